Source: an optimization exercise on an open RTL-to-GDS flow (aim: small area and a short achievable clock period). Production flows keep margins and buffers that such runs may drop.
RTL that was checked went through simulation tests only; none was proved equivalent to the original.
The runs stand in the order in which they began. Some may have run side by side, so a run need not build on the results above it, and the first need not be the original design.
Some runs may be left out. An edit can pass the tests and still lose a function that they never use.
No functional check of the RTL was part of runs 2 to 6, 9 to 15, 17 and 18.

[flow/constraint.sdc]
create_clock -name core_clock -period 8.0 [get_ports {clk}]
set_input_delay 1.6000 -clock core_clock [delete_from_list [all_inputs] [get_ports {clk}]]
set_output_delay 1.6000 -clock core_clock [all_outputs]
set_load 0.01 [all_outputs]
[flow/config.mk]
export PLATFORM = sky130hd
export DESIGN_NAME = ddfs
export DESIGN_NICKNAME = ddfs
export VERILOG_FILES = /design/flow/design.v
export SDC_FILE = /design/flow/constraint.sdc
export NUM_CORES = 4
export LEC_CHECK = 0
export CAP_MARGIN = 20
export CORE_MARGIN = 2
export CORE_UTILIZATION = 45
export PLACE_DENSITY = 0.6
export SLEW_MARGIN = 20
[flow/design.v]
module cordic_unit
    #(
        parameter WIDTH = 24
    )
    (
        input  logic                clk,
        input  logic                rst_n,
        input  signed [WIDTH - 1:0] x_i,
        input  signed [WIDTH - 1:0] y_i,
        input  signed [WIDTH - 1:0] z_i,
        input  logic  [4:0]         shift_i,
        input  signed [WIDTH - 1:0] tan_table_i,
        output signed [WIDTH - 1:0] x_o,
        output signed [WIDTH - 1:0] y_o,
        output signed [WIDTH - 1:0] z_o
    );
    logic signed [WIDTH - 1 : 0] x_ff;
    logic signed [WIDTH - 1 : 0] y_ff;
    logic signed [WIDTH - 1 : 0] z_ff;
    always_ff @(posedge clk, negedge rst_n) begin
        if (!rst_n) begin
            x_ff <= 0;
            y_ff <= 0;
            z_ff <= 0;
        end else begin
            x_ff <= x_i;
            y_ff <= y_i;
            z_ff <= z_i;
        end
    end
    assign x_o = z_ff[WIDTH - 1] ? x_ff + (y_ff >>> shift_i) : x_ff - (y_ff >>> shift_i);
    assign y_o = z_ff[WIDTH - 1] ? y_ff - (x_ff >>> shift_i) : y_ff + (x_ff >>> shift_i);
    assign z_o = z_ff[WIDTH - 1] ? z_ff + tan_table_i        : z_ff - tan_table_i;
endmodule
module cordic
    #(
        parameter ITERATIONS = 16,
        parameter WIDTH      = 16
    )
    (
        input  logic              clk,
        input  logic              rst_n,
        input  signed [WIDTH-1:0] angle_i,
        output signed [WIDTH-1:0] sine_o,
        output signed [WIDTH-1:0] cosine_o
    );
    function automatic logic [31:0] ANGLE_TAN_TABLE(input integer n);
      case (n)
         0: ANGLE_TAN_TABLE = 32'h2000_0000;  
         1: ANGLE_TAN_TABLE = 32'h12E4_051D;  
         2: ANGLE_TAN_TABLE = 32'h09FB_385B;  
         3: ANGLE_TAN_TABLE = 32'h0511_11D4;  
         4: ANGLE_TAN_TABLE = 32'h028B_0D43;  
         5: ANGLE_TAN_TABLE = 32'h0145_d7e1;  
         6: ANGLE_TAN_TABLE = 32'h00a2_f61e;  
         7: ANGLE_TAN_TABLE = 32'h0051_7c55;  
         8: ANGLE_TAN_TABLE = 32'h0028_be53;  
         9: ANGLE_TAN_TABLE = 32'h0014_5f2e;  
        10: ANGLE_TAN_TABLE = 32'h000a_2f98;  
        11: ANGLE_TAN_TABLE = 32'h0005_17cc;  
        12: ANGLE_TAN_TABLE = 32'h0002_8be6;  
        13: ANGLE_TAN_TABLE = 32'h0001_45f3;  
        14: ANGLE_TAN_TABLE = 32'h0000_a2f9;  
        15: ANGLE_TAN_TABLE = 32'h0000_517c;  
        16: ANGLE_TAN_TABLE = 32'h0000_28be;  
        17: ANGLE_TAN_TABLE = 32'h0000_145f;  
        18: ANGLE_TAN_TABLE = 32'h0000_0a2f;  
        19: ANGLE_TAN_TABLE = 32'h0000_0517;  
        20: ANGLE_TAN_TABLE = 32'h0000_028b;  
        21: ANGLE_TAN_TABLE = 32'h0000_0145;  
        22: ANGLE_TAN_TABLE = 32'h0000_00a2;  
        23: ANGLE_TAN_TABLE = 32'h0000_0051;  
        24: ANGLE_TAN_TABLE = 32'h0000_0028;  
        25: ANGLE_TAN_TABLE = 32'h0000_0014;  
        26: ANGLE_TAN_TABLE = 32'h0000_000a;  
        27: ANGLE_TAN_TABLE = 32'h0000_0005;  
        28: ANGLE_TAN_TABLE = 32'h0000_0002;  
        29: ANGLE_TAN_TABLE = 32'h0000_0001;  
        30: ANGLE_TAN_TABLE = 32'h0000_0000;  
        31: ANGLE_TAN_TABLE = 32'h0000_0000;  
        default: ANGLE_TAN_TABLE = 32'h0000_0000;
      endcase
    endfunction
    logic signed            [31:0] START_POINT_X;
    localparam logic signed [31:0] START_POINT_Y = 32'h0000_0000;
    generate
      case(WIDTH) 
        16: assign START_POINT_X = 32'h4db7_0000;
        17: assign START_POINT_X = 32'h4db7_8000;
        18: assign START_POINT_X = 32'h4db8_8000;
        19: assign START_POINT_X = 32'h4db9_8000;
        20: assign START_POINT_X = 32'h4dba_2000;
        21: assign START_POINT_X = 32'h4dba_4000;
        22: assign START_POINT_X = 32'h4dba_4800;
        23: assign START_POINT_X = 32'h4dba_5e00;
        24: assign START_POINT_X = 32'h4dba_6800;
        25: assign START_POINT_X = 32'h4dba_7300;
        26: assign START_POINT_X = 32'h4dba_7480;
        27: assign START_POINT_X = 32'h4dba_75c0;
        28: assign START_POINT_X = 32'h4dba_7650;
        29: assign START_POINT_X = 32'h4dba_7690;
        30: assign START_POINT_X = 32'h4dba_76b0;
        31: assign START_POINT_X = 32'h4dba_76c1;
        32: assign START_POINT_X = 32'h4dba_76c9;
      endcase
    endgenerate
    logic signed [WIDTH - 1 : 0] x_s, y_s;
    logic signed [WIDTH-1:0]      x_w [ITERATIONS-1:0];
    logic signed [WIDTH-1:0]      y_w [ITERATIONS-1:0];
    logic signed [WIDTH-1:0]      z_w [ITERATIONS-1:0];
    logic        [1:0]            quadrant;
    logic        [WIDTH - 1 : 0]  x_ff;
    logic        [WIDTH - 1 : 0]  y_ff;
    logic        [WIDTH - 1 : 0]  z_ff;
    assign x_s = START_POINT_X[31:31-WIDTH+1];
    assign y_s = START_POINT_Y[31:31-WIDTH+1];
    assign quadrant = angle_i[WIDTH - 1:WIDTH - 2];
    always_ff @(posedge clk, negedge rst_n) begin 
      if(!rst_n) begin
        x_ff <= 0;
        y_ff <= 0;
        z_ff <= 0;
      end
      else begin
        case(quadrant)
          2'b00, 2'b11:
          begin
            x_ff <= x_s;
            y_ff <= y_s;
            z_ff <= angle_i;
          end
          2'b01:
          begin
            x_ff <= -y_s;
            y_ff <= x_s;
            z_ff <= {2'b00,angle_i[WIDTH-3:0]};  
          end
          2'b10:
          begin
            x_ff <= y_s;
            y_ff <= -x_s;
            z_ff <= {2'b11,angle_i[WIDTH-3:0]};  
          end
          default: 
          begin
            x_ff <= 0;
            y_ff <= 0;
            z_ff <= 0;
          end
        endcase
      end
    end
    genvar i;
    generate
      for (i = 0; i < ITERATIONS; i++) begin
        if(i==0) begin
          cordic_unit #(.WIDTH(WIDTH))
          inst0(
              .clk(clk),
              .rst_n(rst_n),
              .x_i(x_ff),
              .y_i(y_ff),
              .z_i(z_ff),
              .shift_i(5'b00000),
              .tan_table_i(WIDTH'(ANGLE_TAN_TABLE(0) >> (32-WIDTH))),
              .x_o(x_w[0]),
              .y_o(y_w[0]),
              .z_o(z_w[0])
          );
        end
        else begin
          cordic_unit #(.WIDTH(WIDTH))
          inst_i(
              .clk(clk),
              .rst_n(rst_n),
              .x_i(x_w[i-1]),
              .y_i(y_w[i-1]),
              .z_i(z_w[i-1]),
              .shift_i(i[4:0]),
              .tan_table_i(WIDTH'(ANGLE_TAN_TABLE(i) >> (32-WIDTH))),
              .x_o(x_w[i]),
              .y_o(y_w[i]),
              .z_o(z_w[i])
          );
        end
      end
    endgenerate
    assign sine_o   = y_w[ITERATIONS-1] ;
    assign cosine_o = x_w[ITERATIONS-1] ;
endmodule
module cordic_angle_acc
    #(
        parameter FREQ_START  = 1000000,
        parameter CLK_FREQ    = 100000000,
        parameter ANGLE_WIDTH = 24,
        parameter PARAM_WIDTH = 32
    )
    (
        input  logic                     clk,
        input  logic                     rst_n,
        input  logic [7:0]               freq_i,
        output logic [ANGLE_WIDTH-1:0]   angle_o
    );
    localparam logic [2*PARAM_WIDTH-1:0] basic_inc  = ((2**PARAM_WIDTH - 1) << (PARAM_WIDTH));
    localparam logic [2*PARAM_WIDTH-1:0] basic_step = basic_inc / CLK_FREQ * FREQ_START;
    logic [7:0]               freq,  next_freq;
    logic [PARAM_WIDTH-1:0]   angle, next_angle;
    logic [2*PARAM_WIDTH-1:0] step;
    assign step = basic_step * freq_i;  
    assign angle_o = angle[PARAM_WIDTH-1:PARAM_WIDTH-ANGLE_WIDTH];
    always_ff @(posedge clk, negedge rst_n) begin
        if(!rst_n) begin
            angle <= 0;
        end else begin
            angle <= angle + step[2*PARAM_WIDTH-1:PARAM_WIDTH];
        end
    end
endmodule
module ddfs (
    input  logic        clk,
    input  logic        rst_n,
    input  logic [7:0]  freq_i,
    output logic [15:0] sine_o,
    output logic [15:0] cosine_o
);
    logic [15:0] angle;
    cordic_angle_acc #(.ANGLE_WIDTH(16), .PARAM_WIDTH(32), .CLK_FREQ(330000000), .FREQ_START(1000000))
    ANG_ACC (
        .clk     (clk),
        .rst_n   (rst_n),
        .freq_i  (freq_i),
        .angle_o (angle)
    );
    cordic #(.ITERATIONS(16), .WIDTH(16))
    CORDIC_CORE (
        .clk      (clk),
        .rst_n    (rst_n),
        .angle_i  (angle),
        .sine_o   (sine_o),
        .cosine_o (cosine_o)
    );
endmodule
[flow/run.sh]
#!/bin/bash
# synth_recipe.tcl (not shown) runs the flow's synth.tcl, then flattens the netlist and writes it again
# the make line also repeats each setting of config.mk as NAME=value (left out here)
make -C /OpenROAD-flow-scripts/flow DESIGN_CONFIG=/design/flow/config.mk WORK_HOME=/design/flow/orfs CLKGATE_MAP_FILE= SYNTH_SCRIPT=/design/flow/synth_recipe.tcl finish
==> reports/results.ini, run 1 <==
[route]
via_count_normalized_by_instance_count=5.45
wl_per_cell_um=16.4
antenna_violating_nets_post_route=0
drt_pre_antenna_iters=5
routed_wirelength_mm=133
route.detailed.drc=0
detailed_router_s_first_iteration_violation_count=2489
via_count=44200

[critical_path]
worstSetupPathType=input pin to flip-flop
cpLargestDelayFamily=adder cells
critical_path.n_buffers_inverters=5
critPathCaptureType=flip-flop
cp_max_fo=5
worst_path_largest_cell_delay_ns=0.54
critical_path.most_common_cell=sky130_fd_sc_hd__fa_1
crit_path_top_delay_cell=sky130_fd_sc_hd__fa_1
worst-endpoint-arrival_ns=8.20
setup.worst_path.start_class=input pin
worst_ep_required_time_ns=8.58

[logic_synthesis]
syn-mean-instance-area_um2=9.49
synthesis.nets=7036
ys.flop_type=sky130_fd_sc_hd__dfrtp_1
netlist-cell-type-count=85
total_of_flip_flops_plus_latches_after_synthesis=761
synth_async_sr_flop_share=1.00
netlist_instances=6092
mappedNetlistArea_mm2=0.0578
warnings_from_yosys=6
post_synth_edffs=0
synth_sequential_area_ratio=0.329

[cts]
cts_buffer_depth=3
clkSlewWorstSetupHoldPaths_ns=0.06
tritoncts_num_sinks=761
cts.root.buffer_cell=sky130_fd_sc_hd__clkbuf_16
clock_tree.htree_level_count=3
insertion_delay_ns=0.71
cts_tree=yes
cts_made_buffers=90

[cells_and_area]
finalInstanceArea_mm2=0.0648
diodes=0
final_cell_mix=839 x sky130_fd_sc_hd__ha_1, 761 x sky130_fd_sc_hd__dfrtp_1, 570 x sky130_fd_sc_hd__xnor2_1
number_of_nets_in_the_final_layout=7336
post_route_cells_drive_above_1_share=0.0778
layout_commonest_cell=sky130_fd_sc_hd__ha_1
syn_to_final_growth_pct=12.1

[timing]
fin_crit_sh=0.952
finalMaxSlewViolations=0
transition_at_the_pin_with_the_smallest_max_transition_slack_ns=1.07
clock.fmax_ghz=0.131
setup_viol=0
final_period_minus_worst_setup_slack_ns=7.61
slew_headroom=0.284
hold_viol=0
fin_worst_skew_ns=0.0306

[flow_run]
max_cap_viols=0

[global_routing]
first_global_vias=44100
grt-ovfl-total=0
gr-usage-all-layers=0.204
grt_antenna_before_repair=5
grt_pass1_wl_mm=221
grt_start_max_net_pins=175

[floorplanning]
die-area_mm2=0.131
floorplan.rows=131
die_w_um=362
floorplan.initialDensity=0.454
floorplan.core_area_mm2=0.128
fp.dieH_um=362
ios=42

[run_status]
status=finished clean

[placed_design]
dpl-instance-area_mm2=0.0618
hpwlAfterDp_mm=106
place.port_buffers=41
gpl.final_weighted_congestion=0.915

[min_path]
min_path_type=flip-flop to flip-flop

-- cells by family after synthesis --
logic type | after synthesis | synth area share
and+or+nand+nor | 1689 | 0.141
AOI/OAI and AO/OA | 1421 | 0.160
adders and majority gates | 934 | 0.214
DFF | 761 | 0.329
xor gates and xnor gates | 759 | 0.115
buffers and inverters | 476 | 0.0311
muxes | 52 | 0.00943
-- synth_stat cells, types with 11 or more instances --
cell type | number | area [um2]
sky130_fd_sc_hd__a2111oi_0 | 17 | 149
sky130_fd_sc_hd__a211o_1 | 43 | 377
sky130_fd_sc_hd__a211oi_1 | 59 | 443
sky130_fd_sc_hd__a21boi_0 | 13 | 97.6
sky130_fd_sc_hd__a21o_1 | 121 | 908
sky130_fd_sc_hd__a21oi_1 | 481 | 2410
sky130_fd_sc_hd__a31o_2 | 29 | 254
sky130_fd_sc_hd__a31oi_1 | 63 | 394
sky130_fd_sc_hd__and2_1 | 24 | 150
sky130_fd_sc_hd__and3_1 | 90 | 563
sky130_fd_sc_hd__and4b_1 | 11 | 110
sky130_fd_sc_hd__clkbuf_1 | 46 | 173
sky130_fd_sc_hd__dfrtp_1 | 761 | 19000
sky130_fd_sc_hd__fa_1 | 94 | 1880
sky130_fd_sc_hd__ha_1 | 840 | 10500
sky130_fd_sc_hd__inv_1 | 415 | 1560
sky130_fd_sc_hd__mux2_2 | 20 | 225
sky130_fd_sc_hd__mux2i_1 | 32 | 320
sky130_fd_sc_hd__nand2_1 | 264 | 991
sky130_fd_sc_hd__nand2b_1 | 58 | 363
sky130_fd_sc_hd__nand3_1 | 133 | 666
sky130_fd_sc_hd__nand4_1 | 29 | 181
sky130_fd_sc_hd__nor2_1 | 554 | 2080
sky130_fd_sc_hd__nor2b_1 | 86 | 538
sky130_fd_sc_hd__nor3_1 | 265 | 1330
sky130_fd_sc_hd__nor4_1 | 26 | 163
sky130_fd_sc_hd__nor4b_1 | 18 | 158
sky130_fd_sc_hd__o2111a_1 | 14 | 158
sky130_fd_sc_hd__o2111ai_1 | 20 | 175
sky130_fd_sc_hd__o211ai_1 | 12 | 90.1
sky130_fd_sc_hd__o21a_1 | 86 | 646
sky130_fd_sc_hd__o21ai_0 | 196 | 981
sky130_fd_sc_hd__o21ai_1 | 48 | 240
sky130_fd_sc_hd__o21bai_1 | 61 | 458
sky130_fd_sc_hd__o31ai_1 | 31 | 233
sky130_fd_sc_hd__o41ai_1 | 30 | 263
sky130_fd_sc_hd__or2_2 | 45 | 282
sky130_fd_sc_hd__or3_1 | 55 | 344
sky130_fd_sc_hd__or4_1 | 11 | 82.6
sky130_fd_sc_hd__xnor2_1 | 571 | 5000
sky130_fd_sc_hd__xor2_1 | 186 | 1630
-- repair_timing --
item,CTS,global route
endpoints found under the setup margin,2,11
resized for setup,2,21
setup buffers,0,4
pin swaps,0,8
hold endpoints to repair,0,0
hold buffers,0,0
-- metrics by stage --
stage               worst slack, ns  TNS, ns  std cells   util  hold slack, ns
floorplan                     0.551        0       6092      -           0.331
global placement             -0.653    -4.87       7958  0.485           0.333
global route                -0.0258  -0.0573       8118  0.508           0.346
finish                        0.387        0       8118  0.508           0.342
detailed placement           -0.817    -6.56       7958  0.485           0.336
CTS                          0.0164        0       8114  0.507           0.346
-- layout make-up --
cell class | instances | area, um2
clock buffer | 126 | 2560
fill | 11800 | 62700
multi-input combinational | 4855 | 37100
sequential | 761 | 19000
inverter | 417 | 1570
timing repair buffer | 267 | 2170
clock inverter | 30 | 317
tap | 1662 | 2080
-- worst paths after layout --
| check | slack, ns | cells past startpoint | startpoint | endpoint |
|---|---|---|---|---|
| max in group asynchronous | 5.55 | 2 | rst_n | CORDIC_CORE.genblk2[5].genblk1.inst_i.y_ff[13] |
| hold / removal | 0.34 | 0 | CORDIC_CORE.genblk2[12].genblk1.inst_i.z_ff[0] | CORDIC_CORE.genblk2[13].genblk1.inst_i.z_ff[0] |
| min in group asynchronous | 0.96 | 1 | rst_n | CORDIC_CORE.z_ff[9] |
| setup / recovery | 0.39 | 30 | freq_i[5] | ANG_ACC.angle[29] |
| hold reg to reg | 0.34 | 0 | CORDIC_CORE.genblk2[12].genblk1.inst_i.z_ff[0] | CORDIC_CORE.genblk2[13].genblk1.inst_i.z_ff[0] |
| setup reg to reg | 3.91 | 12 | CORDIC_CORE.genblk2[11].genblk1.inst_i.z_ff[15] | CORDIC_CORE.genblk2[12].genblk1.inst_i.x_ff[15] |
-- state kept, by name, indices dropped and copies added (netlist names), 3 cells and up --
signal / cells
CORDIC_CORE.y_ff: 3
CORDIC_CORE.genblk2.genblk1.inst_i.y_ff: 240
CORDIC_CORE.genblk2.genblk1.inst_i.z_ff: 210
CORDIC_CORE.z_ff: 16
CORDIC_CORE.genblk2.genblk1.inst_i.x_ff: 239
CORDIC_CORE.genblk2.genblk1.inst0.z_ff: 16
ANG_ACC.angle: 32
CORDIC_CORE.genblk2.genblk1.inst0.y_ff: 3
-- metal layers --
metal | vias to the layer above | global-route usage | wire length, um
li1 | 22300 | - | -
met1 | 21200 | 0.267 | 61600
met2 | 589 | 0.358 | 64800
met3 | 166 | 0.0237 | 4000
met4 | 0 | 0.0529 | 2850
met5 | - | 0 | 0
Power of run 1 is not shown: default switching activity piles up to over one toggle a cycle in this logic, so the estimate is an artifact.
==> run 2, diff against run 1 <==
==> flow/design.v (replaced) <==
module cordic_unit #(
    parameter int          SHIFT = 0,
    parameter logic [15:0] TAN   = 16'h0,
    parameter int          ZWI   = 16,
    parameter int          ZWO   = 16
) (
    input  logic                   clk,
    input  logic signed [15:0]     x_i,
    input  logic signed [15:0]     y_i,
    input  logic        [15:0]     z_i,
    output logic signed [15:0]     x_o,
    output logic signed [15:0]     y_o,
    output logic        [15:0]     z_o
);
    logic [ZWO-1:0] z_r;
    assign z_o = 16'(z_r);
    logic        neg;
    logic [15:0] ys, xs;
    assign neg = z_i[ZWI-1];
    assign ys  = 16'(y_i >>> SHIFT) ^ {16{~neg}};
    assign xs  = 16'(x_i >>> SHIFT) ^ {16{neg}};
    always_ff @(posedge clk) begin
        x_o <= x_i + ys + {15'd0, ~neg};
        y_o <= y_i + xs + {15'd0, neg};
        z_r <= neg ? ZWO'(z_i) + ZWO'(TAN) : ZWO'(z_i) - ZWO'(TAN);
    end
endmodule
module cordic (
    input  logic        clk,
    input  logic        rst_n,
    input  logic [15:0] angle_i,
    output logic [15:0] sine_o,
    output logic [15:0] cosine_o
);
    localparam int K = 5;
    function automatic int ZW(input int i);
        case (i)
            0: ZW = 16;  1: ZW = 14;  2: ZW = 14;  3: ZW = 13;  4: ZW = 12;
            5: ZW = 11;  6: ZW = 10;  7: ZW = 9;   8: ZW = 8;   9: ZW = 7;
            10: ZW = 6;  11: ZW = 5;  default: ZW = 4;
        endcase
    endfunction
    function automatic logic [15:0] TAN(input int i);
        case (i)
            0: TAN = 16'h2000;  1: TAN = 16'h12E4;  2: TAN = 16'h09FB;  3: TAN = 16'h0511;
            4: TAN = 16'h028B;  5: TAN = 16'h0145;  6: TAN = 16'h00a2;  7: TAN = 16'h0051;
            8: TAN = 16'h0028;  9: TAN = 16'h0014; 10: TAN = 16'h000a; 11: TAN = 16'h0005;
            12: TAN = 16'h0002; 13: TAN = 16'h0001; default: TAN = 16'h0000;
        endcase
    endfunction
    function automatic logic [31:0] START(input logic [K:0] idx);
        logic [31:0] xy;
        case (idx)
            6'd0: xy = 32'hf1f7_7f1e;
            6'd1: xy = 32'h01e7_7fe2;
            6'd2: xy = 32'h11b0_7eaa;
            6'd3: xy = 32'h2152_7b7a;
            6'd4: xy = 32'h2f70_76c5;
            6'd5: xy = 32'h3dda_6ff1;
            6'd6: xy = 32'h4b36_6770;
            6'd7: xy = 32'h5780_5d46;
            6'd8: xy = 32'h5d46_5780;
            6'd9: xy = 32'h6770_4b36;
            6'd10: xy = 32'h6ff1_3dda;
            6'd11: xy = 32'h76c5_2f70;
            6'd12: xy = 32'h7b7a_2152;
            6'd13: xy = 32'h7eaa_11b0;
            6'd14: xy = 32'h7fe2_01e7;
            6'd15: xy = 32'h7f1e_f1f7;
            6'd16: xy = 32'h80e4_f1f5;
            6'd17: xy = 32'h8020_01e5;
            6'd18: xy = 32'h8157_11ad;
            6'd19: xy = 32'h8485_2151;
            6'd20: xy = 32'h893a_2f6e;
            6'd21: xy = 32'h900e_3dda;
            6'd22: xy = 32'h988f_4b36;
            6'd23: xy = 32'ha2b9_5782;
            6'd24: xy = 32'ha880_5d46;
            6'd25: xy = 32'hb4ca_6772;
            6'd26: xy = 32'hc226_6ff1;
            6'd27: xy = 32'hd090_76c7;
            6'd28: xy = 32'hdeae_7b7a;
            6'd29: xy = 32'hee50_7eac;
            6'd30: xy = 32'hfe19_7fe2;
            6'd31: xy = 32'h0e09_7f20;
            6'd32: xy = 32'h0e0d_80e0;
            6'd33: xy = 32'hfe1b_801e;
            6'd34: xy = 32'hee52_8155;
            6'd35: xy = 32'hdeae_8485;
            6'd36: xy = 32'hd092_8939;
            6'd37: xy = 32'hc226_900f;
            6'd38: xy = 32'hb4ca_988e;
            6'd39: xy = 32'ha87e_a2ba;
            6'd40: xy = 32'ha2ba_a87e;
            6'd41: xy = 32'h988e_b4ca;
            6'd42: xy = 32'h900f_c226;
            6'd43: xy = 32'h8939_d092;
            6'd44: xy = 32'h8485_deae;
            6'd45: xy = 32'h8155_ee52;
            6'd46: xy = 32'h801e_fe1b;
            6'd47: xy = 32'h80e0_0e0d;
            6'd48: xy = 32'h7f20_0e09;
            6'd49: xy = 32'h7fe2_fe19;
            6'd50: xy = 32'h7eac_ee50;
            6'd51: xy = 32'h7b7a_deae;
            6'd52: xy = 32'h76c7_d090;
            6'd53: xy = 32'h6ff1_c226;
            6'd54: xy = 32'h6772_b4ca;
            6'd55: xy = 32'h5d46_a880;
            6'd56: xy = 32'h5782_a2b9;
            6'd57: xy = 32'h4b36_988f;
            6'd58: xy = 32'h3dda_900e;
            6'd59: xy = 32'h2f6e_893a;
            6'd60: xy = 32'h2151_8485;
            6'd61: xy = 32'h11ad_8157;
            6'd62: xy = 32'h01e5_8020;
            6'd63: xy = 32'hf1f5_80e4;
            default: xy = 32'h0;
        endcase
        START = xy;
    endfunction
    logic signed [15:0] z0;
    logic signed [13:0] z1, z2;
    logic signed [12:0] z3;
    assign z0 = {angle_i[15], angle_i[15], angle_i[13:0]};
    assign z1 = z0[15] ? z0[13:0] + 14'sh2000 : z0[13:0] - 14'sh2000;
    assign z2 = z1[13] ? z1 + 14'(TAN(1)) : z1 - 14'(TAN(1));
    assign z3 = z2[13] ? z2[12:0] + 13'(TAN(2)) : z2[12:0] - 13'(TAN(2));
    logic [1:0]  q_r;
    logic        d1_r, d2_r;
    logic [12:0] z3_r;
    always_ff @(posedge clk) begin
        q_r  <= angle_i[15:14];
        d1_r <= z1[13];
        d2_r <= z2[13];
        z3_r <= z3;
    end
    logic signed [11:0] z4;
    logic signed [10:0] z5;
    logic        [31:0] xy5;
    assign z4  = z3_r[12] ? z3_r[11:0] + 12'(TAN(3)) : z3_r[11:0] - 12'(TAN(3));
    assign z5  = z4[11]   ? z4[10:0] + 11'(TAN(4))   : z4[10:0] - 11'(TAN(4));
    assign xy5 = START({q_r, d1_r, d2_r, z3_r[12], z4[11]});
    logic [15:0] x5_r, y5_r;
    logic [10:0] z5_r;
    always_ff @(posedge clk) begin
        x5_r <= xy5[31:16];
        y5_r <= xy5[15:0];
        z5_r <= z5;
    end
    wire [15:0] x_w [K:16];
    wire [15:0] y_w [K:16];
    wire [15:0] z_w [K:16];
    assign x_w[K] = x5_r;
    assign y_w[K] = y5_r;
    assign z_w[K] = {5'd0, z5_r};
    genvar i;
    generate
        for (i = K; i < 16; i++) begin : g_it
            cordic_unit #(.SHIFT(i), .TAN(TAN(i)), .ZWI(ZW(i)), .ZWO(ZW(i+1)))
            u (
                .clk (clk),
                .x_i (x_w[i]),
                .y_i (y_w[i]),
                .z_i (z_w[i]),
                .x_o (x_w[i+1]),
                .y_o (y_w[i+1]),
                .z_o (z_w[i+1])
            );
        end
    endgenerate
    assign sine_o   = y_w[16];
    assign cosine_o = x_w[16];
endmodule
module cordic_angle_acc (
    input  logic        clk,
    input  logic        rst_n,
    input  logic [7:0]  freq_i,
    output logic [15:0] angle_o
);
    logic [7:0]  f1, f2, f3;
    logic [31:0] inc;
    logic [31:0] acc;
    logic [43:0] prod;
    assign prod    = {36'd0, f3} * 44'hC6980C68B;
    assign angle_o = acc[31:16];
    always_ff @(posedge clk, negedge rst_n) begin
        if (!rst_n) begin
            f1  <= 0;
            f2  <= 0;
            f3  <= 0;
            inc <= 0;
            acc <= 0;
        end else begin
            f1  <= freq_i;
            f2  <= f1;
            f3  <= f2;
            inc <= prod[43:12];
            acc <= acc + inc;
        end
    end
endmodule
module ddfs (
    input  logic        clk,
    input  logic        rst_n,
    input  logic [7:0]  freq_i,
    output logic [15:0] sine_o,
    output logic [15:0] cosine_o
);
    logic [15:0] angle;
    cordic_angle_acc ANG_ACC (
        .clk     (clk),
        .rst_n   (rst_n),
        .freq_i  (freq_i),
        .angle_o (angle)
    );
    cordic CORDIC_CORE (
        .clk      (clk),
        .rst_n    (rst_n),
        .angle_i  (angle),
        .sine_o   (sine_o),
        .cosine_o (cosine_o)
    );
endmodule
==> reports/results.ini, run 2 <==
[run_status]
status=finished clean

[critical_path]
r2r.worst_path.cells=19  ; +7
cpLargestDelayFamily=compound AO/OA/AOI/OAI gates
critical_path.endpoint=CORDIC_CORE.z5_r[9]
worst-endpoint-arrival_ns=5.67  ; -2.53 ns
crit_path_top_delay_cell=sky130_fd_sc_hd__ha_1
worst-r2r-setup-slack_ns=2.88  ; -1.03 ns
critical_path_start=CORDIC_CORE.z3_r[12]
cp_max_fo=24  ; +19
r2r_start=CORDIC_CORE.z3_r[12]
critical_path.most_common_cell=sky130_fd_sc_hd__o21ai_0
critPathCaptureType=flip-flop
worstSetupPathType=flip-flop to flip-flop
r2r-end=CORDIC_CORE.z5_r[9]
worst_ep_required_time_ns=8.55  ; -0.03 ns
crit_path_cell_trace=buf_4 -> inv_1 -> ha_1 -> a211oi_2 -> o21ai_1 -> a41oi_1 -> a21oi_2 -> xnor2_2 -> buf_4 -> inv_1 -> ha_1 -> o21ai_0 -> a21boi_1 -> o21ai_0 -> a21boi_1 -> o21ai_0 -> a21boi_0 -> or4_1 -> nand3_1
setup.worst_path.start_class=flip-flop
depth_of_the_critical_timing_path_with_buffers_and_inverters_included=19  ; -37%
critical_path.n_buffers_inverters=4  ; -1
worst_path_largest_cell_delay_ns=0.50  ; -0.04 ns

[floorplanning]
fp.dieH_um=289  ; -20%
floorplan.rows=104  ; -21%
floorplan.initialDensity=0.454  ; about the same
die-area_mm2=0.0832  ; -37%
die_w_um=289  ; -20%
ios=42  ; unchanged
floorplan.core_area_mm2=0.0803  ; -37%

[route]
via_count_normalized_by_instance_count=5.27  ; -3.3%
detailed_router_s_first_iteration_violation_count=1448  ; -42%
wl_per_cell_um=15.0  ; -8.9%
routed_wirelength_mm=75.9  ; -43%
via_count=26800  ; -40%
route.detailed.drc=0  ; unchanged
antenna_violating_nets_post_route=0  ; unchanged
drt_pre_antenna_iters=6  ; +1

[cells_and_area]
post_route_cells_drive_above_1_share=0.0600  ; -0.0178
number_of_nets_in_the_final_layout=4548  ; -38%
layout_commonest_cell=sky130_fd_sc_hd__ha_1
reg.largest.list=CORDIC_CORE.g_it.u.x_o (176), CORDIC_CORE.g_it.u.y_o (176), CORDIC_CORE.g_it.u.z_r (55)
final_cell_mix=514 x sky130_fd_sc_hd__ha_1, 464 x sky130_fd_sc_hd__dfxtp_1, 394 x sky130_fd_sc_hd__xnor2_1
diodes=0  ; unchanged
syn_to_final_growth_pct=10.8
fillerInstances=7474  ; -37%

[cts]
cts_made_buffers=69  ; -23%
cts.root.buffer_cell=sky130_fd_sc_hd__clkbuf_16
postCtsResizedCells=0  ; -2
cts_setup_buffers=0  ; unchanged
holdBufCountCts=0  ; unchanged
tritoncts_num_sinks=555  ; -27%
cts_buffer_depth=3  ; unchanged
cts_tree=yes
insertion_delay_ns=0.61  ; -0.10 ns
clock_tree.htree_level_count=3  ; unchanged
clkSlewWorstSetupHoldPaths_ns=0.06  ; about the same

[logic_synthesis]
post_synth_edffs=0  ; unchanged
synth_sequential_area_ratio=0.317  ; -0.0122
synth_async_sr_flop_share=0.159  ; -0.841
yosysMostFrequentCell=sky130_fd_sc_hd__ha_1
top_cell_type_s_share_of_synthesized_area=0.257  ; -0.0726
yosys-top-cells-count=514 x sky130_fd_sc_hd__ha_1, 467 x sky130_fd_sc_hd__dfxtp_1, 395 x sky130_fd_sc_hd__xnor2_1
warnings_from_yosys=13  ; +7
mappedNetlistArea_mm2=0.0364  ; -37%
synth_top_area_cell=sky130_fd_sc_hd__dfxtp_1
netlist-cell-type-count=86  ; +1.2%
netlist_instances=3909  ; -36%
total_of_flip_flops_plus_latches_after_synthesis=555  ; -27%
ys_top_cells_by_area=sky130_fd_sc_hd__dfxtp_1 26%, sky130_fd_sc_hd__ha_1 18%, sky130_fd_sc_hd__xnor2_1 9.5%
synthesis.nets=4493  ; -36%
syn-mean-instance-area_um2=9.32  ; -1.8%
ys.flop_type=sky130_fd_sc_hd__dfxtp_1

[timing]
fin_setup_tns_ns=0  ; unchanged
final_period_minus_worst_setup_slack_ns=5.12  ; -2.49 ns
transition_at_the_pin_with_the_smallest_max_transition_slack_ns=1.01  ; -0.0595 ns
finalMaxSlewViolations=0  ; unchanged
slew_headroom=0.322  ; +0.0374
hold_viol=0  ; unchanged
fin_worst_skew_ns=0.0271  ; -0.00359 ns
setup_viol=0  ; unchanged
setup_repair_after_global_routing_missed_its_margin=no
clock.fmax_ghz=0.195  ; +49%
fin_crit_sh=0.640  ; -0.311

[placed_design]
gpl.final_weighted_congestion=0.867  ; -5.3%
place.port_buffers=41  ; unchanged
hpwlAfterDp_mm=58.8  ; -45%

[global_routing]
grt_pass1_wl_mm=124  ; -44%
gr-usage-all-layers=0.181  ; -0.0230
grt-ovfl-total=0  ; unchanged
grt_start_max_net_pins=91  ; -48%
grt_antenna_before_repair=0  ; -5
first_global_vias=25600  ; -42%

[min_path]
min_path_type=flip-flop to flip-flop
timing.hold.worst_path_depth=0  ; unchanged

[flow_run]
max_cap_viols=0  ; unchanged

[run 2: metal layers]
metal,track usage,wire [um]
met2,0.325,37100
met1,0.219,33800
met3,0.0272,2470
met5,0,0
met4,0.0642,2530
[run 2: worst min path at each step]
stage	startpoint	slack, ns	end
6_report	CORDIC_CORE.g_it[7].u.z_r[1]	0.32	CORDIC_CORE.g_it[8].u.z_r[1]
5_1_grt	CORDIC_CORE.g_it[7].u.z_r[1]	0.33	CORDIC_CORE.g_it[8].u.z_r[1]
4_1_cts	CORDIC_CORE.g_it[11].u.z_r[0]	0.33	CORDIC_CORE.g_it[12].u.z_r[0]
3_5_place_dp	CORDIC_CORE.g_it[11].u.z_r[0]	0.31	CORDIC_CORE.g_it[12].u.z_r[0]
3_3_place_gp	CORDIC_CORE.g_it[5].u.z_r[0]	0.31	CORDIC_CORE.g_it[6].u.z_r[0]
2_1_floorplan	CORDIC_CORE.g_it[9].u.z_r[0]	0.31	CORDIC_CORE.g_it[10].u.z_r[0]
[run 2: cell families after synthesis]
kind of cell	share of synthesized area
AOI/OAI and AO/OA	0.176
and+or+nand+nor	0.121
xor gates and xnor gates	0.135
adders and majority gates	0.210
muxes	0.0105
DFF	0.317
buffers and inverters	0.0315
[run 2: per-stage QoR]
stage                     utilization  area [um2]  setup WS (ns)  instances  hold WS, ns
after detailed placement        0.473       38000           2.96       4953        0.312
final                           0.503       40300           2.88       5078        0.325
after floorplan                     -       36400           3.49       3909        0.310
after CTS                       0.502       40300           2.93       5078        0.325
after global routing            0.503       40300           2.44       5078        0.330
after global placement          0.473       38000           3.01       4953        0.311
[run 2: worst register-to-register path, cell delays in order, from the launching register on]
cell and delay [ns]:
sky130_fd_sc_hd__dfxtp_1 0.31, sky130_fd_sc_hd__buf_4 0.29, sky130_fd_sc_hd__inv_1 0.40, sky130_fd_sc_hd__ha_1 0.50, sky130_fd_sc_hd__a211oi_2 0.28, sky130_fd_sc_hd__o21ai_1 0.13
sky130_fd_sc_hd__a41oi_1 0.32, sky130_fd_sc_hd__a21oi_2 0.11, sky130_fd_sc_hd__xnor2_2 0.14, sky130_fd_sc_hd__buf_4 0.25, sky130_fd_sc_hd__inv_1 0.45, sky130_fd_sc_hd__ha_1 0.39
sky130_fd_sc_hd__o21ai_0 0.13, sky130_fd_sc_hd__a21boi_1 0.11, sky130_fd_sc_hd__o21ai_0 0.21, sky130_fd_sc_hd__a21boi_1 0.12, sky130_fd_sc_hd__o21ai_0 0.26, sky130_fd_sc_hd__a21boi_0 0.18
sky130_fd_sc_hd__or4_1 0.41, sky130_fd_sc_hd__nand3_1 0.09
[run 2: final cells by class]
| type | count | area, um2 | share of cell area |
|---|---|---|---|
| clock buffers | 104 | 2120 | 0.0526 |
| clock inverters | 21 | 239 | 0.00592 |
| inverters | 217 | 815 | 0.0202 |
| repair buffers | 60 | 551 | 0.0136 |
| multi-input cells | 3061 | 23700 | 0.588 |
| flip-flops and latches | 555 | 11600 | 0.286 |
| well taps | 1060 | 1330 | 0.0329 |
Power of run 2 is left out for the same reason.
==> run 3, diff against run 2 <==
--- a/flow/config.mk
+++ b/flow/config.mk
@@ -10,3 +10,4 @@
 export CORE_UTILIZATION = 45
 export PLACE_DENSITY = 0.6
+export SETUP_SLACK_MARGIN = 5
 export SLEW_MARGIN = 20
==> reports/results.ini, run 3 <==
[run_status]
status=finished clean

[timing]
fin_crit_sh=0.528  ; -0.112
setup_viol=0  ; unchanged
final_period_minus_worst_setup_slack_ns=4.22  ; -0.898 ns
clock.fmax_ghz=0.237  ; +21%
fin_setup_tns_ns=0  ; unchanged
transition_at_the_pin_with_the_smallest_max_transition_slack_ns=1.20  ; +0.186 ns
fin_worst_skew_ns=0.0295  ; +0.00248 ns
setup_repair_after_global_routing_missed_its_margin=yes
finalMaxSlewViolations=0  ; unchanged
hold_viol=0  ; unchanged
slew_headroom=0.200  ; -0.122

[route]
route.detailed.drc=0  ; unchanged
antenna_violating_nets_post_route=0  ; unchanged
wl_per_cell_um=15.7  ; +4.8%
via_count_normalized_by_instance_count=5.32  ; +0.93%
drt_pre_antenna_iters=5  ; -1
via_count=28200  ; +5.4%
routed_wirelength_mm=83.1  ; +9.5%
detailed_router_s_first_iteration_violation_count=1342  ; -7.3%

[cells_and_area]
reg.largest.list=CORDIC_CORE.g_it.u.x_o (176), CORDIC_CORE.g_it.u.y_o (176), CORDIC_CORE.g_it.u.z_r (55)
final_cell_mix=464 x sky130_fd_sc_hd__ha_1, 440 x sky130_fd_sc_hd__dfxtp_1, 378 x sky130_fd_sc_hd__xnor2_1
number_of_nets_in_the_final_layout=4774  ; +5.0%
syn_to_final_growth_pct=23.9
diodes=0  ; unchanged
layout_commonest_cell=sky130_fd_sc_hd__ha_1
post_route_cells_drive_above_1_share=0.201  ; +0.141

[logic_synthesis]
synth_top_area_cell=sky130_fd_sc_hd__dfxtp_1
yosysMostFrequentCell=sky130_fd_sc_hd__ha_1
synthesis.nets=4493  ; unchanged
ys.flop_type=sky130_fd_sc_hd__dfxtp_1
syn-mean-instance-area_um2=9.32  ; unchanged
ys_top_cells_by_area=sky130_fd_sc_hd__dfxtp_1 26%, sky130_fd_sc_hd__ha_1 18%, sky130_fd_sc_hd__xnor2_1 9.5%
netlist_instances=3909  ; unchanged
synth_sequential_area_ratio=0.317  ; unchanged
top_cell_type_s_share_of_synthesized_area=0.257  ; unchanged
netlist-cell-type-count=86  ; unchanged
total_of_flip_flops_plus_latches_after_synthesis=555  ; unchanged
post_synth_edffs=0  ; unchanged
warnings_from_yosys=13  ; unchanged
mappedNetlistArea_mm2=0.0364  ; unchanged
yosys-top-cells-count=514 x sky130_fd_sc_hd__ha_1, 467 x sky130_fd_sc_hd__dfxtp_1, 395 x sky130_fd_sc_hd__xnor2_1
synth_async_sr_flop_share=0.159  ; unchanged

[critical_path]
r2r_start=ANG_ACC.f3[6]
r2r.worst_path.cells=17  ; -2
worst_ep_required_time_ns=8.53  ; -0.02 ns
r2r-end=ANG_ACC.inc[30]
crit_path_top_delay_cell=sky130_fd_sc_hd__fa_1
crit_path_cell_trace=buf_4 -> ha_4 -> ha_1 -> inv_1 -> fa_1 -> fa_1 -> inv_1 -> ha_4 -> a21oi_4 -> o211ai_1 -> or3b_1 -> and3_4 -> o31ai_4 -> a21oi_4 -> a221o_1 -> a21boi_2 -> xnor2_1
setup.worst_path.start_class=flip-flop
cp_max_fo=6  ; -75%
worstSetupPathType=flip-flop to flip-flop
worst-endpoint-arrival_ns=4.75  ; -0.92 ns
worst-r2r-setup-slack_ns=3.78  ; +0.90 ns
worst_path_largest_cell_delay_ns=0.49  ; about the same
critPathCaptureType=flip-flop

[placed_design]
gpl.final_weighted_congestion=0.881  ; +1.7%
place.port_buffers=41  ; unchanged
hpwlAfterDp_mm=59.0  ; +0.28%

[min_path]
timing.hold.worst_path_depth=0  ; unchanged
worst_hold_startpoint=CORDIC_CORE.g_it[7].u.z_r[2]
min_to=CORDIC_CORE.g_it[8].u.z_r[2]
min_path_type=flip-flop to flip-flop

[cts]
insertion_delay_ns=0.62  ; about the same
cts_made_buffers=68  ; -1.4%
cts_tree=yes
clkSlewWorstSetupHoldPaths_ns=0.06  ; about the same
cts_buffer_depth=3  ; unchanged
clock_tree.htree_level_count=3  ; unchanged
cts.root.buffer_cell=sky130_fd_sc_hd__clkbuf_16
tritoncts_num_sinks=555  ; unchanged
holdBufCountCts=0  ; unchanged

[global_routing]
first_global_vias=27000  ; +5.5%
grt_start_max_net_pins=101  ; +11%
grt_antenna_before_repair=0  ; unchanged
grt_pass1_wl_mm=132  ; +6.1%
grt-ovfl-total=0  ; unchanged
gr-usage-all-layers=0.192  ; +0.0108

[floorplanning]
die-area_mm2=0.0832  ; unchanged
fp.dieH_um=289  ; unchanged
floorplan.core_area_mm2=0.0803  ; unchanged
die_w_um=289  ; unchanged
ios=42  ; unchanged
floorplan.initialDensity=0.454  ; unchanged
floorplan.rows=104  ; unchanged

[flow_run]
max_cap_viols=0  ; unchanged

==> run 3: cell counts after synthesis <==
Identical to the previous run, type by type.
==> run 3: kinds of logic (layout without fill, tap and decap cells) <==
| family | after synthesis | count (layout) | synth area share |
|---|---|---|---|
| compound gates | 949 | 949 | 0.176 |
| flops | 555 | 555 | 0.317 |
| fa+ha+maj | 574 | 574 | 0.210 |
| xor+xnor | 560 | 560 | 0.135 |
| buf+inv | 293 | 628 | 0.0315 |
| simple gates | 947 | 947 | 0.121 |
| mux | 31 | 31 | 0.0105 |
==> run 3: worst max path at each step <==
stage / from / endpoint / slack (ns) / depth (start not counted)
after floorplan: ANG_ACC.f3[6] / ANG_ACC.inc[30] / 3.74 / 19
after global placement: CORDIC_CORE.z3_r[12] / CORDIC_CORE.z5_r[9] / 3.22 / 18
after detailed placement: CORDIC_CORE.z3_r[12] / CORDIC_CORE.z5_r[9] / 3.20 / 18
after CTS: ANG_ACC.f3[6] / ANG_ACC.inc[30] / 3.78 / 18
after global routing: ANG_ACC.f3[7] / ANG_ACC.inc[30] / 3.63 / 17
final: ANG_ACC.f3[6] / ANG_ACC.inc[30] / 3.78 / 17
==> run 3: per-stage QoR <==
step	instance area (um2)	utilization	std cells	setup slack (ns)	hold slack, ns
2_1_floorplan	37200	-	3909	3.74	0.310
3_3_place_gp	38600	0.480	4948	3.22	0.311
3_5_place_dp	38600	0.480	4948	3.20	0.312
4_1_cts	43200	0.538	5196	3.78	0.325
5_1_grt	45100	0.562	5304	3.63	0.336
6_report	45100	0.562	5304	3.78	0.324
==> run 3: cell type report <==
cell class	count	area [um2]
clock buffers	95	1950
clock inverters	29	398
fillers	6930	35200
inverters	217	861
multi-input cells	3061	26300
flip-flops and latches	555	11600
well taps	1060	1330
repair buffers	287	2670
==> run 3: repair_timing <==
| action | in CTS | in global routing |
|---|---|---|
| endpoints found under the setup margin | 216 | 128 |
| hold endpoints to repair | 0 | 0 |
| pin swaps | 137 | 152 |
| buffers inserted | 122 | 106 |
| gates cloned | 2 | 2 |
| resized for setup | 313 | 226 |
==> run 3: worst max-delay path: cells and delay by family (launching register included) <==
| family | cells | cell delay (ns) |
|---|---|---|
| DFF | 1 | 0.42 |
| adders and majority gates | 5 | 1.66 |
| buffers and inverters | 3 | 0.32 |
| AOI/OAI and AO/OA | 6 | 1.05 |
| and+or+nand+nor | 2 | 0.58 |
| xor gates and xnor gates | 1 | 0.12 |
==> run 3: layer usage <==
| metal | global-route usage | wire [um] |
|---|---|---|
| met1 | 0.227 | 34800 |
| met2 | 0.349 | 42500 |
| met3 | 0.0270 | 2660 |
| met4 | 0.0747 | 3140 |
| met5 | 0 | 0 |
Power of run 3 is left out for the same reason.
==> run 4, diff against run 3 <==
--- a/flow/design.v
+++ b/flow/design.v
@@ -120,26 +120,62 @@
         START = xy;
     endfunction
-    logic signed [15:0] z0;
-    logic signed [13:0] z1, z2;
-    logic signed [12:0] z3;
-    assign z0 = {angle_i[15], angle_i[15], angle_i[13:0]};
-    assign z1 = z0[15] ? z0[13:0] + 14'sh2000 : z0[13:0] - 14'sh2000;
-    assign z2 = z1[13] ? z1 + 14'(TAN(1)) : z1 - 14'(TAN(1));
-    assign z3 = z2[13] ? z2[12:0] + 13'(TAN(2)) : z2[12:0] - 13'(TAN(2));
+    logic signed [13:0] z1;
+    assign z1 = {~angle_i[13], angle_i[12:0]};
+    logic d1, d2, d3, d4;
+    logic [1:0] s2;
+    logic [3:0] s3;
+    logic [7:0] s4;
+    assign d1 = z1[13];
+    assign s2[0] = z1 < 15'sd4836;
+    assign s2[1] = z1 < -15'sd4836;
+    assign s3[0] = z1 < 15'sd7391;
+    assign s3[1] = z1 < 15'sd2281;
+    assign s3[2] = z1 < -15'sd2281;
+    assign s3[3] = z1 < -15'sd7391;
+    assign s4[0] = z1 < 15'sd8688;
+    assign s4[1] = z1 < 15'sd6094;
+    assign s4[2] = z1 < 15'sd3578;
+    assign s4[3] = z1 < 15'sd984;
+    assign s4[4] = z1 < -15'sd984;
+    assign s4[5] = z1 < -15'sd3578;
+    assign s4[6] = z1 < -15'sd6094;
+    assign s4[7] = z1 < -15'sd8688;
+    assign d2 = s2[d1];
+    assign d3 = s3[{d1, d2}];
+    assign d4 = s4[{d1, d2, d3}];
     logic [1:0]  q_r;
-    logic        d1_r, d2_r;
-    logic [12:0] z3_r;
+    logic        d1_r, d2_r, d3_r, d4_r;
+    logic [13:0] z1_r;
     always_ff @(posedge clk) begin
         q_r  <= angle_i[15:14];
-        d1_r <= z1[13];
-        d2_r <= z2[13];
-        z3_r <= z3;
-    end
-    logic signed [11:0] z4;
-    logic signed [10:0] z5;
-    logic        [31:0] xy5;
-    assign z4  = z3_r[12] ? z3_r[11:0] + 12'(TAN(3)) : z3_r[11:0] - 12'(TAN(3));
-    assign z5  = z4[11]   ? z4[10:0] + 11'(TAN(4))   : z4[10:0] - 11'(TAN(4));
-    assign xy5 = START({q_r, d1_r, d2_r, z3_r[12], z4[11]});
+        d1_r <= d1;
+        d2_r <= d2;
+        d3_r <= d3;
+        d4_r <= d4;
+        z1_r <= z1;
+    end
+    logic [10:0] z5;
+    logic [31:0] xy5;
+    always_comb begin
+        case ({d1_r, d2_r, d3_r, d4_r})
+            4'd0: z5 = 11'(z1_r - 14'sd9339);
+            4'd1: z5 = 11'(z1_r - 14'sd8037);
+            4'd2: z5 = 11'(z1_r - 14'sd6745);
+            4'd3: z5 = 11'(z1_r - 14'sd5443);
+            4'd4: z5 = 11'(z1_r - 14'sd4229);
+            4'd5: z5 = 11'(z1_r - 14'sd2927);
+            4'd6: z5 = 11'(z1_r - 14'sd1635);
+            4'd7: z5 = 11'(z1_r - 14'sd333);
+            4'd8: z5 = 11'(z1_r + 14'sd333);
+            4'd9: z5 = 11'(z1_r + 14'sd1635);
+            4'd10: z5 = 11'(z1_r + 14'sd2927);
+            4'd11: z5 = 11'(z1_r + 14'sd4229);
+            4'd12: z5 = 11'(z1_r + 14'sd5443);
+            4'd13: z5 = 11'(z1_r + 14'sd6745);
+            4'd14: z5 = 11'(z1_r + 14'sd8037);
+            4'd15: z5 = 11'(z1_r + 14'sd9339);
+        endcase
+    end
+    assign xy5 = START({q_r, d1_r, d2_r, d3_r, d4_r});
     logic [15:0] x5_r, y5_r;
     logic [10:0] z5_r;
@@ -179,23 +215,80 @@
     output logic [15:0] angle_o
 );
-    logic [7:0]  f1, f2, f3;
-    logic [31:0] inc;
-    logic [31:0] acc;
-    logic [43:0] prod;
-    assign prod    = {36'd0, f3} * 44'hC6980C68B;
-    assign angle_o = acc[31:16];
+    localparam logic [35:0] C = 36'hC6980C68B;
+    function automatic logic [43:0] TL(input logic [3:0] n);   
+        case (n)
+            4'd0: TL = 44'h00000000000;
+            4'd1: TL = 44'h00c6980c68b;
+            4'd2: TL = 44'h018d3018d16;
+            4'd3: TL = 44'h0253c8253a1;
+            4'd4: TL = 44'h031a6031a2c;
+            4'd5: TL = 44'h03e0f83e0b7;
+            4'd6: TL = 44'h04a7904a742;
+            4'd7: TL = 44'h056e2856dcd;
+            4'd8: TL = 44'h0634c063458;
+            4'd9: TL = 44'h06fb586fae3;
+            4'd10: TL = 44'h07c1f07c16e;
+            4'd11: TL = 44'h088888887f9;
+            4'd12: TL = 44'h094f2094e84;
+            4'd13: TL = 44'h0a15b8a150f;
+            4'd14: TL = 44'h0adc50adb9a;
+            4'd15: TL = 44'h0ba2e8ba225;
+        endcase
+    endfunction
+    function automatic logic [43:0] TH(input logic [3:0] n);   
+        case (n)
+            4'd0: TH = 44'h00000000000;
+            4'd1: TH = 44'h0c6980c68b0;
+            4'd2: TH = 44'h18d3018d160;
+            4'd3: TH = 44'h253c8253a10;
+            4'd4: TH = 44'h31a6031a2c0;
+            4'd5: TH = 44'h3e0f83e0b70;
+            4'd6: TH = 44'h4a7904a7420;
+            4'd7: TH = 44'h56e2856dcd0;
+            4'd8: TH = 44'h634c0634580;
+            4'd9: TH = 44'h6fb586fae30;
+            4'd10: TH = 44'h7c1f07c16e0;
+            4'd11: TH = 44'h88888887f90;
+            4'd12: TH = 44'h94f2094e840;
+            4'd13: TH = 44'ha15b8a150f0;
+            4'd14: TH = 44'hadc50adb9a0;
+            4'd15: TH = 44'hba2e8ba2250;
+        endcase
+    endfunction
+    logic [7:0]  f0, f1, f2;
+    logic [15:0] inc_lo, inc_hi;
+    logic        c_a, c_lo;
+    logic [15:0] acc_lo, acc_hi;
+    logic [43:0] u1h, u1l, u2h, u2l;
+    logic [28:0] s_lo;
+    logic [16:0] a_lo;
+    assign u1h  = TH(f1[7:4]);
+    assign u1l  = TL(f1[3:0]);
+    assign u2h  = TH(f2[7:4]);
+    assign u2l  = TL(f2[3:0]);
+    assign s_lo = {1'b0, u1h[27:0]} + {1'b0, u1l[27:0]};
+    assign a_lo = {1'b0, acc_lo} + {1'b0, inc_lo};
+    assign angle_o = acc_hi;
     always_ff @(posedge clk, negedge rst_n) begin
         if (!rst_n) begin
-            f1  <= 0;
-            f2  <= 0;
-            f3  <= 0;
-            inc <= 0;
-            acc <= 0;
+            f0     <= 0;
+            f1     <= 0;
+            f2     <= 0;
+            inc_lo <= 0;
+            c_a    <= 0;
+            inc_hi <= 0;
+            acc_lo <= 0;
+            c_lo   <= 0;
+            acc_hi <= 0;
         end else begin
-            f1  <= freq_i;
-            f2  <= f1;
-            f3  <= f2;
-            inc <= prod[43:12];
-            acc <= acc + inc;
+            f0     <= freq_i;
+            f1     <= f0;
+            f2     <= f1;
+            inc_lo <= s_lo[27:12];
+            c_a    <= s_lo[28];
+            inc_hi <= u2h[43:28] + u2l[43:28] + {15'd0, c_a};
+            acc_lo <= a_lo[15:0];
+            c_lo   <= a_lo[16];
+            acc_hi <= acc_hi + inc_hi + {15'd0, c_lo};
         end
     end
--- a/flow/config.mk
+++ b/flow/config.mk
@@ -10,4 +10,3 @@
 export CORE_UTILIZATION = 45
 export PLACE_DENSITY = 0.6
-export SETUP_SLACK_MARGIN = 5
 export SLEW_MARGIN = 20
==> reports/results.ini, run 4 <==
[run_status]
status=finished clean

[critical_path]
setup.worst_path.start_class=flip-flop
worst_ep_required_time_ns=8.46  ; -0.07 ns
worst-endpoint-arrival_ns=4.57  ; -0.18 ns
cp_max_fo=14  ; +8
critPathCaptureType=flip-flop
worstSetupPathType=flip-flop to flip-flop

[cts]
cts_buffer_depth=3  ; unchanged
cts_tree=yes
cts_made_buffers=69  ; +1.5%
holdBufCountCts=0  ; unchanged
postCtsResizedCells=0  ; -100%
tritoncts_num_sinks=557  ; +0.36%
insertion_delay_ns=0.60  ; -0.02 ns
clock_tree.htree_level_count=3  ; unchanged
clkSlewWorstSetupHoldPaths_ns=0.06  ; about the same
cts.root.buffer_cell=sky130_fd_sc_hd__clkbuf_16
cts_setup_buffers=0  ; -100%

[logic_synthesis]
netlist-cell-type-count=81  ; -5.8%
mappedNetlistArea_mm2=0.0355  ; -2.5%
synthesis.nets=4438  ; -1.2%
syn-mean-instance-area_um2=9.01  ; -3.3%
warnings_from_yosys=13  ; unchanged
synth_async_sr_flop_share=0.162  ; +0.00302
ys.flop_type=sky130_fd_sc_hd__dfxtp_1
yosys-top-cells-count=467 x sky130_fd_sc_hd__dfxtp_1, 451 x sky130_fd_sc_hd__ha_1, 355 x sky130_fd_sc_hd__xnor2_1
yosysMostFrequentCell=sky130_fd_sc_hd__dfxtp_1
netlist_instances=3941  ; +0.82%
synth_top_area_cell=sky130_fd_sc_hd__dfxtp_1
ys_top_cells_by_area=sky130_fd_sc_hd__dfxtp_1 26%, sky130_fd_sc_hd__ha_1 16%, sky130_fd_sc_hd__xnor2_1 8.8%
post_synth_edffs=0  ; unchanged
total_of_flip_flops_plus_latches_after_synthesis=557  ; +0.36%
synth_sequential_area_ratio=0.327  ; +0.00958
top_cell_type_s_share_of_synthesized_area=0.263  ; +0.00661

[timing]
clock.fmax_ghz=0.243  ; +2.8%
setup_viol=0  ; unchanged
fin_crit_sh=0.513  ; -0.0145
fin_worst_skew_ns=0.0346  ; +0.00504 ns
slew_headroom=0.352  ; +0.152
final_period_minus_worst_setup_slack_ns=4.11  ; -0.116 ns
finalMaxSlewViolations=0  ; unchanged
hold_viol=0  ; unchanged
setup_repair_after_global_routing_missed_its_margin=no
fin_setup_tns_ns=0  ; unchanged
transition_at_the_pin_with_the_smallest_max_transition_slack_ns=0.971  ; -0.229 ns

[global_routing]
grt_antenna_before_repair=0  ; unchanged
first_global_vias=26100  ; -3.5%
gr-usage-all-layers=0.185  ; -0.00700
grt_pass1_wl_mm=126  ; -4.8%
grt-ovfl-total=0  ; unchanged
grt_start_max_net_pins=95  ; -5.9%

[route]
wl_per_cell_um=14.9  ; -4.7%
route.detailed.drc=0  ; unchanged
via_count=27100  ; -3.8%
detailed_router_s_first_iteration_violation_count=1521  ; +13%
via_count_normalized_by_instance_count=5.35  ; +0.54%
drt_pre_antenna_iters=6  ; +1
routed_wirelength_mm=75.8  ; -8.8%
antenna_violating_nets_post_route=0  ; unchanged

[placed_design]
gpl.final_weighted_congestion=0.923  ; +4.8%
hpwlAfterDp_mm=57.7  ; -2.1%
place.port_buffers=41  ; unchanged

[flow_run]
max_cap_viols=0  ; unchanged

[min_path]
min_path_type=flip-flop to flip-flop

[cells_and_area]
final_cell_mix=464 x sky130_fd_sc_hd__dfxtp_1, 451 x sky130_fd_sc_hd__ha_1, 354 x sky130_fd_sc_hd__xnor2_1
post_route_cells_drive_above_1_share=0.0520  ; -0.149
layout_commonest_cell=sky130_fd_sc_hd__dfxtp_1
diodes=0  ; unchanged
syn_to_final_growth_pct=10.7
number_of_nets_in_the_final_layout=4467  ; -6.4%
reg.largest.list=CORDIC_CORE.g_it.u.x_o (176), CORDIC_CORE.g_it.u.y_o (176), CORDIC_CORE.g_it.u.z_r (55)

[floorplanning]
floorplan.core_area_mm2=0.0786  ; -2.1%
ios=42  ; unchanged
die_w_um=285  ; -1.2%
floorplan.initialDensity=0.452  ; -0.00197
fp.dieH_um=285  ; -1.2%
floorplan.rows=103  ; -0.96%
die-area_mm2=0.0812  ; -2.5%

## run 4: layer usage
metal / share of wire / track usage
met1: 0.43 / 0.215
met2: 0.50 / 0.341
met3: 0.034 / 0.0254
met4: 0.036 / 0.0730
met5: 0 / 0
## run 4: path summary, 6_finish.rpt
kind | startpoint | end | slack (ns) | cells after the start
min in group asynchronous | rst_n | ANG_ACC.inc_hi[11] | 0.91 | 1
max reg2reg | ANG_ACC.f1[4] | ANG_ACC.inc_lo[14] | 3.89 | 15
max in group asynchronous | rst_n | ANG_ACC.acc_lo[8] | 5.94 | 2
min reg2reg | CORDIC_CORE.g_it[7].u.z_r[0] | CORDIC_CORE.g_it[8].u.z_r[0] | 0.32 | 0
min | CORDIC_CORE.g_it[7].u.z_r[0] | CORDIC_CORE.g_it[8].u.z_r[0] | 0.32 | 0
max | ANG_ACC.f1[4] | ANG_ACC.inc_lo[14] | 3.89 | 15
## run 4: critical path, cell delays in order (launching register included)
cell and delay [ns]:
sky130_fd_sc_hd__dfrtp_1 0.67, sky130_fd_sc_hd__inv_1 0.20, sky130_fd_sc_hd__ha_1 0.44, sky130_fd_sc_hd__nand2b_1 0.21
sky130_fd_sc_hd__nand3_1 0.12, sky130_fd_sc_hd__o21ai_0 0.09, sky130_fd_sc_hd__ha_1 0.34, sky130_fd_sc_hd__o21ai_0 0.09
sky130_fd_sc_hd__a211oi_1 0.31, sky130_fd_sc_hd__o311a_1 0.26, sky130_fd_sc_hd__o31a_1 0.20, sky130_fd_sc_hd__o2111ai_1 0.17
sky130_fd_sc_hd__a21oi_2 0.38, sky130_fd_sc_hd__mux2i_1 0.22, sky130_fd_sc_hd__o311ai_1 0.13, sky130_fd_sc_hd__xnor2_1 0.16
## run 4: cell type report
| type | instances | area [um2] |
|---|---|---|
| clock buffers | 102 | 2070 |
| clock inverters | 22 | 231 |
| fillers | 7442 | 39300 |
| inverters | 217 | 815 |
| multi-input cells | 3063 | 22700 |
| flip-flops and latches | 557 | 11600 |
| well taps | 1050 | 1310 |
| repair buffers | 62 | 566 |
## run 4: cell families after synthesis
group / after synthesis / share of synthesized area
AO/OA/AOI/OAI: 1010 / 0.185
XOR/XNOR: 511 / 0.126
adder cells (fa/ha/maj): 487 / 0.179
buffers and inverters: 321 / 0.0343
flip-flops: 557 / 0.327
multiplexers: 42 / 0.0149
AND/OR/NAND/NOR: 1013 / 0.134
## run 4: per-stage QoR
| step | hold slack, ns | cell area, um2 | instances | util | setup WS, ns |
|---|---|---|---|---|---|
| 3_3_place_gp | 0.311 | 37000 | 4949 | 0.471 | 4.02 |
| 3_5_place_dp | 0.313 | 37000 | 4949 | 0.471 | 3.94 |
| 6_report | 0.320 | 39300 | 5073 | 0.500 | 3.89 |
| 2_1_floorplan | 0.310 | 35500 | 3941 | - | 4.27 |
| 4_1_cts | 0.322 | 39300 | 5073 | 0.500 | 3.94 |
| 5_1_grt | 0.332 | 39300 | 5073 | 0.500 | 3.51 |
Power of run 4 is left out for the same reason.
==> run 5, diff against run 4 <==
--- a/flow/config.mk
+++ b/flow/config.mk
@@ -10,3 +10,4 @@
 export CORE_UTILIZATION = 45
 export PLACE_DENSITY = 0.6
+export SETUP_SLACK_MARGIN = 5
 export SLEW_MARGIN = 20
==> reports/results.ini, run 5 <==
[logic_synthesis]
synth_top_family_by_area=compound AO/OA/AOI/OAI gates
yosysMostFrequentCell=sky130_fd_sc_hd__dfxtp_1
synth_async_sr_flop_share=0.162  ; unchanged
yosys.area_share.adder=0.179  ; unchanged
synth_xor_area_frac=0.126  ; unchanged
syn-mean-instance-area_um2=9.01  ; unchanged
synth_top_area_cell=sky130_fd_sc_hd__dfxtp_1
netlist-cell-type-count=81  ; unchanged
synth-simple-area-share=0.134  ; unchanged
synth_sequential_area_ratio=0.327  ; unchanged
yosys-top-cells-count=467 x sky130_fd_sc_hd__dfxtp_1, 451 x sky130_fd_sc_hd__ha_1, 355 x sky130_fd_sc_hd__xnor2_1
netlist_instances=3941  ; unchanged
top_cell_type_s_share_of_synthesized_area=0.263  ; unchanged
ys.flop_type=sky130_fd_sc_hd__dfxtp_1
total_of_flip_flops_plus_latches_after_synthesis=557  ; unchanged
synthesis.nets=4438  ; unchanged
mappedNetlistArea_mm2=0.0355  ; unchanged
post_synth_edffs=0  ; unchanged
muxShareOfSynthArea=0.0149  ; unchanged
ys_top_cells_by_area=sky130_fd_sc_hd__dfxtp_1 26%, sky130_fd_sc_hd__ha_1 16%, sky130_fd_sc_hd__xnor2_1 8.8%
warnings_from_yosys=13  ; unchanged
compound_gate_portion_of_the_synthesized_area=0.185  ; unchanged

[critical_path]
worstSetupPathType=flip-flop to flip-flop
critical_path.endpoint=ANG_ACC.inc_lo[14]
r2r.worst_path.cells=13  ; -2
r2r_start=ANG_ACC.f1[0]
worst-endpoint-arrival_ns=3.84  ; -0.73 ns
worst_ep_required_time_ns=8.51  ; +0.05 ns
critPathCaptureType=flip-flop
worst-r2r-setup-slack_ns=4.68  ; +0.78 ns
cp_max_fo=4  ; -10
setup.worst_path.start_class=flip-flop
critical_path_start=ANG_ACC.f1[0]
r2r-end=ANG_ACC.inc_lo[14]

[min_path]
timing.hold.worst_path_depth=0  ; unchanged
min_path_type=flip-flop to flip-flop

[timing]
hold_viol=0  ; unchanged
clock.fmax_ghz=0.301  ; +24%
final_period_minus_worst_setup_slack_ns=3.32  ; -0.785 ns
fin_worst_skew_ns=0.0365  ; +0.00188 ns
slew_headroom=0.391  ; +0.0390
fin_setup_tns_ns=0  ; unchanged
setup_viol=0  ; unchanged
finalMaxSlewViolations=0  ; unchanged
setup_repair_after_global_routing_missed_its_margin=yes
transition_at_the_pin_with_the_smallest_max_transition_slack_ns=0.912  ; -0.0591 ns
fin_crit_sh=0.415  ; -0.0981

[cts]
cts_tree=yes
holdBufCountCts=0  ; unchanged
clkSlewWorstSetupHoldPaths_ns=0.06  ; about the same
insertion_delay_ns=0.66  ; +0.06 ns
tritoncts_num_sinks=557  ; unchanged
clock_tree.htree_level_count=2  ; -1
cts_made_buffers=61  ; -12%
cts.root.buffer_cell=sky130_fd_sc_hd__clkbuf_16
cts_buffer_depth=3  ; unchanged

[cells_and_area]
final_cell_mix=443 x sky130_fd_sc_hd__dfxtp_1, 429 x sky130_fd_sc_hd__ha_1, 340 x sky130_fd_sc_hd__xnor2_1
area.sequential_mm2=0.0117  ; +0.83%
multi_input_comb_area_mm2=0.0240  ; +5.6%
reg.largest.list=CORDIC_CORE.g_it.u.x_o (176), CORDIC_CORE.g_it.u.y_o (176), CORDIC_CORE.g_it.u.z_r (55)
syn_to_final_growth_pct=18.2
fin_cells=5217  ; +2.8%
layout_commonest_cell=sky130_fd_sc_hd__dfxtp_1
post_route_cells_drive_above_1_share=0.140  ; +0.0880
number_of_nets_in_the_final_layout=4611  ; +3.2%
diodes=0  ; unchanged
fillerInstances=7136  ; -4.1%

[global_routing]
grt_pass1_wl_mm=126  ; +0.40%
gr-usage-all-layers=0.185  ; about the same
first_global_vias=26200  ; +0.40%
grt_start_max_net_pins=91  ; -4.2%
grt_antenna_before_repair=0  ; unchanged
grt-ovfl-total=0  ; unchanged

[route]
routed_wirelength_mm=79.4  ; +4.8%
detailed_router_s_first_iteration_violation_count=1547  ; +1.7%
antenna_violating_nets_post_route=0  ; unchanged
via_count=28100  ; +3.5%
via_count_normalized_by_instance_count=5.38  ; +0.66%
drt_pre_antenna_iters=5  ; -1
route.detailed.drc=0  ; unchanged
wl_per_cell_um=15.2  ; +1.9%

[floorplanning]
ios=42  ; unchanged
floorplan.rows=103  ; unchanged
floorplan.initialDensity=0.452  ; unchanged
die-area_mm2=0.0812  ; unchanged
die_w_um=285  ; unchanged
floorplan.core_area_mm2=0.0786  ; unchanged
fp.dieH_um=285  ; unchanged

[run_status]
status=finished clean

[placed_design]
gpl.final_weighted_congestion=0.888  ; -3.8%
hpwlAfterDp_mm=57.1  ; -1.0%
place.port_buffers=41  ; unchanged
total_placed_cells_including_tap_cells=4941  ; -0.16%

[flow_run]
max_cap_viols=0  ; unchanged

run 5: cell counts after synthesis:
Identical to the previous run, type by type.
run 5: area by class of cell:
cell class / instances / area share
Timing Repair Buffer: 214 / 0.0455
Multi-Input combinational cell: 3063 / 0.571
Inverter: 217 / 0.0199
Clock inverter: 30 / 0.0117
Tap cell: 1050 / 0.0313
Clock buffer: 86 / 0.0412
Sequential cell: 557 / 0.279
run 5: logic make-up after synthesis:
group,after synthesis
flops,557
buf+inv,321
fa+ha+maj,487
compound gates,1010
simple gates,1013
xor+xnor,511
mux,42
run 5: worst max-delay path, stage by stage, from the launching register on:
cell and delay, ns:
sky130_fd_sc_hd__dfrtp_2 0.44, sky130_fd_sc_hd__buf_4 0.15, sky130_fd_sc_hd__ha_4 0.16, sky130_fd_sc_hd__mux4_2 0.50, sky130_fd_sc_hd__ha_4 0.31, sky130_fd_sc_hd__nand4_1 0.11
sky130_fd_sc_hd__a211oi_2 0.19, sky130_fd_sc_hd__o311a_1 0.22, sky130_fd_sc_hd__o31a_1 0.19, sky130_fd_sc_hd__o2111ai_2 0.18, sky130_fd_sc_hd__a21oi_4 0.28, sky130_fd_sc_hd__mux2i_1 0.20
sky130_fd_sc_hd__o311ai_1 0.12, sky130_fd_sc_hd__xnor2_1 0.14
run 5: through the flow:
| stage | cell area (um2) | hold slack (ns) | util | setup slack [ns] |
|---|---|---|---|---|
| finish | 42000 | 0.326 | 0.534 | 4.68 |
| global route | 42000 | 0.333 | 0.534 | 4.53 |
| CTS | 40700 | 0.327 | 0.518 | 4.69 |
| detailed placement | 37200 | 0.312 | 0.473 | 4.13 |
| global placement | 37200 | 0.311 | 0.473 | 4.13 |
| floorplan | 35900 | 0.310 | - | 4.76 |
run 5: worst min-delay path by stage:
stage / start / end / slack [ns]
after floorplan: CORDIC_CORE.g_it[9].u.z_r[0] / CORDIC_CORE.g_it[10].u.z_r[0] / 0.31
after CTS: CORDIC_CORE.g_it[7].u.z_r[0] / CORDIC_CORE.g_it[8].u.z_r[0] / 0.33
final: CORDIC_CORE.g_it[7].u.z_r[1] / CORDIC_CORE.g_it[8].u.z_r[1] / 0.33
after global routing: CORDIC_CORE.g_it[7].u.z_r[2] / CORDIC_CORE.g_it[8].u.z_r[2] / 0.33
after detailed placement: CORDIC_CORE.g_it[7].u.z_r[0] / CORDIC_CORE.g_it[8].u.z_r[0] / 0.31
after global placement: CORDIC_CORE.g_it[9].u.z_r[0] / CORDIC_CORE.g_it[10].u.z_r[0] / 0.31
run 5: timing repair:
| item | 4_1_cts | 5_1_grt |
|---|---|---|
| gates resized for setup | 172 | 140 |
| pin swaps | 47 | 88 |
| gates cloned | 2 | 3 |
| setup buffers | 87 | 68 |
| endpoints found under the setup margin | 155 | 90 |
run 5: layer usage:
metal  up-vias  wire (um)  global-route usage
met1     13000      32700               0.214
li1      14400          -                   -
met2       566      40700               0.348
met4         0       2830              0.0670
met3       198       3150              0.0226
met5         -          0                   0
Power of run 5 is left out for the same reason.
==> run 6, diff against run 5 <==
--- a/flow/config.mk
+++ b/flow/config.mk
@@ -6,8 +6,8 @@
 export NUM_CORES = 4
 export LEC_CHECK = 0
+export ABC_AREA = 1
 export CAP_MARGIN = 20
 export CORE_MARGIN = 2
 export CORE_UTILIZATION = 45
 export PLACE_DENSITY = 0.6
-export SETUP_SLACK_MARGIN = 5
 export SLEW_MARGIN = 20
==> reports/results.ini, run 6 <==
[run_status]
status=finished clean

[logic_synthesis]
ys_top_cells_by_area=sky130_fd_sc_hd__dfxtp_1 26%, sky130_fd_sc_hd__ha_1 16%, sky130_fd_sc_hd__xor2_1 9.6%
total_of_flip_flops_plus_latches_after_synthesis=557  ; unchanged
synth_sequential_area_ratio=0.321  ; -0.00584
mappedNetlistArea_mm2=0.0362  ; +1.8%
ys.flop_type=sky130_fd_sc_hd__dfxtp_1
synth_top_area_cell=sky130_fd_sc_hd__dfxtp_1
syn-mean-instance-area_um2=8.08  ; -10%
synthesis.nets=4970  ; +12%
yosys-top-cells-count=828 x sky130_fd_sc_hd__nand2_1, 467 x sky130_fd_sc_hd__dfxtp_1, 451 x sky130_fd_sc_hd__ha_1
netlist_instances=4473  ; +13%
yosysMostFrequentCell=sky130_fd_sc_hd__nand2_1
netlist-cell-type-count=63  ; -22%
warnings_from_yosys=13  ; unchanged
post_synth_edffs=0  ; unchanged
top_cell_type_s_share_of_synthesized_area=0.259  ; -0.00471
synth_async_sr_flop_share=0.162  ; unchanged

[route]
routed_wirelength_mm=89.6  ; +13%
drt_pre_antenna_iters=6  ; +1
wl_per_cell_um=15.9  ; +4.3%
via_count_normalized_by_instance_count=5.24  ; -2.6%
detailed_router_s_first_iteration_violation_count=1646  ; +6.4%
via_count=29600  ; +5.4%
route.detailed.drc=0  ; unchanged
antenna_violating_nets_post_route=0  ; unchanged

[timing]
fin_setup_tns_ns=0  ; unchanged
fin_crit_sh=0.458  ; +0.0427
slew_headroom=0.332  ; -0.0589
clock.fmax_ghz=0.273  ; -9.3%
setup_repair_after_global_routing_missed_its_margin=no
setup_viol=0  ; unchanged
finalMaxSlewViolations=0  ; unchanged
final_period_minus_worst_setup_slack_ns=3.66  ; +0.342 ns
hold_viol=0  ; unchanged
fin_worst_skew_ns=0.0118  ; -0.0246 ns
worst_hold_slack_ns=0.326  ; -0.000150 ns
transition_at_the_pin_with_the_smallest_max_transition_slack_ns=0.999  ; +0.0870 ns

[cells_and_area]
fin_cells=5645  ; +8.2%
number_of_nets_in_the_final_layout=5037  ; +9.2%
finalInstanceArea_mm2=0.0400  ; -4.6%
reg.largest.list=CORDIC_CORE.g_it.u.x_o (176), CORDIC_CORE.g_it.u.y_o (176), CORDIC_CORE.g_it.u.z_r (55)
diodes=0  ; unchanged
final_cell_mix=828 x sky130_fd_sc_hd__nand2_1, 466 x sky130_fd_sc_hd__dfxtp_1, 451 x sky130_fd_sc_hd__ha_1
post_route_cells_drive_above_1_share=0.0422  ; -0.0977
layout_commonest_cell=sky130_fd_sc_hd__nand2_1
syn_to_final_growth_pct=10.6

[global_routing]
grt_start_max_net_pins=81  ; -11%
grt_antenna_before_repair=0  ; unchanged
first_global_vias=28600  ; +9.2%
grt-ovfl-total=0  ; unchanged
gr-usage-all-layers=0.217  ; +0.0324
grt_pass1_wl_mm=146  ; +16%

[critical_path]
cp_max_fo=12  ; +8
worst_ep_required_time_ns=8.49  ; -0.02 ns
critPathCaptureType=flip-flop
worst-endpoint-arrival_ns=4.15  ; +0.31 ns
r2r.worst_path.cells=13  ; unchanged
setup.worst_path.start_class=flip-flop
worstSetupPathType=flip-flop to flip-flop

[floorplanning]
fp.dieH_um=287  ; +0.89%
floorplan.core_area_mm2=0.0793  ; +0.82%
die_w_um=287  ; +0.89%
floorplan.rows=103  ; unchanged
die-area_mm2=0.0826  ; +1.8%
floorplan.initialDensity=0.456  ; +0.00449
ios=42  ; unchanged

[placed_design]
gpl.final_weighted_congestion=0.953  ; +7.3%
hpwlAfterDp_mm=71.2  ; +25%
total_placed_cells_including_tap_cells=5519  ; +12%
dpl-instance-area_mm2=0.0377  ; +1.4%
place.port_buffers=41  ; unchanged

[cts]
clkSlewWorstSetupHoldPaths_ns=0.05  ; about the same
tritoncts_num_sinks=557  ; unchanged
cts_setup_buffers=0  ; -100%
postCtsResizedCells=0  ; -100%
clock_tree.htree_level_count=3  ; +1
cts_tree=yes
cts_buffer_depth=3  ; unchanged
cts.root.buffer_cell=sky130_fd_sc_hd__clkbuf_16
holdBufCountCts=0  ; unchanged
insertion_delay_ns=0.61  ; -0.05 ns
cts_made_buffers=68  ; +11%

[min_path]
min_path_type=flip-flop to flip-flop
timing.hold.worst_path_depth=0  ; unchanged

[flow_run]
max_cap_viols=0  ; unchanged

==> run 6: cell types whose count changed after synthesis, moves of 35 or more <==
| cell | change |
|---|---|
| sky130_fd_sc_hd__clkbuf_1 | -35 |
| sky130_fd_sc_hd__xnor2_1 | -210 |
| sky130_fd_sc_hd__o21bai_1 | -38 |
| sky130_fd_sc_hd__nor3_1 | -49 |
| sky130_fd_sc_hd__nand2_1 | +580 |
| sky130_fd_sc_hd__inv_1 | +135 |
| sky130_fd_sc_hd__xor2_1 | +242 |
| sky130_fd_sc_hd__a21oi_1 | +146 |
| sky130_fd_sc_hd__nand3_1 | +143 |
| sky130_fd_sc_hd__nand2b_1 | -70 |
| sky130_fd_sc_hd__nor2b_1 | -45 |
| sky130_fd_sc_hd__and2_1 | -37 |
==> run 6: cell families after synthesis <==
family	Yosys count	synth area share
xor+xnor	543	0.132
buf+inv	427	0.0460
compound gates	993	0.159
fa+ha+maj	487	0.176
simple gates	1466	0.167
flops	557	0.321
==> run 6: final timing paths <==
| path | startpoint | endpoint | slack [ns] |
|---|---|---|---|
| min | CORDIC_CORE.g_it[7].u.z_r[0] | CORDIC_CORE.g_it[8].u.z_r[0] | 0.33 |
| min in group asynchronous | rst_n | ANG_ACC.f0[3] | 0.82 |
| max | CORDIC_CORE.d4_r | CORDIC_CORE.z5_r[7] | 4.34 |
| max in group asynchronous | rst_n | ANG_ACC.inc_lo[6] | 6.25 |
| min reg2reg | CORDIC_CORE.g_it[7].u.z_r[0] | CORDIC_CORE.g_it[8].u.z_r[0] | 0.33 |
| max reg2reg | CORDIC_CORE.d4_r | CORDIC_CORE.z5_r[7] | 4.34 |
==> run 6: layer usage <==
layer	routed length, um	share of wire	GRT usage	vias up
met1	40400	0.45	0.280	13400
li1	-	-	-	15400
met4	3500	0.039	0.0854	0
met2	42300	0.47	0.371	656
met5	0	0	0	-
met3	3340	0.037	0.0242	190
==> run 6: final cells by class <==
type,instances,area (um2)
clock buffer,87,1850
inverter,365,1370
tap,1050,1310
fill,7624,39200
sequential,557,11600
clock inverter,38,418
timing repair buffer,59,547
multi-input combinational,3489,22900
==> run 6: worst max-delay path: stages (launching register included) <==
cell and delay, ns:
sky130_fd_sc_hd__dfxtp_1 0.60, sky130_fd_sc_hd__inv_1 0.29, sky130_fd_sc_hd__ha_1 0.39, sky130_fd_sc_hd__nor2_1 0.35
sky130_fd_sc_hd__inv_1 0.15, sky130_fd_sc_hd__nand2_1 0.23, sky130_fd_sc_hd__nand4_1 0.23, sky130_fd_sc_hd__nand2_1 0.12
sky130_fd_sc_hd__ha_1 0.28, sky130_fd_sc_hd__a21oi_1 0.19, sky130_fd_sc_hd__o21ai_0 0.16, sky130_fd_sc_hd__a31oi_1 0.26
sky130_fd_sc_hd__o21ai_0 0.14, sky130_fd_sc_hd__xor2_1 0.15
==> run 6: stage by stage <==
step / util / setup WS (ns)
finish: 0.505 / 4.34
global route: 0.505 / 4.04
CTS: 0.505 / 4.37
detailed placement: 0.476 / 4.38
global placement: 0.476 / 4.39
floorplan: - / 5.03
Power of run 6 is left out for the same reason.
==> run 7, diff against run 6 <==
--- a/flow/design.v
+++ b/flow/design.v
@@ -257,15 +257,20 @@
     endfunction
     logic [7:0]  f0, f1, f2;
+    logic [1:0]  s_a;
+    logic        c_a, c_b, c_lo;
     logic [15:0] inc_lo, inc_hi;
-    logic        c_a, c_lo;
     logic [15:0] acc_lo, acc_hi;
-    logic [43:0] u1h, u1l, u2h, u2l;
-    logic [28:0] s_lo;
+    logic [43:0] u0h, u0l, u1h, u1l, u2h, u2l;
+    logic [14:0] s0;
+    logic [14:0] s1;
     logic [16:0] a_lo;
+    assign u0h  = TH(f0[7:4]);
+    assign u0l  = TL(f0[3:0]);
     assign u1h  = TH(f1[7:4]);
     assign u1l  = TL(f1[3:0]);
     assign u2h  = TH(f2[7:4]);
     assign u2l  = TL(f2[3:0]);
-    assign s_lo = {1'b0, u1h[27:0]} + {1'b0, u1l[27:0]};
+    assign s0   = {1'b0, u0h[13:0]} + {1'b0, u0l[13:0]};
+    assign s1   = {1'b0, u1h[27:14]} + {1'b0, u1l[27:14]} + {14'd0, c_a};
     assign a_lo = {1'b0, acc_lo} + {1'b0, inc_lo};
     assign angle_o = acc_hi;
@@ -275,6 +280,8 @@
             f1     <= 0;
             f2     <= 0;
-            inc_lo <= 0;
+            s_a    <= 0;
             c_a    <= 0;
+            inc_lo <= 0;
+            c_b    <= 0;
             inc_hi <= 0;
             acc_lo <= 0;
@@ -284,8 +291,10 @@
             f0     <= freq_i;
             f1     <= f0;
+            s_a    <= s0[13:12];
+            c_a    <= s0[14];
             f2     <= f1;
-            inc_lo <= s_lo[27:12];
-            c_a    <= s_lo[28];
-            inc_hi <= u2h[43:28] + u2l[43:28] + {15'd0, c_a};
+            inc_lo <= {s1[13:0], s_a};
+            c_b    <= s1[14];
+            inc_hi <= u2h[43:28] + u2l[43:28] + {15'd0, c_b};
             acc_lo <= a_lo[15:0];
             c_lo   <= a_lo[16];
--- a/flow/config.mk
+++ b/flow/config.mk
@@ -10,4 +10,6 @@
 export CORE_MARGIN = 2
 export CORE_UTILIZATION = 45
+export CTS_BUF_LIST = sky130_fd_sc_hd__clkbuf_8
 export PLACE_DENSITY = 0.6
+export SETUP_SLACK_MARGIN = 5
 export SLEW_MARGIN = 20
==> reports/results.ini, run 7 <==
[floorplanning]
floorplan.rows=103  ; unchanged
die_w_um=287  ; -0.20%
ios=42  ; unchanged
fp.dieH_um=287  ; -0.20%
floorplan.initialDensity=0.455  ; -0.00112
die-area_mm2=0.0823  ; -0.40%
floorplan.core_area_mm2=0.0791  ; -0.16%

[logic_synthesis]
yosysMostFrequentCell=sky130_fd_sc_hd__nand2_1
yosys.area_share.adder=0.181  ; +0.00461
ys_top_cells_by_area=sky130_fd_sc_hd__dfxtp_1 26%, sky130_fd_sc_hd__ha_1 16%, sky130_fd_sc_hd__xor2_1 9.0%
synth-simple-area-share=0.167  ; -0.000185
ys.flop_type=sky130_fd_sc_hd__dfxtp_1
top_cell_type_s_share_of_synthesized_area=0.260  ; +0.00106
yosys-top-cells-count=851 x sky130_fd_sc_hd__nand2_1, 467 x sky130_fd_sc_hd__dfxtp_1, 459 x sky130_fd_sc_hd__ha_1
muxShareOfSynthArea=0  ; unchanged
synth_xor_area_frac=0.132  ; +0.000782
synth_top_area_cell=sky130_fd_sc_hd__dfxtp_1
netlist_instances=4393  ; -1.8%
post_synth_edffs=0  ; unchanged
synth_async_sr_flop_share=0.166  ; +0.00449
synthesis.nets=4900  ; -1.4%
syn-mean-instance-area_um2=8.20  ; +1.4%
total_of_flip_flops_plus_latches_after_synthesis=560  ; +0.54%
warnings_from_yosys=13  ; unchanged
synth_sequential_area_ratio=0.324  ; +0.00340
mappedNetlistArea_mm2=0.0360  ; -0.41%
compound_gate_portion_of_the_synthesized_area=0.153  ; -0.00578
synth_top_family_by_area=adder cells
netlist-cell-type-count=60  ; -4.8%

[global_routing]
use_met1=0.260  ; -0.0195
use_met2=0.354  ; -0.0178
grt-ovfl-total=0  ; unchanged
grt_start_max_net_pins=66  ; -19%
grt_pass1_wl_mm=139  ; -5.4%
first_global_vias=28200  ; -1.4%
groute.layer.met3.usage=0.0275  ; +0.00321
gr-usage-all-layers=0.203  ; -0.0144
global_route.peak_usage_layer=met2
grt_antenna_before_repair=1  ; +1

[critical_path]
crit_path_cell_trace=clkinvlp_4 -> ha_2 -> inv_2 -> nor2_4 -> inv_1 -> nand3_1 -> nor4_2 -> inv_1 -> ha_1 -> nand2_1 -> o21ai_1 -> a31oi_2 -> o21ai_0 -> xor2_1
critPathCaptureType=flip-flop
r2r_start=CORDIC_CORE.d4_r
critical_path.most_common_cell=sky130_fd_sc_hd__inv_1
r2r-end=CORDIC_CORE.z5_r[7]
cp_max_fo=12  ; unchanged
worst_ep_required_time_ns=8.59  ; +0.10 ns
r2r.worst_path.cells=14  ; +1
worst-endpoint-arrival_ns=3.52  ; -0.63 ns
worst_path_largest_cell_delay_ns=0.43  ; -0.17 ns
critical_path.n_buffers_inverters=4  ; +2
setup.worst_path.start_class=flip-flop
worstSetupPathType=flip-flop to flip-flop
crit_path_top_delay_cell=sky130_fd_sc_hd__dfxtp_4
cpLargestDelayFamily=simple AND/OR/NAND/NOR gates
worst-r2r-setup-slack_ns=5.07  ; +0.74 ns

[cells_and_area]
post-route-util=0.506  ; +0.000933
number_of_nets_in_the_final_layout=5012  ; -0.50%
final_cell_mix=848 x sky130_fd_sc_hd__nand2_1, 464 x sky130_fd_sc_hd__dfxtp_1, 452 x sky130_fd_sc_hd__ha_1
reg.largest.list=CORDIC_CORE.g_it.u.x_o (176), CORDIC_CORE.g_it.u.y_o (176), CORDIC_CORE.g_it.u.z_r (55)
fin_cells=5635  ; -0.18%
syn_to_final_growth_pct=11.1
layout_commonest_cell=sky130_fd_sc_hd__nand2_1
post_route_cells_drive_above_1_share=0.0718  ; +0.0296

[timing]
final_period_minus_worst_setup_slack_ns=2.93  ; -0.735 ns
fin_setup_tns_ns=0  ; unchanged
setup_repair_after_global_routing_missed_its_margin=yes
setup_viol=0  ; unchanged
fin_worst_skew_ns=0.0505  ; +0.0387 ns
transition_at_the_pin_with_the_smallest_max_transition_slack_ns=0.959  ; -0.0403 ns
slew_headroom=0.356  ; +0.0245
finalWorstSetupSlack_ns=5.07  ; +0.735 ns
finalMaxSlewViolations=0  ; unchanged
clock.fmax_ghz=0.341  ; +25%
hold_viol=0  ; unchanged
fin_crit_sh=0.366  ; -0.0919

[cts]
cts_buffer_depth=3  ; unchanged
insertion_delay_ns=0.71  ; +0.10 ns
clkSlewWorstSetupHoldPaths_ns=0.06  ; about the same
holdBufCountCts=0  ; unchanged
cts_tree=yes
clock_tree.htree_level_count=3  ; unchanged
cts_made_buffers=98  ; +44%
tritoncts_num_sinks=560  ; +0.54%
cts.root.buffer_cell=sky130_fd_sc_hd__clkbuf_8

[run_status]
status=finished clean

[route]
routed_wirelength_mm=84.3  ; -6.0%
route.detailed.drc=0  ; unchanged
antenna_violating_nets_post_route=0  ; unchanged
drt_pre_antenna_iters=5  ; -1
detailed_router_s_first_iteration_violation_count=1690  ; +2.7%
via_count_normalized_by_instance_count=5.18  ; -1.2%
via_count=29200  ; -1.3%
wl_per_cell_um=15.0  ; -5.8%

[placed_design]
place.port_buffers=41  ; unchanged
hpwlAfterDp_mm=66.0  ; -7.4%
gpl.final_weighted_congestion=0.958  ; +0.50%
total_placed_cells_including_tap_cells=5438  ; -1.5%
preCtsSetupSlack_ns=4.42  ; +0.0423 ns

[min_path]
timing.hold.worst_path_depth=0  ; unchanged
worst_hold_startpoint=CORDIC_CORE.g_it[9].u.z_r[0]
min_to=CORDIC_CORE.g_it[10].u.z_r[0]
min_path_type=flip-flop to flip-flop

[flow_run]
max_cap_viols=0  ; unchanged

==> run 7: changes by cell type after synthesis, sizes merged, moves of 13 or more <==
cell and change:
a21oi -39, inv -38, xnor2 +30, xor2 -29
o21ai -23, nand2 +19, nand3 +18, nor3 -17
o31ai -14, a31oi +13
==> run 7: cell families (layout without fill, tap and decap cells) <==
logic type | count (synthesis) | count (layout)
compound gates | 936 | 936
xor+xnor | 544 | 544
fa+ha+maj | 497 | 497
buf+inv | 387 | 577
flops | 560 | 560
other cells | 0 | 2
simple gates | 1469 | 1469
==> run 7: area by class of cell <==
cell class / instances / area (um2)
timing repair buffer: 75 / 639
sequential: 560 / 11700
clock inverter: 48 / 334
antenna: 2 / 5.00
inverter: 324 / 1240
clock buffer: 130 / 1790
multi-input combinational: 3446 / 23000
fill: 7769 / 39100
tap: 1050 / 1310
==> run 7: metal layers <==
metal / up-vias / share of wire / wire [um]
li1: 15200 / - / -
met1: 13300 / 0.46 / 38600
met2: 568 / 0.48 / 40200
met3: 158 / 0.041 / 3430
met4: 0 / 0.024 / 2000
met5: - / 0 / 0
==> run 7: stage by stage <==
stage	hold slack, ns	instance area (um2)
6_report	0.317	40000
4_1_cts	0.311	39800
3_5_place_dp	0.312	37500
5_1_grt	0.335	40000
3_3_place_gp	0.310	37500
2_1_floorplan	0.310	36000
==> run 7: how the worst max path moves through the flow <==
stage / from / endpoint / slack (ns) / cells after the start
floorplan: CORDIC_CORE.d4_r / CORDIC_CORE.z5_r[7] / 5.02 / 14
global placement: CORDIC_CORE.d4_r / CORDIC_CORE.z5_r[7] / 4.50 / 15
detailed placement: CORDIC_CORE.d4_r / CORDIC_CORE.z5_r[7] / 4.42 / 15
CTS: CORDIC_CORE.d4_r / CORDIC_CORE.z5_r[7] / 4.87 / 15
global route: CORDIC_CORE.d4_r / CORDIC_CORE.z5_r[7] / 4.84 / 14
finish: CORDIC_CORE.d4_r / CORDIC_CORE.z5_r[7] / 5.07 / 14
==> run 7: what timing repair did <==
action,4_1_cts,5_1_grt
setup buffers,8,9
pin swaps,1,5
gates resized for setup,69,50
setup endpoints to repair,56,35
==> run 7: worst register-to-register path, cell delays in order, from the launching register on <==
cell and delay (ns):
sky130_fd_sc_hd__dfxtp_4 0.43, sky130_fd_sc_hd__clkinvlp_4 0.12, sky130_fd_sc_hd__ha_2 0.25, sky130_fd_sc_hd__inv_2 0.13, sky130_fd_sc_hd__nor2_4 0.07, sky130_fd_sc_hd__inv_1 0.18, sky130_fd_sc_hd__nand3_1 0.16, sky130_fd_sc_hd__nor4_2 0.36
sky130_fd_sc_hd__inv_1 0.09, sky130_fd_sc_hd__ha_1 0.29, sky130_fd_sc_hd__nand2_1 0.07, sky130_fd_sc_hd__o21ai_1 0.21, sky130_fd_sc_hd__a31oi_2 0.14, sky130_fd_sc_hd__o21ai_0 0.20, sky130_fd_sc_hd__xor2_1 0.16
Power of run 7 is left out for the same reason.
==> run 8, diff against run 7 <==
--- a/flow/config.mk
+++ b/flow/config.mk
@@ -10,5 +10,4 @@
 export CORE_MARGIN = 2
 export CORE_UTILIZATION = 45
-export CTS_BUF_LIST = sky130_fd_sc_hd__clkbuf_8
 export PLACE_DENSITY = 0.6
 export SETUP_SLACK_MARGIN = 5
==> reports/results.ini, run 8 <==
[cts]
holdBufCountCts=0  ; unchanged
clkSlewWorstSetupHoldPaths_ns=0.06  ; about the same
cts_buffer_depth=3  ; unchanged
tritoncts_num_sinks=560  ; unchanged
cts_made_buffers=68  ; -31%
insertion_delay_ns=0.60  ; -0.11 ns
cts_tree=yes
cts.root.buffer_cell=sky130_fd_sc_hd__clkbuf_16
clock_tree.htree_level_count=3  ; unchanged

[critical_path]
worst-r2r-setup-slack_ns=5.10  ; +0.03 ns
r2r_start=CORDIC_CORE.d3_r
crit_path_cell_trace=clkinvlp_4 -> ha_2 -> inv_1 -> nor2_4 -> inv_2 -> nand3_1 -> nor4_2 -> inv_1 -> ha_1 -> nand2_1 -> o21ai_1 -> a31oi_2 -> o21ai_0 -> xor2_1
critical_path.n_buffers_inverters=4  ; unchanged
worst_ep_required_time_ns=8.49  ; -0.10 ns
cp_max_fo=10  ; -2
critical_path.most_common_cell=sky130_fd_sc_hd__inv_1
worst-endpoint-arrival_ns=3.39  ; -0.13 ns
r2r-end=CORDIC_CORE.z5_r[7]
critical_path.endpoint=CORDIC_CORE.z5_r[7]
critPathCaptureType=flip-flop
worst_path_largest_cell_delay_ns=0.42  ; about the same
cpLargestDelayFamily=simple AND/OR/NAND/NOR gates
crit_path_top_delay_cell=sky130_fd_sc_hd__dfxtp_4
r2r.worst_path.cells=14  ; unchanged
critical_path_start=CORDIC_CORE.d3_r
worstSetupPathType=flip-flop to flip-flop
setup.worst_path.start_class=flip-flop
depth_of_the_critical_timing_path_with_buffers_and_inverters_included=14  ; unchanged

[route]
detailed_router_s_first_iteration_violation_count=1766  ; +4.5%
met3WireLength_mm=3.16  ; -8.0%
wl_per_cell_um=15.1  ; +0.66%
via_count=29000  ; -0.71%
via_count_normalized_by_instance_count=5.20  ; +0.39%
drt_pre_antenna_iters=5  ; unchanged
route.detailed.drc=0  ; unchanged
wirelength_met1_mm=38.5  ; -0.40%
top_layer=met4
routed_wirelength_mm=83.9  ; -0.44%
antenna_violating_nets_post_route=0  ; unchanged
met2_wirelength_mm=40.4  ; +0.42%

[logic_synthesis]
post_synth_edffs=0  ; unchanged
syn-mean-instance-area_um2=8.20  ; unchanged
mappedNetlistArea_mm2=0.0360  ; unchanged
netlist-cell-type-count=60  ; unchanged
top_cell_type_s_share_of_synthesized_area=0.260  ; unchanged
synth_sequential_area_ratio=0.324  ; unchanged
synth_top_area_cell=sky130_fd_sc_hd__dfxtp_1
synthesis.nets=4900  ; unchanged
yosys-top-cells-count=851 x sky130_fd_sc_hd__nand2_1, 467 x sky130_fd_sc_hd__dfxtp_1, 459 x sky130_fd_sc_hd__ha_1
yosysMostFrequentCell=sky130_fd_sc_hd__nand2_1
synth_async_sr_flop_share=0.166  ; unchanged
warnings_from_yosys=13  ; unchanged
ys_top_cells_by_area=sky130_fd_sc_hd__dfxtp_1 26%, sky130_fd_sc_hd__ha_1 16%, sky130_fd_sc_hd__xor2_1 9.0%
netlist_instances=4393  ; unchanged
ys.flop_type=sky130_fd_sc_hd__dfxtp_1
total_of_flip_flops_plus_latches_after_synthesis=560  ; unchanged

[global_routing]
first_global_vias=27900  ; -1.0%
grt-ovfl-total=0  ; unchanged
grt_pass1_wl_mm=138  ; -0.23%
grt_antenna_before_repair=0  ; -1
grt_start_max_net_pins=66  ; unchanged
gr-usage-all-layers=0.203  ; -0.000293

[cells_and_area]
syn_to_final_growth_pct=11.5
reg.largest.list=CORDIC_CORE.g_it.u.x_o (176), CORDIC_CORE.g_it.u.y_o (176), CORDIC_CORE.g_it.u.z_r (55)
diodes=0  ; -2
post_route_cells_drive_above_1_share=0.0628  ; -0.00900
layout_commonest_cell=sky130_fd_sc_hd__nand2_1
finalInstanceArea_mm2=0.0402  ; +0.38%
final_cell_mix=848 x sky130_fd_sc_hd__nand2_1, 462 x sky130_fd_sc_hd__dfxtp_1, 452 x sky130_fd_sc_hd__ha_1
post-route-util=0.508  ; +0.00190
number_of_nets_in_the_final_layout=4983  ; -0.58%

[placed_design]
hpwlAfterDp_mm=66.0  ; unchanged
place.port_buffers=41  ; unchanged
dpl-instance-area_mm2=0.0375  ; unchanged
gpl.final_weighted_congestion=0.958  ; unchanged

[timing]
hold_viol=0  ; unchanged
transition_at_the_pin_with_the_smallest_max_transition_slack_ns=0.960  ; +0.000722 ns
worst_hold_slack_ns=0.308  ; -0.00983 ns
fin_worst_skew_ns=0.0356  ; -0.0148 ns
setup_viol=0  ; unchanged
clock.fmax_ghz=0.345  ; +1.1%
fin_setup_tns_ns=0  ; unchanged
fin_crit_sh=0.362  ; -0.00406
setup_repair_after_global_routing_missed_its_margin=yes
final_period_minus_worst_setup_slack_ns=2.90  ; -0.0325 ns
finalMaxSlewViolations=0  ; unchanged
slew_headroom=0.356  ; -0.000485

[floorplanning]
die-area_mm2=0.0823  ; unchanged
ios=42  ; unchanged
fp.dieH_um=287  ; unchanged
floorplan.core_area_mm2=0.0791  ; unchanged
floorplan.initialDensity=0.455  ; unchanged
floorplan.rows=103  ; unchanged
die_w_um=287  ; unchanged

[min_path]
min_path_type=flip-flop to flip-flop
worst_hold_startpoint=CORDIC_CORE.g_it[9].u.z_r[0]

[run_status]
status=finished clean

[flow_run]
max_cap_viols=0  ; unchanged

==> run 8: cell counts after synthesis <==
No cell type changed its count.
==> run 8: what timing repair did <==
item,4_1_cts,5_1_grt
endpoints found under the setup margin,54,44
setup buffers,6,12
resized for setup,72,50
pin swaps,2,6
==> run 8: worst min path at each step <==
stage / end / slack (ns) / cells after the start
floorplan: CORDIC_CORE.g_it[10].u.z_r[0] / 0.31 / 0
global route: CORDIC_CORE.g_it[10].u.z_r[0] / 0.32 / 0
CTS: CORDIC_CORE.g_it[10].u.z_r[0] / 0.31 / 0
detailed placement: CORDIC_CORE.g_it[9].u.z_r[1] / 0.31 / 0
global placement: CORDIC_CORE.g_it[8].u.z_r[1] / 0.31 / 0
finish: CORDIC_CORE.g_it[10].u.z_r[0] / 0.31 / 0
==> run 8: routing by layer <==
layer / global-route usage / up-vias
met5: 0 / -
li1: - / 15100
met2: 0.354 / 564
met1: 0.262 / 13200
met3: 0.0242 / 133
met4: 0.0589 / 0
==> run 8: worst reg2reg max path: cells and delay by family (launching register included) <==
kind / cells / cell delay, ns
AO/OA/AOI/OAI: 3 / 0.55
XOR/XNOR: 1 / 0.16
adder cells (fa/ha/maj): 2 / 0.52
buffers and inverters: 4 / 0.51
flip-flops: 1 / 0.42
AND/OR/NAND/NOR: 4 / 0.65
==> run 8: logic make-up (layout without fill, tap and decap cells) <==
logic type,count (synthesis),in the layout,synth area share
buffers and inverters,387,517,0.0431
AO/OA/AOI/OAI,936,936,0.153
flip-flops,560,560,0.324
XOR/XNOR,544,544,0.132
AND/OR/NAND/NOR,1469,1469,0.167
adder cells (fa/ha/maj),497,497,0.181
==> run 8: layout make-up <==
class | count | area, um2
clock inverters | 19 | 243
well taps | 1050 | 1310
repair buffers | 76 | 651
multi-input cells | 3446 | 23000
fillers | 7704 | 39000
clock buffers | 98 | 2010
flip-flops and latches | 560 | 11700
inverters | 324 | 1240
==> run 8: per-stage QoR <==
stage,setup WS [ns],std cells
global route,4.88,5573
finish,5.10,5573
global placement,4.50,5438
CTS,4.93,5561
floorplan,5.02,4393
detailed placement,4.42,5438
Power of run 8 is left out for the same reason.
==> run 9, diff against run 8 <==
--- a/flow/design.v
+++ b/flow/design.v
@@ -15,4 +15,24 @@
     logic [ZWO-1:0] z_r;
     assign z_o = 16'(z_r);
+    function automatic logic [15:0] add16(input logic [15:0] a, input logic [15:0] b, input logic ci);
+        logic [15:0] g, p, G, P, c;
+        g = a & b;
+        p = a ^ b;
+        g[0] = g[0] | (p[0] & ci);
+        G = g;
+        P = p;
+        for (int l = 1; l < 16; l = l * 2)
+            for (int k = 2 * l - 1; k < 16; k = k + 2 * l) begin
+                G[k] = G[k] | (P[k] & G[k-l]);
+                P[k] = P[k] & P[k-l];
+            end
+        for (int l = 4; l >= 1; l = l / 2)
+            for (int k = 3 * l - 1; k < 16; k = k + 2 * l) begin
+                G[k] = G[k] | (P[k] & G[k-l]);
+                P[k] = P[k] & P[k-l];
+            end
+        c = {G[14:0], ci};
+        add16 = p ^ c;
+    endfunction
     logic        neg;
     logic [15:0] ys, xs;
@@ -21,6 +41,6 @@
     assign xs  = 16'(x_i >>> SHIFT) ^ {16{neg}};
     always_ff @(posedge clk) begin
-        x_o <= x_i + ys + {15'd0, ~neg};
-        y_o <= y_i + xs + {15'd0, neg};
+        x_o <= add16(x_i, ys, ~neg);
+        y_o <= add16(y_i, xs, neg);
         z_r <= neg ? ZWO'(z_i) + ZWO'(TAN) : ZWO'(z_i) - ZWO'(TAN);
     end
@@ -256,48 +276,48 @@
         endcase
     endfunction
-    logic [7:0]  f0, f1, f2;
-    logic [1:0]  s_a;
-    logic        c_a, c_b, c_lo;
-    logic [15:0] inc_lo, inc_hi;
+    logic [7:0]  fz, fa, fb, fc;
+    logic        c12;
+    logic        ca, cb;
     logic [15:0] acc_lo, acc_hi;
-    logic [43:0] u0h, u0l, u1h, u1l, u2h, u2l;
-    logic [14:0] s0;
-    logic [14:0] s1;
-    logic [16:0] a_lo;
-    assign u0h  = TH(f0[7:4]);
-    assign u0l  = TL(f0[3:0]);
-    assign u1h  = TH(f1[7:4]);
-    assign u1l  = TL(f1[3:0]);
-    assign u2h  = TH(f2[7:4]);
-    assign u2l  = TL(f2[3:0]);
-    assign s0   = {1'b0, u0h[13:0]} + {1'b0, u0l[13:0]};
-    assign s1   = {1'b0, u1h[27:14]} + {1'b0, u1l[27:14]} + {14'd0, c_a};
-    assign a_lo = {1'b0, acc_lo} + {1'b0, inc_lo};
+    logic [43:0] uah, ual, ubh, ubl, uch, ucl;
+    logic [12:0] s12;
+    logic [16:0] s_lo;
+    logic [15:0] ps_lo, pc_lo, ps_hi, pc_hi;
+    logic [16:0] s_hi;
+    assign uah  = TH(fa[7:4]);
+    assign ual  = TL(fa[3:0]);
+    assign ubh  = TH(fb[7:4]);
+    assign ubl  = TL(fb[3:0]);
+    assign uch  = TH(fc[7:4]);
+    assign ucl  = TL(fc[3:0]);
+    assign s12  = {1'b0, uah[11:0]} + {1'b0, ual[11:0]};
+    assign ps_lo = acc_lo ^ ubh[27:12] ^ ubl[27:12];
+    assign pc_lo = (acc_lo & ubh[27:12]) | (acc_lo & ubl[27:12]) | (ubh[27:12] & ubl[27:12]);
+    assign s_lo  = {1'b0, ps_lo} + {1'b0, pc_lo[14:0], c12};
+    assign ps_hi = acc_hi ^ uch[43:28] ^ ucl[43:28];
+    assign pc_hi = (acc_hi & uch[43:28]) | (acc_hi & ucl[43:28]) | (uch[43:28] & ucl[43:28]);
+    assign s_hi  = {ps_hi, 1'b1} + {pc_hi[14:0], ca, cb};
     assign angle_o = acc_hi;
     always_ff @(posedge clk, negedge rst_n) begin
         if (!rst_n) begin
-            f0     <= 0;
-            f1     <= 0;
-            f2     <= 0;
-            s_a    <= 0;
-            c_a    <= 0;
-            inc_lo <= 0;
-            c_b    <= 0;
-            inc_hi <= 0;
+            fz     <= 0;
+            fa     <= 0;
+            fb     <= 0;
+            fc     <= 0;
+            c12    <= 0;
+            ca     <= 0;
+            cb     <= 0;
             acc_lo <= 0;
-            c_lo   <= 0;
             acc_hi <= 0;
         end else begin
-            f0     <= freq_i;
-            f1     <= f0;
-            s_a    <= s0[13:12];
-            c_a    <= s0[14];
-            f2     <= f1;
-            inc_lo <= {s1[13:0], s_a};
-            c_b    <= s1[14];
-            inc_hi <= u2h[43:28] + u2l[43:28] + {15'd0, c_b};
-            acc_lo <= a_lo[15:0];
-            c_lo   <= a_lo[16];
-            acc_hi <= acc_hi + inc_hi + {15'd0, c_lo};
+            fz     <= freq_i;
+            fa     <= fz;
+            fb     <= fa;
+            c12    <= s12[12];
+            fc     <= fb;
+            acc_lo <= s_lo[15:0];
+            ca     <= s_lo[16];
+            cb     <= pc_lo[15];
+            acc_hi <= s_hi[16:1];
         end
     end
--- a/flow/config.mk
+++ b/flow/config.mk
@@ -10,4 +10,6 @@
 export CORE_MARGIN = 2
 export CORE_UTILIZATION = 45
+export CTS_CLUSTER_DIAMETER = 100
+export CTS_CLUSTER_SIZE = 30
 export PLACE_DENSITY = 0.6
 export SETUP_SLACK_MARGIN = 5
==> reports/results.ini, run 9 <==
[cells_and_area]
layout_commonest_cell=sky130_fd_sc_hd__inv_1
syn_to_final_growth_pct=15.9
post_route_cells_drive_above_1_share=0.147  ; +0.0846
final_cell_mix=589 x sky130_fd_sc_hd__inv_1, 449 x sky130_fd_sc_hd__dfxtp_1, 444 x sky130_fd_sc_hd__nand2_1
fillerInstances=6796  ; -12%
number_of_nets_in_the_final_layout=4485  ; -10%
diodes=0  ; unchanged
post-route-util=0.524  ; +0.0163
reg.largest.list=CORDIC_CORE.g_it.u.x_o (176), CORDIC_CORE.g_it.u.y_o (176), CORDIC_CORE.g_it.u.z_r (55)
fin_cells=4851  ; -13%

[global_routing]
first_global_vias=23300  ; -17%
grt_start_max_net_pins=68  ; +3.0%
grt_antenna_before_repair=0  ; unchanged
grt-ovfl-total=0  ; unchanged
gr-usage-all-layers=0.180  ; -0.0230
grt_pass1_wl_mm=115  ; -17%

[critical_path]
worst_path_largest_cell_delay_ns=0.51  ; +0.09 ns
worst-endpoint-arrival_ns=3.56  ; +0.17 ns
setup.worst_path.start_class=flip-flop
r2r.worst_path.cells=12  ; -2
worstSetupPathType=flip-flop to flip-flop
r2r-end=ANG_ACC.acc_hi[7]
crit_path_cell_trace=inv_4 -> ha_2 -> nor2_1 -> o32ai_2 -> inv_1 -> fa_2 -> fa_2 -> o21ai_4 -> a21boi_2 -> o21ai_2 -> buf_4 -> xor2_1
crit_path_top_delay_cell=sky130_fd_sc_hd__fa_2
r2r_start=ANG_ACC.fc[0]
critical_path.most_common_cell=sky130_fd_sc_hd__fa_2
critical_path.n_buffers_inverters=3  ; -1
cp_max_fo=3  ; -7
cpLargestDelayFamily=adder cells
critPathCaptureType=flip-flop
depth_of_the_critical_timing_path_with_buffers_and_inverters_included=12  ; -2
worst_ep_required_time_ns=8.55  ; +0.06 ns
worst-r2r-setup-slack_ns=4.99  ; -0.12 ns

[timing]
clock.fmax_ghz=0.332  ; -3.8%
fin_worst_skew_ns=0.0340  ; -0.00165 ns
finalMaxSlewViolations=0  ; unchanged
final_period_minus_worst_setup_slack_ns=3.01  ; +0.116 ns
hold_viol=0  ; unchanged
transition_at_the_pin_with_the_smallest_max_transition_slack_ns=0.883  ; -0.0765 ns
fin_setup_tns_ns=0  ; unchanged
setup_viol=0  ; unchanged
setup_repair_after_global_routing_missed_its_margin=yes
slew_headroom=0.411  ; +0.0556
fin_crit_sh=0.377  ; +0.0144

[min_path]
min_to=CORDIC_CORE.g_it[12].u.z_r[0]
timing.hold.worst_path_depth=0  ; unchanged
min_path_type=flip-flop to flip-flop
worst_hold_startpoint=CORDIC_CORE.g_it[11].u.z_r[0]

[floorplanning]
floorplan.initialDensity=0.452  ; -0.00323
die-area_mm2=0.0766  ; -7.0%
ios=42  ; unchanged
floorplan.core_area_mm2=0.0741  ; -6.4%
fp.dieH_um=277  ; -3.5%
floorplan.rows=100  ; -2.9%
die_w_um=277  ; -3.5%

[logic_synthesis]
ys_top_cells_by_area=sky130_fd_sc_hd__dfxtp_1 28%, sky130_fd_sc_hd__ha_1 15%, sky130_fd_sc_hd__fa_1 13%
warnings_from_yosys=13  ; unchanged
netlist_instances=3673  ; -16%
yosys-top-cells-count=631 x sky130_fd_sc_hd__inv_1, 471 x sky130_fd_sc_hd__nand2_1, 467 x sky130_fd_sc_hd__dfxtp_1
total_of_flip_flops_plus_latches_after_synthesis=534  ; -4.6%
mappedNetlistArea_mm2=0.0335  ; -7.1%
netlist-cell-type-count=62  ; +3.3%
post_synth_edffs=0  ; unchanged
ys.flop_type=sky130_fd_sc_hd__dfxtp_1
synth_async_sr_flop_share=0.125  ; -0.0406
synth_top_area_cell=sky130_fd_sc_hd__dfxtp_1
top_cell_type_s_share_of_synthesized_area=0.279  ; +0.0197
synth_sequential_area_ratio=0.329  ; +0.00518
syn-mean-instance-area_um2=9.11  ; +11%
synthesis.nets=4297  ; -12%
yosysMostFrequentCell=sky130_fd_sc_hd__inv_1

[cts]
cts_buffer_depth=3  ; unchanged
clock_tree.htree_level_count=1  ; -2
tritoncts_num_sinks=534  ; -4.6%
clkSlewWorstSetupHoldPaths_ns=0.11  ; +0.05 ns
insertion_delay_ns=0.63  ; +0.03 ns
cts.root.buffer_cell=sky130_fd_sc_hd__clkbuf_16
cts_made_buffers=28  ; -59%
cts_tree=yes

[run_status]
status=finished clean

[flow_run]
max_cap_viols=0  ; unchanged

[route]
detailed_router_s_first_iteration_violation_count=1238  ; -30%
route.detailed.drc=0  ; unchanged
antenna_violating_nets_post_route=0  ; unchanged
via_count=23800  ; -18%
routed_wirelength_mm=70.1  ; -17%
wl_per_cell_um=14.4  ; -4.1%
via_count_normalized_by_instance_count=4.91  ; -5.7%
drt_pre_antenna_iters=6  ; +1

[placed_design]
total_placed_cells_including_tap_cells=4632  ; -15%
gpl.final_weighted_congestion=0.937  ; -2.2%
hpwlAfterDp_mm=53.2  ; -19%
place.port_buffers=41  ; unchanged

## run 9: worst max-delay path by stage
stage,start,endpoint,slack [ns]
floorplan,CORDIC_CORE.g_it[13].u.x_o[15],CORDIC_CORE.g_it[14].u.y_o[15],4.99
global placement,CORDIC_CORE.g_it[8].u.z_r[6],CORDIC_CORE.g_it[9].u.x_o[15],4.26
detailed placement,CORDIC_CORE.g_it[8].u.z_r[6],CORDIC_CORE.g_it[9].u.x_o[15],4.25
CTS,ANG_ACC.fb[0],ANG_ACC.acc_lo[11],4.98
global route,ANG_ACC.fc[0],ANG_ACC.acc_hi[9],4.88
finish,ANG_ACC.fc[0],ANG_ACC.acc_hi[7],4.99
## run 9: metal layers
| metal | up-vias | share of wire | track usage |
|---|---|---|---|
| met2 | 392 | 0.51 | 0.333 |
| met5 | - | 0 | 0 |
| met4 | 0 | 0.027 | 0.0426 |
| met3 | 122 | 0.031 | 0.0162 |
| met1 | 11200 | 0.43 | 0.224 |
| li1 | 12100 | - | - |
## run 9: what timing repair did
item                                   4_1_cts  5_1_grt
pin swaps                                   28       88
cloned                                       0        3
resized for setup                          207      216
endpoints found under the hold margin        0        0
setup buffers                               70       95
setup endpoints to repair                  246      105
hold buffers                                 0        0
## run 9: kinds of logic after synthesis
group | count (synthesis) | synth area share
AOI/OAI and AO/OA | 633 | 0.115
xor gates and xnor gates | 373 | 0.0978
adders and majority gates | 614 | 0.276
buffers and inverters | 704 | 0.0803
DFF | 534 | 0.329
muxes | 15 | 0.00452
and+or+nand+nor | 800 | 0.0969
## run 9: worst reg2reg max path: stages, from the launching register on
cell,delay (ns)
sky130_fd_sc_hd__dfrtp_2,0.45
sky130_fd_sc_hd__inv_4,0.08
sky130_fd_sc_hd__ha_2,0.19
sky130_fd_sc_hd__nor2_1,0.06
sky130_fd_sc_hd__o32ai_2,0.27
sky130_fd_sc_hd__inv_1,0.10
sky130_fd_sc_hd__fa_2,0.51
sky130_fd_sc_hd__fa_2,0.44
sky130_fd_sc_hd__o21ai_4,0.21
sky130_fd_sc_hd__a21boi_2,0.11
sky130_fd_sc_hd__o21ai_2,0.23
sky130_fd_sc_hd__buf_4,0.15
sky130_fd_sc_hd__xor2_1,0.14
## run 9: through the flow
step / hold slack, ns / area, um2 / worst slack (ns)
after floorplan: 0.310 / 33700 / 4.99
after global placement: 0.310 / 35100 / 4.26
after detailed placement: 0.312 / 35100 / 4.25
after CTS: 0.340 / 37200 / 4.98
after global routing: 0.348 / 38800 / 4.88
final: 0.336 / 38800 / 4.99
## run 9: final cells by class
cell class	count	area, um2	share of cell area
timing repair buffer	218	1860	0.0480
multi-input combinational	2435	21100	0.544
inverter	643	2500	0.0645
tap	969	1210	0.0312
sequential	534	11100	0.286
timing repair inverter	1	5.00	0.000129
clock buffer	30	739	0.0191
clock inverter	21	264	0.00680
Power of run 9 is left out for the same reason.
==> run 10, diff against run 9 <==
--- a/flow/design.v
+++ b/flow/design.v
@@ -15,24 +15,4 @@
     logic [ZWO-1:0] z_r;
     assign z_o = 16'(z_r);
-    function automatic logic [15:0] add16(input logic [15:0] a, input logic [15:0] b, input logic ci);
-        logic [15:0] g, p, G, P, c;
-        g = a & b;
-        p = a ^ b;
-        g[0] = g[0] | (p[0] & ci);
-        G = g;
-        P = p;
-        for (int l = 1; l < 16; l = l * 2)
-            for (int k = 2 * l - 1; k < 16; k = k + 2 * l) begin
-                G[k] = G[k] | (P[k] & G[k-l]);
-                P[k] = P[k] & P[k-l];
-            end
-        for (int l = 4; l >= 1; l = l / 2)
-            for (int k = 3 * l - 1; k < 16; k = k + 2 * l) begin
-                G[k] = G[k] | (P[k] & G[k-l]);
-                P[k] = P[k] & P[k-l];
-            end
-        c = {G[14:0], ci};
-        add16 = p ^ c;
-    endfunction
     logic        neg;
     logic [15:0] ys, xs;
@@ -41,6 +21,6 @@
     assign xs  = 16'(x_i >>> SHIFT) ^ {16{neg}};
     always_ff @(posedge clk) begin
-        x_o <= add16(x_i, ys, ~neg);
-        y_o <= add16(y_i, xs, neg);
+        x_o <= x_i + ys + {15'd0, ~neg};
+        y_o <= y_i + xs + {15'd0, neg};
         z_r <= neg ? ZWO'(z_i) + ZWO'(TAN) : ZWO'(z_i) - ZWO'(TAN);
     end
==> reports/results.ini, run 10 <==
[run_status]
status=finished clean

[critical_path]
worst-r2r-setup-slack_ns=4.99  ; about the same
worstSetupPathType=flip-flop to flip-flop
critical_path.n_buffers_inverters=4  ; +1
r2r.worst_path.cells=18  ; +6
cpLargestDelayFamily=adder cells
cp_max_fo=4  ; +1
crit_path_top_delay_cell=sky130_fd_sc_hd__fa_1
crit_path_cell_trace=inv_4 -> ha_4 -> nand2_2 -> inv_2 -> nor2_2 -> inv_2 -> nor2_2 -> a21oi_2 -> fa_1 -> inv_2 -> ha_4 -> nand2_4 -> o21ai_4 -> a21boi_4 -> o21ai_2 -> nand3_1 -> nand2_1 -> xor2_1
worst-endpoint-arrival_ns=3.58  ; +0.02 ns
worst_ep_required_time_ns=8.56  ; about the same
setup.worst_path.start_class=flip-flop
critPathCaptureType=flip-flop
worst_path_largest_cell_delay_ns=0.56  ; +0.05 ns
r2r-end=ANG_ACC.acc_hi[14]
critical_path.most_common_cell=sky130_fd_sc_hd__inv_2
r2r_start=ANG_ACC.fc[0]

[cells_and_area]
diodes=0  ; unchanged
reg.largest.list=CORDIC_CORE.g_it.u.x_o (176), CORDIC_CORE.g_it.u.y_o (176), CORDIC_CORE.g_it.u.z_r (55)
fillerInstances=7617  ; +12%
final_cell_mix=793 x sky130_fd_sc_hd__nand2_1, 462 x sky130_fd_sc_hd__dfxtp_1, 424 x sky130_fd_sc_hd__ha_1
multi_input_comb_area_mm2=0.0236  ; +12%
number_of_nets_in_the_final_layout=5018  ; +12%
layout_commonest_cell=sky130_fd_sc_hd__nand2_1
syn_to_final_growth_pct=10.1
area.sequential_mm2=0.0111  ; -0.36%
post_route_cells_drive_above_1_share=0.0841  ; -0.0632

[min_path]
timing.hold.worst_path_depth=0  ; unchanged
min_to=CORDIC_CORE.g_it[6].u.z_r[0]
worst_hold_startpoint=CORDIC_CORE.g_it[5].u.z_r[0]
min_path_type=flip-flop to flip-flop

[timing]
finalMaxSlewViolations=0  ; unchanged
clock.fmax_ghz=0.332  ; about the same
transition_at_the_pin_with_the_smallest_max_transition_slack_ns=0.926  ; +0.0425 ns
fin_crit_sh=0.377  ; about the same
final_period_minus_worst_setup_slack_ns=3.01  ; +0.00277 ns
hold_viol=0  ; unchanged
fin_worst_skew_ns=0.0360  ; +0.00197 ns
setup_repair_after_global_routing_missed_its_margin=yes
worst_hold_slack_ns=0.332  ; -0.00444 ns
setup_viol=0  ; unchanged
fin_setup_tns_ns=0  ; unchanged
slew_headroom=0.382  ; -0.0290

[global_routing]
grt_pass1_wl_mm=142  ; +23%
grt-ovfl-total=0  ; unchanged
gr-usage-all-layers=0.208  ; +0.0282
grt_start_max_net_pins=68  ; unchanged
grt_antenna_before_repair=0  ; unchanged
first_global_vias=28300  ; +22%

[logic_synthesis]
syn-mean-instance-area_um2=8.12  ; -11%
netlist_instances=4430  ; +21%
synthesis.nets=4943  ; +15%
synth_sequential_area_ratio=0.307  ; -0.0228
ys.flop_type=sky130_fd_sc_hd__dfxtp_1
top_cell_type_s_share_of_synthesized_area=0.260  ; -0.0193
ys_top_cells_by_area=sky130_fd_sc_hd__dfxtp_1 26%, sky130_fd_sc_hd__ha_1 16%, sky130_fd_sc_hd__xor2_1 9.4%
warnings_from_yosys=13  ; unchanged
post_synth_edffs=0  ; unchanged
netlist-cell-type-count=71  ; +15%
synth_async_sr_flop_share=0.125  ; unchanged
mappedNetlistArea_mm2=0.0360  ; +7.4%
total_of_flip_flops_plus_latches_after_synthesis=534  ; unchanged
synth_top_area_cell=sky130_fd_sc_hd__dfxtp_1
yosys-top-cells-count=804 x sky130_fd_sc_hd__nand2_1, 467 x sky130_fd_sc_hd__dfxtp_1, 448 x sky130_fd_sc_hd__ha_1
yosysMostFrequentCell=sky130_fd_sc_hd__nand2_1

[floorplanning]
ios=42  ; unchanged
floorplan.initialDensity=0.455  ; +0.00325
die_w_um=287  ; +3.6%
die-area_mm2=0.0822  ; +7.3%
floorplan.rows=103  ; +3.0%
floorplan.core_area_mm2=0.0790  ; +6.7%
fp.dieH_um=287  ; +3.6%

[cts]
cts.root.buffer_cell=sky130_fd_sc_hd__clkbuf_16
cts_buffer_depth=3  ; unchanged
insertion_delay_ns=0.63  ; about the same
clkSlewWorstSetupHoldPaths_ns=0.11  ; about the same
cts_made_buffers=30  ; +7.1%
tritoncts_num_sinks=534  ; unchanged
clock_tree.htree_level_count=1  ; unchanged
cts_tree=yes

[route]
route.detailed.drc=0  ; unchanged
antenna_violating_nets_post_route=0  ; unchanged
via_count=29300  ; +23%
drt_pre_antenna_iters=7  ; +1
routed_wirelength_mm=87.6  ; +25%
wl_per_cell_um=15.7  ; +8.7%
via_count_normalized_by_instance_count=5.26  ; +7.1%
detailed_router_s_first_iteration_violation_count=1990  ; +61%

[placed_design]
gpl.final_weighted_congestion=0.940  ; +0.31%
place.port_buffers=41  ; unchanged
hpwlAfterDp_mm=69.6  ; +31%

[flow_run]
max_cap_viols=0  ; unchanged

==> run 10: how the worst max path moves through the flow <==
stage,start,to,slack [ns],cells past startpoint
2_1_floorplan,ANG_ACC.fb[4],ANG_ACC.acc_lo[14],5.00,18
3_3_place_gp,ANG_ACC.fc[0],ANG_ACC.acc_hi[13],4.67,16
3_5_place_dp,ANG_ACC.fb[0],ANG_ACC.acc_lo[14],4.62,15
4_1_cts,ANG_ACC.fc[4],ANG_ACC.acc_hi[9],4.99,13
5_1_grt,ANG_ACC.fc[0],ANG_ACC.acc_hi[14],4.76,18
6_report,ANG_ACC.fc[0],ANG_ACC.acc_hi[14],4.99,18
==> run 10: area by class of cell <==
type                            instances  area share
Clock buffer                           36      0.0209
Clock inverter                         19     0.00682
Inverter                              412      0.0401
Multi-Input combinational cell       3421       0.597
Sequential cell                       534       0.279
Tap cell                             1050      0.0332
Timing Repair Buffer                  106      0.0228
==> run 10: kinds of logic after synthesis <==
| logic type | count (synthesis) | synth area share |
|---|---|---|
| AOI/OAI and AO/OA | 956 | 0.158 |
| xor gates and xnor gates | 508 | 0.124 |
| adders and majority gates | 503 | 0.187 |
| buffers and inverters | 475 | 0.0526 |
| DFF | 534 | 0.307 |
| muxes | 2 | 0.000592 |
| and+or+nand+nor | 1452 | 0.172 |
==> run 10: timing repair <==
action / CTS / global route
hold buffers: 0 / 0
gates resized for setup: 103 / 114
setup buffers: 15 / 28
pin swaps: 4 / 35
endpoints found under the setup margin: 67 / 45
gates cloned: 0 / 1
==> run 10: layer usage <==
layer	up-vias	track usage	routed length, um
met3	151	0.0189	3260
met5	-	0	0
met4	0	0.0547	2600
li1	15100	-	-
met1	13400	0.258	37800
met2	659	0.383	43900
==> run 10: worst register-to-register path, cell delays in order, from the launching register on <==
cell and delay (ns):
sky130_fd_sc_hd__dfrtp_2 0.45, sky130_fd_sc_hd__inv_4 0.08, sky130_fd_sc_hd__ha_4 0.20, sky130_fd_sc_hd__nand2_2 0.06, sky130_fd_sc_hd__inv_2 0.04, sky130_fd_sc_hd__nor2_2 0.10
sky130_fd_sc_hd__inv_2 0.06, sky130_fd_sc_hd__nor2_2 0.11, sky130_fd_sc_hd__a21oi_2 0.05, sky130_fd_sc_hd__fa_1 0.56, sky130_fd_sc_hd__inv_2 0.05, sky130_fd_sc_hd__ha_4 0.30
sky130_fd_sc_hd__nand2_4 0.06, sky130_fd_sc_hd__o21ai_4 0.22, sky130_fd_sc_hd__a21boi_4 0.09, sky130_fd_sc_hd__o21ai_2 0.20, sky130_fd_sc_hd__nand3_1 0.11, sky130_fd_sc_hd__nand2_1 0.09
sky130_fd_sc_hd__xor2_1 0.14
==> run 10: per-stage QoR <==
stage / utilization / cell area, um2 / setup slack [ns] / cells
after floorplan: - / 36000 / 5.00 / 4430
after global placement: 0.475 / 37500 / 4.67 / 5479
after detailed placement: 0.475 / 37500 / 4.62 / 5479
after CTS: 0.492 / 38900 / 4.99 / 5549
after global routing: 0.501 / 39600 / 4.76 / 5578
final: 0.501 / 39600 / 4.99 / 5578
Power of run 10 is left out for the same reason.
==> run 11, diff against run 10 <==
--- a/flow/design.v
+++ b/flow/design.v
@@ -15,4 +15,24 @@
     logic [ZWO-1:0] z_r;
     assign z_o = 16'(z_r);
+    function automatic logic [15:0] add16(input logic [15:0] a, input logic [15:0] b, input logic ci);
+        logic [15:0] g, p, G, P, c;
+        g = a & b;
+        p = a ^ b;
+        g[0] = g[0] | (p[0] & ci);
+        G = g;
+        P = p;
+        for (int l = 1; l < 16; l = l * 2)
+            for (int k = 2 * l - 1; k < 16; k = k + 2 * l) begin
+                G[k] = G[k] | (P[k] & G[k-l]);
+                P[k] = P[k] & P[k-l];
+            end
+        for (int l = 4; l >= 1; l = l / 2)
+            for (int k = 3 * l - 1; k < 16; k = k + 2 * l) begin
+                G[k] = G[k] | (P[k] & G[k-l]);
+                P[k] = P[k] & P[k-l];
+            end
+        c = {G[14:0], ci};
+        add16 = p ^ c;
+    endfunction
     logic        neg;
     logic [15:0] ys, xs;
@@ -21,6 +41,6 @@
     assign xs  = 16'(x_i >>> SHIFT) ^ {16{neg}};
     always_ff @(posedge clk) begin
-        x_o <= x_i + ys + {15'd0, ~neg};
-        y_o <= y_i + xs + {15'd0, neg};
+        x_o <= add16(x_i, ys, ~neg);
+        y_o <= add16(y_i, xs, neg);
         z_r <= neg ? ZWO'(z_i) + ZWO'(TAN) : ZWO'(z_i) - ZWO'(TAN);
     end
--- a/flow/config.mk
+++ b/flow/config.mk
@@ -6,5 +6,4 @@
 export NUM_CORES = 4
 export LEC_CHECK = 0
-export ABC_AREA = 1
 export CAP_MARGIN = 20
 export CORE_MARGIN = 2
==> reports/results.ini, run 11 <==
[run_status]
status=finished clean

[cts]
clkSlewWorstSetupHoldPaths_ns=0.11  ; about the same
cts_buffer_depth=3  ; unchanged
cts_tree=yes
tritoncts_num_sinks=534  ; unchanged
clock_tree.htree_level_count=1  ; unchanged
insertion_delay_ns=0.59  ; -0.04 ns
cts_made_buffers=25  ; -17%
cts.root.buffer_cell=sky130_fd_sc_hd__clkbuf_16

[timing]
setup_repair_after_global_routing_missed_its_margin=yes
clock.fmax_ghz=0.296  ; -11%
setup_viol=0  ; unchanged
fin_crit_sh=0.423  ; +0.0460
slew_headroom=0.339  ; -0.0432
transition_at_the_pin_with_the_smallest_max_transition_slack_ns=0.988  ; +0.0621 ns
final_period_minus_worst_setup_slack_ns=3.38  ; +0.368 ns
fin_worst_skew_ns=0.0213  ; -0.0147 ns
fin_setup_tns_ns=0  ; unchanged
hold_viol=0  ; unchanged
finalMaxSlewViolations=0  ; unchanged

[global_routing]
grt-ovfl-total=0  ; unchanged
grt_antenna_before_repair=1  ; +1
first_global_vias=24200  ; -14%
gr-usage-all-layers=0.198  ; -0.0101
grt_start_max_net_pins=83  ; +22%
grt_pass1_wl_mm=122  ; -14%

[floorplanning]
die-area_mm2=0.0754  ; -8.3%
die_w_um=275  ; -4.2%
fp.dieH_um=275  ; -4.2%
floorplan.core_area_mm2=0.0727  ; -8.0%
floorplan.initialDensity=0.453  ; -0.00212
floorplan.rows=99  ; -3.9%
ios=42  ; unchanged

[logic_synthesis]
total_of_flip_flops_plus_latches_after_synthesis=534  ; unchanged
netlist_instances=3268  ; -26%
synthesis.nets=3892  ; -21%
synth_top_area_cell=sky130_fd_sc_hd__dfxtp_1
synth_async_sr_flop_share=0.125  ; unchanged
mappedNetlistArea_mm2=0.0329  ; -8.4%
syn-mean-instance-area_um2=10.1  ; +24%
yosys-top-cells-count=467 x sky130_fd_sc_hd__dfxtp_1, 405 x sky130_fd_sc_hd__ha_1, 394 x sky130_fd_sc_hd__inv_1
post_synth_edffs=0  ; unchanged
warnings_from_yosys=13  ; unchanged
ys_top_cells_by_area=sky130_fd_sc_hd__dfxtp_1 28%, sky130_fd_sc_hd__ha_1 15%, sky130_fd_sc_hd__fa_1 13%
top_cell_type_s_share_of_synthesized_area=0.284  ; +0.0238
synth_sequential_area_ratio=0.335  ; +0.0281
yosysMostFrequentCell=sky130_fd_sc_hd__dfxtp_1
ys.flop_type=sky130_fd_sc_hd__dfxtp_1
netlist-cell-type-count=70  ; -1.4%

[critical_path]
worstSetupPathType=flip-flop to flip-flop
r2r_start=ANG_ACC.fc[5]
r2r-end=ANG_ACC.acc_hi[14]
worst-endpoint-arrival_ns=3.87  ; +0.29 ns
r2r.worst_path.cells=16  ; -2
setup.worst_path.start_class=flip-flop
worst_ep_required_time_ns=8.49  ; -0.07 ns
cp_max_fo=6  ; +2
worst-r2r-setup-slack_ns=4.62  ; -0.37 ns
critPathCaptureType=flip-flop

[route]
antenna_violating_nets_post_route=0  ; unchanged
top_layer=met4
drt_pre_antenna_iters=6  ; -1
via_count_normalized_by_instance_count=5.22  ; -0.77%
met2_wirelength_mm=40.4  ; -8.0%
routed_wirelength_mm=76.0  ; -13%
detailed_router_s_first_iteration_violation_count=1153  ; -42%
route.detailed.drc=0  ; unchanged
wirelength_met1_mm=30.8  ; -19%
via_count=23300  ; -21%
wl_per_cell_um=17.1  ; +8.6%
met3WireLength_mm=2.71  ; -17%

[placed_design]
place.port_buffers=41  ; unchanged
gpl.final_weighted_congestion=0.881  ; -6.3%
hpwlAfterDp_mm=54.3  ; -22%

[cells_and_area]
number_of_nets_in_the_final_layout=4107  ; -18%
post_route_cells_drive_above_1_share=0.201  ; +0.117
reg.largest.list=CORDIC_CORE.g_it.u.x_o (176), CORDIC_CORE.g_it.u.y_o (176), CORDIC_CORE.g_it.u.z_r (55)
layout_commonest_cell=sky130_fd_sc_hd__dfxtp_1
syn_to_final_growth_pct=20.5
final_cell_mix=440 x sky130_fd_sc_hd__dfxtp_1, 367 x sky130_fd_sc_hd__ha_1, 348 x sky130_fd_sc_hd__inv_1
diodes=0  ; unchanged
fillerInstances=6275  ; -18%

[min_path]
min_path_type=flip-flop to flip-flop
worst_hold_startpoint=CORDIC_CORE.g_it[7].u.z_r[1]
timing.hold.worst_path_depth=0  ; unchanged
min_to=CORDIC_CORE.g_it[8].u.z_r[1]

[flow_run]
max_cap_viols=0  ; unchanged

run 11: final cells by class:
| class | count | area, um2 | share of cell area |
|---|---|---|---|
| multi-input combinational | 2233 | 22300 | 0.562 |
| timing repair buffer | 288 | 2690 | 0.0677 |
| clock buffer | 30 | 644 | 0.0162 |
| clock inverter | 12 | 194 | 0.00488 |
| tap | 959 | 1200 | 0.0302 |
| inverter | 401 | 1550 | 0.0391 |
| sequential | 534 | 11100 | 0.280 |
run 11: cell families after synthesis:
| kind of cell | Yosys count | synth area share |
|---|---|---|
| AOI/OAI and AO/OA | 686 | 0.140 |
| xor gates and xnor gates | 381 | 0.101 |
| adders and majority gates | 614 | 0.281 |
| buffers and inverters | 501 | 0.0577 |
| DFF | 534 | 0.335 |
| muxes | 45 | 0.0166 |
| and+or+nand+nor | 507 | 0.0689 |
run 11: worst max-delay path, stage by stage (launching register included):
cell	delay, ns
sky130_fd_sc_hd__dfrtp_2	0.50
sky130_fd_sc_hd__buf_6	0.15
sky130_fd_sc_hd__ha_2	0.16
sky130_fd_sc_hd__inv_2	0.05
sky130_fd_sc_hd__o21ai_1	0.05
sky130_fd_sc_hd__a21o_1	0.20
sky130_fd_sc_hd__fa_1	0.55
sky130_fd_sc_hd__inv_2	0.05
sky130_fd_sc_hd__ha_4	0.27
sky130_fd_sc_hd__nand2_1	0.07
sky130_fd_sc_hd__o211ai_1	0.41
sky130_fd_sc_hd__a31oi_4	0.17
sky130_fd_sc_hd__a21oi_2	0.22
sky130_fd_sc_hd__nand2_2	0.09
sky130_fd_sc_hd__o21ai_2	0.13
sky130_fd_sc_hd__a21oi_2	0.07
sky130_fd_sc_hd__xnor2_1	0.12
run 11: timing repair:
item,in CTS,in global routing
pin swaps,96,219
cloned,3,0
setup endpoints to repair,233,114
resized for setup,214,252
buffers inserted,134,101
hold buffers,0,0
run 11: worst max path at each step:
stage | startpoint | endpoint | slack [ns] | cells after the start
2_1_floorplan | ANG_ACC.fc[1] | ANG_ACC.acc_hi[13] | 4.76 | 16
3_3_place_gp | CORDIC_CORE.d2_r | CORDIC_CORE.z5_r[10] | 4.28 | 14
3_5_place_dp | CORDIC_CORE.g_it[7].u.z_r[7] | CORDIC_CORE.g_it[8].u.y_o[15] | 4.19 | 12
4_1_cts | ANG_ACC.fb[0] | ANG_ACC.ca | 4.59 | 16
5_1_grt | ANG_ACC.fc[5] | ANG_ACC.acc_hi[14] | 4.43 | 16
6_report | ANG_ACC.fc[5] | ANG_ACC.acc_hi[14] | 4.62 | 16
run 11: metal layers:
metal,track usage,vias up
li1,-,11400
met1,0.236,11400
met2,0.374,412
met3,0.0207,123
met4,0.0539,0
met5,0,-
run 11: stage by stage:
stage	cells	area, um2	util	hold WS (ns)	worst slack, ns
final	4457	39700	0.546	0.327	4.62
after global routing	4457	39700	0.546	0.344	4.43
after floorplan	3268	33800	-	0.310	4.76
after CTS	4356	37600	0.517	0.336	4.59
after global placement	4177	34800	0.479	0.311	4.28
after detailed placement	4177	34800	0.479	0.312	4.19
Power of run 11 is left out for the same reason.
==> run 12, diff against run 11 <==
--- a/flow/config.mk
+++ b/flow/config.mk
@@ -6,4 +6,5 @@
 export NUM_CORES = 4
 export LEC_CHECK = 0
+export ABC_AREA = 1
 export CAP_MARGIN = 20
 export CORE_MARGIN = 2
@@ -12,4 +13,4 @@
 export CTS_CLUSTER_SIZE = 30
 export PLACE_DENSITY = 0.6
-export SETUP_SLACK_MARGIN = 5
+export SETUP_SLACK_MARGIN = 4.5
 export SLEW_MARGIN = 20
==> reports/results.ini, run 12 <==
[run_status]
status=finished clean

[critical_path]
setup.worst_path.start_class=flip-flop
critical_path_start=CORDIC_CORE.g_it[7].u.z_r[7]
r2r-end=CORDIC_CORE.g_it[8].u.x_o[15]
worstSetupPathType=flip-flop to flip-flop
worst-r2r-setup-slack_ns=4.73  ; +0.11 ns
worst_ep_required_time_ns=8.50  ; about the same
critPathCaptureType=flip-flop
r2r.worst_path.cells=13  ; -3
r2r_start=CORDIC_CORE.g_it[7].u.z_r[7]
critical_path.endpoint=CORDIC_CORE.g_it[8].u.x_o[15]
cp_max_fo=18  ; +12
worst-endpoint-arrival_ns=3.77  ; -0.10 ns

[route]
route.detailed.drc=0  ; unchanged
via_count=22900  ; -1.5%
drt_pre_antenna_iters=6  ; unchanged
routed_wirelength_mm=66.7  ; -12%
via_count_normalized_by_instance_count=4.86  ; -6.9%
antenna_violating_nets_post_route=0  ; unchanged
wl_per_cell_um=14.1  ; -17%
detailed_router_s_first_iteration_violation_count=1251  ; +8.5%

[placed_design]
hpwlAfterDp_mm=53.0  ; -2.4%
place.port_buffers=41  ; unchanged
preCtsSetupSlack_ns=4.00  ; -0.191 ns
gpl.final_weighted_congestion=0.932  ; +5.8%

[timing]
finalWorstSetupSlack_ns=4.73  ; +0.113 ns
hold_viol=0  ; unchanged
slew_headroom=0.286  ; -0.0530
fin_worst_skew_ns=0.0293  ; +0.00807 ns
final_period_minus_worst_setup_slack_ns=3.27  ; -0.113 ns
fin_setup_tns_ns=0  ; unchanged
setup_repair_after_global_routing_missed_its_margin=yes
transition_at_the_pin_with_the_smallest_max_transition_slack_ns=1.07  ; +0.0820 ns
setup_viol=0  ; unchanged
clock.fmax_ghz=0.306  ; +3.5%
fin_crit_sh=0.409  ; -0.0141
finalMaxSlewViolations=0  ; unchanged

[cts]
cts.root.buffer_cell=sky130_fd_sc_hd__clkbuf_16
clkSlewWorstSetupHoldPaths_ns=0.11  ; about the same
cts_tree=yes
cts_made_buffers=28  ; +12%
clock_tree.htree_level_count=1  ; unchanged
tritoncts_num_sinks=534  ; unchanged
insertion_delay_ns=0.63  ; +0.04 ns
cts_buffer_depth=3  ; unchanged
holdBufCountCts=0  ; unchanged

[cells_and_area]
layout_commonest_cell=sky130_fd_sc_hd__inv_1
fillerInstances=7037  ; +12%
diodes=0  ; unchanged
number_of_nets_in_the_final_layout=4353  ; +6.0%
multi_input_comb_area_mm2=0.0201  ; -10%
post_route_cells_drive_above_1_share=0.0629  ; -0.138
reg.largest.list=CORDIC_CORE.g_it.u.x_o (176), CORDIC_CORE.g_it.u.y_o (176), CORDIC_CORE.g_it.u.z_r (55)
final_cell_mix=620 x sky130_fd_sc_hd__inv_1, 469 x sky130_fd_sc_hd__nand2_1, 459 x sky130_fd_sc_hd__dfxtp_1
area.sequential_mm2=0.0111  ; -0.57%
syn_to_final_growth_pct=9.23

[logic_synthesis]
yosys-top-cells-count=631 x sky130_fd_sc_hd__inv_1, 471 x sky130_fd_sc_hd__nand2_1, 467 x sky130_fd_sc_hd__dfxtp_1
ys.flop_type=sky130_fd_sc_hd__dfxtp_1
synth_async_sr_flop_share=0.125  ; unchanged
warnings_from_yosys=13  ; unchanged
yosysMostFrequentCell=sky130_fd_sc_hd__inv_1
top_cell_type_s_share_of_synthesized_area=0.279  ; -0.00452
ys_top_cells_by_area=sky130_fd_sc_hd__dfxtp_1 28%, sky130_fd_sc_hd__ha_1 15%, sky130_fd_sc_hd__fa_1 13%
total_of_flip_flops_plus_latches_after_synthesis=534  ; unchanged
synthesis.nets=4297  ; +10%
mappedNetlistArea_mm2=0.0335  ; +1.6%
synth_top_area_cell=sky130_fd_sc_hd__dfxtp_1
post_synth_edffs=0  ; unchanged
netlist_instances=3673  ; +12%
syn-mean-instance-area_um2=9.11  ; -9.6%
netlist-cell-type-count=62  ; -11%
synth_sequential_area_ratio=0.329  ; -0.00533

[floorplanning]
die-area_mm2=0.0766  ; +1.6%
ios=42  ; unchanged
fp.dieH_um=277  ; +0.79%
die_w_um=277  ; +0.79%
floorplan.initialDensity=0.452  ; -0.00112
floorplan.core_area_mm2=0.0741  ; +1.9%
floorplan.rows=100  ; +1.0%

[global_routing]
first_global_vias=22600  ; -6.8%
grt-ovfl-total=0  ; unchanged
gr-usage-all-layers=0.175  ; -0.0223
grt_antenna_before_repair=1  ; unchanged
grt_pass1_wl_mm=112  ; -7.8%
grt_start_max_net_pins=68  ; -18%

[flow_run]
max_cap_viols=0  ; unchanged

[min_path]
min_path_type=flip-flop to flip-flop

## run 12: cell count changes after synthesis, moves of 39 or more
cell                       change
sky130_fd_sc_hd__inv_1       +237
sky130_fd_sc_hd__nand3_1      +74
sky130_fd_sc_hd__a21boi_0     +63
sky130_fd_sc_hd__nor3_1       -66
sky130_fd_sc_hd__nor2_1       +40
sky130_fd_sc_hd__a21o_1      -131
sky130_fd_sc_hd__xnor2_1      -42
sky130_fd_sc_hd__nand2_1     +303
sky130_fd_sc_hd__o21ai_0      +73
sky130_fd_sc_hd__clkbuf_1     -39
## run 12: layer usage
layer,vias to the layer above,GRT usage,wire (um)
met1,10600,0.225,29900
met2,395,0.317,32900
met5,-,0,0
li1,11800,-,-
met4,0,0.0433,1710
met3,98,0.0176,2140
## run 12: worst min path at each step
stage                                 startpoint                            end  slack [ns]  cells past startpoint
finish              CORDIC_CORE.g_it[5].u.z_r[0]   CORDIC_CORE.g_it[6].u.z_r[0]        0.34                      0
detailed placement  CORDIC_CORE.g_it[9].u.z_r[0]  CORDIC_CORE.g_it[10].u.z_r[0]        0.31                      0
CTS                 CORDIC_CORE.g_it[9].u.z_r[0]  CORDIC_CORE.g_it[10].u.z_r[0]        0.34                      0
global placement    CORDIC_CORE.g_it[7].u.z_r[2]   CORDIC_CORE.g_it[8].u.z_r[2]        0.31                      0
floorplan           CORDIC_CORE.g_it[9].u.z_r[0]  CORDIC_CORE.g_it[10].u.z_r[0]        0.31                      0
global route        CORDIC_CORE.g_it[9].u.z_r[0]  CORDIC_CORE.g_it[10].u.z_r[0]        0.34                      0
## run 12: layout make-up
class,count,area share
clock buffer,31,0.0203
clock inverter,20,0.00804
inverter,643,0.0669
multi-input combinational,2435,0.548
sequential,534,0.302
tap,969,0.0332
timing repair buffer,87,0.0206
## run 12: logic make-up after synthesis
logic type,share of synthesized area
xor+xnor,0.0978
compound gates,0.115
mux,0.00452
flops,0.329
buf+inv,0.0803
simple gates,0.0969
fa+ha+maj,0.276
## run 12: timing repair
item,4_1_cts,5_1_grt
cloned,0,0
gates resized for setup,29,69
pin swaps,0,4
endpoints found under the setup margin,87,101
buffers inserted,16,17
## run 12: per-stage QoR
step                      utilization  cells  hold slack, ns  instance area [um2]
after floorplan                     -   3673           0.310                33500
after global placement          0.472   4635           0.313                34900
after detailed placement        0.472   4635           0.314                34900
after CTS                       0.489   4702           0.343                36200
after global routing            0.494   4719           0.345                36600
final                           0.494   4719           0.339                36600
## run 12: worst max-delay path: stages (launching register included)
cell,delay [ns]
sky130_fd_sc_hd__dfxtp_1,0.32
sky130_fd_sc_hd__buf_4,0.33
sky130_fd_sc_hd__xor2_2,0.35
sky130_fd_sc_hd__inv_1,0.26
sky130_fd_sc_hd__ha_1,0.40
sky130_fd_sc_hd__nand2_1,0.06
sky130_fd_sc_hd__inv_1,0.07
sky130_fd_sc_hd__nand3_1,0.06
sky130_fd_sc_hd__o21ai_0,0.38
sky130_fd_sc_hd__nand2_1,0.10
sky130_fd_sc_hd__nand2_1,0.10
sky130_fd_sc_hd__a21boi_0,0.13
sky130_fd_sc_hd__fa_1,0.43
sky130_fd_sc_hd__xnor2_1,0.14
Power of run 12 is left out for the same reason.
==> run 13, diff against run 12 <==
--- a/flow/design.v
+++ b/flow/design.v
@@ -15,5 +15,5 @@
     logic [ZWO-1:0] z_r;
     assign z_o = 16'(z_r);
-    function automatic logic [15:0] add16(input logic [15:0] a, input logic [15:0] b, input logic ci);
+    function automatic logic [16:0] add16(input logic [15:0] a, input logic [15:0] b, input logic ci);
         logic [15:0] g, p, G, P, c;
         g = a & b;
@@ -33,5 +33,5 @@
             end
         c = {G[14:0], ci};
-        add16 = p ^ c;
+        add16 = {G[15], p ^ c};
     endfunction
     logic        neg;
@@ -41,6 +41,6 @@
     assign xs  = 16'(x_i >>> SHIFT) ^ {16{neg}};
     always_ff @(posedge clk) begin
-        x_o <= add16(x_i, ys, ~neg);
-        y_o <= add16(y_i, xs, neg);
+        x_o <= 16'(add16(x_i, ys, ~neg));
+        y_o <= 16'(add16(y_i, xs, neg));
         z_r <= neg ? ZWO'(z_i) + ZWO'(TAN) : ZWO'(z_i) - ZWO'(TAN);
     end
@@ -140,4 +140,24 @@
         START = xy;
     endfunction
+    function automatic logic [16:0] add16(input logic [15:0] a, input logic [15:0] b, input logic ci);
+        logic [15:0] g, p, G, P, c;
+        g = a & b;
+        p = a ^ b;
+        g[0] = g[0] | (p[0] & ci);
+        G = g;
+        P = p;
+        for (int l = 1; l < 16; l = l * 2)
+            for (int k = 2 * l - 1; k < 16; k = k + 2 * l) begin
+                G[k] = G[k] | (P[k] & G[k-l]);
+                P[k] = P[k] & P[k-l];
+            end
+        for (int l = 4; l >= 1; l = l / 2)
+            for (int k = 3 * l - 1; k < 16; k = k + 2 * l) begin
+                G[k] = G[k] | (P[k] & G[k-l]);
+                P[k] = P[k] & P[k-l];
+            end
+        c = {G[14:0], ci};
+        add16 = {G[15], p ^ c};
+    endfunction
     logic signed [13:0] z1;
     assign z1 = {~angle_i[13], angle_i[12:0]};
@@ -175,26 +195,28 @@
         z1_r <= z1;
     end
+    logic [13:0] off5;
     logic [10:0] z5;
     logic [31:0] xy5;
     always_comb begin
         case ({d1_r, d2_r, d3_r, d4_r})
-            4'd0: z5 = 11'(z1_r - 14'sd9339);
-            4'd1: z5 = 11'(z1_r - 14'sd8037);
-            4'd2: z5 = 11'(z1_r - 14'sd6745);
-            4'd3: z5 = 11'(z1_r - 14'sd5443);
-            4'd4: z5 = 11'(z1_r - 14'sd4229);
-            4'd5: z5 = 11'(z1_r - 14'sd2927);
-            4'd6: z5 = 11'(z1_r - 14'sd1635);
-            4'd7: z5 = 11'(z1_r - 14'sd333);
-            4'd8: z5 = 11'(z1_r + 14'sd333);
-            4'd9: z5 = 11'(z1_r + 14'sd1635);
-            4'd10: z5 = 11'(z1_r + 14'sd2927);
-            4'd11: z5 = 11'(z1_r + 14'sd4229);
-            4'd12: z5 = 11'(z1_r + 14'sd5443);
-            4'd13: z5 = 11'(z1_r + 14'sd6745);
-            4'd14: z5 = 11'(z1_r + 14'sd8037);
-            4'd15: z5 = 11'(z1_r + 14'sd9339);
+            4'd0: off5 = 14'h1b85;
+            4'd1: off5 = 14'h209b;
+            4'd2: off5 = 14'h25a7;
+            4'd3: off5 = 14'h2abd;
+            4'd4: off5 = 14'h2f7b;
+            4'd5: off5 = 14'h3491;
+            4'd6: off5 = 14'h399d;
+            4'd7: off5 = 14'h3eb3;
+            4'd8: off5 = 14'h014d;
+            4'd9: off5 = 14'h0663;
+            4'd10: off5 = 14'h0b6f;
+            4'd11: off5 = 14'h1085;
+            4'd12: off5 = 14'h1543;
+            4'd13: off5 = 14'h1a59;
+            4'd14: off5 = 14'h1f65;
+            4'd15: off5 = 14'h247b;
         endcase
     end
+    assign z5 = 11'(add16({2'b0, z1_r}, {2'b0, off5}, 1'b0));
     assign xy5 = START({q_r, d1_r, d2_r, d3_r, d4_r});
     logic [15:0] x5_r, y5_r;
@@ -236,4 +258,24 @@
 );
     localparam logic [35:0] C = 36'hC6980C68B;
+    function automatic logic [16:0] add16(input logic [15:0] a, input logic [15:0] b, input logic ci);
+        logic [15:0] g, p, G, P, c;
+        g = a & b;
+        p = a ^ b;
+        g[0] = g[0] | (p[0] & ci);
+        G = g;
+        P = p;
+        for (int l = 1; l < 16; l = l * 2)
+            for (int k = 2 * l - 1; k < 16; k = k + 2 * l) begin
+                G[k] = G[k] | (P[k] & G[k-l]);
+                P[k] = P[k] & P[k-l];
+            end
+        for (int l = 4; l >= 1; l = l / 2)
+            for (int k = 3 * l - 1; k < 16; k = k + 2 * l) begin
+                G[k] = G[k] | (P[k] & G[k-l]);
+                P[k] = P[k] & P[k-l];
+            end
+        c = {G[14:0], ci};
+        add16 = {G[15], p ^ c};
+    endfunction
     function automatic logic [43:0] TL(input logic [3:0] n);   
         case (n)
@@ -276,48 +318,63 @@
         endcase
     endfunction
-    logic [7:0]  fz, fa, fb, fc;
+    logic [7:0]  fa, fb, fc, fd;
     logic        c12;
-    logic        ca, cb;
-    logic [15:0] acc_lo, acc_hi;
-    logic [43:0] uah, ual, ubh, ubl, uch, ucl;
+    logic        ca0, cb0, ca1, cb1;
+    logic [10:0] acc0, acc1;
+    logic [9:0]  acc2;
+    logic [5:0]  acc1_d;
+    logic [43:0] uah, ual, ubh, ubl, uch, ucl, udh, udl;
     logic [12:0] s12;
-    logic [16:0] s_lo;
-    logic [15:0] ps_lo, pc_lo, ps_hi, pc_hi;
-    logic [16:0] s_hi;
-    assign uah  = TH(fa[7:4]);
-    assign ual  = TL(fa[3:0]);
-    assign ubh  = TH(fb[7:4]);
-    assign ubl  = TL(fb[3:0]);
-    assign uch  = TH(fc[7:4]);
-    assign ucl  = TL(fc[3:0]);
-    assign s12  = {1'b0, uah[11:0]} + {1'b0, ual[11:0]};
-    assign ps_lo = acc_lo ^ ubh[27:12] ^ ubl[27:12];
-    assign pc_lo = (acc_lo & ubh[27:12]) | (acc_lo & ubl[27:12]) | (ubh[27:12] & ubl[27:12]);
-    assign s_lo  = {1'b0, ps_lo} + {1'b0, pc_lo[14:0], c12};
-    assign ps_hi = acc_hi ^ uch[43:28] ^ ucl[43:28];
-    assign pc_hi = (acc_hi & uch[43:28]) | (acc_hi & ucl[43:28]) | (uch[43:28] & ucl[43:28]);
-    assign s_hi  = {ps_hi, 1'b1} + {pc_hi[14:0], ca, cb};
-    assign angle_o = acc_hi;
+    logic [16:0] s0, s1, s2;
+    logic [10:0] p0, q0, p1, q1;
+    logic [9:0]  p2, q2;
+    assign uah = TH(fa[7:4]);
+    assign ual = TL(fa[3:0]);
+    assign ubh = TH(fb[7:4]);
+    assign ubl = TL(fb[3:0]);
+    assign uch = TH(fc[7:4]);
+    assign ucl = TL(fc[3:0]);
+    assign udh = TH(fd[7:4]);
+    assign udl = TL(fd[3:0]);
+    assign s12 = 13'(add16({4'd0, uah[11:0]}, {4'd0, ual[11:0]}, 1'b0));
+    assign p0 = acc0 ^ ubh[22:12] ^ ubl[22:12];
+    assign q0 = (acc0 & ubh[22:12]) | (acc0 & ubl[22:12]) | (ubh[22:12] & ubl[22:12]);
+    assign s0 = add16({5'd0, p0}, {5'd0, q0[9:0], 1'b0}, c12);
+    assign p1 = acc1 ^ uch[33:23] ^ ucl[33:23];
+    assign q1 = (acc1 & uch[33:23]) | (acc1 & ucl[33:23]) | (uch[33:23] & ucl[33:23]);
+    assign s1 = add16({5'd0, p1}, {5'd0, q1[9:0], ca0}, cb0);
+    assign p2 = acc2 ^ udh[43:34] ^ udl[43:34];
+    assign q2 = (acc2 & udh[43:34]) | (acc2 & udl[43:34]) | (udh[43:34] & udl[43:34]);
+    assign s2 = add16({6'd0, p2}, {6'd0, q2[8:0], ca1}, cb1);
+    assign angle_o = {acc2, acc1_d};
     always_ff @(posedge clk, negedge rst_n) begin
         if (!rst_n) begin
-            fz     <= 0;
             fa     <= 0;
             fb     <= 0;
             fc     <= 0;
+            fd     <= 0;
             c12    <= 0;
-            ca     <= 0;
-            cb     <= 0;
-            acc_lo <= 0;
-            acc_hi <= 0;
+            acc0   <= 0;
+            ca0    <= 0;
+            cb0    <= 0;
+            acc1   <= 0;
+            ca1    <= 0;
+            cb1    <= 0;
+            acc2   <= 0;
+            acc1_d <= 0;
         end else begin
-            fz     <= freq_i;
-            fa     <= fz;
+            fa     <= freq_i;
             fb     <= fa;
             c12    <= s12[12];
             fc     <= fb;
-            acc_lo <= s_lo[15:0];
-            ca     <= s_lo[16];
-            cb     <= pc_lo[15];
-            acc_hi <= s_hi[16:1];
+            acc0   <= s0[10:0];
+            ca0    <= s0[11];
+            cb0    <= q0[10];
+            fd     <= fc;
+            acc1   <= s1[10:0];
+            ca1    <= s1[11];
+            cb1    <= q1[10];
+            acc2   <= s2[9:0];
+            acc1_d <= acc1[10:5];
         end
     end
--- a/flow/config.mk
+++ b/flow/config.mk
@@ -13,4 +13,4 @@
 export CTS_CLUSTER_SIZE = 30
 export PLACE_DENSITY = 0.6
-export SETUP_SLACK_MARGIN = 4.5
+export SETUP_SLACK_MARGIN = 5
 export SLEW_MARGIN = 20
==> reports/results.ini, run 13 <==
[floorplanning]
fp.dieH_um=278  ; +0.37%
die_w_um=278  ; +0.37%
ios=42  ; unchanged
floorplan.initialDensity=0.454  ; +0.00188
floorplan.core_area_mm2=0.0743  ; +0.34%
floorplan.rows=100  ; unchanged
die-area_mm2=0.0772  ; +0.75%

[placed_design]
place.port_buffers=41  ; unchanged
dpl-instance-area_mm2=0.0357  ; +2.2%
hpwlAfterDp_mm=50.6  ; -4.5%
gpl.final_weighted_congestion=0.925  ; -0.65%

[logic_synthesis]
total_of_flip_flops_plus_latches_after_synthesis=552  ; +3.4%
synth_async_sr_flop_share=0.136  ; +0.0104
muxShareOfSynthArea=0.00301  ; -0.00152
compound_gate_portion_of_the_synthesized_area=0.101  ; -0.0134
yosys-top-cells-count=762 x sky130_fd_sc_hd__inv_1, 477 x sky130_fd_sc_hd__dfxtp_1, 442 x sky130_fd_sc_hd__nand2_1
top_cell_type_s_share_of_synthesized_area=0.283  ; +0.00384
synth_top_area_cell=sky130_fd_sc_hd__dfxtp_1
yosysMostFrequentCell=sky130_fd_sc_hd__inv_1
yosys.area_share.adder=0.283  ; +0.00706
syn-mean-instance-area_um2=9.23  ; +1.3%
post_synth_edffs=0  ; unchanged
synth_xor_area_frac=0.0923  ; -0.00548
mappedNetlistArea_mm2=0.0337  ; +0.76%
synth_top_family_by_area=adder cells
ys.flop_type=sky130_fd_sc_hd__dfxtp_1
ys_top_cells_by_area=sky130_fd_sc_hd__dfxtp_1 28%, sky130_fd_sc_hd__ha_1 15%, sky130_fd_sc_hd__fa_1 14%
synthesis.nets=4291  ; -0.14%
netlist_instances=3655  ; -0.49%
netlist-cell-type-count=54  ; -13%
synth-simple-area-share=0.0879  ; -0.00900
warnings_from_yosys=13  ; unchanged
synth_sequential_area_ratio=0.339  ; +0.00940

[timing]
fin_crit_sh=0.458  ; +0.0489
transition_at_the_pin_with_the_smallest_max_transition_slack_ns=0.956  ; -0.114 ns
fin_worst_skew_ns=0.0391  ; +0.00975 ns
clock.fmax_ghz=0.273  ; -11%
hold_viol=0  ; unchanged
finalMaxSlewViolations=0  ; unchanged
fin_setup_tns_ns=0  ; unchanged
setup_viol=0  ; unchanged
setup_repair_after_global_routing_missed_its_margin=yes
worst_hold_slack_ns=0.338  ; -0.000818 ns
final_period_minus_worst_setup_slack_ns=3.66  ; +0.391 ns
slew_headroom=0.363  ; +0.0765

[cells_and_area]
layout_commonest_cell=sky130_fd_sc_hd__inv_1
area.sequential_mm2=0.0115  ; +3.9%
reg.largest.list=CORDIC_CORE.g_it.u.x_o (176), CORDIC_CORE.g_it.u.y_o (176), CORDIC_CORE.g_it.u.z_r (55)
fillerInstances=6434  ; -8.6%
multi_input_comb_area_mm2=0.0218  ; +8.9%
finalInstanceArea_mm2=0.0415  ; +14%
final_cell_mix=683 x sky130_fd_sc_hd__inv_1, 460 x sky130_fd_sc_hd__dfxtp_1, 403 x sky130_fd_sc_hd__nand2_1
post_route_cells_drive_above_1_share=0.197  ; +0.134
diodes=0  ; unchanged
number_of_nets_in_the_final_layout=4581  ; +5.2%
syn_to_final_growth_pct=23.1

[global_routing]
grt-ovfl-total=0  ; unchanged
first_global_vias=23500  ; +4.0%
grt_pass1_wl_mm=115  ; +2.3%
gr-usage-all-layers=0.178  ; +0.00270
grt_antenna_before_repair=0  ; -1
grt_start_max_net_pins=76  ; +12%

[cts]
cts_made_buffers=28  ; unchanged
insertion_delay_ns=0.64  ; about the same
tritoncts_num_sinks=552  ; +3.4%
clkSlewWorstSetupHoldPaths_ns=0.11  ; about the same
cts.root.buffer_cell=sky130_fd_sc_hd__clkbuf_16
cts_tree=yes
clock_tree.htree_level_count=1  ; unchanged
cts_buffer_depth=3  ; unchanged

[critical_path]
critPathCaptureType=flip-flop
worst-endpoint-arrival_ns=4.23  ; +0.46 ns
cp_max_fo=2  ; -16
worst_ep_required_time_ns=8.57  ; +0.07 ns
worstSetupPathType=flip-flop to flip-flop
setup.worst_path.start_class=flip-flop

[route]
via_count_normalized_by_instance_count=4.81  ; -0.96%
route.detailed.drc=0  ; unchanged
routed_wirelength_mm=71.0  ; +6.5%
drt_pre_antenna_iters=5  ; -1
wl_per_cell_um=14.4  ; +1.8%
detailed_router_s_first_iteration_violation_count=974  ; -22%
antenna_violating_nets_post_route=0  ; unchanged
via_count=23700  ; +3.6%

[min_path]
min_path_type=flip-flop to flip-flop

[flow_run]
max_cap_viols=0  ; unchanged

[run_status]
status=finished clean

==> run 13: layout make-up <==
cell class	count	share of cell area
Clock buffer	33	0.0181
Clock inverter	18	0.00624
Inverter	771	0.0720
Multi-Input combinational cell	2270	0.526
Sequential cell	552	0.277
Tap cell	969	0.0292
Timing Repair Buffer	322	0.0720
==> run 13: kinds of logic after synthesis <==
| kind of cell | after synthesis |
|---|---|
| muxes | 10 |
| xor gates and xnor gates | 354 |
| and+or+nand+nor | 741 |
| buffers and inverters | 833 |
| AOI/OAI and AO/OA | 539 |
| adders and majority gates | 626 |
| DFF | 552 |
==> run 13: worst paths after layout <==
| kind | start | end | slack, ns | depth (start not counted) |
|---|---|---|---|---|
| setup / recovery | ANG_ACC.fd[5] | ANG_ACC.acc2[9] | 4.34 | 19 |
| hold / removal | CORDIC_CORE.g_it[8].u.z_r[1] | CORDIC_CORE.g_it[9].u.z_r[1] | 0.34 | 0 |
| setup reg to reg | ANG_ACC.fd[5] | ANG_ACC.acc2[9] | 4.34 | 19 |
| hold reg to reg | CORDIC_CORE.g_it[8].u.z_r[1] | CORDIC_CORE.g_it[9].u.z_r[1] | 0.34 | 0 |
| max in group asynchronous | rst_n | ANG_ACC.fd[1] | 6.23 | 1 |
| min in group asynchronous | rst_n | ANG_ACC.fa[3] | 1.10 | 1 |
==> run 13: timing repair <==
item                       in CTS  in global routing
setup endpoints to repair     187                 76
pin swaps                      95                176
buffers inserted              142                121
gates cloned                    3                  4
resized for setup             233                303
hold buffers                    0                  0
==> run 13: per-layer routing <==
metal / global-route usage / wire, um
met1: 0.226 / 31500
met2: 0.327 / 36400
met3: 0.0156 / 1620
met4: 0.0391 / 1590
met5: 0 / 0
==> run 13: worst max-delay path, cell delays in order, from the launching register on <==
cell,delay (ns)
sky130_fd_sc_hd__dfrtp_2,0.43
sky130_fd_sc_hd__inv_2,0.08
sky130_fd_sc_hd__ha_4,0.21
sky130_fd_sc_hd__nor2_4,0.09
sky130_fd_sc_hd__o21ai_2,0.05
sky130_fd_sc_hd__nand2_1,0.09
sky130_fd_sc_hd__inv_2,0.04
sky130_fd_sc_hd__fa_1,0.48
sky130_fd_sc_hd__fa_2,0.39
sky130_fd_sc_hd__fa_2,0.36
sky130_fd_sc_hd__inv_2,0.06
sky130_fd_sc_hd__nor2_1,0.05
sky130_fd_sc_hd__a211oi_2,0.18
sky130_fd_sc_hd__o21ai_1,0.11
sky130_fd_sc_hd__a21o_1,0.17
sky130_fd_sc_hd__a21oi_2,0.13
sky130_fd_sc_hd__fa_2,0.23
sky130_fd_sc_hd__xnor2_2,0.11
sky130_fd_sc_hd__xor2_1,0.18
sky130_fd_sc_hd__xor2_1,0.15
==> run 13: metrics by stage <==
| step | std cells | setup WS (ns) | util |
|---|---|---|---|
| 2_1_floorplan | 3655 | 4.34 | - |
| 3_5_place_dp | 4614 | 4.11 | 0.480 |
| 4_1_cts | 4810 | 4.32 | 0.522 |
| 5_1_grt | 4935 | 4.18 | 0.559 |
| 6_report | 4935 | 4.34 | 0.559 |
| 3_3_place_gp | 4614 | 4.14 | 0.480 |
Power of run 13 is left out for the same reason.
==> run 14, diff against run 13 <==
--- a/flow/design.v
+++ b/flow/design.v
@@ -318,63 +318,48 @@
         endcase
     endfunction
-    logic [7:0]  fa, fb, fc, fd;
-    logic        c12;
-    logic        ca0, cb0, ca1, cb1;
-    logic [10:0] acc0, acc1;
-    logic [9:0]  acc2;
-    logic [5:0]  acc1_d;
-    logic [43:0] uah, ual, ubh, ubl, uch, ucl, udh, udl;
-    logic [12:0] s12;
-    logic [16:0] s0, s1, s2;
-    logic [10:0] p0, q0, p1, q1;
-    logic [9:0]  p2, q2;
-    assign uah = TH(fa[7:4]);
-    assign ual = TL(fa[3:0]);
-    assign ubh = TH(fb[7:4]);
-    assign ubl = TL(fb[3:0]);
-    assign uch = TH(fc[7:4]);
-    assign ucl = TL(fc[3:0]);
-    assign udh = TH(fd[7:4]);
-    assign udl = TL(fd[3:0]);
-    assign s12 = 13'(add16({4'd0, uah[11:0]}, {4'd0, ual[11:0]}, 1'b0));
-    assign p0 = acc0 ^ ubh[22:12] ^ ubl[22:12];
-    assign q0 = (acc0 & ubh[22:12]) | (acc0 & ubl[22:12]) | (ubh[22:12] & ubl[22:12]);
-    assign s0 = add16({5'd0, p0}, {5'd0, q0[9:0], 1'b0}, c12);
-    assign p1 = acc1 ^ uch[33:23] ^ ucl[33:23];
-    assign q1 = (acc1 & uch[33:23]) | (acc1 & ucl[33:23]) | (uch[33:23] & ucl[33:23]);
-    assign s1 = add16({5'd0, p1}, {5'd0, q1[9:0], ca0}, cb0);
-    assign p2 = acc2 ^ udh[43:34] ^ udl[43:34];
-    assign q2 = (acc2 & udh[43:34]) | (acc2 & udl[43:34]) | (udh[43:34] & udl[43:34]);
-    assign s2 = add16({6'd0, p2}, {6'd0, q2[8:0], ca1}, cb1);
-    assign angle_o = {acc2, acc1_d};
+    logic [7:0]  f0, f1, f2;
+    logic [1:0]  s_a;
+    logic        c_a, c_b, c_lo;
+    logic [15:0] inc_lo, inc_hi;
+    logic [15:0] acc_lo, acc_hi;
+    logic [43:0] u0h, u0l, u1h, u1l, u2h, u2l;
+    logic [14:0] s0;
+    logic [14:0] s1;
+    logic [16:0] a_lo;
+    assign u0h  = TH(f0[7:4]);
+    assign u0l  = TL(f0[3:0]);
+    assign u1h  = TH(f1[7:4]);
+    assign u1l  = TL(f1[3:0]);
+    assign u2h  = TH(f2[7:4]);
+    assign u2l  = TL(f2[3:0]);
+    assign s0   = 15'(add16({2'd0, u0h[13:0]}, {2'd0, u0l[13:0]}, 1'b0));
+    assign s1   = 15'(add16({2'd0, u1h[27:14]}, {2'd0, u1l[27:14]}, c_a));
+    assign a_lo = add16(acc_lo, inc_lo, 1'b0);
+    assign angle_o = acc_hi;
     always_ff @(posedge clk, negedge rst_n) begin
         if (!rst_n) begin
-            fa     <= 0;
-            fb     <= 0;
-            fc     <= 0;
-            fd     <= 0;
-            c12    <= 0;
-            acc0   <= 0;
-            ca0    <= 0;
-            cb0    <= 0;
-            acc1   <= 0;
-            ca1    <= 0;
-            cb1    <= 0;
-            acc2   <= 0;
-            acc1_d <= 0;
+            f0     <= 0;
+            f1     <= 0;
+            f2     <= 0;
+            s_a    <= 0;
+            c_a    <= 0;
+            inc_lo <= 0;
+            c_b    <= 0;
+            inc_hi <= 0;
+            acc_lo <= 0;
+            c_lo   <= 0;
+            acc_hi <= 0;
         end else begin
-            fa     <= freq_i;
-            fb     <= fa;
-            c12    <= s12[12];
-            fc     <= fb;
-            acc0   <= s0[10:0];
-            ca0    <= s0[11];
-            cb0    <= q0[10];
-            fd     <= fc;
-            acc1   <= s1[10:0];
-            ca1    <= s1[11];
-            cb1    <= q1[10];
-            acc2   <= s2[9:0];
-            acc1_d <= acc1[10:5];
+            f0     <= freq_i;
+            f1     <= f0;
+            s_a    <= s0[13:12];
+            c_a    <= s0[14];
+            f2     <= f1;
+            inc_lo <= {s1[13:0], s_a};
+            c_b    <= s1[14];
+            inc_hi <= 16'(add16(u2h[43:28], u2l[43:28], c_b));
+            acc_lo <= a_lo[15:0];
+            c_lo   <= a_lo[16];
+            acc_hi <= 16'(add16(acc_hi, inc_hi, c_lo));
         end
     end
==> reports/results.ini, run 14 <==
[critical_path]
cp_max_fo=3  ; +1
critPathCaptureType=flip-flop
worst-r2r-setup-slack_ns=4.84  ; +0.50 ns
crit_path_top_delay_cell=sky130_fd_sc_hd__dfrtp_2
crit_path_cell_trace=inv_4 -> ha_2 -> a21oi_2 -> o22ai_2 -> fa_2 -> fa_2 -> nand2_1 -> nand2_1 -> a21oi_2 -> nor2_1 -> nor2_1 -> nor2_1 -> o21ai_1 -> nand2_2 -> nand3_2 -> nand2_2 -> fa_2 -> xor2_1
worst_ep_required_time_ns=8.51  ; -0.06 ns
worst_path_largest_cell_delay_ns=0.41  ; -0.07 ns
worstSetupPathType=flip-flop to flip-flop
worst-endpoint-arrival_ns=3.68  ; -0.55 ns
setup.worst_path.start_class=flip-flop

[logic_synthesis]
ys.flop_type=sky130_fd_sc_hd__dfxtp_1
yosys-top-cells-count=709 x sky130_fd_sc_hd__inv_1, 477 x sky130_fd_sc_hd__dfxtp_1, 414 x sky130_fd_sc_hd__ha_1
netlist-cell-type-count=56  ; +3.7%
synth_sequential_area_ratio=0.348  ; +0.00931
synth_top_area_cell=sky130_fd_sc_hd__dfxtp_1
top_cell_type_s_share_of_synthesized_area=0.280  ; -0.00325
total_of_flip_flops_plus_latches_after_synthesis=570  ; +3.3%
ys_top_cells_by_area=sky130_fd_sc_hd__dfxtp_1 28%, sky130_fd_sc_hd__ha_1 15%, sky130_fd_sc_hd__fa_1 13%
netlist_instances=3637  ; -0.49%
syn-mean-instance-area_um2=9.38  ; +1.7%
synth_async_sr_flop_share=0.163  ; +0.0273
warnings_from_yosys=13  ; unchanged
mappedNetlistArea_mm2=0.0341  ; +1.2%
synthesis.nets=4279  ; -0.28%
yosysMostFrequentCell=sky130_fd_sc_hd__inv_1
post_synth_edffs=0  ; unchanged

[floorplanning]
ios=42  ; unchanged
floorplan.rows=100  ; unchanged
die-area_mm2=0.0780  ; +1.1%
die_w_um=279  ; +0.57%
floorplan.initialDensity=0.457  ; +0.00296
fp.dieH_um=279  ; +0.57%
floorplan.core_area_mm2=0.0747  ; +0.50%

[global_routing]
grt_pass1_wl_mm=111  ; -3.5%
grt-ovfl-total=0  ; unchanged
grt_antenna_before_repair=0  ; unchanged
gr-usage-all-layers=0.171  ; -0.00719
first_global_vias=22700  ; -3.4%
grt_start_max_net_pins=59  ; -22%

[cts]
clkSlewWorstSetupHoldPaths_ns=0.11  ; about the same
cts_made_buffers=28  ; unchanged
cts.root.buffer_cell=sky130_fd_sc_hd__clkbuf_16
cts_tree=yes
insertion_delay_ns=0.63  ; about the same
cts_buffer_depth=3  ; unchanged
tritoncts_num_sinks=570  ; +3.3%
clock_tree.htree_level_count=1  ; unchanged

[route]
routed_wirelength_mm=67.3  ; -5.2%
detailed_router_s_first_iteration_violation_count=1003  ; +3.0%
route.detailed.drc=0  ; unchanged
via_count_normalized_by_instance_count=4.83  ; +0.39%
drt_pre_antenna_iters=5  ; unchanged
antenna_violating_nets_post_route=0  ; unchanged
wl_per_cell_um=14.1  ; -2.0%
via_count=23100  ; -2.9%

[placed_design]
hpwlAfterDp_mm=50.9  ; +0.59%
total_placed_cells_including_tap_cells=4598  ; -0.35%
place.port_buffers=41  ; unchanged
gpl.final_weighted_congestion=0.925  ; about the same

[timing]
setup_viol=0  ; unchanged
fin_worst_skew_ns=0.0476  ; +0.00849 ns
hold_viol=0  ; unchanged
final_period_minus_worst_setup_slack_ns=3.16  ; -0.497 ns
slew_headroom=0.413  ; +0.0502
fin_crit_sh=0.395  ; -0.0622
fin_setup_tns_ns=0  ; unchanged
transition_at_the_pin_with_the_smallest_max_transition_slack_ns=0.880  ; -0.0762 ns
clock.fmax_ghz=0.316  ; +16%
finalMaxSlewViolations=0  ; unchanged
setup_repair_after_global_routing_missed_its_margin=yes

[flow_run]
max_cap_viols=0  ; unchanged

[cells_and_area]
diodes=0  ; unchanged
reg.largest.list=CORDIC_CORE.g_it.u.x_o (176), CORDIC_CORE.g_it.u.y_o (176), CORDIC_CORE.g_it.u.z_r (55)
layout_commonest_cell=sky130_fd_sc_hd__inv_1
post_route_cells_drive_above_1_share=0.125  ; -0.0718
final_cell_mix=673 x sky130_fd_sc_hd__inv_1, 460 x sky130_fd_sc_hd__dfxtp_1, 383 x sky130_fd_sc_hd__ha_1
number_of_nets_in_the_final_layout=4427  ; -3.4%
syn_to_final_growth_pct=14.9
fin_cells=4774  ; -3.3%

[run_status]
status=finished clean

[min_path]
min_path_type=flip-flop to flip-flop

run 14: critical path: cells and delay by family (launching register included):
kind / cells / cell delay (ns)
adders and majority gates: 4 / 1.23
and+or+nand+nor: 8 / 0.61
AOI/OAI and AO/OA: 4 / 0.60
DFF: 1 / 0.41
xor gates and xnor gates: 1 / 0.15
buffers and inverters: 1 / 0.05
run 14: repair_timing:
action | CTS | global route
resized for setup | 158 | 170
pin swaps | 36 | 54
hold buffers | 0 | 0
setup buffers | 72 | 51
endpoints found under the hold margin | 0 | 0
gates cloned | 1 | 2
endpoints found under the setup margin | 204 | 91
run 14: routing by layer:
| metal | up-vias | track usage | share of wire |
|---|---|---|---|
| met3 | 108 | 0.0148 | 0.027 |
| li1 | 11800 | - | - |
| met5 | - | 0 | 0 |
| met1 | 10800 | 0.209 | 0.43 |
| met2 | 343 | 0.319 | 0.51 |
| met4 | 0 | 0.0474 | 0.030 |
run 14: cells by family after synthesis:
family,synth area share
XOR/XNOR,0.0950
buffers and inverters,0.0862
flip-flops,0.348
adder cells (fa/ha/maj),0.280
multiplexers,0.00330
AO/OA/AOI/OAI,0.108
AND/OR/NAND/NOR,0.0800
run 14: per-stage QoR:
stage / hold slack (ns) / worst slack, ns / cell area, um2 / util
2_1_floorplan: 0.310 / 4.91 / 34600 / -
3_3_place_gp: 0.311 / 4.13 / 36000 / 0.482
3_5_place_dp: 0.312 / 4.04 / 36000 / 0.482
4_1_cts: 0.338 / 4.91 / 38000 / 0.509
5_1_grt: 0.347 / 4.66 / 39200 / 0.525
6_report: 0.335 / 4.84 / 39200 / 0.525
run 14: final cells by class:
class                      instances  area [um2]
tap                              969        1210
fill                            6682       35500
clock buffer                      33         761
sequential                       570       12000
inverter                         715        2740
multi-input combinational       2293       20700
clock inverter                    17         254
timing repair buffer             177        1540
run 14: worst paths after layout:
path / endpoint / from / depth (start not counted)
worst min register to register: CORDIC_CORE.g_it[6].u.z_r[0] / CORDIC_CORE.g_it[5].u.z_r[0] / 0
worst max register to register: ANG_ACC.inc_hi[11] / ANG_ACC.f2[0] / 18
max in group asynchronous: ANG_ACC.acc_hi[12] / rst_n / 2
worst min-delay path: CORDIC_CORE.g_it[6].u.z_r[0] / CORDIC_CORE.g_it[5].u.z_r[0] / 0
worst max-delay path: ANG_ACC.inc_hi[11] / ANG_ACC.f2[0] / 18
min in group asynchronous: ANG_ACC.f0[2] / rst_n / 1
Power of run 14 is left out for the same reason.
==> run 15, diff against run 14 <==
--- a/flow/design.v
+++ b/flow/design.v
@@ -140,24 +140,4 @@
         START = xy;
     endfunction
-    function automatic logic [16:0] add16(input logic [15:0] a, input logic [15:0] b, input logic ci);
-        logic [15:0] g, p, G, P, c;
-        g = a & b;
-        p = a ^ b;
-        g[0] = g[0] | (p[0] & ci);
-        G = g;
-        P = p;
-        for (int l = 1; l < 16; l = l * 2)
-            for (int k = 2 * l - 1; k < 16; k = k + 2 * l) begin
-                G[k] = G[k] | (P[k] & G[k-l]);
-                P[k] = P[k] & P[k-l];
-            end
-        for (int l = 4; l >= 1; l = l / 2)
-            for (int k = 3 * l - 1; k < 16; k = k + 2 * l) begin
-                G[k] = G[k] | (P[k] & G[k-l]);
-                P[k] = P[k] & P[k-l];
-            end
-        c = {G[14:0], ci};
-        add16 = {G[15], p ^ c};
-    endfunction
     logic signed [13:0] z1;
     assign z1 = {~angle_i[13], angle_i[12:0]};
@@ -195,28 +175,26 @@
         z1_r <= z1;
     end
-    logic [13:0] off5;
     logic [10:0] z5;
     logic [31:0] xy5;
     always_comb begin
         case ({d1_r, d2_r, d3_r, d4_r})
-            4'd0: off5 = 14'h1b85;
-            4'd1: off5 = 14'h209b;
-            4'd2: off5 = 14'h25a7;
-            4'd3: off5 = 14'h2abd;
-            4'd4: off5 = 14'h2f7b;
-            4'd5: off5 = 14'h3491;
-            4'd6: off5 = 14'h399d;
-            4'd7: off5 = 14'h3eb3;
-            4'd8: off5 = 14'h014d;
-            4'd9: off5 = 14'h0663;
-            4'd10: off5 = 14'h0b6f;
-            4'd11: off5 = 14'h1085;
-            4'd12: off5 = 14'h1543;
-            4'd13: off5 = 14'h1a59;
-            4'd14: off5 = 14'h1f65;
-            4'd15: off5 = 14'h247b;
+            4'd0: z5 = 11'(z1_r - 14'sd9339);
+            4'd1: z5 = 11'(z1_r - 14'sd8037);
+            4'd2: z5 = 11'(z1_r - 14'sd6745);
+            4'd3: z5 = 11'(z1_r - 14'sd5443);
+            4'd4: z5 = 11'(z1_r - 14'sd4229);
+            4'd5: z5 = 11'(z1_r - 14'sd2927);
+            4'd6: z5 = 11'(z1_r - 14'sd1635);
+            4'd7: z5 = 11'(z1_r - 14'sd333);
+            4'd8: z5 = 11'(z1_r + 14'sd333);
+            4'd9: z5 = 11'(z1_r + 14'sd1635);
+            4'd10: z5 = 11'(z1_r + 14'sd2927);
+            4'd11: z5 = 11'(z1_r + 14'sd4229);
+            4'd12: z5 = 11'(z1_r + 14'sd5443);
+            4'd13: z5 = 11'(z1_r + 14'sd6745);
+            4'd14: z5 = 11'(z1_r + 14'sd8037);
+            4'd15: z5 = 11'(z1_r + 14'sd9339);
         endcase
     end
-    assign z5 = 11'(add16({2'b0, z1_r}, {2'b0, off5}, 1'b0));
     assign xy5 = START({q_r, d1_r, d2_r, d3_r, d4_r});
     logic [15:0] x5_r, y5_r;
@@ -258,24 +236,4 @@
 );
     localparam logic [35:0] C = 36'hC6980C68B;
-    function automatic logic [16:0] add16(input logic [15:0] a, input logic [15:0] b, input logic ci);
-        logic [15:0] g, p, G, P, c;
-        g = a & b;
-        p = a ^ b;
-        g[0] = g[0] | (p[0] & ci);
-        G = g;
-        P = p;
-        for (int l = 1; l < 16; l = l * 2)
-            for (int k = 2 * l - 1; k < 16; k = k + 2 * l) begin
-                G[k] = G[k] | (P[k] & G[k-l]);
-                P[k] = P[k] & P[k-l];
-            end
-        for (int l = 4; l >= 1; l = l / 2)
-            for (int k = 3 * l - 1; k < 16; k = k + 2 * l) begin
-                G[k] = G[k] | (P[k] & G[k-l]);
-                P[k] = P[k] & P[k-l];
-            end
-        c = {G[14:0], ci};
-        add16 = {G[15], p ^ c};
-    endfunction
     function automatic logic [43:0] TL(input logic [3:0] n);   
         case (n)
@@ -333,7 +291,7 @@
     assign u2h  = TH(f2[7:4]);
     assign u2l  = TL(f2[3:0]);
-    assign s0   = 15'(add16({2'd0, u0h[13:0]}, {2'd0, u0l[13:0]}, 1'b0));
-    assign s1   = 15'(add16({2'd0, u1h[27:14]}, {2'd0, u1l[27:14]}, c_a));
-    assign a_lo = add16(acc_lo, inc_lo, 1'b0);
+    assign s0   = {1'b0, u0h[13:0]} + {1'b0, u0l[13:0]};
+    assign s1   = {1'b0, u1h[27:14]} + {1'b0, u1l[27:14]} + {14'd0, c_a};
+    assign a_lo = {1'b0, acc_lo} + {1'b0, inc_lo};
     assign angle_o = acc_hi;
     always_ff @(posedge clk, negedge rst_n) begin
@@ -358,8 +316,8 @@
             inc_lo <= {s1[13:0], s_a};
             c_b    <= s1[14];
-            inc_hi <= 16'(add16(u2h[43:28], u2l[43:28], c_b));
+            inc_hi <= u2h[43:28] + u2l[43:28] + {15'd0, c_b};
             acc_lo <= a_lo[15:0];
             c_lo   <= a_lo[16];
-            acc_hi <= 16'(add16(acc_hi, inc_hi, c_lo));
+            acc_hi <= acc_hi + inc_hi + {15'd0, c_lo};
         end
     end
==> reports/results.ini, run 15 <==
[run_status]
status=finished clean

[route]
routed_wirelength_mm=71.1  ; +5.5%
detailed_router_s_first_iteration_violation_count=1147  ; +14%
via_count_normalized_by_instance_count=4.91  ; +1.7%
wl_per_cell_um=14.1  ; +0.24%
drt_pre_antenna_iters=5  ; unchanged
antenna_violating_nets_post_route=0  ; unchanged
route.detailed.drc=0  ; unchanged
via_count=24700  ; +7.1%

[timing]
finalMaxSlewViolations=0  ; unchanged
transition_at_the_pin_with_the_smallest_max_transition_slack_ns=0.727  ; -0.153 ns
setup_viol=0  ; unchanged
worst_hold_slack_ns=0.339  ; +0.00446 ns
slew_headroom=0.515  ; +0.103
clock.fmax_ghz=0.350  ; +11%
fin_crit_sh=0.358  ; -0.0380
final_period_minus_worst_setup_slack_ns=2.86  ; -0.304 ns
fin_worst_skew_ns=0.0416  ; -0.00595 ns
fin_setup_tns_ns=0  ; unchanged
hold_viol=0  ; unchanged
setup_repair_after_global_routing_missed_its_margin=yes
finalWorstSetupSlack_ns=5.14  ; +0.304 ns

[logic_synthesis]
synth_top_area_cell=sky130_fd_sc_hd__dfxtp_1
synthesis.nets=4452  ; +4.0%
post_synth_edffs=0  ; unchanged
yosys.area_share.adder=0.260  ; -0.0198
yosysMostFrequentCell=sky130_fd_sc_hd__inv_1
ys.flop_type=sky130_fd_sc_hd__dfxtp_1
total_of_flip_flops_plus_latches_after_synthesis=560  ; -1.8%
netlist-cell-type-count=63  ; +13%
synth-simple-area-share=0.103  ; +0.0232
synth_top_family_by_area=adder cells
ys_top_cells_by_area=sky130_fd_sc_hd__dfxtp_1 27%, sky130_fd_sc_hd__ha_1 15%, sky130_fd_sc_hd__fa_1 11%
top_cell_type_s_share_of_synthesized_area=0.269  ; -0.0109
mappedNetlistArea_mm2=0.0348  ; +1.9%
synth_sequential_area_ratio=0.336  ; -0.0122
synth_xor_area_frac=0.0978  ; +0.00278
synth_async_sr_flop_share=0.166  ; +0.00291
compound_gate_portion_of_the_synthesized_area=0.118  ; +0.0104
yosys-top-cells-count=647 x sky130_fd_sc_hd__inv_1, 518 x sky130_fd_sc_hd__nand2_1, 467 x sky130_fd_sc_hd__dfxtp_1
netlist_instances=3835  ; +5.4%
warnings_from_yosys=13  ; unchanged
syn-mean-instance-area_um2=9.06  ; -3.4%
muxShareOfSynthArea=0.00403  ; +0.000731

[floorplanning]
die_w_um=282  ; +0.92%
ios=42  ; unchanged
floorplan.initialDensity=0.456  ; -0.000582
fp.dieH_um=282  ; +0.92%
die-area_mm2=0.0795  ; +1.9%
floorplan.rows=101  ; +1.0%
floorplan.core_area_mm2=0.0762  ; +2.0%

[global_routing]
gr-usage-all-layers=0.180  ; +0.00890
grt_pass1_wl_mm=119  ; +7.2%
first_global_vias=24300  ; +7.2%
grt_antenna_before_repair=0  ; unchanged
grt-ovfl-total=0  ; unchanged
grt_start_max_net_pins=70  ; +19%

[cts]
cts.root.buffer_cell=sky130_fd_sc_hd__clkbuf_16
insertion_delay_ns=0.63  ; about the same
clock_tree.htree_level_count=1  ; unchanged
clkSlewWorstSetupHoldPaths_ns=0.12  ; about the same
cts_buffer_depth=3  ; unchanged
cts_made_buffers=31  ; +11%
cts_tree=yes
holdBufCountCts=0  ; unchanged
tritoncts_num_sinks=560  ; -1.8%

[cells_and_area]
fillerInstances=7036  ; +5.3%
area.sequential_mm2=0.0117  ; -1.8%
reg.largest.list=CORDIC_CORE.g_it.u.x_o (176), CORDIC_CORE.g_it.u.y_o (176), CORDIC_CORE.g_it.u.z_r (55)
post_route_cells_drive_above_1_share=0.107  ; -0.0180
final_cell_mix=616 x sky130_fd_sc_hd__inv_1, 511 x sky130_fd_sc_hd__nand2_1, 450 x sky130_fd_sc_hd__dfxtp_1
number_of_nets_in_the_final_layout=4588  ; +3.6%
layout_commonest_cell=sky130_fd_sc_hd__inv_1
finalInstanceArea_mm2=0.0393  ; +0.35%
multi_input_comb_area_mm2=0.0211  ; +1.7%
syn_to_final_growth_pct=13.2
diodes=0  ; unchanged

[critical_path]
critical_path.endpoint=CORDIC_CORE.g_it[10].u.x_o[14]
critical_path.most_common_cell=sky130_fd_sc_hd__nand2_1
critical_path_start=CORDIC_CORE.g_it[9].u.z_r[5]
worst-r2r-setup-slack_ns=5.14  ; +0.30 ns
cp_max_fo=11  ; +8
r2r_start=CORDIC_CORE.g_it[9].u.z_r[5]
setup.worst_path.start_class=flip-flop
depth_of_the_critical_timing_path_with_buffers_and_inverters_included=12  ; -6
r2r-end=CORDIC_CORE.g_it[10].u.x_o[14]
crit_path_top_delay_cell=sky130_fd_sc_hd__dfxtp_4
r2r.worst_path.cells=12  ; -6
crit_path_cell_trace=buf_12 -> xor2_4 -> inv_4 -> ha_1 -> a21o_1 -> a221oi_2 -> o21ai_2 -> nand2_1 -> nand2_1 -> a21boi_1 -> fa_1 -> inv_1
worstSetupPathType=flip-flop to flip-flop
worst_ep_required_time_ns=8.59  ; +0.08 ns
critical_path.n_buffers_inverters=3  ; +2
critPathCaptureType=flip-flop
worst_path_largest_cell_delay_ns=0.46  ; +0.05 ns
worst-endpoint-arrival_ns=3.45  ; -0.23 ns
cpLargestDelayFamily=adder cells

[placed_design]
preCtsSetupSlack_ns=4.25  ; +0.210 ns
dpl-instance-area_mm2=0.0365  ; +1.3%
gpl.final_weighted_congestion=0.965  ; +4.4%
place.port_buffers=41  ; unchanged
hpwlAfterDp_mm=55.1  ; +8.3%

[flow_run]
max_cap_viols=0  ; unchanged

[min_path]
min_path_type=flip-flop to flip-flop

==> run 15: logic make-up after synthesis <==
group / after synthesis
xor gates and xnor gates: 388
adders and majority gates: 607
DFF: 560
buffers and inverters: 726
muxes: 14
and+or+nand+nor: 869
AOI/OAI and AO/OA: 671
==> run 15: area by class of cell <==
class / instances / share of cell area
clock buffers: 35 / 0.0212
repair inverters: 1 / 0.000191
repair buffers: 164 / 0.0359
inverters: 664 / 0.0655
clock inverters: 23 / 0.00989
multi-input cells: 2549 / 0.536
well taps: 1030 / 0.0328
flip-flops and latches: 560 / 0.298
==> run 15: routing by layer <==
layer	up-vias	wire, um	global-route usage
met5	-	0	0
met2	345	34500	0.318
met1	11600	33000	0.237
met3	98	2020	0.0161
met4	0	1490	0.0411
li1	12700	-	-
==> run 15: worst register-to-register path, delay by kind of cell (launching register included) <==
kind	cells	cell delay, ns
flops	1	0.46
compound gates	4	0.81
buf+inv	3	0.33
fa+ha+maj	2	0.83
xor+xnor	1	0.26
simple gates	2	0.13
==> run 15: worst min-delay path by stage <==
stage	from	endpoint	slack, ns	depth (start not counted)
5_1_grt	CORDIC_CORE.g_it[7].u.z_r[2]	CORDIC_CORE.g_it[8].u.z_r[2]	0.35	0
4_1_cts	CORDIC_CORE.g_it[5].u.z_r[0]	CORDIC_CORE.g_it[6].u.z_r[0]	0.34	0
3_5_place_dp	CORDIC_CORE.g_it[5].u.z_r[0]	CORDIC_CORE.g_it[6].u.z_r[0]	0.31	0
2_1_floorplan	CORDIC_CORE.g_it[9].u.z_r[0]	CORDIC_CORE.g_it[10].u.z_r[0]	0.31	0
3_3_place_gp	CORDIC_CORE.g_it[8].u.z_r[1]	CORDIC_CORE.g_it[9].u.z_r[1]	0.31	0
6_report	CORDIC_CORE.g_it[5].u.z_r[0]	CORDIC_CORE.g_it[6].u.z_r[0]	0.34	0
==> run 15: stage by stage <==
step,instances,util
2_1_floorplan,3835,-
3_3_place_gp,4855,0.479
3_5_place_dp,4855,0.479
4_1_cts,4972,0.505
5_1_grt,5026,0.516
6_report,5026,0.516
==> run 15: timing repair <==
| item | 4_1_cts | 5_1_grt |
|---|---|---|
| pin swaps | 8 | 21 |
| setup buffers | 58 | 53 |
| hold endpoints to repair | 0 | 0 |
| gates resized for setup | 123 | 124 |
| setup endpoints to repair | 215 | 105 |
| cloned | 1 | 1 |
Power of run 15 is left out for the same reason.
==> run 16, diff against run 15 <==
--- a/flow/design.v
+++ b/flow/design.v
@@ -15,24 +15,4 @@
     logic [ZWO-1:0] z_r;
     assign z_o = 16'(z_r);
-    function automatic logic [16:0] add16(input logic [15:0] a, input logic [15:0] b, input logic ci);
-        logic [15:0] g, p, G, P, c;
-        g = a & b;
-        p = a ^ b;
-        g[0] = g[0] | (p[0] & ci);
-        G = g;
-        P = p;
-        for (int l = 1; l < 16; l = l * 2)
-            for (int k = 2 * l - 1; k < 16; k = k + 2 * l) begin
-                G[k] = G[k] | (P[k] & G[k-l]);
-                P[k] = P[k] & P[k-l];
-            end
-        for (int l = 4; l >= 1; l = l / 2)
-            for (int k = 3 * l - 1; k < 16; k = k + 2 * l) begin
-                G[k] = G[k] | (P[k] & G[k-l]);
-                P[k] = P[k] & P[k-l];
-            end
-        c = {G[14:0], ci};
-        add16 = {G[15], p ^ c};
-    endfunction
     logic        neg;
     logic [15:0] ys, xs;
@@ -41,6 +21,6 @@
     assign xs  = 16'(x_i >>> SHIFT) ^ {16{neg}};
     always_ff @(posedge clk) begin
-        x_o <= 16'(add16(x_i, ys, ~neg));
-        y_o <= 16'(add16(y_i, xs, neg));
+        x_o <= x_i + ys + {15'd0, ~neg};
+        y_o <= y_i + xs + {15'd0, neg};
         z_r <= neg ? ZWO'(z_i) + ZWO'(TAN) : ZWO'(z_i) - ZWO'(TAN);
     end
--- a/flow/config.mk
+++ b/flow/config.mk
@@ -9,8 +9,8 @@
 export CAP_MARGIN = 20
 export CORE_MARGIN = 2
-export CORE_UTILIZATION = 45
+export CORE_UTILIZATION = 60
 export CTS_CLUSTER_DIAMETER = 100
 export CTS_CLUSTER_SIZE = 30
-export PLACE_DENSITY = 0.6
+export PLACE_DENSITY = 0.75
 export SETUP_SLACK_MARGIN = 5
 export SLEW_MARGIN = 20
==> reports/results.ini, run 16 <==
[cells_and_area]
reg.largest.list=CORDIC_CORE.g_it.u.x_o (176), CORDIC_CORE.g_it.u.y_o (176), CORDIC_CORE.g_it.u.z_r (55)
area.sequential_mm2=0.0117  ; -0.29%
fillerInstances=5262  ; -25%
post-route-util=0.649  ; +0.133
diodes=0  ; unchanged
post_route_cells_drive_above_1_share=0.0490  ; -0.0584
multi_input_comb_area_mm2=0.0230  ; +8.9%
final_cell_mix=849 x sky130_fd_sc_hd__nand2_1, 461 x sky130_fd_sc_hd__dfxtp_1, 452 x sky130_fd_sc_hd__ha_1
layout_commonest_cell=sky130_fd_sc_hd__nand2_1
number_of_nets_in_the_final_layout=4943  ; +7.7%
syn_to_final_growth_pct=6.51

[global_routing]
grt-ovfl-total=0  ; unchanged
grt_pass1_wl_mm=131  ; +11%
gr-usage-all-layers=0.251  ; +0.0709
first_global_vias=27100  ; +12%
grt_start_max_net_pins=63  ; -10%
grt_antenna_before_repair=1  ; +1

[timing]
setup_repair_after_global_routing_missed_its_margin=yes
setup_viol=0  ; unchanged
fin_setup_tns_ns=0  ; unchanged
finalMaxSlewViolations=0  ; unchanged
slew_headroom=0.293  ; -0.223
hold_viol=0  ; unchanged
transition_at_the_pin_with_the_smallest_max_transition_slack_ns=1.06  ; +0.333 ns
final_period_minus_worst_setup_slack_ns=2.90  ; +0.0358 ns
fin_worst_skew_ns=0.0218  ; -0.0198 ns
clock.fmax_ghz=0.345  ; -1.2%
fin_crit_sh=0.362  ; +0.00448

[logic_synthesis]
warnings_from_yosys=13  ; unchanged
yosysMostFrequentCell=sky130_fd_sc_hd__nand2_1
post_synth_edffs=0  ; unchanged
mappedNetlistArea_mm2=0.0360  ; +3.6%
total_of_flip_flops_plus_latches_after_synthesis=560  ; unchanged
syn-mean-instance-area_um2=8.20  ; -9.6%
top_cell_type_s_share_of_synthesized_area=0.260  ; -0.00936
synth_sequential_area_ratio=0.324  ; -0.0117
ys.flop_type=sky130_fd_sc_hd__dfxtp_1
ys_top_cells_by_area=sky130_fd_sc_hd__dfxtp_1 26%, sky130_fd_sc_hd__ha_1 16%, sky130_fd_sc_hd__xor2_1 9.0%
netlist-cell-type-count=60  ; -4.8%
synth_top_area_cell=sky130_fd_sc_hd__dfxtp_1
netlist_instances=4393  ; +15%
synthesis.nets=4900  ; +10%
yosys-top-cells-count=851 x sky130_fd_sc_hd__nand2_1, 467 x sky130_fd_sc_hd__dfxtp_1, 459 x sky130_fd_sc_hd__ha_1
synth_async_sr_flop_share=0.166  ; unchanged

[floorplanning]
floorplan.initialDensity=0.609  ; +0.153
floorplan.rows=89  ; -12%
ios=42  ; unchanged
die_w_um=249  ; -12%
die-area_mm2=0.0620  ; -22%
floorplan.core_area_mm2=0.0591  ; -22%
fp.dieH_um=249  ; -12%

[route]
antenna_violating_nets_post_route=0  ; unchanged
via_count_normalized_by_instance_count=5.53  ; +12%
routed_wirelength_mm=79.0  ; +11%
wl_per_cell_um=15.1  ; +7.0%
via_count=28900  ; +17%
drt_pre_antenna_iters=6  ; +1
detailed_router_s_first_iteration_violation_count=1710  ; +49%
route.detailed.drc=0  ; unchanged

[critical_path]
crit_path_top_delay_cell=sky130_fd_sc_hd__ha_4
critPathCaptureType=flip-flop
worstSetupPathType=flip-flop to flip-flop
worst_ep_required_time_ns=8.53  ; -0.06 ns
worst-endpoint-arrival_ns=3.43  ; -0.02 ns
critical_path.n_buffers_inverters=3  ; unchanged
cp_max_fo=39  ; +28
setup.worst_path.start_class=flip-flop
cpLargestDelayFamily=simple AND/OR/NAND/NOR gates
worst_path_largest_cell_delay_ns=0.34  ; -0.12 ns
crit_path_cell_trace=buf_12 -> nor2_4 -> clkinvlp_4 -> nor2_4 -> nor2_1 -> o21ai_0 -> nor2_1 -> nand3_2 -> nand4_1 -> ha_4 -> inv_1 -> nor3_2 -> a21oi_1 -> o21ai_0 -> xor2_1

[cts]
clock_tree.htree_level_count=1  ; unchanged
holdBufCountCts=0  ; unchanged
clkSlewWorstSetupHoldPaths_ns=0.11  ; about the same
cts_tree=yes
tritoncts_num_sinks=560  ; unchanged
cts.root.buffer_cell=sky130_fd_sc_hd__clkbuf_16
insertion_delay_ns=0.60  ; -0.03 ns
cts_buffer_depth=3  ; unchanged
cts_made_buffers=25  ; -19%

[flow_run]
max_cap_viols=0  ; unchanged

[run_status]
status=finished clean

[placed_design]
place.port_buffers=41  ; unchanged
hpwlAfterDp_mm=63.1  ; +15%
gpl.final_weighted_congestion=0.966  ; about the same

[min_path]
min_path_type=flip-flop to flip-flop

==> run 16: changes by cell type after synthesis, moves of 135 or more <==
cell,before,now
sky130_fd_sc_hd__xor2_1,234,369
sky130_fd_sc_hd__inv_1,647,309
sky130_fd_sc_hd__nand3_1,106,264
sky130_fd_sc_hd__a21oi_1,211,396
sky130_fd_sc_hd__nand2_1,518,851
sky130_fd_sc_hd__fa_1,192,38
==> run 16: kinds of logic (layout without fill, tap and decap cells) <==
| family | count (synthesis) | in the layout | share of synthesized area |
|---|---|---|---|
| simple gates | 1469 | 1469 | 0.167 |
| buf+inv | 387 | 443 | 0.0431 |
| xor+xnor | 544 | 544 | 0.132 |
| fa+ha+maj | 497 | 497 | 0.181 |
| compound gates | 936 | 936 | 0.153 |
| flops | 560 | 560 | 0.324 |
==> run 16: worst paths after layout <==
| kind | cells past startpoint | startpoint | slack [ns] | end |
|---|---|---|---|---|
| worst max-delay path | 15 | CORDIC_CORE.d1_r | 5.10 | CORDIC_CORE.z5_r[8] |
| worst min-delay path | 0 | CORDIC_CORE.g_it[7].u.z_r[2] | 0.33 | CORDIC_CORE.g_it[8].u.z_r[2] |
| worst max register to register | 15 | CORDIC_CORE.d1_r | 5.10 | CORDIC_CORE.z5_r[8] |
| worst min register to register | 0 | CORDIC_CORE.g_it[7].u.z_r[2] | 0.33 | CORDIC_CORE.g_it[8].u.z_r[2] |
| max in group asynchronous | 2 | rst_n | 5.95 | ANG_ACC.f2[2] |
| min in group asynchronous | 1 | rst_n | 0.97 | ANG_ACC.s_a[0] |
==> run 16: through the flow <==
| stage | std cells | hold slack (ns) | cell area (um2) | setup WS (ns) |
|---|---|---|---|---|
| 2_1_floorplan | 4393 | 0.310 | 36000 | 5.02 |
| 3_3_place_gp | 5158 | 0.310 | 37200 | 4.42 |
| 3_5_place_dp | 5158 | 0.312 | 37200 | 4.36 |
| 4_1_cts | 5208 | 0.337 | 38100 | 4.92 |
| 5_1_grt | 5222 | 0.346 | 38400 | 4.87 |
| 6_report | 5222 | 0.328 | 38400 | 5.10 |
==> run 16: worst register-to-register path, delay by kind of cell (launching register included) <==
| kind | cells | cell delay [ns] |
|---|---|---|
| AO/OA/AOI/OAI | 3 | 0.45 |
| XOR/XNOR | 1 | 0.16 |
| adder cells (fa/ha/maj) | 1 | 0.34 |
| buffers and inverters | 3 | 0.51 |
| flip-flops | 1 | 0.33 |
| AND/OR/NAND/NOR | 7 | 1.06 |
==> run 16: timing repair <==
action,in CTS,in global routing
resized for setup,65,53
buffers inserted,10,13
pin swaps,0,5
setup endpoints to repair,53,55
==> run 16: layout make-up <==
class / count / share of cell area
clock buffers: 29 / 0.0170
well taps: 773 / 0.0252
clock inverters: 11 / 0.00382
inverters: 324 / 0.0324
flip-flops and latches: 560 / 0.305
repair buffers: 79 / 0.0175
multi-input cells: 3446 / 0.599
==> run 16: per-layer routing <==
metal	track usage	wire, um	vias to the layer above
li1	-	-	15000
met1	0.332	36300	13100
met2	0.436	37200	611
met3	0.0270	3230	142
met4	0.0653	2280	2
met5	0	13	-
Power of run 16 is left out for the same reason.
==> run 17, diff against run 16 <==
--- a/flow/design.v
+++ b/flow/design.v
@@ -26,4 +26,20 @@
     end
 endmodule
+module cordic_last (
+    input  logic               clk,
+    input  logic signed [15:0] x_i,
+    input  logic signed [15:0] y_i,
+    input  logic               d_i,
+    output logic signed [15:0] x_o,
+    output logic signed [15:0] y_o
+);
+    logic signed [15:0] x15, y15;
+    assign x15 = x_i + (16'(y_i >>> 14) ^ {16{~d_i}}) + {15'd0, ~d_i};
+    assign y15 = y_i + (16'(x_i >>> 14) ^ {16{d_i}}) + {15'd0, d_i};
+    always_ff @(posedge clk) begin
+        x_o <= x15 + (16'(y15 >>> 15) ^ {16{~d_i}}) + {15'd0, ~d_i};
+        y_o <= y15 + (16'(x15 >>> 15) ^ {16{d_i}}) + {15'd0, d_i};
+    end
+endmodule
 module cordic (
     input  logic        clk,
@@ -187,5 +203,5 @@
     wire [15:0] x_w [K:16];
     wire [15:0] y_w [K:16];
-    wire [15:0] z_w [K:16];
+    wire [15:0] z_w [K:14];
     assign x_w[K] = x5_r;
     assign y_w[K] = y5_r;
@@ -193,5 +209,5 @@
     genvar i;
     generate
-        for (i = K; i < 16; i++) begin : g_it
+        for (i = K; i < 14; i++) begin : g_it
             cordic_unit #(.SHIFT(i), .TAN(TAN(i)), .ZWI(ZW(i)), .ZWO(ZW(i+1)))
             u (
@@ -206,4 +222,12 @@
         end
     endgenerate
+    cordic_last u_last (
+        .clk (clk),
+        .x_i (x_w[14]),
+        .y_i (y_w[14]),
+        .d_i (z_w[14][ZW(14)-1]),
+        .x_o (x_w[16]),
+        .y_o (y_w[16])
+    );
     assign sine_o   = y_w[16];
     assign cosine_o = x_w[16];
@@ -256,5 +280,5 @@
         endcase
     endfunction
-    logic [7:0]  f0, f1, f2;
+    logic [7:0]  fd, f0, f1, f2;
     logic [1:0]  s_a;
     logic        c_a, c_b, c_lo;
@@ -277,4 +301,5 @@
     always_ff @(posedge clk, negedge rst_n) begin
         if (!rst_n) begin
+            fd     <= 0;
             f0     <= 0;
             f1     <= 0;
@@ -289,5 +314,6 @@
             acc_hi <= 0;
         end else begin
-            f0     <= freq_i;
+            fd     <= freq_i;
+            f0     <= fd;
             f1     <= f0;
             s_a    <= s0[13:12];
--- a/flow/config.mk
+++ b/flow/config.mk
@@ -9,8 +9,8 @@
 export CAP_MARGIN = 20
 export CORE_MARGIN = 2
-export CORE_UTILIZATION = 60
+export CORE_UTILIZATION = 45
 export CTS_CLUSTER_DIAMETER = 100
 export CTS_CLUSTER_SIZE = 30
-export PLACE_DENSITY = 0.75
+export PLACE_DENSITY = 0.6
 export SETUP_SLACK_MARGIN = 5
 export SLEW_MARGIN = 20
==> reports/results.ini, run 17 <==
[run_status]
status=finished clean

[floorplanning]
ios=42  ; unchanged
floorplan.core_area_mm2=0.0762  ; +29%
die-area_mm2=0.0793  ; +28%
fp.dieH_um=282  ; +13%
die_w_um=282  ; +13%
floorplan.initialDensity=0.455  ; -0.154
floorplan.rows=101  ; +13%

[route]
via_count=28200  ; -2.1%
via_count_normalized_by_instance_count=5.14  ; -7.0%
met3WireLength_mm=2.45  ; -24%
antenna_violating_nets_post_route=0  ; unchanged
routed_wirelength_mm=82.0  ; +3.9%
drt_pre_antenna_iters=6  ; unchanged
top_layer=met4
wl_per_cell_um=14.9  ; -1.3%
route.detailed.drc=0  ; unchanged
detailed_router_s_first_iteration_violation_count=1554  ; -9.1%
wirelength_met1_mm=35.3  ; -2.6%
met2_wirelength_mm=41.9  ; +13%

[cts]
tritoncts_num_sinks=535  ; -4.5%
cts.root.buffer_cell=sky130_fd_sc_hd__clkbuf_16
cts_made_buffers=27  ; +8.0%
cts_buffer_depth=3  ; unchanged
insertion_delay_ns=0.62  ; +0.02 ns
cts_tree=yes
clock_tree.htree_level_count=1  ; unchanged
clkSlewWorstSetupHoldPaths_ns=0.11  ; about the same

[placed_design]
gpl.final_weighted_congestion=0.930  ; -3.8%
place.port_buffers=41  ; unchanged
hpwlAfterDp_mm=61.4  ; -2.8%

[timing]
hold_viol=0  ; unchanged
fin_worst_skew_ns=0.0234  ; +0.00151 ns
finalMaxSlewViolations=0  ; unchanged
transition_at_the_pin_with_the_smallest_max_transition_slack_ns=0.978  ; -0.0821 ns
fin_setup_tns_ns=0  ; unchanged
clock.fmax_ghz=0.296  ; -14%
setup_viol=0  ; unchanged
final_period_minus_worst_setup_slack_ns=3.38  ; +0.488 ns
fin_crit_sh=0.423  ; +0.0610
setup_repair_after_global_routing_missed_its_margin=yes
slew_headroom=0.344  ; +0.0508

[global_routing]
grt_antenna_before_repair=0  ; -1
grt-ovfl-total=0  ; unchanged
grt_pass1_wl_mm=131  ; -0.37%
first_global_vias=26900  ; -0.69%
gr-usage-all-layers=0.199  ; -0.0514
grt_start_max_net_pins=65  ; +3.2%

[cells_and_area]
number_of_nets_in_the_final_layout=4941  ; -0.040%
layout_commonest_cell=sky130_fd_sc_hd__nand2_1
final_cell_mix=672 x sky130_fd_sc_hd__nand2_1, 421 x sky130_fd_sc_hd__dfxtp_1, 404 x sky130_fd_sc_hd__inv_1
reg.largest.list=CORDIC_CORE.g_it.u.x_o (144), CORDIC_CORE.g_it.u.y_o (144), CORDIC_CORE.g_it.u.z_r (54)
syn_to_final_growth_pct=17.0
post_route_cells_drive_above_1_share=0.136  ; +0.0875
diodes=0  ; unchanged

[logic_synthesis]
post_synth_edffs=0  ; unchanged
ys_top_cells_by_area=sky130_fd_sc_hd__dfxtp_1 25%, sky130_fd_sc_hd__ha_1 16%, sky130_fd_sc_hd__xor2_1 8.9%
netlist_instances=4265  ; -2.9%
yosysMostFrequentCell=sky130_fd_sc_hd__nand2_1
synth_async_sr_flop_share=0.189  ; +0.0227
synth_top_area_cell=sky130_fd_sc_hd__dfxtp_1
syn-mean-instance-area_um2=8.14  ; -0.76%
warnings_from_yosys=12  ; -1
top_cell_type_s_share_of_synthesized_area=0.250  ; -0.00921
netlist-cell-type-count=60  ; unchanged
yosys-top-cells-count=738 x sky130_fd_sc_hd__nand2_1, 449 x sky130_fd_sc_hd__ha_1, 448 x sky130_fd_sc_hd__inv_1
synthesis.nets=4762  ; -2.8%
synth_sequential_area_ratio=0.323  ; -0.000994
total_of_flip_flops_plus_latches_after_synthesis=535  ; -4.5%
mappedNetlistArea_mm2=0.0347  ; -3.6%
ys.flop_type=sky130_fd_sc_hd__dfxtp_1

[critical_path]
setup.worst_path.start_class=flip-flop
worstSetupPathType=flip-flop to flip-flop
crit_path_top_delay_cell=sky130_fd_sc_hd__dfxtp_4
cp_max_fo=8  ; -79%
critPathCaptureType=flip-flop
critical_path.most_common_cell=sky130_fd_sc_hd__nand2_1
worst-endpoint-arrival_ns=3.88  ; +0.45 ns
worst_ep_required_time_ns=8.50  ; -0.03 ns
worst_path_largest_cell_delay_ns=0.38  ; +0.04 ns

[flow_run]
max_cap_viols=0  ; unchanged

[min_path]
min_path_type=flip-flop to flip-flop

## run 17: cell count changes after synthesis, moves of 18 or more
cell,before,now
sky130_fd_sc_hd__a21o_1,50,16
sky130_fd_sc_hd__buf_2,23,5
sky130_fd_sc_hd__clkbuf_1,24,45
sky130_fd_sc_hd__dfxtp_1,467,434
sky130_fd_sc_hd__inv_1,309,448
sky130_fd_sc_hd__nand2_1,851,738
sky130_fd_sc_hd__nand2_2,2,21
sky130_fd_sc_hd__nand3_1,264,182
sky130_fd_sc_hd__nor2_1,292,271
sky130_fd_sc_hd__o21a_1,25,2
sky130_fd_sc_hd__o21ai_1,16,34
sky130_fd_sc_hd__o21ai_2,39,1
sky130_fd_sc_hd__xor2_1,369,351
## run 17: final cells by class
cell class / instances / area [um2]
repair inverters: 2 / 10.0
inverters: 455 / 1760
clock buffers: 32 / 704
repair buffers: 207 / 1900
fillers: 7038 / 35600
multi-input cells: 3216 / 23400
well taps: 1030 / 1290
clock inverters: 16 / 223
flip-flops and latches: 535 / 11300
## run 17: per-stage QoR
| step | hold WS, ns | area [um2] | worst slack, ns | utilization | cells |
|---|---|---|---|---|---|
| finish | 0.338 | 40600 | 4.62 | 0.533 | 5493 |
| detailed placement | 0.312 | 36300 | 3.76 | 0.476 | 5285 |
| floorplan | 0.310 | 34800 | 4.61 | - | 4265 |
| global placement | 0.310 | 36300 | 3.79 | 0.476 | 5285 |
| CTS | 0.339 | 39400 | 4.65 | 0.518 | 5438 |
| global route | 0.346 | 40600 | 4.35 | 0.533 | 5493 |
## run 17: kinds of logic after synthesis
| family | after synthesis | share of synthesized area |
|---|---|---|
| compound gates | 882 | 0.142 |
| xor+xnor | 526 | 0.134 |
| fa+ha+maj | 487 | 0.184 |
| buf+inv | 519 | 0.0571 |
| flops | 535 | 0.323 |
| mux | 1 | 0.000288 |
| simple gates | 1315 | 0.159 |
## run 17: per-layer routing
| metal | vias to the layer above | global-route usage |
|---|---|---|
| li1 | 14600 | - |
| met1 | 12900 | 0.240 |
| met2 | 540 | 0.376 |
| met3 | 133 | 0.0181 |
| met4 | 0 | 0.0558 |
| met5 | - | 0 |
## run 17: what timing repair did
action	in CTS	in global routing
endpoints found under the setup margin	121	69
gates cloned	8	1
pin swaps	85	116
setup buffers	97	54
resized for setup	332	211
hold buffers	0	0
## run 17: worst max-delay path, delay by kind of cell (launching register included)
family | cells | cell delay (ns)
buf+inv | 6 | 0.65
xor+xnor | 1 | 0.22
fa+ha+maj | 2 | 0.58
flops | 1 | 0.38
compound gates | 3 | 0.42
simple gates | 13 | 1.02
## run 17: worst paths after layout
check | from | slack (ns) | cells past startpoint | endpoint
max in group asynchronous | rst_n | 5.84 | 2 | ANG_ACC.f2[4]
min in group asynchronous | rst_n | 0.94 | 1 | ANG_ACC.fd[4]
hold / removal | CORDIC_CORE.g_it[11].u.z_r[0] | 0.34 | 0 | CORDIC_CORE.g_it[12].u.z_r[0]
setup reg to reg | CORDIC_CORE.g_it[13].u.z_r[3] | 4.62 | 25 | CORDIC_CORE.u_last.x_o[10]
setup / recovery | CORDIC_CORE.g_it[13].u.z_r[3] | 4.62 | 25 | CORDIC_CORE.u_last.x_o[10]
hold reg to reg | CORDIC_CORE.g_it[11].u.z_r[0] | 0.34 | 0 | CORDIC_CORE.g_it[12].u.z_r[0]
Power of run 17 is left out for the same reason.
==> run 18, diff against run 17 <==
--- a/flow/design.v
+++ b/flow/design.v
@@ -42,4 +42,36 @@
     end
 endmodule
+module cordic_pair #(
+    parameter int          SHIFT = 0,
+    parameter logic [15:0] TAN0  = 16'h0,
+    parameter logic [15:0] TAN1  = 16'h0,
+    parameter int          ZWI   = 16,
+    parameter int          ZWM   = 16,
+    parameter int          ZWO   = 16
+) (
+    input  logic               clk,
+    input  logic signed [15:0] x_i,
+    input  logic signed [15:0] y_i,
+    input  logic        [15:0] z_i,
+    output logic signed [15:0] x_o,
+    output logic signed [15:0] y_o,
+    output logic        [15:0] z_o
+);
+    logic           n0, n1;
+    logic [ZWM-1:0] zm;
+    logic [ZWO-1:0] z_r;
+    logic signed [15:0] xm, ym;
+    assign z_o = 16'(z_r);
+    assign n0 = z_i[ZWI-1];
+    assign zm = n0 ? ZWM'(z_i) + ZWM'(TAN0) : ZWM'(z_i) - ZWM'(TAN0);
+    assign n1 = zm[ZWM-1];
+    assign xm = x_i + (16'(y_i >>> SHIFT) ^ {16{~n0}}) + {15'd0, ~n0};
+    assign ym = y_i + (16'(x_i >>> SHIFT) ^ {16{n0}}) + {15'd0, n0};
+    always_ff @(posedge clk) begin
+        x_o <= xm + (16'(ym >>> (SHIFT + 1)) ^ {16{~n1}}) + {15'd0, ~n1};
+        y_o <= ym + (16'(xm >>> (SHIFT + 1)) ^ {16{n1}}) + {15'd0, n1};
+        z_r <= n1 ? ZWO'(zm) + ZWO'(TAN1) : ZWO'(zm) - ZWO'(TAN1);
+    end
+endmodule
 module cordic (
     input  logic        clk,
@@ -204,4 +236,5 @@
     wire [15:0] y_w [K:16];
     wire [15:0] z_w [K:14];
+    wire [15:0] x_w13, y_w13, z_w13;
     assign x_w[K] = x5_r;
     assign y_w[K] = y5_r;
@@ -209,5 +242,5 @@
     genvar i;
     generate
-        for (i = K; i < 14; i++) begin : g_it
+        for (i = K; i < 12; i++) begin : g_it
             cordic_unit #(.SHIFT(i), .TAN(TAN(i)), .ZWI(ZW(i)), .ZWO(ZW(i+1)))
             u (
@@ -222,4 +255,14 @@
         end
     endgenerate
+    cordic_pair #(.SHIFT(12), .TAN0(TAN(12)), .TAN1(TAN(13)), .ZWI(ZW(12)), .ZWM(ZW(13)), .ZWO(ZW(14)))
+    u_pair (
+        .clk (clk),
+        .x_i (x_w[12]),
+        .y_i (y_w[12]),
+        .z_i (z_w[12]),
+        .x_o (x_w[14]),
+        .y_o (y_w[14]),
+        .z_o (z_w[14])
+    );
     cordic_last u_last (
         .clk (clk),
@@ -280,5 +323,5 @@
         endcase
     endfunction
-    logic [7:0]  fd, f0, f1, f2;
+    logic [7:0]  fe, fd, f0, f1, f2;
     logic [1:0]  s_a;
     logic        c_a, c_b, c_lo;
@@ -301,4 +344,5 @@
     always_ff @(posedge clk, negedge rst_n) begin
         if (!rst_n) begin
+            fe     <= 0;
             fd     <= 0;
             f0     <= 0;
@@ -314,5 +358,6 @@
             acc_hi <= 0;
         end else begin
-            fd     <= freq_i;
+            fe     <= freq_i;
+            fd     <= fe;
             f0     <= fd;
             f1     <= f0;
==> reports/results.ini, run 18 <==
[run_status]
status=finished clean

[logic_synthesis]
top_cell_type_s_share_of_synthesized_area=0.227  ; -0.0230
synthesis.nets=4960  ; +4.2%
netlist_instances=4465  ; +4.7%
total_of_flip_flops_plus_latches_after_synthesis=507  ; -5.2%
muxShareOfSynthArea=0.000286  ; -0.00000284
synth_sequential_area_ratio=0.305  ; -0.0180
synth_top_area_cell=sky130_fd_sc_hd__dfxtp_1
synth_async_sr_flop_share=0.215  ; +0.0262
mappedNetlistArea_mm2=0.0350  ; +1.0%
synth-simple-area-share=0.190  ; +0.0303
yosys.area_share.adder=0.181  ; -0.00274
yosys-top-cells-count=886 x sky130_fd_sc_hd__nand2_1, 491 x sky130_fd_sc_hd__inv_1, 448 x sky130_fd_sc_hd__ha_1
post_synth_edffs=0  ; unchanged
synth_top_family_by_area=simple AND/OR/NAND/NOR gates
ys_top_cells_by_area=sky130_fd_sc_hd__dfxtp_1 23%, sky130_fd_sc_hd__ha_1 16%, sky130_fd_sc_hd__nand2_1 9.5%
synth_xor_area_frac=0.129  ; -0.00464
netlist-cell-type-count=68  ; +13%
warnings_from_yosys=11  ; -1
compound_gate_portion_of_the_synthesized_area=0.133  ; -0.00990
ys.flop_type=sky130_fd_sc_hd__dfxtp_1
syn-mean-instance-area_um2=7.85  ; -3.5%
yosysMostFrequentCell=sky130_fd_sc_hd__nand2_1

[route]
via_count_normalized_by_instance_count=5.20  ; +1.2%
antenna_violating_nets_post_route=0  ; unchanged
via_count=30200  ; +6.8%
routed_wirelength_mm=91.3  ; +11%
route.detailed.drc=0  ; unchanged
wl_per_cell_um=15.7  ; +5.4%
detailed_router_s_first_iteration_violation_count=1689  ; +8.7%
drt_pre_antenna_iters=6  ; unchanged

[cts]
tritoncts_num_sinks=507  ; -5.2%
clock_tree.htree_level_count=2  ; +1
cts_made_buffers=34  ; +26%
clkSlewWorstSetupHoldPaths_ns=0.11  ; about the same
cts.root.buffer_cell=sky130_fd_sc_hd__clkbuf_16
insertion_delay_ns=0.59  ; -0.03 ns
cts_buffer_depth=3  ; unchanged
cts_tree=yes
holdBufCountCts=0  ; unchanged

[timing]
finalMaxSlewViolations=0  ; unchanged
fin_worst_skew_ns=0.0336  ; +0.0102 ns
slew_headroom=0.477  ; +0.134
setup_viol=0  ; unchanged
fin_setup_tns_ns=0  ; unchanged
final_period_minus_worst_setup_slack_ns=3.60  ; +0.212 ns
setup_repair_after_global_routing_missed_its_margin=yes
hold_viol=0  ; unchanged
clock.fmax_ghz=0.278  ; -5.9%
fin_crit_sh=0.449  ; +0.0265
transition_at_the_pin_with_the_smallest_max_transition_slack_ns=0.778  ; -0.199 ns

[critical_path]
r2r-end=CORDIC_CORE.u_last.x_o[10]
r2r_start=CORDIC_CORE.u_pair.z_r[3]
critical_path.most_common_cell=sky130_fd_sc_hd__nand2_2
setup.worst_path.start_class=flip-flop
worstSetupPathType=flip-flop to flip-flop
worst-r2r-setup-slack_ns=4.40  ; -0.21 ns
critPathCaptureType=flip-flop
cp_max_fo=5  ; -3
worst-endpoint-arrival_ns=4.05  ; +0.17 ns
crit_path_top_delay_cell=sky130_fd_sc_hd__dfxtp_4
worst_path_largest_cell_delay_ns=0.42  ; +0.04 ns
worst_ep_required_time_ns=8.46  ; -0.04 ns
r2r.worst_path.cells=25  ; unchanged

[global_routing]
grt-ovfl-total=0  ; unchanged
use_met2=0.402  ; +0.0259
use_met1=0.252  ; +0.0119
grt_pass1_wl_mm=142  ; +8.9%
first_global_vias=28900  ; +7.3%
gr-usage-all-layers=0.213  ; +0.0135
grt_start_max_net_pins=66  ; +1.5%
global_route.peak_usage_layer=met2
groute.layer.met3.usage=0.0189  ; +0.000857
grt_antenna_before_repair=0  ; unchanged

[floorplanning]
floorplan.rows=102  ; +0.99%
ios=42  ; unchanged
die_w_um=283  ; +0.49%
floorplan.core_area_mm2=0.0773  ; +1.5%
floorplan.initialDensity=0.453  ; -0.00223
die-area_mm2=0.0801  ; +0.98%
fp.dieH_um=283  ; +0.49%

[placed_design]
gpl.final_weighted_congestion=0.899  ; -3.3%
place.port_buffers=41  ; unchanged
hpwlAfterDp_mm=64.8  ; +5.5%

[cells_and_area]
fillerInstances=6961  ; -1.1%
number_of_nets_in_the_final_layout=5226  ; +5.8%
syn_to_final_growth_pct=23.7
final_cell_mix=778 x sky130_fd_sc_hd__nand2_1, 437 x sky130_fd_sc_hd__inv_1, 380 x sky130_fd_sc_hd__dfxtp_1
layout_commonest_cell=sky130_fd_sc_hd__nand2_1
diodes=0  ; unchanged
reg.largest.list=CORDIC_CORE.g_it.u.x_o (112), CORDIC_CORE.g_it.u.y_o (112), CORDIC_CORE.g_it.u.z_r (49)
post_route_cells_drive_above_1_share=0.193  ; +0.0567

[min_path]
worst_hold_startpoint=CORDIC_CORE.g_it[8].u.z_r[1]
min_path_type=flip-flop to flip-flop
timing.hold.worst_path_depth=0  ; unchanged
min_to=CORDIC_CORE.g_it[9].u.z_r[1]

[flow_run]
max_cap_viols=0  ; unchanged

[run 18: kinds of logic after synthesis]
logic type,after synthesis
AND/OR/NAND/NOR,1568
AO/OA/AOI/OAI,829
buffers and inverters,567
XOR/XNOR,508
flip-flops,507
adder cells (fa/ha/maj),485
multiplexers,1
[run 18: how the worst max path moves through the flow]
stage / from / to / slack, ns / cells past startpoint
2_1_floorplan: CORDIC_CORE.u_pair.z_r[3] / CORDIC_CORE.u_last.y_o[14] / 4.52 / 22
6_report: CORDIC_CORE.u_pair.z_r[3] / CORDIC_CORE.u_last.x_o[10] / 4.40 / 25
3_5_place_dp: CORDIC_CORE.u_pair.z_r[3] / CORDIC_CORE.u_last.y_o[14] / 3.63 / 18
4_1_cts: CORDIC_CORE.g_it[11].u.z_r[3] / CORDIC_CORE.u_pair.x_o[8] / 4.52 / 19
5_1_grt: CORDIC_CORE.u_pair.x_o[15] / CORDIC_CORE.u_last.x_o[10] / 4.23 / 25
3_3_place_gp: CORDIC_CORE.u_pair.z_r[3] / CORDIC_CORE.u_last.y_o[14] / 3.67 / 20
[run 18: final cells by class]
| cell class | instances | area, um2 | area share |
|---|---|---|---|
| clock buffers | 42 | 955 | 0.0220 |
| clock inverters | 20 | 300 | 0.00693 |
| multi-input cells | 3396 | 25300 | 0.583 |
| well taps | 1040 | 1300 | 0.0300 |
| repair buffers | 286 | 2790 | 0.0644 |
| flip-flops and latches | 507 | 10800 | 0.248 |
| inverters | 506 | 1990 | 0.0459 |
[run 18: worst max-delay path: cells and delay by family, from the launching register on]
kind	cells	cell delay, ns
buffers and inverters	4	0.43
XOR/XNOR	1	0.22
flip-flops	1	0.42
adder cells (fa/ha/maj)	2	0.60
AND/OR/NAND/NOR	16	1.35
AO/OA/AOI/OAI	2	0.46
[run 18: metal layers]
layer	up-vias	wire length, um	part of all wire
met4	0	3280	0.036
met2	629	47100	0.52
met3	211	2700	0.030
li1	15400	-	-
met1	14000	38200	0.42
met5	-	0	0
[run 18: through the flow]
step                      std cells  setup slack (ns)  utilization  cell area (um2)  hold slack, ns
after detailed placement       5500              3.63        0.478            37000           0.318
after global routing           5797              4.23        0.561            43400           0.346
after floorplan                4465              4.52            -            35400           0.310
final                          5797              4.40        0.561            43400           0.340
after global placement         5500              3.67        0.478            37000           0.315
after CTS                      5705              4.52        0.534            41300           0.344
[run 18: what timing repair did]
| item | in CTS | in global routing |
|---|---|---|
| gates cloned | 9 | 3 |
| setup endpoints to repair | 147 | 99 |
| buffers inserted | 134 | 89 |
| resized for setup | 445 | 351 |
| pin swaps | 149 | 172 |
Power of run 18 is left out for the same reason.
==> run 19, diff against run 18 <==
==> flow/design.v: back to that of run 7 <==
==> reports/results.ini, run 19 <==
[global_routing]
gr-usage-all-layers=0.198  ; -0.0148
first_global_vias=27500  ; -4.9%
grt_antenna_before_repair=0  ; unchanged
grt-ovfl-total=0  ; unchanged
grt_start_max_net_pins=66  ; unchanged
grt_pass1_wl_mm=136  ; -4.1%

[cells_and_area]
number_of_nets_in_the_final_layout=4945  ; -5.4%
fillerInstances=7791  ; +12%
post_route_cells_drive_above_1_share=0.0514  ; -0.142
diodes=0  ; unchanged
reg.largest.list=CORDIC_CORE.g_it.u.x_o (176), CORDIC_CORE.g_it.u.y_o (176), CORDIC_CORE.g_it.u.z_r (55)
layout_commonest_cell=sky130_fd_sc_hd__nand2_1
final_cell_mix=849 x sky130_fd_sc_hd__nand2_1, 461 x sky130_fd_sc_hd__dfxtp_1, 452 x sky130_fd_sc_hd__ha_1
multi_input_comb_area_mm2=0.0230  ; -9.1%
area.sequential_mm2=0.0117  ; +8.8%
syn_to_final_growth_pct=8.16

[logic_synthesis]
yosys-top-cells-count=851 x sky130_fd_sc_hd__nand2_1, 467 x sky130_fd_sc_hd__dfxtp_1, 459 x sky130_fd_sc_hd__ha_1
top_cell_type_s_share_of_synthesized_area=0.260  ; +0.0322
total_of_flip_flops_plus_latches_after_synthesis=560  ; +10%
synth_top_area_cell=sky130_fd_sc_hd__dfxtp_1
warnings_from_yosys=13  ; +2
ys.flop_type=sky130_fd_sc_hd__dfxtp_1
mappedNetlistArea_mm2=0.0360  ; +2.8%
syn-mean-instance-area_um2=8.20  ; +4.4%
yosysMostFrequentCell=sky130_fd_sc_hd__nand2_1
netlist-cell-type-count=60  ; -12%
ys_top_cells_by_area=sky130_fd_sc_hd__dfxtp_1 26%, sky130_fd_sc_hd__ha_1 16%, sky130_fd_sc_hd__xor2_1 9.0%
synthesis.nets=4900  ; -1.2%
post_synth_edffs=0  ; unchanged
synth_async_sr_flop_share=0.166  ; -0.0489
synth_sequential_area_ratio=0.324  ; +0.0190
netlist_instances=4393  ; -1.6%

[floorplanning]
die_w_um=287  ; +1.4%
fp.dieH_um=287  ; +1.4%
die-area_mm2=0.0823  ; +2.7%
ios=42  ; unchanged
floorplan.core_area_mm2=0.0791  ; +2.3%
floorplan.rows=103  ; +0.98%
floorplan.initialDensity=0.455  ; +0.00199

[critical_path]
setup.worst_path.start_class=flip-flop
r2r_start=CORDIC_CORE.d4_r
r2r-end=CORDIC_CORE.z5_r[7]
cp_max_fo=7  ; +2
critPathCaptureType=flip-flop
worst_ep_required_time_ns=8.53  ; +0.07 ns
worst-endpoint-arrival_ns=3.41  ; -0.64 ns
worst-r2r-setup-slack_ns=5.12  ; +0.71 ns
r2r.worst_path.cells=15  ; -40%
worstSetupPathType=flip-flop to flip-flop

[route]
wl_per_cell_um=15.1  ; -4.4%
route.detailed.drc=0  ; unchanged
routed_wirelength_mm=82.9  ; -9.2%
antenna_violating_nets_post_route=0  ; unchanged
via_count=28700  ; -4.8%
via_count_normalized_by_instance_count=5.22  ; +0.21%
drt_pre_antenna_iters=6  ; unchanged
detailed_router_s_first_iteration_violation_count=1843  ; +9.1%

[timing]
setup_viol=0  ; unchanged
clock.fmax_ghz=0.347  ; +25%
slew_headroom=0.363  ; -0.114
finalMaxSlewViolations=0  ; unchanged
fin_setup_tns_ns=0  ; unchanged
finalWorstSetupSlack_ns=5.12  ; +0.714 ns
hold_viol=0  ; unchanged
final_period_minus_worst_setup_slack_ns=2.88  ; -0.714 ns
fin_worst_skew_ns=0.0368  ; +0.00322 ns
transition_at_the_pin_with_the_smallest_max_transition_slack_ns=0.948  ; +0.170 ns
setup_repair_after_global_routing_missed_its_margin=yes
fin_crit_sh=0.360  ; -0.0893

[placed_design]
hpwlAfterDp_mm=66.0  ; +1.8%
place.port_buffers=41  ; unchanged
gpl.final_weighted_congestion=0.958  ; +6.5%
preCtsSetupSlack_ns=4.42  ; +0.790 ns

[cts]
cts.root.buffer_cell=sky130_fd_sc_hd__clkbuf_16
cts_buffer_depth=3  ; unchanged
insertion_delay_ns=0.64  ; +0.05 ns
tritoncts_num_sinks=560  ; +10%
holdBufCountCts=0  ; unchanged
cts_tree=yes
clock_tree.htree_level_count=1  ; -1
clkSlewWorstSetupHoldPaths_ns=0.11  ; about the same
cts_made_buffers=28  ; -18%

[min_path]
timing.hold.worst_path_depth=0  ; unchanged
min_to=CORDIC_CORE.g_it[6].u.z_r[0]
worst_hold_startpoint=CORDIC_CORE.g_it[5].u.z_r[0]
min_path_type=flip-flop to flip-flop

[run_status]
status=finished clean

[flow_run]
max_cap_viols=0  ; unchanged

-- run 19: cell count changes after synthesis, sizes merged, moves of 20 or more --
cell | previous run | this run
a21o | 13 | 50
a31oi | 31 | 56
dfxtp | 398 | 467
nand2 | 929 | 854
buf | 18 | 38
o21a | 3 | 25
inv | 503 | 323
xor2 | 346 | 369
-- run 19: cell type report --
| type | instances | area share |
|---|---|---|
| timing repair buffer | 78 | 0.0175 |
| inverter | 324 | 0.0319 |
| sequential | 560 | 0.300 |
| clock buffer | 31 | 0.0185 |
| tap | 1050 | 0.0337 |
| multi-input combinational | 3446 | 0.590 |
| clock inverter | 18 | 0.00826 |
-- run 19: kinds of logic after synthesis --
kind of cell | Yosys count | synth area share
simple gates | 1469 | 0.167
xor+xnor | 544 | 0.132
compound gates | 936 | 0.153
fa+ha+maj | 497 | 0.181
buf+inv | 387 | 0.0431
flops | 560 | 0.324
-- run 19: critical path, cell delays in order, from the launching register on --
cell and delay (ns):
sky130_fd_sc_hd__dfxtp_4 0.42, sky130_fd_sc_hd__clkinvlp_4 0.13, sky130_fd_sc_hd__ha_2 0.26, sky130_fd_sc_hd__inv_2 0.13, sky130_fd_sc_hd__nor2_4 0.07, sky130_fd_sc_hd__inv_2 0.11
sky130_fd_sc_hd__nand3_1 0.13, sky130_fd_sc_hd__nor3_2 0.16, sky130_fd_sc_hd__nand3_1 0.17, sky130_fd_sc_hd__nand4_1 0.17, sky130_fd_sc_hd__ha_4 0.24, sky130_fd_sc_hd__a21oi_2 0.14
sky130_fd_sc_hd__o21ai_1 0.11, sky130_fd_sc_hd__a31oi_1 0.26, sky130_fd_sc_hd__o21ai_0 0.13, sky130_fd_sc_hd__xor2_1 0.15
-- run 19: timing repair --
item,4_1_cts,5_1_grt
endpoints found under the hold margin,0,0
resized for setup,67,53
gates cloned,0,1
pin swaps,3,6
setup endpoints to repair,54,37
setup buffers,9,10
-- run 19: stage by stage --
stage,std cells,area (um2),hold slack (ns),util
after global routing,5507,39000,0.344,0.492
final,5507,39000,0.337,0.492
after CTS,5496,38700,0.341,0.489
after global placement,5438,37500,0.310,0.474
after detailed placement,5438,37500,0.312,0.474
after floorplan,4393,36000,0.310,-
-- run 19: worst max-delay path by stage --
stage | from | slack (ns) | to | depth (start not counted)
3_5_place_dp | CORDIC_CORE.d4_r | 4.42 | CORDIC_CORE.z5_r[7] | 15
6_report | CORDIC_CORE.d4_r | 5.12 | CORDIC_CORE.z5_r[7] | 15
3_3_place_gp | CORDIC_CORE.d4_r | 4.50 | CORDIC_CORE.z5_r[7] | 15
4_1_cts | CORDIC_CORE.d4_r | 4.85 | CORDIC_CORE.z5_r[7] | 15
5_1_grt | CORDIC_CORE.d4_r | 4.87 | CORDIC_CORE.z5_r[7] | 15
2_1_floorplan | CORDIC_CORE.d4_r | 5.02 | CORDIC_CORE.z5_r[7] | 14
-- run 19: layer usage --
metal	vias to the layer above	wire length, um	global-route usage
met5	-	0	0
met4	0	1680	0.0428
met3	113	2710	0.0169
met2	513	39800	0.350
met1	13100	38700	0.262
li1	15000	-	-
Power of run 19 is left out for the same reason.
==> run 20, diff against run 19 <==
==> flow/flow/run.sh (new file) <==
#!/bin/bash
set -euo pipefail
export BUFFER_PORTS_ARGS="-buffer_cell sky130_fd_sc_hd__buf_4"
export SETUP_SLACK_MARGIN=5.4
bash standard.sh > standard.log 2>&1
==> flow/standard.sh (new file) <==
#!/bin/bash
# synth_recipe.tcl (not shown) runs the flow's synth.tcl, then flattens the netlist and writes it again
# the make line also repeats each setting of config.mk as NAME=value (left out here)
make -C /OpenROAD-flow-scripts/flow DESIGN_CONFIG=/design/flow/config.mk WORK_HOME=/design/flow/orfs CLKGATE_MAP_FILE= SYNTH_SCRIPT=/design/flow/synth_recipe.tcl "${@:-finish}"
--- a/flow/config.mk
+++ b/flow/config.mk
@@ -13,4 +13,3 @@
 export CTS_CLUSTER_SIZE = 30
 export PLACE_DENSITY = 0.6
-export SETUP_SLACK_MARGIN = 5
 export SLEW_MARGIN = 20
removed: flow/run.sh
==> reports/results.ini, run 20 <==
[timing]
fin_crit_sh=0.336  ; -0.0246
final_period_minus_worst_setup_slack_ns=2.68  ; -0.197 ns
hold_viol=0  ; unchanged
finalMaxSlewViolations=0  ; unchanged
clock.fmax_ghz=0.373  ; +7.3%
fin_setup_tns_ns=0  ; unchanged
slew_headroom=0.454  ; +0.0904
setup_viol=0  ; unchanged
fin_worst_skew_ns=0.0214  ; -0.0154 ns
setup_repair_after_global_routing_missed_its_margin=yes
transition_at_the_pin_with_the_smallest_max_transition_slack_ns=0.812  ; -0.136 ns

[floorplanning]
floorplan.rows=103  ; unchanged
ios=42  ; unchanged
die-area_mm2=0.0823  ; unchanged
floorplan.core_area_mm2=0.0791  ; unchanged
floorplan.initialDensity=0.455  ; unchanged
die_w_um=287  ; unchanged
fp.dieH_um=287  ; unchanged

[route]
route.detailed.drc=0  ; unchanged
via_count=29100  ; +1.4%
routed_wirelength_mm=84.8  ; +2.3%
wl_per_cell_um=15.2  ; +0.74%
via_count_normalized_by_instance_count=5.21  ; -0.13%
drt_pre_antenna_iters=5  ; -1
detailed_router_s_first_iteration_violation_count=1783  ; -3.3%
antenna_violating_nets_post_route=0  ; unchanged

[logic_synthesis]
top_cell_type_s_share_of_synthesized_area=0.260  ; unchanged
syn-mean-instance-area_um2=8.20  ; unchanged
post_synth_edffs=0  ; unchanged
netlist_instances=4393  ; unchanged
mappedNetlistArea_mm2=0.0360  ; unchanged
netlist-cell-type-count=60  ; unchanged
yosys-top-cells-count=851 x sky130_fd_sc_hd__nand2_1, 467 x sky130_fd_sc_hd__dfxtp_1, 459 x sky130_fd_sc_hd__ha_1
synthesis.nets=4900  ; unchanged
ys_top_cells_by_area=sky130_fd_sc_hd__dfxtp_1 26%, sky130_fd_sc_hd__ha_1 16%, sky130_fd_sc_hd__xor2_1 9.0%
ys.flop_type=sky130_fd_sc_hd__dfxtp_1
synth_top_area_cell=sky130_fd_sc_hd__dfxtp_1
warnings_from_yosys=13  ; unchanged
total_of_flip_flops_plus_latches_after_synthesis=560  ; unchanged
synth_sequential_area_ratio=0.324  ; unchanged
synth_async_sr_flop_share=0.166  ; unchanged
yosysMostFrequentCell=sky130_fd_sc_hd__nand2_1

[cts]
holdBufCountCts=0  ; unchanged
cts_made_buffers=29  ; +3.6%
insertion_delay_ns=0.64  ; about the same
cts_buffer_depth=3  ; unchanged
tritoncts_num_sinks=560  ; unchanged
cts_tree=yes
clock_tree.htree_level_count=1  ; unchanged
cts.root.buffer_cell=sky130_fd_sc_hd__clkbuf_16
clkSlewWorstSetupHoldPaths_ns=0.11  ; about the same

[global_routing]
grt_start_max_net_pins=63  ; -4.5%
first_global_vias=28100  ; +2.3%
grt_antenna_before_repair=1  ; +1
grt_pass1_wl_mm=139  ; +1.7%
gr-usage-all-layers=0.202  ; +0.00378
grt-ovfl-total=0  ; unchanged

[cells_and_area]
syn_to_final_growth_pct=12.8
reg.largest.list=CORDIC_CORE.g_it.u.x_o (176), CORDIC_CORE.g_it.u.y_o (176), CORDIC_CORE.g_it.u.z_r (55)
fin_cells=5593  ; +1.6%
post_route_cells_drive_above_1_share=0.109  ; +0.0571
layout_commonest_cell=sky130_fd_sc_hd__nand2_1
diodes=0  ; unchanged
final_cell_mix=837 x sky130_fd_sc_hd__nand2_1, 436 x sky130_fd_sc_hd__ha_1, 423 x sky130_fd_sc_hd__dfxtp_1
finalInstanceArea_mm2=0.0406  ; +4.3%
number_of_nets_in_the_final_layout=5029  ; +1.7%

[critical_path]
worst-endpoint-arrival_ns=1.08  ; -2.33 ns
setup.worst_path.start_class=flip-flop
critical_path.n_buffers_inverters=1  ; -2
cp_max_fo=1  ; -6
worst_path_largest_cell_delay_ns=0.34  ; -0.08 ns
worst_ep_required_time_ns=6.40  ; -2.13 ns
cpLargestDelayFamily=flip-flops
worstSetupPathType=flip-flop to output port
crit_path_cell_trace=buf_6
critPathCaptureType=output port
crit_path_top_delay_cell=sky130_fd_sc_hd__dfxtp_2

[min_path]
min_path_type=flip-flop to flip-flop

[placed_design]
hpwlAfterDp_mm=65.9  ; about the same
gpl.final_weighted_congestion=0.941  ; -1.8%
place.port_buffers=41  ; unchanged
total_placed_cells_including_tap_cells=5437  ; -0.018%
dpl-instance-area_mm2=0.0375  ; about the same

[flow_run]
max_cap_viols=0  ; unchanged

[run_status]
status=finished clean

[run 20: cell counts after synthesis]
Identical to the previous run, type by type.
[run 20: layout make-up]
cell class	count	area [um2]
clock inverter	17	272
inverter	324	1290
fill	7527	38500
sequential	560	11800
tap	1050	1310
timing repair inverter	1	5.00
clock buffer	35	758
multi-input combinational	3446	23700
timing repair buffer	160	1480
[run 20: metrics by stage]
step                hold slack (ns)  setup slack [ns]  utilization
floorplan                     0.310              5.33            -
global placement              0.310              4.48        0.474
detailed placement            0.312              4.45        0.474
CTS                           0.341              5.18        0.501
global route                  0.346              5.18        0.513
finish                        0.328              5.32        0.513
[run 20: cell families (layout without fill, tap and decap cells)]
group                    count (synthesis)  count (layout)  share of synthesized area
buffers and inverters                  387             537                     0.0431
AO/OA/AOI/OAI                          936             936                      0.153
AND/OR/NAND/NOR                       1469            1469                      0.167
XOR/XNOR                               544             544                      0.132
adder cells (fa/ha/maj)                497             497                      0.181
flip-flops                             560             560                      0.324
[run 20: path summary, 6_finish.rpt]
check | startpoint | to | slack [ns] | cells past startpoint
setup / recovery | CORDIC_CORE.g_it[15].u.x_o[1] | cosine_o[1] | 5.32 | 1
hold / removal | CORDIC_CORE.g_it[5].u.z_r[0] | CORDIC_CORE.g_it[6].u.z_r[0] | 0.33 | 0
setup reg to reg | ANG_ACC.f1[5] | ANG_ACC.inc_lo[12] | 5.32 | 16
hold reg to reg | CORDIC_CORE.g_it[5].u.z_r[0] | CORDIC_CORE.g_it[6].u.z_r[0] | 0.33 | 0
max in group asynchronous | rst_n | ANG_ACC.f0[4] | 5.94 | 2
min in group asynchronous | rst_n | ANG_ACC.acc_lo[3] | 0.93 | 1
[run 20: layer usage]
layer  track usage  vias up  part of all wire
met3        0.0223      152             0.038
met4        0.0520        0             0.028
met1         0.263    13300              0.45
met2         0.354      514              0.48
li1              -    15100                 -
met5             0        -                 0
[run 20: repair_timing]
| item | 4_1_cts | 5_1_grt |
|---|---|---|
| cloned | 3 | 1 |
| pin swaps | 31 | 52 |
| endpoints found under the setup margin | 146 | 132 |
| resized for setup | 165 | 148 |
| setup buffers | 48 | 52 |
Power of run 20 is left out for the same reason.
==> run 21, diff against run 20 <==
==> flow/flow/run.sh (replaced) <==
#!/bin/bash
set -euo pipefail
export BUFFER_PORTS_ARGS="-buffer_cell sky130_fd_sc_hd__buf_4"
export SETUP_SLACK_MARGIN=5.6
bash standard.sh > standard.log 2>&1
==> reports/results.ini, run 21 <==
[run_status]
status=finished clean

[critical_path]
depth_of_the_critical_timing_path_with_buffers_and_inverters_included=15  ; +14
setup.worst_path.start_class=flip-flop
r2r-end=ANG_ACC.inc_lo[6]
critical_path.n_buffers_inverters=7  ; +6
critical_path.most_common_cell=sky130_fd_sc_hd__buf_4
critical_path_start=ANG_ACC.f1[4]
r2r_start=ANG_ACC.f1[4]
crit_path_cell_trace=inv_4 -> ha_4 -> inv_4 -> o21ai_2 -> xor2_1 -> fa_2 -> fa_2 -> nand3_2 -> nand2_2 -> buf_4 -> buf_4 -> buf_4 -> buf_4 -> buf_4 -> xor2_1
critPathCaptureType=flip-flop
worst_ep_required_time_ns=8.53  ; +2.13 ns
r2r.worst_path.cells=15  ; -1
cp_max_fo=3  ; +2
worst_path_largest_cell_delay_ns=0.44  ; +0.10 ns
worstSetupPathType=flip-flop to flip-flop
critical_path.endpoint=ANG_ACC.inc_lo[6]
worst-endpoint-arrival_ns=3.20  ; +2.12 ns
cpLargestDelayFamily=adder cells
crit_path_top_delay_cell=sky130_fd_sc_hd__dfrtp_2
worst-r2r-setup-slack_ns=5.32  ; about the same

[floorplanning]
fp.dieH_um=287  ; unchanged
die-area_mm2=0.0823  ; unchanged
floorplan.core_area_mm2=0.0791  ; unchanged
ios=42  ; unchanged
die_w_um=287  ; unchanged
floorplan.rows=103  ; unchanged
floorplan.initialDensity=0.455  ; unchanged

[route]
routed_wirelength_mm=84.6  ; -0.31%
route.detailed.drc=0  ; unchanged
wl_per_cell_um=14.9  ; -1.5%
via_count=29500  ; +1.3%
antenna_violating_nets_post_route=0  ; unchanged
drt_pre_antenna_iters=6  ; +1
via_count_normalized_by_instance_count=5.21  ; +0.11%
detailed_router_s_first_iteration_violation_count=1633  ; -8.4%

[global_routing]
grt_start_max_net_pins=63  ; unchanged
gr-usage-all-layers=0.200  ; -0.00189
grt-ovfl-total=0  ; unchanged
grt_antenna_before_repair=0  ; -1
grt_pass1_wl_mm=138  ; -0.20%
first_global_vias=28200  ; +0.32%

[timing]
setup_repair_after_global_routing_missed_its_margin=yes
hold_viol=0  ; unchanged
setup_viol=0  ; unchanged
final_period_minus_worst_setup_slack_ns=2.68  ; -0.00793 ns
fin_crit_sh=0.335  ; -0.000991
transition_at_the_pin_with_the_smallest_max_transition_slack_ns=0.666  ; -0.146 ns
slew_headroom=0.556  ; +0.102
finalMaxSlewViolations=0  ; unchanged
fin_setup_tns_ns=0  ; unchanged
fin_worst_skew_ns=0.0334  ; +0.0120 ns
clock.fmax_ghz=0.374  ; +0.30%

[placed_design]
hpwlAfterDp_mm=64.1  ; -2.8%
gpl.final_weighted_congestion=0.942  ; +0.11%
place.port_buffers=41  ; unchanged

[cells_and_area]
fillerInstances=7448  ; -1.0%
layout_commonest_cell=sky130_fd_sc_hd__nand2_1
post_route_cells_drive_above_1_share=0.141  ; +0.0324
area.sequential_mm2=0.0118  ; +0.11%
diodes=0  ; unchanged
final_cell_mix=829 x sky130_fd_sc_hd__nand2_1, 427 x sky130_fd_sc_hd__ha_1, 421 x sky130_fd_sc_hd__dfxtp_1
reg.largest.list=CORDIC_CORE.g_it.u.x_o (176), CORDIC_CORE.g_it.u.y_o (176), CORDIC_CORE.g_it.u.z_r (55)
syn_to_final_growth_pct=16.9
number_of_nets_in_the_final_layout=5095  ; +1.3%
multi_input_comb_area_mm2=0.0244  ; +2.8%

[logic_synthesis]
ys_top_cells_by_area=sky130_fd_sc_hd__dfxtp_1 26%, sky130_fd_sc_hd__ha_1 16%, sky130_fd_sc_hd__xor2_1 9.0%
mappedNetlistArea_mm2=0.0360  ; unchanged
syn-mean-instance-area_um2=8.20  ; unchanged
synthesis.nets=4900  ; unchanged
yosysMostFrequentCell=sky130_fd_sc_hd__nand2_1
warnings_from_yosys=13  ; unchanged
yosys-top-cells-count=851 x sky130_fd_sc_hd__nand2_1, 467 x sky130_fd_sc_hd__dfxtp_1, 459 x sky130_fd_sc_hd__ha_1
netlist-cell-type-count=60  ; unchanged
post_synth_edffs=0  ; unchanged
netlist_instances=4393  ; unchanged
synth_sequential_area_ratio=0.324  ; unchanged
ys.flop_type=sky130_fd_sc_hd__dfxtp_1
top_cell_type_s_share_of_synthesized_area=0.260  ; unchanged
total_of_flip_flops_plus_latches_after_synthesis=560  ; unchanged
synth_top_area_cell=sky130_fd_sc_hd__dfxtp_1
synth_async_sr_flop_share=0.166  ; unchanged

[cts]
insertion_delay_ns=0.64  ; about the same
cts_buffer_depth=3  ; unchanged
tritoncts_num_sinks=560  ; unchanged
cts_made_buffers=31  ; +6.9%
clock_tree.htree_level_count=1  ; unchanged
holdBufCountCts=0  ; unchanged
clkSlewWorstSetupHoldPaths_ns=0.11  ; about the same
cts_tree=yes
cts.root.buffer_cell=sky130_fd_sc_hd__clkbuf_16

[min_path]
min_path_type=flip-flop to flip-flop

[flow_run]
max_cap_viols=0  ; unchanged

-- run 21: cell counts after synthesis --
Identical to the previous run, type by type.
-- run 21: final cells by class --
cell class | instances | area share
Timing Repair Buffer | 224 | 0.0519
Inverter | 324 | 0.0309
Clock buffer | 32 | 0.0185
Sequential cell | 560 | 0.280
Timing Repair inverter | 1 | 0.000119
Tap cell | 1050 | 0.0312
Multi-Input combinational cell | 3446 | 0.579
Clock inverter | 24 | 0.00850
-- run 21: kinds of logic after synthesis --
kind of cell / count (synthesis) / synth area share
DFF: 560 / 0.324
adders and majority gates: 497 / 0.181
buffers and inverters: 387 / 0.0431
AOI/OAI and AO/OA: 936 / 0.153
xor gates and xnor gates: 544 / 0.132
and+or+nand+nor: 1469 / 0.167
-- run 21: timing repair --
| item | 4_1_cts | 5_1_grt |
|---|---|---|
| pin swaps | 76 | 71 |
| gates cloned | 3 | 1 |
| endpoints found under the setup margin | 216 | 171 |
| resized for setup | 282 | 166 |
| buffers inserted | 96 | 71 |
-- run 21: metrics by stage --
stage,utilization,setup WS [ns],cells,cell area [um2],hold slack (ns)
CTS,0.516,5.28,5589,40800,0.329
detailed placement,0.476,4.40,5434,37600,0.315
global route,0.532,5.21,5661,42100,0.336
global placement,0.476,4.57,5434,37600,0.310
floorplan,-,5.37,4393,36300,0.310
finish,0.532,5.32,5661,42100,0.327
-- run 21: per-layer routing --
| metal | vias up | share of wire | GRT usage |
|---|---|---|---|
| li1 | 15300 | - | - |
| met1 | 13600 | 0.48 | 0.273 |
| met2 | 564 | 0.46 | 0.340 |
| met3 | 143 | 0.034 | 0.0183 |
| met4 | 0 | 0.027 | 0.0499 |
| met5 | - | 0 | 0 |
-- run 21: worst min-delay path by stage --
stage                                          to                         start  slack, ns  cells after the start
detailed placement   CORDIC_CORE.g_it[8].u.z_r[2]  CORDIC_CORE.g_it[7].u.z_r[2]       0.31                      0
global route         CORDIC_CORE.g_it[8].u.z_r[0]  CORDIC_CORE.g_it[7].u.z_r[0]       0.34                      0
floorplan           CORDIC_CORE.g_it[10].u.z_r[0]  CORDIC_CORE.g_it[9].u.z_r[0]       0.31                      0
finish               CORDIC_CORE.g_it[8].u.z_r[0]  CORDIC_CORE.g_it[7].u.z_r[0]       0.33                      0
global placement     CORDIC_CORE.g_it[9].u.z_r[1]  CORDIC_CORE.g_it[8].u.z_r[1]       0.31                      0
CTS                  CORDIC_CORE.g_it[8].u.z_r[0]  CORDIC_CORE.g_it[7].u.z_r[0]       0.33                      0
Power of run 21 is left out for the same reason.
==> run 22, diff against run 21 <==
==> flow/flow/run.sh (replaced) <==
#!/bin/bash
set -euo pipefail
export BUFFER_PORTS_ARGS="-buffer_cell sky130_fd_sc_hd__buf_4"
export SETUP_SLACK_MARGIN=5.4
bash standard.sh > standard.log 2>&1
--- a/flow/config.mk
+++ b/flow/config.mk
@@ -10,5 +10,5 @@
 export CORE_MARGIN = 2
 export CORE_UTILIZATION = 45
-export CTS_CLUSTER_DIAMETER = 100
+export CTS_CLUSTER_DIAMETER = 150
 export CTS_CLUSTER_SIZE = 30
 export PLACE_DENSITY = 0.6
==> reports/results.ini, run 22 <==
[run_status]
status=finished clean

[logic_synthesis]
top_cell_type_s_share_of_synthesized_area=0.260  ; unchanged
syn-mean-instance-area_um2=8.20  ; unchanged
yosysMostFrequentCell=sky130_fd_sc_hd__nand2_1
ys.flop_type=sky130_fd_sc_hd__dfxtp_1
netlist-cell-type-count=60  ; unchanged
mappedNetlistArea_mm2=0.0360  ; unchanged
total_of_flip_flops_plus_latches_after_synthesis=560  ; unchanged
ys_top_cells_by_area=sky130_fd_sc_hd__dfxtp_1 26%, sky130_fd_sc_hd__ha_1 16%, sky130_fd_sc_hd__xor2_1 9.0%
muxShareOfSynthArea=0  ; unchanged
synth_xor_area_frac=0.132  ; unchanged
synth_sequential_area_ratio=0.324  ; unchanged
yosys.area_share.adder=0.181  ; unchanged
netlist_instances=4393  ; unchanged
synthesis.nets=4900  ; unchanged
post_synth_edffs=0  ; unchanged
synth_top_area_cell=sky130_fd_sc_hd__dfxtp_1
synth_async_sr_flop_share=0.166  ; unchanged
yosys-top-cells-count=851 x sky130_fd_sc_hd__nand2_1, 467 x sky130_fd_sc_hd__dfxtp_1, 459 x sky130_fd_sc_hd__ha_1
synth-simple-area-share=0.167  ; unchanged
compound_gate_portion_of_the_synthesized_area=0.153  ; unchanged
synth_top_family_by_area=adder cells
warnings_from_yosys=13  ; unchanged

[route]
route.detailed.drc=0  ; unchanged
routed_wirelength_mm=84.9  ; +0.41%
drt_pre_antenna_iters=6  ; unchanged
antenna_violating_nets_post_route=0  ; unchanged
wl_per_cell_um=15.2  ; +2.1%
detailed_router_s_first_iteration_violation_count=1790  ; +9.6%
via_count_normalized_by_instance_count=5.24  ; +0.46%
via_count=29200  ; -1.2%

[floorplanning]
floorplan.rows=103  ; unchanged
floorplan.initialDensity=0.455  ; unchanged
fp.dieH_um=287  ; unchanged
floorplan.core_area_mm2=0.0791  ; unchanged
die-area_mm2=0.0823  ; unchanged
die_w_um=287  ; unchanged
ios=42  ; unchanged

[critical_path]
setup.worst_path.start_class=flip-flop
critPathCaptureType=flip-flop
worstSetupPathType=flip-flop to flip-flop
crit_path_top_delay_cell=sky130_fd_sc_hd__dfrtp_2
crit_path_cell_trace=inv_4 -> ha_4 -> o21ai_4 -> o22ai_1 -> inv_1 -> fa_2 -> fa_2 -> o21ai_4 -> buf_4 -> a21oi_4 -> o21a_1 -> xnor2_2
worst-r2r-setup-slack_ns=5.32  ; about the same
worst-endpoint-arrival_ns=3.16  ; -0.04 ns
worst_path_largest_cell_delay_ns=0.42  ; -0.02 ns
worst_ep_required_time_ns=8.48  ; -0.05 ns
cp_max_fo=4  ; +1

[timing]
fin_crit_sh=0.335  ; +0.000891
hold_viol=0  ; unchanged
setup_viol=0  ; unchanged
setup_repair_after_global_routing_missed_its_margin=yes
clock.fmax_ghz=0.373  ; -0.27%
slew_headroom=0.502  ; -0.0536
transition_at_the_pin_with_the_smallest_max_transition_slack_ns=0.740  ; +0.0740 ns
final_period_minus_worst_setup_slack_ns=2.68  ; +0.00713 ns
fin_worst_skew_ns=0.0314  ; -0.00207 ns
finalMaxSlewViolations=0  ; unchanged
fin_setup_tns_ns=0  ; unchanged

[global_routing]
grt_start_max_net_pins=63  ; unchanged
grt-ovfl-total=0  ; unchanged
grt_antenna_before_repair=2  ; +2
first_global_vias=28000  ; -0.67%
grt_pass1_wl_mm=138  ; about the same
gr-usage-all-layers=0.202  ; +0.00157

[cts]
cts_buffer_depth=3  ; unchanged
clock_tree.htree_level_count=1  ; unchanged
tritoncts_num_sinks=560  ; unchanged
cts_tree=yes
cts_made_buffers=23  ; -26%
insertion_delay_ns=0.60  ; -0.04 ns
clkSlewWorstSetupHoldPaths_ns=0.12  ; about the same
cts.root.buffer_cell=sky130_fd_sc_hd__clkbuf_16
holdBufCountCts=0  ; unchanged

[cells_and_area]
fillerInstances=7587  ; +1.9%
layout_commonest_cell=sky130_fd_sc_hd__nand2_1
post_route_cells_drive_above_1_share=0.103  ; -0.0376
final_cell_mix=838 x sky130_fd_sc_hd__nand2_1, 438 x sky130_fd_sc_hd__ha_1, 423 x sky130_fd_sc_hd__dfxtp_1
diodes=0  ; unchanged
reg.largest.list=CORDIC_CORE.g_it.u.x_o (176), CORDIC_CORE.g_it.u.y_o (176), CORDIC_CORE.g_it.u.z_r (55)
number_of_nets_in_the_final_layout=5019  ; -1.5%
syn_to_final_growth_pct=11.7

[min_path]
min_path_type=flip-flop to flip-flop

[placed_design]
hpwlAfterDp_mm=65.9  ; +2.8%
place.port_buffers=41  ; unchanged
gpl.final_weighted_congestion=0.941  ; -0.11%

[flow_run]
max_cap_viols=0  ; unchanged

run 22: cell counts after synthesis:
Identical to the previous run, type by type.
run 22: through the flow:
stage          instance area [um2]  worst slack [ns]  hold slack [ns]  std cells  utilization
6_report                     40200              5.32            0.339       5568        0.508
5_1_grt                      40200              5.19            0.348       5568        0.508
4_1_cts                      39300              5.21            0.336       5522        0.497
3_5_place_dp                 37500              4.45            0.312       5437        0.474
3_3_place_gp                 37500              4.48            0.310       5437        0.474
2_1_floorplan                36100              5.33            0.310       4393            -
run 22: routing by layer:
metal / GRT usage / part of all wire
met1: 0.265 / 0.46
met2: 0.354 / 0.48
met3: 0.0195 / 0.036
met4: 0.0496 / 0.026
met5: 0 / 0.00037
run 22: worst max-delay path: cells and delay by family, from the launching register on:
family	cells	cell delay [ns]
compound gates	5	0.67
xor+xnor	1	0.14
fa+ha+maj	3	1.05
buf+inv	3	0.28
flops	1	0.42
run 22: cells by family after synthesis:
group | Yosys count
AND/OR/NAND/NOR | 1469
AO/OA/AOI/OAI | 936
flip-flops | 560
XOR/XNOR | 544
adder cells (fa/ha/maj) | 497
buffers and inverters | 387
run 22: final cells by class:
| cell class | instances | area, um2 | area share |
|---|---|---|---|
| clock inverters | 2 | 46.3 | 0.00115 |
| well taps | 1050 | 1310 | 0.0327 |
| inverters | 324 | 1290 | 0.0321 |
| repair inverters | 1 | 5.00 | 0.000124 |
| repair buffers | 156 | 1440 | 0.0359 |
| flip-flops and latches | 560 | 11800 | 0.293 |
| clock buffers | 29 | 608 | 0.0151 |
| multi-input cells | 3446 | 23700 | 0.590 |
run 22: path summary, 6_finish.rpt:
path / cells after the start / to / from
setup / recovery: 12 / ANG_ACC.inc_hi[10] / ANG_ACC.f2[0]
hold / removal: 0 / CORDIC_CORE.g_it[8].u.z_r[0] / CORDIC_CORE.g_it[7].u.z_r[0]
setup reg to reg: 12 / ANG_ACC.inc_hi[10] / ANG_ACC.f2[0]
hold reg to reg: 0 / CORDIC_CORE.g_it[8].u.z_r[0] / CORDIC_CORE.g_it[7].u.z_r[0]
max in group asynchronous: 2 / ANG_ACC.f0[5] / rst_n
min in group asynchronous: 1 / ANG_ACC.acc_lo[1] / rst_n
run 22: repair_timing:
action | 4_1_cts | 5_1_grt
setup buffers | 51 | 45
gates resized for setup | 170 | 149
cloned | 3 | 1
pin swaps | 30 | 61
endpoints found under the setup margin | 145 | 129
Power of run 22 is left out for the same reason.
==> run 23, diff against run 22 <==
==> flow/flow/run.sh (replaced) <==
#!/bin/bash
set -euo pipefail
export BUFFER_PORTS_ARGS="-buffer_cell sky130_fd_sc_hd__buf_4"
export SETUP_SLACK_MARGIN=5.3
bash standard.sh > standard.log 2>&1
--- a/flow/config.mk
+++ b/flow/config.mk
@@ -7,9 +7,9 @@
 export LEC_CHECK = 0
 export ABC_AREA = 1
-export CAP_MARGIN = 20
+export CAP_MARGIN = 5
 export CORE_MARGIN = 2
 export CORE_UTILIZATION = 45
-export CTS_CLUSTER_DIAMETER = 150
+export CTS_CLUSTER_DIAMETER = 100
 export CTS_CLUSTER_SIZE = 30
 export PLACE_DENSITY = 0.6
-export SLEW_MARGIN = 20
+export SLEW_MARGIN = 5
==> reports/results.ini, run 23 <==
[logic_synthesis]
synth_top_area_cell=sky130_fd_sc_hd__dfxtp_1
yosys-top-cells-count=851 x sky130_fd_sc_hd__nand2_1, 467 x sky130_fd_sc_hd__dfxtp_1, 459 x sky130_fd_sc_hd__ha_1
post_synth_edffs=0  ; unchanged
mappedNetlistArea_mm2=0.0360  ; unchanged
netlist-cell-type-count=60  ; unchanged
synth_sequential_area_ratio=0.324  ; unchanged
yosysMostFrequentCell=sky130_fd_sc_hd__nand2_1
warnings_from_yosys=13  ; unchanged
total_of_flip_flops_plus_latches_after_synthesis=560  ; unchanged
top_cell_type_s_share_of_synthesized_area=0.260  ; unchanged
syn-mean-instance-area_um2=8.20  ; unchanged
netlist_instances=4393  ; unchanged
synthesis.nets=4900  ; unchanged
synth_async_sr_flop_share=0.166  ; unchanged
ys_top_cells_by_area=sky130_fd_sc_hd__dfxtp_1 26%, sky130_fd_sc_hd__ha_1 16%, sky130_fd_sc_hd__xor2_1 9.0%
ys.flop_type=sky130_fd_sc_hd__dfxtp_1

[critical_path]
worst_ep_required_time_ns=8.51  ; +0.03 ns
r2r-end=ANG_ACC.c_b
r2r_start=ANG_ACC.f1[5]
cp_max_fo=4  ; unchanged
setup.worst_path.start_class=flip-flop
r2r.worst_path.cells=17  ; +5
critPathCaptureType=flip-flop
worst-endpoint-arrival_ns=3.21  ; +0.05 ns
worst-r2r-setup-slack_ns=5.30  ; about the same
worstSetupPathType=flip-flop to flip-flop

[placed_design]
gpl.final_weighted_congestion=0.985  ; +4.6%
place.port_buffers=41  ; unchanged
hpwlAfterDp_mm=65.4  ; -0.81%
dpl-instance-area_mm2=0.0375  ; -0.21%

[timing]
clock.fmax_ghz=0.371  ; -0.54%
setup_repair_after_global_routing_missed_its_margin=yes
hold_viol=0  ; unchanged
transition_at_the_pin_with_the_smallest_max_transition_slack_ns=1.08  ; +0.340 ns
final_period_minus_worst_setup_slack_ns=2.70  ; +0.0145 ns
fin_worst_skew_ns=0.0217  ; -0.00961 ns
setup_viol=0  ; unchanged
finalMaxSlewViolations=0  ; unchanged
fin_setup_tns_ns=0  ; unchanged
slew_headroom=0.279  ; -0.223
fin_crit_sh=0.337  ; +0.00181
worst_hold_slack_ns=0.329  ; -0.0105 ns

[run_status]
status=finished clean

[global_routing]
grt_antenna_before_repair=0  ; -2
grt-ovfl-total=0  ; unchanged
gr-usage-all-layers=0.197  ; -0.00470
grt_start_max_net_pins=63  ; unchanged
first_global_vias=27600  ; -1.7%
grt_pass1_wl_mm=136  ; -2.0%

[cts]
tritoncts_num_sinks=560  ; unchanged
insertion_delay_ns=0.62  ; +0.02 ns
clock_tree.htree_level_count=1  ; unchanged
cts_tree=yes
clkSlewWorstSetupHoldPaths_ns=0.11  ; about the same
cts_buffer_depth=3  ; unchanged
cts.root.buffer_cell=sky130_fd_sc_hd__clkbuf_16
cts_made_buffers=28  ; +22%

[cells_and_area]
number_of_nets_in_the_final_layout=4998  ; -0.42%
syn_to_final_growth_pct=11.5
diodes=0  ; unchanged
post-route-util=0.507  ; -0.000933
post_route_cells_drive_above_1_share=0.0971  ; -0.00625
layout_commonest_cell=sky130_fd_sc_hd__nand2_1
fillerInstances=7649  ; +0.82%
reg.largest.list=CORDIC_CORE.g_it.u.x_o (176), CORDIC_CORE.g_it.u.y_o (176), CORDIC_CORE.g_it.u.z_r (55)
final_cell_mix=839 x sky130_fd_sc_hd__nand2_1, 439 x sky130_fd_sc_hd__ha_1, 428 x sky130_fd_sc_hd__dfxtp_1
finalInstanceArea_mm2=0.0401  ; -0.18%

[route]
wl_per_cell_um=15.0  ; -1.4%
route.detailed.drc=0  ; unchanged
via_count_normalized_by_instance_count=5.22  ; -0.34%
routed_wirelength_mm=83.6  ; -1.5%
antenna_violating_nets_post_route=0  ; unchanged
via_count=29000  ; -0.49%
detailed_router_s_first_iteration_violation_count=1697  ; -5.2%
drt_pre_antenna_iters=8  ; +2

[floorplanning]
die_w_um=287  ; unchanged
die-area_mm2=0.0823  ; unchanged
floorplan.core_area_mm2=0.0791  ; unchanged
floorplan.initialDensity=0.455  ; unchanged
floorplan.rows=103  ; unchanged
fp.dieH_um=287  ; unchanged
ios=42  ; unchanged

[min_path]
min_path_type=flip-flop to flip-flop
timing.hold.worst_path_depth=0  ; unchanged
min_to=CORDIC_CORE.g_it[9].u.z_r[1]
worst_hold_startpoint=CORDIC_CORE.g_it[8].u.z_r[1]

[flow_run]
max_cap_viols=0  ; unchanged

## run 23: cell counts after synthesis
No cell type changed its count.
## run 23: per-layer routing
| layer | wire length [um] | global-route usage |
|---|---|---|
| met5 | 0 | 0 |
| met3 | 3240 | 0.0188 |
| met1 | 38100 | 0.256 |
| met4 | 1980 | 0.0488 |
| met2 | 40300 | 0.348 |
## run 23: what timing repair did
| item | 4_1_cts | 5_1_grt |
|---|---|---|
| hold buffers | 0 | 0 |
| buffers inserted | 22 | 51 |
| setup endpoints to repair | 143 | 102 |
| gates cloned | 1 | 3 |
| pin swaps | 12 | 41 |
| resized for setup | 128 | 153 |
## run 23: worst max-delay path by stage
stage	from	end	slack (ns)	cells after the start
after floorplan	CORDIC_CORE.d3_r	CORDIC_CORE.z5_r[7]	5.28	15
after detailed placement	CORDIC_CORE.d1_r	CORDIC_CORE.z5_r[7]	4.46	14
after global routing	ANG_ACC.f1[5]	ANG_ACC.c_b	5.16	17
after CTS	CORDIC_CORE.d4_r	CORDIC_CORE.z5_r[7]	5.17	15
after global placement	CORDIC_CORE.d1_r	CORDIC_CORE.z5_r[7]	4.55	14
final	ANG_ACC.f1[5]	ANG_ACC.c_b	5.30	17
## run 23: cell families after synthesis
group / share of synthesized area
xor+xnor: 0.132
fa+ha+maj: 0.181
simple gates: 0.167
buf+inv: 0.0431
flops: 0.324
compound gates: 0.153
## run 23: metrics by stage
step	cells	setup slack [ns]
after detailed placement	5434	4.46
after global routing	5560	5.16
after floorplan	4393	5.28
after global placement	5434	4.55
after CTS	5506	5.17
final	5560	5.30
## run 23: worst max-delay path, cell delays in order, from the launching register on
cell	delay, ns
sky130_fd_sc_hd__dfrtp_2	0.45
sky130_fd_sc_hd__inv_4	0.08
sky130_fd_sc_hd__ha_4	0.21
sky130_fd_sc_hd__inv_4	0.06
sky130_fd_sc_hd__o21ai_4	0.05
sky130_fd_sc_hd__xor2_2	0.16
sky130_fd_sc_hd__fa_2	0.41
sky130_fd_sc_hd__fa_2	0.37
sky130_fd_sc_hd__nand3_2	0.07
sky130_fd_sc_hd__nand2_2	0.06
sky130_fd_sc_hd__a21oi_2	0.11
sky130_fd_sc_hd__inv_1	0.05
sky130_fd_sc_hd__a21oi_2	0.13
sky130_fd_sc_hd__inv_1	0.08
sky130_fd_sc_hd__nand3_2	0.07
sky130_fd_sc_hd__nand2_2	0.07
sky130_fd_sc_hd__nand4_1	0.09
sky130_fd_sc_hd__nand2_1	0.08
## run 23: layout make-up
cell class,count,area (um2),area share
Sequential cell,560,11800,0.293
Clock buffer,33,751,0.0187
Multi-Input combinational cell,3446,23600,0.588
Timing Repair Buffer,130,1190,0.0297
Timing Repair inverter,1,5.00,0.000125
Clock inverter,16,230,0.00574
Tap cell,1050,1310,0.0327
Inverter,324,1290,0.0322
Power of run 23 is left out for the same reason.
==> run 24, diff against run 23 <==
--- a/flow/config.mk
+++ b/flow/config.mk
@@ -7,5 +7,5 @@
 export LEC_CHECK = 0
 export ABC_AREA = 1
-export CAP_MARGIN = 5
+export CAP_MARGIN = 20
 export CORE_MARGIN = 2
 export CORE_UTILIZATION = 45
@@ -13,3 +13,3 @@
 export CTS_CLUSTER_SIZE = 30
 export PLACE_DENSITY = 0.6
-export SLEW_MARGIN = 5
+export SLEW_MARGIN = 20
==> reports/results.ini, run 24 <==
[floorplanning]
floorplan.rows=103  ; unchanged
floorplan.initialDensity=0.455  ; unchanged
die_w_um=287  ; unchanged
die-area_mm2=0.0823  ; unchanged
ios=42  ; unchanged
fp.dieH_um=287  ; unchanged
floorplan.core_area_mm2=0.0791  ; unchanged

[cts]
clkSlewWorstSetupHoldPaths_ns=0.11  ; about the same
cts_buffer_depth=3  ; unchanged
insertion_delay_ns=0.62  ; about the same
tritoncts_num_sinks=560  ; unchanged
cts.root.buffer_cell=sky130_fd_sc_hd__clkbuf_16
cts_tree=yes
cts_made_buffers=28  ; unchanged
holdBufCountCts=0  ; unchanged
clock_tree.htree_level_count=1  ; unchanged

[timing]
hold_viol=0  ; unchanged
setup_repair_after_global_routing_missed_its_margin=yes
final_period_minus_worst_setup_slack_ns=2.70  ; -0.000970 ns
slew_headroom=0.441  ; +0.162
fin_setup_tns_ns=0  ; unchanged
clock.fmax_ghz=0.371  ; about the same
fin_worst_skew_ns=0.0219  ; +0.000162 ns
transition_at_the_pin_with_the_smallest_max_transition_slack_ns=0.830  ; -0.250 ns
worst_hold_slack_ns=0.330  ; +0.00131 ns
setup_viol=0  ; unchanged
fin_crit_sh=0.337  ; about the same
finalMaxSlewViolations=0  ; unchanged

[critical_path]
worst_ep_required_time_ns=8.51  ; about the same
worst-endpoint-arrival_ns=3.20  ; about the same
critPathCaptureType=flip-flop
worstSetupPathType=flip-flop to flip-flop
setup.worst_path.start_class=flip-flop
cp_max_fo=4  ; unchanged

[logic_synthesis]
ys_top_cells_by_area=sky130_fd_sc_hd__dfxtp_1 26%, sky130_fd_sc_hd__ha_1 16%, sky130_fd_sc_hd__xor2_1 9.0%
ys.flop_type=sky130_fd_sc_hd__dfxtp_1
synth_async_sr_flop_share=0.166  ; unchanged
top_cell_type_s_share_of_synthesized_area=0.260  ; unchanged
total_of_flip_flops_plus_latches_after_synthesis=560  ; unchanged
post_synth_edffs=0  ; unchanged
netlist_instances=4393  ; unchanged
synthesis.nets=4900  ; unchanged
yosys-top-cells-count=851 x sky130_fd_sc_hd__nand2_1, 467 x sky130_fd_sc_hd__dfxtp_1, 459 x sky130_fd_sc_hd__ha_1
synth_sequential_area_ratio=0.324  ; unchanged
warnings_from_yosys=13  ; unchanged
yosysMostFrequentCell=sky130_fd_sc_hd__nand2_1
mappedNetlistArea_mm2=0.0360  ; unchanged
synth_top_area_cell=sky130_fd_sc_hd__dfxtp_1
syn-mean-instance-area_um2=8.20  ; unchanged
netlist-cell-type-count=60  ; unchanged

[global_routing]
grt_pass1_wl_mm=136  ; unchanged
grt_antenna_before_repair=1  ; +1
grt_start_max_net_pins=63  ; unchanged
gr-usage-all-layers=0.197  ; unchanged
grt-ovfl-total=0  ; unchanged
first_global_vias=27600  ; unchanged

[route]
via_count_normalized_by_instance_count=5.23  ; +0.18%
wl_per_cell_um=15.1  ; +0.14%
via_count=29100  ; +0.20%
routed_wirelength_mm=83.7  ; +0.16%
drt_pre_antenna_iters=8  ; unchanged
antenna_violating_nets_post_route=0  ; unchanged
route.detailed.drc=0  ; unchanged
detailed_router_s_first_iteration_violation_count=1594  ; -6.1%

[cells_and_area]
layout_commonest_cell=sky130_fd_sc_hd__nand2_1
number_of_nets_in_the_final_layout=4998  ; unchanged
final_cell_mix=839 x sky130_fd_sc_hd__nand2_1, 440 x sky130_fd_sc_hd__ha_1, 428 x sky130_fd_sc_hd__dfxtp_1
syn_to_final_growth_pct=11.4  ; about the same
reg.largest.list=CORDIC_CORE.g_it.u.x_o (176), CORDIC_CORE.g_it.u.y_o (176), CORDIC_CORE.g_it.u.z_r (55)
post_route_cells_drive_above_1_share=0.0971  ; unchanged

[placed_design]
gpl.final_weighted_congestion=0.985  ; unchanged
place.port_buffers=41  ; unchanged
hpwlAfterDp_mm=65.4  ; unchanged

[min_path]
min_path_type=flip-flop to flip-flop

[run_status]
status=finished clean

[flow_run]
max_cap_viols=0  ; unchanged

run 24: cells by family (layout without fill, tap and decap cells):
kind of cell | after synthesis | in the layout | share of synthesized area
buffers and inverters | 387 | 504 | 0.0431
other | 0 | 1 | 0
AOI/OAI and AO/OA | 936 | 936 | 0.153
adders and majority gates | 497 | 497 | 0.181
DFF | 560 | 560 | 0.324
and+or+nand+nor | 1469 | 1469 | 0.167
xor gates and xnor gates | 544 | 544 | 0.132
run 24: path summary, 6_finish.rpt:
path / slack (ns) / cells past startpoint / to / startpoint
max in group asynchronous: 5.93 / 2 / ANG_ACC.f1[6] / rst_n
worst min register to register: 0.33 / 0 / CORDIC_CORE.g_it[9].u.z_r[1] / CORDIC_CORE.g_it[8].u.z_r[1]
worst max-delay path: 5.30 / 17 / ANG_ACC.c_b / ANG_ACC.f1[5]
min in group asynchronous: 0.98 / 1 / ANG_ACC.f2[5] / rst_n
worst max register to register: 5.30 / 17 / ANG_ACC.c_b / ANG_ACC.f1[5]
worst min-delay path: 0.33 / 0 / CORDIC_CORE.g_it[9].u.z_r[1] / CORDIC_CORE.g_it[8].u.z_r[1]
run 24: timing repair:
item,CTS,global route
pin swaps,12,43
setup buffers,22,50
resized for setup,128,150
cloned,1,3
endpoints found under the setup margin,143,102
run 24: final cells by class:
cell class	count	area (um2)
inverter	324	1280
sequential	560	11800
fill	7642	39000
clock buffer	33	751
timing repair inverter	1	5.00
multi-input combinational	3446	23600
timing repair buffer	130	1200
clock inverter	16	230
antenna	1	2.50
tap	1050	1310
run 24: worst max-delay path: stages, from the launching register on:
cell	delay (ns)
sky130_fd_sc_hd__dfrtp_2	0.45
sky130_fd_sc_hd__inv_4	0.08
sky130_fd_sc_hd__ha_4	0.21
sky130_fd_sc_hd__inv_4	0.06
sky130_fd_sc_hd__o21ai_4	0.05
sky130_fd_sc_hd__xor2_2	0.16
sky130_fd_sc_hd__fa_2	0.41
sky130_fd_sc_hd__fa_2	0.37
sky130_fd_sc_hd__nand3_2	0.07
sky130_fd_sc_hd__nand2_2	0.06
sky130_fd_sc_hd__a21oi_2	0.11
sky130_fd_sc_hd__inv_1	0.05
sky130_fd_sc_hd__a21oi_2	0.13
sky130_fd_sc_hd__inv_1	0.08
sky130_fd_sc_hd__nand3_2	0.07
sky130_fd_sc_hd__nand2_2	0.07
sky130_fd_sc_hd__nand4_1	0.09
sky130_fd_sc_hd__nand2_1	0.08
run 24: per-layer routing:
layer	global-route usage	wire length, um	part of all wire	vias to the layer above
met5	0	13	0.00016	-
li1	-	-	-	15000
met3	0.0188	3430	0.041	162
met1	0.256	38000	0.45	13300
met2	0.348	40100	0.48	606
met4	0.0488	2200	0.026	2
run 24: metrics by stage:
step                instances  utilization  setup slack (ns)  instance area (um2)
finish                   5561        0.507              5.30                40100
global route             5560        0.507              5.16                40100
CTS                      5506        0.493              5.17                39000
detailed placement       5434        0.473              4.46                37500
global placement         5434        0.473              4.55                37500
floorplan                4393            -              5.28                36100
Power of run 24 is left out for the same reason.

==> separate check: timing with driven ports <==
Ports are ideal in the flow. The routed layouts listed here were re-timed in OpenROAD. Step 1 sets driving cells, clkbuf_16 on the clock port and buf_2 on the other inputs (assumed; they add their load-dependent delay and slew). Step 2 times the ports against the registers' clock, not the clock port: input delays grow and output delays shrink by t, the midpoint of the rising clock arrivals with the driver on. a / b / c = ideal / step 1 / step 2; a / b = the first two.
run | shift t [ns] | setup WS [ns] | worst setup path at the end | slew at the worst register clock pin (ns) | worst data-port slew with drivers (ns)
run 1 | 0.772 | 0.387 / 0.444 / -0.328 | input to register | 0.06 / 0.06 | 0.05
run 2 | 0.661 | 2.878 / 2.878 / 2.878 | register to register | 0.07 / 0.07 | 0.04
run 3 | 0.667 | 3.776 / 3.776 / 3.776 | register to register | 0.06 / 0.06 | 0.05
run 4 | 0.657 | 3.892 / 3.892 / 3.892 | register to register | 0.07 / 0.07 | 0.04
run 5 | 0.712 | 4.677 / 4.677 / 4.677 | register to register | 0.07 / 0.07 | 0.05
run 6 | 0.669 | 4.336 / 4.336 / 4.336 | register to register | 0.06 / 0.06 | 0.05
run 7 | 0.750 | 5.071 / 5.064 / 5.071 | register to register | 0.07 / 0.07 | 0.03
run 8 | 0.647 | 5.103 / 5.103 / 5.103 | register to register | 0.06 / 0.06 | 0.03
run 9 | 0.679 | 4.988 / 4.988 / 4.988 | register to register | 0.11 / 0.11 | 0.06
run 10 | 0.681 | 4.985 / 4.985 / 4.985 | register to register | 0.12 / 0.12 | 0.04
run 11 | 0.653 | 4.617 / 4.617 / 4.617 | register to register | 0.11 / 0.11 | 0.04
run 12 | 0.673 | 4.730 / 4.730 / 4.730 | register to register | 0.11 / 0.11 | 0.04
run 13 | 0.688 | 4.339 / 4.339 / 4.339 | register to register | 0.11 / 0.11 | 0.03
run 14 | 0.670 | 4.836 / 4.836 / 4.836 | register to register | 0.11 / 0.11 | 0.05
run 15 | 0.682 | 5.140 / 5.090 / 5.140 | register to register | 0.12 / 0.12 | 0.04
run 16 | 0.647 | 5.104 / 5.104 / 5.104 | register to register | 0.12 / 0.12 | 0.03
run 17 | 0.671 | 4.616 / 4.616 / 4.616 | register to register | 0.12 / 0.12 | 0.04
run 18 | 0.643 | 4.405 / 4.405 / 4.405 | register to register | 0.11 / 0.11 | 0.04
run 19 | 0.689 | 5.119 / 5.106 / 5.119 | register to register | 0.11 / 0.11 | 0.03
run 20 | 0.694 | 5.316 / 5.248 / 5.291 | input, reset recovery | 0.11 / 0.11 | 0.03
run 21 | 0.689 | 5.324 / 5.268 / 5.283 | input, reset recovery | 0.11 / 0.11 | 0.03
run 22 | 0.647 | 5.316 / 5.283 / 5.312 | input, reset recovery | 0.12 / 0.12 | 0.03
run 23 | 0.678 | 5.302 / 5.269 / 5.296 | input, reset recovery | 0.12 / 0.12 | 0.04
run 24 | 0.677 | 5.303 / 5.269 / 5.300 | input, reset recovery | 0.11 / 0.11 | 0.04
With both steps, setup timing fails in run 1, where it was met with ideal ports. For run 1, which loses most, drivers alone change the setup slack by +0.057 ns; drivers and shift together by -0.715 ns. The worst setup slack also covers recovery checks on asynchronous resets.
